This design comes from an exercise in tuning for small area on the open sky130 flow, not from production work.
Where RTL was checked, it was by simulation tests only, not by an equivalence proof against the original.
Order is by start time. A run may have started before the one above it ended, and the first run may already hold edits.
Not every run is shown, and edits may drop behaviour that the tests do not exercise.
Function not checked in run 4: the RTL went through the layout flow alone.
No driver is modelled on the clock port, so clocking that relies on it looks cheaper here than on a real chip.
Power and IR drop assume default switching activity.

<file path="flow/run.sh">
#!/bin/bash
# synth_recipe.tcl (not shown) runs the flow's synth.tcl, then flattens the netlist and writes it again
# the make line also repeats each setting of config.mk as NAME=value (left out here)
make -C /OpenROAD-flow-scripts/flow DESIGN_CONFIG=/design/flow/config.mk WORK_HOME=/design/flow/orfs CLKGATE_MAP_FILE= SYNTH_SCRIPT=/design/flow/synth_recipe.tcl finish
</file>
<file path="flow/config.mk">
export PLATFORM = sky130hd
export DESIGN_NAME = switches_top
export DESIGN_NICKNAME = switches_top
export VERILOG_FILES = /design/flow/design.v
export SDC_FILE = /design/flow/constraint.sdc
export NUM_CORES = 4
export LEC_CHECK = 0
export CAP_MARGIN = 20
export CORE_MARGIN = 2
export CORE_UTILIZATION = 40
export PLACE_DENSITY = 0.6
export SLEW_MARGIN = 20
</file>
<file path="flow/constraint.sdc">
create_clock -name core_clock -period 8.0 [get_ports {clk}]
set_input_delay 1.6000 -clock core_clock [delete_from_list [all_inputs] [get_ports {clk}]]
set_output_delay 1.6000 -clock core_clock [all_outputs]
set_load 0.01 [all_outputs]
</file>
<file path="flow/design.v">
`timescale 1ns / 1ps
`timescale 1ns / 1ps
`timescale 1ns / 1ps
`timescale 1ns / 1ps
module switches_top(clk, reset, hsync, vsync, switches_p1, switches_p2, rgb);
	input	[7:0]	switches_p1;
	input	[7:0]	switches_p2;
	input			clk;
	input			reset;
	output	reg		hsync;
	output	reg		vsync;
	output	[2:0]	rgb;
	reg		[4:0]	hc;
	reg		[3:0]	ho;
	reg		[4:0]	vc;
	reg		[3:0]	vo;
	wire			hend	= (hc == 5'd20) && (ho == 4'd9);	 
	wire			vend	= (vc == 5'd17) && (vo == 4'd6);	 
	always @(posedge clk) begin
		if (reset || hend) begin
			hc <= 5'd0;
			ho <= 4'd1;
		end
		else if (ho == 4'd14) begin
			hc <= hc + 5'd1;
			ho <= 4'd0;
		end
		else
			ho <= ho + 4'd1;
	end
	always @(posedge clk) begin
		if (reset || (hend && vend)) begin
			vc <= 5'd0;
			vo <= 4'd0;
		end
		else if (hend) begin
			if (vo == 4'd14) begin
				vc <= vc + 5'd1;
				vo <= 4'd0;
			end
			else
				vo <= vo + 4'd1;
		end
	end
	always @(posedge clk) begin
		hsync <= (hc == 5'd17 && ho >= 4'd9) || hc == 5'd18 || (hc == 5'd19 && ho <= 4'd1);
		vsync <= (vc == 5'd16 && vo == 4'd14) || (vc == 5'd17 && vo <= 4'd1);
	end
	wire			h_on	= hc < 5'd17 || (hc == 5'd17 && ho <= 4'd1);	 
	wire			v_on	= vc < 5'd16;									 
	wire			display_on = h_on && v_on;
	wire			borders	= display_on && ((hc == 5'd0 && ho <= 4'd2) || (hc == 5'd17 && ho == 4'd1)
								|| (vc == 5'd0 && vo <= 4'd1) || (vc == 5'd15 && vo == 4'd14));
	reg				ev_q;
	reg				tick;
	reg		[5:0]	fcnt;	 
	always @(posedge clk) begin
		ev_q <= (vc == 5'd16) && (vo == 4'd14) && (hc == 5'd0) && (ho == 4'd1);
		tick <= ev_q && !reset && (fcnt[1:0] == 2'b11);
		if (reset)
			fcnt <= 6'b111100;
		else if (ev_q)
			fcnt <= fcnt + 6'd1;
	end
	reg		[7:0]	dir_sw_q;
	wire	[7:0]	dir_sw	= {switches_p2[3:0], switches_p1[3:0]};
	wire			dir_edge = |(dir_sw & ~dir_sw_q);
	reg		[1:0]	dir1;
	reg		[1:0]	dir2;
	always @(posedge clk) begin
		dir_sw_q <= dir_sw;
		if (reset || dir_edge) begin
			if (reset || (switches_p1[1] && dir1 != 2'b01))
				dir1 <= 2'b00;
			else if (switches_p1[0] && dir1 != 2'b00)
				dir1 <= 2'b01;
			else if (switches_p1[2] && dir1 != 2'b10)
				dir1 <= 2'b11;
			else if (switches_p1[3] && dir1 != 2'b11)
				dir1 <= 2'b10;
			if (!reset && switches_p2[1] && dir2 != 2'b01)
				dir2 <= 2'b00;
			else if (reset || (switches_p2[0] && dir2 != 2'b00))
				dir2 <= 2'b01;
			else if (switches_p2[2] && dir2 != 2'b10)
				dir2 <= 2'b11;
			else if (switches_p2[3] && dir2 != 2'b11)
				dir2 <= 2'b10;
		end
	end
	reg				game_over;
	wire			step	= tick && !game_over;
	wire	[4:0]	head_h1, head_v1, head_h2, head_v2;
	wire	[4:0]	nh1, nv1, nh2, nv2;
	wire	[4:0]	dh1, dv1, dh2, dv2;
	wire			hit1_0, hit1_1, hit1_2, hit1_3, hit1_4;
	wire			hit2_0, hit2_1, hit2_2, hit2_3, hit2_4;
	wire			head_hit1, head_hit2;
	wire			self1, self2;
	assign dh1 = hc - head_h1;
	assign dv1 = vc - head_v1;
	assign dh2 = hc - head_h2;
	assign dv2 = vc - head_v2;
	snake #(.H0(5'd1), .V0(5'd1), .D0(2'b00)) snake1 (
		.clk(clk), .reset(reset), .step(step), .dir(dir1),
		.dh(dh1), .dv(dv1),
		.head_h(head_h1), .head_v(head_v1), .next_h(nh1), .next_v(nv1),
		.head_hit(head_hit1), .hit0(hit1_0), .hit1(hit1_1), .hit2(hit1_2), .hit3(hit1_3), .hit4(hit1_4),
		.self_hit(self1)
	);
	snake #(.H0(5'd15), .V0(5'd14), .D0(2'b01)) snake2 (
		.clk(clk), .reset(reset), .step(step), .dir(dir2),
		.dh(dh2), .dv(dv2),
		.head_h(head_h2), .head_v(head_v2), .next_h(nh2), .next_v(nv2),
		.head_hit(head_hit2), .hit0(hit2_0), .hit1(hit2_1), .hit2(hit2_2), .hit3(hit2_3), .hit4(hit2_4),
		.self_hit(self2)
	);
	wire			out1	= nh1 == 5'd18 || nh1 == 5'd31 || nv1 == 5'd17 || nv1 == 5'd31;
	wire			out2	= nh2 == 5'd18 || nh2 == 5'd31 || nv2 == 5'd17 || nv2 == 5'd31;
	always @(posedge clk) begin
		if (reset)
			game_over <= 1'b0;
		else if (step)
			game_over <= out1 || out2 || self1 || self2;
	end
	reg		[3:0]	apple_a;	 
	reg				apple_rst;	 
	reg		[1:0]	grow1;
	reg		[1:0]	grow2;
	wire	[3:0]	apple_h	= apple_a;
	wire	[3:0]	apple_v	= {apple_a[2] | apple_rst, apple_a[1:0], 1'b0};
	wire			eat1	= nh1 == {1'b0, apple_h} && nv1 == {1'b0, apple_v};
	wire			eat2	= nh2 == {1'b0, apple_h} && nv2 == {1'b0, apple_v};
	always @(posedge clk) begin
		if (reset) begin
			apple_a <= 4'd8;
			apple_rst <= 1'b1;
			grow1 <= 2'd0;
			grow2 <= 2'd0;
		end
		else if (tick) begin
			if (eat1 || eat2) begin
				apple_a <= fcnt[5:2];
				apple_rst <= 1'b0;
			end
			if (eat1 && grow1 != 2'd3)
				grow1 <= grow1 + 2'd1;
			if (eat2 && grow2 != 2'd3)
				grow2 <= grow2 + 2'd1;
		end
	end
	wire			win_tail	= ho >= 4'd1 && ho <= 4'd11 && vo >= 4'd3 && vo <= 4'd13;
	wire			win_head	= ho <= 4'd13 && vo >= 4'd1 && vo <= 4'd14;
	wire			win_apple	= ho >= 4'd1 && ho <= 4'd14 && vo >= 4'd1 && vo <= 4'd14;
	wire			grid		= ho == 4'd1 && vo == 4'd0;
	wire			t01_1	= win_tail && (hit1_0 || hit1_1);
	wire			t01_2	= win_tail && (hit2_0 || hit2_1);
	wire			t24_1	= win_tail && ((hit1_2 && grow1 != 2'd0) || (hit1_3 && grow1[1]) || (hit1_4 && grow1 == 2'd3));
	wire			t24_2	= win_tail && ((hit2_2 && grow2 != 2'd0) || (hit2_3 && grow2[1]) || (hit2_4 && grow2 == 2'd3));
	wire			h1		= win_head && head_hit1;
	wire			h2		= win_head && head_hit2;
	wire			apple	= win_apple && hc == {1'b0, apple_h} && vc == {1'b0, apple_v};
	reg				s1_r, s1_g, s1_b, s1_k1, s1_k2;
	reg				s2_r, s2_g, s2_b, s2_k1, s2_k2;
	reg				s3_r, s3_g, s3_b, s3_k1, s3_k2;
	reg				q_r, q_g, q_b;
	always @(posedge clk) begin
		s1_r <= t01_1 || t01_2;
		s1_g <= t01_1 || h1 || h2;
		s1_b <= t01_2 || h2;
		s1_k1 <= !reset && t24_1;
		s1_k2 <= !reset && t24_2;
		s2_r <= s1_r || apple;
		s2_g <= s1_g;
		s2_b <= s1_b;
		s2_k1 <= !reset && s1_k1;
		s2_k2 <= !reset && s1_k2;
		s3_r <= s2_r;
		s3_g <= s2_g || grid;
		s3_b <= s2_b || grid;
		s3_k1 <= !reset && s2_k1;
		s3_k2 <= !reset && s2_k2;
		q_r <= display_on && (s3_r || s3_k1 || s3_k2);
		q_g <= display_on && (s3_g || s3_k1);
		q_b <= display_on && (s3_b || s3_k2);
	end
	assign rgb = {game_over || q_b || borders, q_g, q_r};
endmodule
module snake(clk, reset, step, dir, dh, dv, head_h, head_v, next_h, next_v,
		head_hit, hit0, hit1, hit2, hit3, hit4, self_hit);
	input			clk;
	input			reset;
	input			step;
	input	[1:0]	dir;
	input	[4:0]	dh;		 
	input	[4:0]	dv;		 
	output	reg [4:0]	head_h;
	output	reg [4:0]	head_v;
	output	[4:0]	next_h;
	output	[4:0]	next_v;
	output			head_hit;
	output			hit0, hit1, hit2, hit3, hit4;
	output			self_hit;
	parameter	H0 = 5'd1;
	parameter	V0 = 5'd1;
	parameter	D0 = 2'b00;
	reg		[1:0]	d0, d1, d2, d3, d4;
	reg				v1, v2, v3, v4;
	function [4:0] sx;	 
		input [1:0] c;
		sx = c[1] ? 5'd0 : (c[0] ? 5'h1f : 5'd1);
	endfunction
	function [4:0] sy;	 
		input [1:0] c;
		sy = c[1] ? (c[0] ? 5'h1f : 5'd1) : 5'd0;
	endfunction
	assign next_h = head_h + sx(dir);
	assign next_v = head_v + sy(dir);
	always @(posedge clk) begin
		if (reset) begin
			head_h <= H0;
			head_v <= V0;
			d0 <= D0;
			v1 <= 1'b0;
			v2 <= 1'b0;
			v3 <= 1'b0;
			v4 <= 1'b0;
		end
		else if (step) begin
			head_h <= next_h;
			head_v <= next_v;
			d0 <= dir;
			v1 <= 1'b1;
			v2 <= v1;
			v3 <= v2;
			v4 <= v3;
		end
		if (!reset && step) begin
			d1 <= d0;
			d2 <= d1;
			d3 <= d2;
			d4 <= d3;
		end
	end
	wire	[4:0]	th0 = 5'd0 - sx(d0);
	wire	[4:0]	tv0 = 5'd0 - sy(d0);
	wire	[4:0]	th1 = v1 ? th0 - sx(d1) : th0;
	wire	[4:0]	tv1 = v1 ? tv0 - sy(d1) : tv0;
	wire	[4:0]	th2 = v2 ? th1 - sx(d2) : th1;
	wire	[4:0]	tv2 = v2 ? tv1 - sy(d2) : tv1;
	wire	[4:0]	th3 = v3 ? th2 - sx(d3) : th2;
	wire	[4:0]	tv3 = v3 ? tv2 - sy(d3) : tv2;
	wire	[4:0]	th4 = v4 ? th3 - sx(d4) : th3;
	wire	[4:0]	tv4 = v4 ? tv3 - sy(d4) : tv3;
	assign head_hit = dh == 5'd0 && dv == 5'd0;
	assign hit0 = dh == th0 && dv == tv0;
	assign hit1 = dh == th1 && dv == tv1;
	assign hit2 = dh == th2 && dv == tv2;
	assign hit3 = dh == th3 && dv == tv3;
	assign hit4 = dh == th4 && dv == tv4;
	wire	[4:0]	mh = sx(dir);
	wire	[4:0]	mv = sy(dir);
	assign self_hit = (mh == th0 && mv == tv0) || (mh == th1 && mv == tv1)
		|| (mh == th2 && mv == tv2) || (mh == th3 && mv == tv3);
endmodule
</file>
==> summary.txt, run 1 <==
Worst hold path
The worst hold path passes through 0 cells. The startpoint of the lowest-slack hold path is s2_r. The min-delay analysis places its worst path in the category reg2reg.

Setup path
The largest individual stage delay along the critical path comes from the cell sky130_fd_sc_hd__a21boi_0. For the worst flop-to-flop path, the logic depth is 23. Broken down by cell family, the worst path's largest delay share belongs to compound AO/OA/AOI/OAI gates. The critical path starts at snake1.d0[1].

The critical path's most frequent cell is sky130_fd_sc_hd__inv_1. The signal arrival time at the worst endpoint is about 6.5 ns. The largest single stage delay on the critical path is 0.63 ns.

The critical path contains buffers and inverters numbering 4 combined. Traced cell by cell, the critical path runs through inv_1 > nor2_1 > inv_1 > fa_1 > a21boi_0 > inv_1 > ha_1 > nor2b_1 > o21a_1 > or3_1 > a31oi_1 > inv_1 > ha_1 > xor2_1 > nand2_1 > o21ai_0 > ha_1 > xor2_1 > nand2_1 > o221ai_1 > xnor2_1 > nand4_1 > o21ai_0. In this run the worst path has a maximum fanout of 12. The start-to-end type of the worst setup path is reg2reg. Setup slack on the worst reg-to-reg path comes out at 1.82 ns. The worst flop-to-flop path startpoint is snake1.d0[1]. The startpoint class of the critical path is a register. The worst setup path is captured at a register. STA puts the critical path data required time at about 8.3 ns. In this run the number of cells on the critical path is 23.

Logic synthesis
The summed instance area of the synthesized netlist is 0.0104 sq mm. The synthesized area per cell is 8.25 sq um. For this run, the register share of the synthesized area comes to 0.234. The count of yosys warnings during synthesis is 3. The dominant synthesized flop cell is sky130_fd_sc_hd__dfxtp_1. The cell count after synthesis came out at 1263.

The total nets after synthesis is 1406. The post-synthesis sequential element count is 112. The count of distinct cell types in the synthesized netlist is 77. The number of enable flip-flop cells after synthesis is 20.

The share of flip-flops with an asynchronous set or reset is 0.

Finish
Leaving out fill and tap cells, the most frequent cell in the layout is sky130_fd_sc_hd__nand2_1. For this run, the post-layout net count is 1387. After filler insertion, the fill cell instance count of the layout stands at 2626. The number of diodes added for antenna fixing is 0.

Once layout is done, the placed cells without fillers occupy roughly 0.011 sq mm. The library cells used most frequently in the layout, excluding fill and tap cells, are sky130_fd_sc_hd__nand2_1, sky130_fd_sc_hd__inv_1, sky130_fd_sc_hd__ha_1. The relative area change from synthesis to final layout is 6.95%.

In the final layout, the share of cells above drive strength 1 is 0.0424.

Clock network
At the later pin of the worst-skew pair, clock insertion delay measures between 0.3 and 0.4 ns. CTS saw 112 sinks. The clock slew seen by the registers of the worst setup and hold paths is around 0.090 ns. The H-tree was split into 3 levels. CTS placed an instance of sky130_fd_sc_hd__clkbuf_16 at the clock tree root. The number of gates resized after CTS was 0. The number of hold buffers added after CTS was 0.

The number of buffers created by CTS is 9. The buffer depth of the longest clock path is 2. The CTS tree is done.

The number of setup buffers added after CTS is 0.

Timing
The final critical-path required period is slightly above 6 ns. Setup violations remaining at the end of the flow were counted as 0. The fmax is 162 MHz.

Setup repair after global routing left no endpoint under its margin. The final clock period utilization by the worst path is 0.772. Headroom to the max-slew limit came out at 0.243. The final hold violation count was 0. On the final layout, the worst clock skew is 0.0135 ns. The number of pins with negative max-slew slack in the final report came to 0. The final sum of negative setup slack is 0 ns.

The actual slew at the worst max-slew pin is about 1.1 ns.

Drt
For this run, the detailed router's first-pass iteration total came to 5. The number of DRC violations after detailed routing is 0. The number of design-rule violations left by the first detailed-router iteration is 666. Dividing the detail-routed via count by the number of cells gives 5.49. The final route contains 8702 vias.

The final antenna-violating net count is 0. The final layout contains routed wiring with a total length of 26800 um. In the final routed layout, each cell accounts on average for 16.9 um.

Floorplan
The floorplan step set the die height to 165 um. The die covers approximately 0.027 sq mm. The floorplan step defined a core boundary enclosing between 0.02 and 0.03 sq mm. The initial utilization of the core area, before any placement, comes to 0.403. The number of I/O pins is 23. The cell row count is 59. The width of the chip is 165 um.

Placed design
The final weighted congestion in routability-driven placement is 0.873. In this run the cell area measured after placement is 0.0108 sq mm. The count of port buffers added during placement is 14. The wire-length estimate of the detail-placed layout is 20700 um.

Power
The areal power density over the cells is 115 mW/mm^2. IR analysis of the VDD net gives a maximum drop of 0.132 mV. The static leakage is 4.72 nW.

Global routing
The initial antenna violation count is 0. The residual overflow from global routing is 0. The overall fraction of global-route tracks in use is 0.200. The via count of the first global-routing pass is between 7000 and 8000. The first global-routing pass estimated roughly 43000 um of wire.

The maximum number of pins on one net before global-route repair is 50.

Flow run
The number of max-cap violations is 0.

Run status
The run finished with no timing, DRC or antenna violations.
==> metrics by stage <==
stage / power (mW) / utilization / setup WS (ns) / instances / hold WS [ns]
5_1_grt: 1.33 / 0.431 / 1.35 / 1584 / 0.351
2_1_floorplan: 0.746 / - / 2.76 / 1263 / 0.310
3_5_place_dp: 0.797 / 0.419 / 1.90 / 1568 / 0.313
3_3_place_gp: 0.794 / 0.419 / 1.90 / 1568 / 0.314
4_1_cts: 1.29 / 0.431 / 1.82 / 1584 / 0.341
6_report: 1.28 / 0.431 / 1.82 / 1584 / 0.337
==> final cells by class <==
type                            instances  area (sq um)  share of cell area
Timing Repair Buffer                   23           203              0.0182
Tap cell                              335           419              0.0376
Inverter                              105           394              0.0354
Clock buffer                            9           225              0.0202
Clock inverter                          7          98.8             0.00887
Sequential cell                       112          2440               0.219
Multi-Input combinational cell        993          7360               0.661
==> state kept, by name, summed over array words and instances, names as in the netlist, 4 cells and up <==
signal	flops
ho	4
fcnt	6
snake1.head_v	5
hc	5
vo	4
snake2.head_h	5
apple_a	4
snake2.head_v	5
snake1.head_h	5
dir_sw_q	8
vc	5
==> cell usage after synthesis, drive strengths merged, types with 12 or more instances <==
master / number / area share
o21ai: 36 / 0.018
a211oi: 19 / 0.014
nor2: 99 / 0.036
dfxtp: 92 / 0.18
nand2: 114 / 0.041
inv: 104 / 0.037
xnor2: 85 / 0.072
buf: 14 / 0.0079
nand3: 40 / 0.019
nor2b: 23 / 0.014
fa: 24 / 0.046
a21oi: 76 / 0.037
a21o: 23 / 0.017
clkbuf: 39 / 0.014
mux2i: 32 / 0.033
nand4: 21 / 0.013
o21a: 12 / 0.0086
xor2: 58 / 0.049
nor3: 24 / 0.012
or3: 21 / 0.013
edfxtp: 20 / 0.058
ha: 101 / 0.12
nand2b: 33 / 0.020
==> report_power, final <==
group          total [mW]  switching (mW)  internal, mW
Combinational       0.182           0.106        0.0769
Clock               0.493           0.262         0.231
Sequential          0.603          0.0195         0.583
Total                1.28           0.387         0.891
==> cell families (layout without fill, tap and decap cells) <==
family / Yosys count / in the layout / synth area share
muxes: 36 / 36 / 0.0375
AOI/OAI and AO/OA: 241 / 241 / 0.155
xor gates and xnor gates: 148 / 148 / 0.132
buffers and inverters: 158 / 144 / 0.0598
DFF: 112 / 112 / 0.234
and+or+nand+nor: 443 / 443 / 0.214
adders and majority gates: 125 / 125 / 0.167
==> per-layer routing <==
| metal | wire, um | vias up | share of wire | track usage |
|---|---|---|---|---|
| li1 | - | 4369 | - | - |
| met1 | 13100 | 4145 | 0.49 | 0.280 |
| met2 | 12400 | 157 | 0.46 | 0.329 |
| met3 | 887 | 31 | 0.033 | 0.0237 |
| met4 | 472 | 0 | 0.018 | 0.0505 |
| met5 | 0 | - | 0 | 0 |
==> worst paths after layout <==
check	end
max	s1_k1
max reg2reg	s1_k1
min	s3_r
min reg2reg	s3_r
==> run 2: changes to the inputs <==
==> flow/design.v (replaced) <==
`timescale 1ns / 1ps
`timescale 1ns / 1ps
`timescale 1ns / 1ps
`timescale 1ns / 1ps
module switches_top(clk, reset, hsync, vsync, switches_p1, switches_p2, rgb);
	input	[7:0]	switches_p1;
	input	[7:0]	switches_p2;
	input			clk;
	input			reset;
	output	reg		hsync;
	output	reg		vsync;
	output	[2:0]	rgb;
	reg		[4:0]	hc;
	reg		[3:0]	ho;
	reg		[4:0]	vc;
	reg		[3:0]	vo;
	function [5:0] incdec;
		input [5:0] x;
		input en;
		input dec;
		integer i;
		reg t;
		begin
			t = en;
			for (i = 0; i < 6; i = i + 1) begin
				incdec[i] = x[i] ^ t;
				t = t & (x[i] ^ dec);
			end
		end
	endfunction
	wire			hend	= (hc == 5'd20) && (ho == 4'd9);	 
	wire			vend	= (vc == 5'd17) && (vo == 4'd6);	 
	wire	[5:0]	hc_inc6	= incdec({1'b0, hc}, 1'b1, 1'b0);
	wire	[5:0]	vc_inc6	= incdec({1'b0, vc}, 1'b1, 1'b0);
	wire	[5:0]	ho_inc6	= incdec({2'b0, ho}, 1'b1, 1'b0);
	wire	[5:0]	vo_inc6	= incdec({2'b0, vo}, 1'b1, 1'b0);
	wire	[4:0]	hc_inc	= hc_inc6[4:0];
	wire	[4:0]	vc_inc	= vc_inc6[4:0];
	wire	[3:0]	ho_inc	= ho_inc6[3:0];
	wire	[3:0]	vo_inc	= vo_inc6[3:0];
	always @(posedge clk) begin
		if (reset || hend) begin
			hc <= 5'd0;
			ho <= 4'd1;
		end
		else if (ho == 4'd14) begin
			hc <= hc_inc;
			ho <= 4'd0;
		end
		else
			ho <= ho_inc;
	end
	always @(posedge clk) begin
		if (reset || (hend && vend)) begin
			vc <= 5'd0;
			vo <= 4'd0;
		end
		else if (hend) begin
			if (vo == 4'd14) begin
				vc <= vc_inc;
				vo <= 4'd0;
			end
			else
				vo <= vo_inc;
		end
	end
	always @(posedge clk) begin
		hsync <= (hc == 5'd17 && ho >= 4'd9) || hc == 5'd18 || (hc == 5'd19 && ho <= 4'd1);
		vsync <= (vc == 5'd16 && vo == 4'd14) || (vc == 5'd17 && vo <= 4'd1);
	end
	wire			h_on	= hc < 5'd17 || (hc == 5'd17 && ho <= 4'd1);	 
	wire			v_on	= vc < 5'd16;									 
	wire			display_on = h_on && v_on;
	wire			borders	= display_on && ((hc == 5'd0 && ho <= 4'd2) || (hc == 5'd17 && ho == 4'd1)
								|| (vc == 5'd0 && vo <= 4'd1) || (vc == 5'd15 && vo == 4'd14));
	reg				ev_q;
	reg				tick;
	reg		[5:0]	fcnt;	 
	always @(posedge clk) begin
		ev_q <= (vc == 5'd16) && (vo == 4'd14) && (hc == 5'd0) && (ho == 4'd1);
		tick <= ev_q && !reset && (fcnt[1:0] == 2'b11);
		if (reset)
			fcnt <= 6'b111100;
		else if (ev_q)
			fcnt <= incdec(fcnt, 1'b1, 1'b0);
	end
	reg		[7:0]	dir_sw_q;
	wire	[7:0]	dir_sw	= {switches_p2[3:0], switches_p1[3:0]};
	wire			dir_edge = |(dir_sw & ~dir_sw_q);
	reg		[1:0]	dir1;
	reg		[1:0]	dir2;
	always @(posedge clk) begin
		dir_sw_q <= dir_sw;
		if (reset || dir_edge) begin
			if (reset || (switches_p1[1] && dir1 != 2'b01))
				dir1 <= 2'b00;
			else if (switches_p1[0] && dir1 != 2'b00)
				dir1 <= 2'b01;
			else if (switches_p1[2] && dir1 != 2'b10)
				dir1 <= 2'b11;
			else if (switches_p1[3] && dir1 != 2'b11)
				dir1 <= 2'b10;
			if (!reset && switches_p2[1] && dir2 != 2'b01)
				dir2 <= 2'b00;
			else if (reset || (switches_p2[0] && dir2 != 2'b00))
				dir2 <= 2'b01;
			else if (switches_p2[2] && dir2 != 2'b10)
				dir2 <= 2'b11;
			else if (switches_p2[3] && dir2 != 2'b11)
				dir2 <= 2'b10;
		end
	end
	wire	[4:0]	vnext	= (vo == 4'd14) ? vc_inc : (vend ? 5'd0 : vc);
	wire	[4:0]	nxt_h	= (hc == 5'd20) ? 5'd0 : hc_inc;
	wire	[4:0]	nxt_v	= (hc == 5'd20) ? vnext : vc;
	wire			cell_end = ho == 4'd14 || hend;
	reg				game_over;
	wire			step	= tick && !game_over;
	wire	[4:0]	head_h1, head_v1, head_h2, head_v2;
	wire	[4:0]	nh1, nv1, nh2, nv2;
	wire			t01_c1, t24_c1, t01_c2, t24_c2;
	wire			col1, col2;
	reg		[1:0]	grow1;
	reg		[1:0]	grow2;
	snake #(.H0(5'd1), .V0(5'd1), .D0(2'b00)) snake1 (
		.clk(clk), .reset(reset), .tick(tick), .step(step), .dir(dir1), .grow(grow1),
		.ho(ho), .cell_end(cell_end), .nxt_h(nxt_h), .nxt_v(nxt_v),
		.head_h(head_h1), .head_v(head_v1), .next_h(nh1), .next_v(nv1),
		.t01(t01_c1), .t24(t24_c1), .collide(col1)
	);
	snake #(.H0(5'd15), .V0(5'd14), .D0(2'b01)) snake2 (
		.clk(clk), .reset(reset), .tick(tick), .step(step), .dir(dir2), .grow(grow2),
		.ho(ho), .cell_end(cell_end), .nxt_h(nxt_h), .nxt_v(nxt_v),
		.head_h(head_h2), .head_v(head_v2), .next_h(nh2), .next_v(nv2),
		.t01(t01_c2), .t24(t24_c2), .collide(col2)
	);
	wire			out1	= nh1 == 5'd18 || nh1 == 5'd31 || nv1 == 5'd17 || nv1 == 5'd31;
	wire			out2	= nh2 == 5'd18 || nh2 == 5'd31 || nv2 == 5'd17 || nv2 == 5'd31;
	always @(posedge clk) begin
		if (reset)
			game_over <= 1'b0;
		else if (step)
			game_over <= out1 || out2 || col1 || col2;
	end
	reg		[3:0]	apple_a;	 
	reg				apple_rst;	 
	wire	[3:0]	apple_h	= apple_a;
	wire	[3:0]	apple_v	= {apple_a[2] | apple_rst, apple_a[1:0], 1'b0};
	wire			eat1	= nh1 == {1'b0, apple_h} && nv1 == {1'b0, apple_v};
	wire			eat2	= nh2 == {1'b0, apple_h} && nv2 == {1'b0, apple_v};
	always @(posedge clk) begin
		if (reset) begin
			apple_a <= 4'd8;
			apple_rst <= 1'b1;
			grow1 <= 2'd0;
			grow2 <= 2'd0;
		end
		else if (tick) begin
			if (eat1 || eat2) begin
				apple_a <= fcnt[5:2];
				apple_rst <= 1'b0;
			end
			if (eat1 && grow1 != 2'd3)
				grow1 <= grow1 + 2'd1;
			if (eat2 && grow2 != 2'd3)
				grow2 <= grow2 + 2'd1;
		end
	end
	wire			win_tail	= ho >= 4'd1 && ho <= 4'd11 && vo >= 4'd3 && vo <= 4'd13;
	wire			win_head	= ho <= 4'd13 && vo >= 4'd1 && vo <= 4'd14;
	wire			win_apple	= ho >= 4'd1 && ho <= 4'd14 && vo >= 4'd1 && vo <= 4'd14;
	wire			grid		= ho == 4'd1 && vo == 4'd0;
	wire			t01_1	= win_tail && t01_c1;
	wire			t01_2	= win_tail && t01_c2;
	wire			t24_1	= win_tail && t24_c1;
	wire			t24_2	= win_tail && t24_c2;
	wire			h1		= win_head && hc == head_h1 && vc == head_v1;
	wire			h2		= win_head && hc == head_h2 && vc == head_v2;
	wire			apple	= win_apple && hc == {1'b0, apple_h} && vc == {1'b0, apple_v};
	reg				s1_r, s1_g, s1_b, s1_k1, s1_k2;
	reg				s2_r, s2_g, s2_b, s2_k1, s2_k2;
	reg				s3_r, s3_g, s3_b, s3_k1, s3_k2;
	reg				q_r, q_g, q_b;
	always @(posedge clk) begin
		s1_r <= t01_1 || t01_2;
		s1_g <= t01_1 || h1 || h2;
		s1_b <= t01_2 || h2;
		s1_k1 <= !reset && t24_1;
		s1_k2 <= !reset && t24_2;
		s2_r <= s1_r || apple;
		s2_g <= s1_g;
		s2_b <= s1_b;
		s2_k1 <= !reset && s1_k1;
		s2_k2 <= !reset && s1_k2;
		s3_r <= s2_r;
		s3_g <= s2_g || grid;
		s3_b <= s2_b || grid;
		s3_k1 <= !reset && s2_k1;
		s3_k2 <= !reset && s2_k2;
		q_r <= display_on && (s3_r || s3_k1 || s3_k2);
		q_g <= display_on && (s3_g || s3_k1);
		q_b <= display_on && (s3_b || s3_k2);
	end
	assign rgb = {game_over || q_b || borders, q_g, q_r};
endmodule
module snake(clk, reset, tick, step, dir, grow, ho, cell_end, nxt_h, nxt_v,
		head_h, head_v, next_h, next_v, t01, t24, collide);
	input			clk;
	input			reset;
	input			tick;		 
	input			step;		 
	input	[1:0]	dir;
	input	[1:0]	grow;		 
	input	[3:0]	ho;
	input			cell_end;
	input	[4:0]	nxt_h;
	input	[4:0]	nxt_v;
	output	reg [4:0]	head_h;
	output	reg [4:0]	head_v;
	output	[4:0]	next_h;		 
	output	[4:0]	next_v;
	output	reg		t01;		 
	output	reg		t24;		 
	output			collide;	 
	parameter	H0 = 5'd1;
	parameter	V0 = 5'd1;
	parameter	D0 = 2'b00;
	reg		[1:0]	d0, d1, d2, d3, d4;
	reg				v1, v2, v3, v4;
	reg		[4:0]	wh, wv;
	reg				a01, a24;
	wire			from_head = tick || ho == 4'd1;
	reg		[1:0]	c;
	reg				z;
	always @* begin
		c = 2'b00;
		z = 1'b1;
		if (tick) begin
			c = dir; z = 1'b0;
		end
		else case (ho)
			4'd1: begin c = d0 ^ 2'b01; z = 1'b0; end
			4'd2: begin c = d1 ^ 2'b01; z = !v1; end
			4'd3: begin c = d2 ^ 2'b01; z = !v2; end
			4'd4: begin c = d3 ^ 2'b01; z = !v3; end
			4'd5: begin c = d4 ^ 2'b01; z = !v4; end
			default: begin c = 2'b00; z = 1'b1; end
		endcase
	end
	wire	[4:0]	xh = from_head ? head_h : wh;
	wire	[4:0]	xv = from_head ? head_v : wv;
	function [4:0] incdec;
		input [4:0] x;
		input en;
		input dec;
		integer i;
		reg t;
		begin
			t = en;
			for (i = 0; i < 5; i = i + 1) begin
				incdec[i] = x[i] ^ t;
				t = t & (x[i] ^ dec);
			end
		end
	endfunction
	assign next_h = incdec(xh, !z && !c[1], c[0]);
	assign next_v = incdec(xv, !z && c[1], c[0]);
	wire			hit = wh == nxt_h && wv == nxt_v;
	always @(posedge clk) begin
		wh <= next_h;
		wv <= next_v;
		case (ho)
			4'd2: a01 <= hit;
			4'd3: a01 <= a01 || hit;
			4'd4: a24 <= hit && grow != 2'd0;
			4'd5: a24 <= a24 || (hit && grow[1]);
			4'd6: a24 <= a24 || (hit && grow == 2'd3);
			default: ;
		endcase
		if (reset) begin
			t01 <= 1'b0;
			t24 <= 1'b0;
		end
		else if (cell_end) begin
			t01 <= a01;
			t24 <= a24;
		end
	end
	always @(posedge clk) begin
		if (reset) begin
			head_h <= H0;
			head_v <= V0;
			d0 <= D0;
			v1 <= 1'b0;
			v2 <= 1'b0;
			v3 <= 1'b0;
			v4 <= 1'b0;
		end
		else if (step) begin
			head_h <= next_h;
			head_v <= next_v;
			d0 <= dir;
			v1 <= 1'b1;
			v2 <= v1;
			v3 <= v2;
			v4 <= v3;
		end
		if (!reset && step) begin
			d1 <= d0;
			d2 <= d1;
			d3 <= d2;
			d4 <= d3;
		end
	end
	assign collide = (dir == (d0 ^ 2'b01))
		|| (v2 && dir[1] != d0[1] && d1 == (dir ^ 2'b01) && d2 == (d0 ^ 2'b01));
endmodule
==> summary.txt, run 2 <==
Run status
The flow ran to the end and the layout has no timing, DRC or antenna violations.

Power
The areal power density over the cells is 237 mW/mm^2 (+110%). The maximum resistive drop on vdd is 0.146 mV (+11%). The internal power contribution was 1.48 mW (+66%). The net switching power is 0.688 mW (+78%). The static leakage is 3.42 nW (-28%). The clock share of power is 0.384 (-0.002).

The logic gate share of total power is 0.233 (+0.090). The register share of total power is 0.383 (-0.089). The switching share of total power came to 0.318 (+0.0155).

Setup path
The data required time at the worst endpoint came to 8.36 ns (+0.09 ns). The capturing element type of the critical path is a register. The worst setup path is launched from a register. The signal arrival time at the worst endpoint is 5.15 ns (-1.30 ns).

The top fanout value on the critical path came to 17 (+5). The cell with the largest stage delay on the worst path is sky130_fd_sc_hd__nor2_4. The critical path's largest stage delay is 0.56 ns (-0.07 ns).

The critical path is of the reg2reg type. The signal on the critical path passes through inv_1 > ha_1 > nor3b_4 > buf_4 > nor2_4 > mux2i_1 > nor4bb_1 > o211ai_1 > xor2_1 > nor4_1 > nand4_1 > or3_1 > a21oi_1.

Global routing
The wire length of the first global-routing pass is 36000 um (-16%). The overall fraction of global-route tracks in use is 0.213 (+0.0122). The initial antenna violation count is 0 (unchanged). The maximum number of pins on one net before global-route repair is 45 (-10%). The residual overflow from global routing came to 0 (unchanged). The via count of the first global-routing pass was 6483 (-19%).

Floorplan
The height of the chip is 147 um (-11%). The width of the chip is 147 um (-11%). The initial cell density of the core is 0.407 (+0.00372). The cell row count is 52 (-12%). The number of I/O pins was 23 (unchanged).

The core box area came to 0.0202 sq mm (-22%). The full die area was 0.0217 sq mm (-21%).

Logic synthesis
The fraction of synthesized area in multiplexers was 0.0521 (+0.0147). The number of enable flip-flop cells after synthesis is 24 (+20%). The cell with the most instances after synthesis is sky130_fd_sc_hd__dfxtp_1. By count the netlist is led by sky130_fd_sc_hd__dfxtp_1, sky130_fd_sc_hd__nand2_1, sky130_fd_sc_hd__nor2_1, sky130_fd_sc_hd__a21oi_1, sky130_fd_sc_hd__xnor2_1.

The adder-cell share of the synthesized area came to 0.0457 (-0.122). The share of flip-flops with an asynchronous set or reset was 0 (unchanged). The dominant combinational cell family by area after synthesis is simple AND/OR/NAND/NOR gates. The summed instance area of the synthesized netlist came to 0.00821 sq mm (-21%). The xor-xnor portion of the synthesized cell area is 0.106 (-0.0262). The count of yosys warnings during synthesis is 3 (unchanged). By area the synthesized netlist is led by sky130_fd_sc_hd__dfxtp_1, sky130_fd_sc_hd__edfxtp_1, sky130_fd_sc_hd__xnor2_1. The post-synthesis sequential element count is 140 (+25%). The count of distinct cell types in the synthesized netlist was 82 (+6.5%). The fraction of post-synthesis cell area in the top cell type by area came to 0.283 (+0.106). The synthesized area per cell is 8.74 sq um (+6.0%). The proportion of synthesized chip area in sequential cells is 0.371 (+0.136). The biggest area consumer among synthesized cells is sky130_fd_sc_hd__dfxtp_1.

The total nets after synthesis was 987 (-30%). The dominant synthesized flop cell is sky130_fd_sc_hd__dfxtp_1. The compound-cell area share of the yosys netlist is 0.153 (-0.00223). The post-synthesis simple-gate area fraction is 0.229 (+0.0152). The synthesized instance count is 939 (-26%).

Drt
The average routed wire per standard cell is 18.5 um (+9.3%). The number of DRC violations after detailed routing is 0 (unchanged). The number of vias after detailed routing is 6888 (-21%).

The sum of routed wire length over all layers was 22400 um (-17%). The number of design-rule violations left by the first detailed-router iteration is 597 (-10%). The first-pass detailed-route iteration total is 7 (+2). The final antenna-violating net count is 0 (unchanged). The via density per instance was 5.70 (+3.7%).

Finish
Leaving out fill and tap cells, the most frequent cell in the layout is sky130_fd_sc_hd__dfxtp_1. The final design utilization is 0.453 (+0.0217). The share of final-layout standard cells stronger than drive strength 1 is 0.0745 (+0.0321). The number of fill cells was 1987 (-24%).

In the layout the commonest cells are sky130_fd_sc_hd__dfxtp_1, sky130_fd_sc_hd__nand2_1, sky130_fd_sc_hd__nor2_1. The relative area change from synthesis to final layout is 11.3%. The area of all sequential standard cells came to 0.00304 sq mm (+25%). The flip-flop count of the largest register, all copies and words added is 8 (unchanged). In the final layout, the registers with the most flip-flops are dir_sw_q x8, fcnt x6.

The number of diodes added for antenna fixing came to 0 (unchanged). The final net count was 975 (-30%). The area of combinational cells with multiple inputs is 0.00481 sq mm (-35%).

Ranked by flip-flop count, first place goes to dir_sw_q.

Placed design
The worst slack after detailed placement was 3.33 ns (+1.42 ns). The count of port buffers added during placement is 14 (unchanged). The HPWL reported at the end of detailed placement came to 16000 um (-23%). The final weighted congestion in routability-driven placement is 0.936 (+7.2%).

Worst hold path
The kind of path behind the tightest hold check is reg2reg.

Timing
The final setup skew is 0.0118 ns (-0.00168 ns). The final critical-path required period is 4.80 ns (-1.38 ns). The worst slew margin relative to its limit came to 0.326 (+0.0829).

The actual slew at the worst max-slew pin is 1.01 ns (-0.110 ns). The minimum hold slack is 0.327 ns (-0.00999 ns). The number of pins with negative max-slew slack in the final report is 0 (unchanged). The final clock period utilization by the worst path is 0.599 (-0.173). The final sum of negative setup slack is 0 ns (unchanged). The fmax came to 209 MHz (+29%). The final hold violation count is 0 (unchanged).

The worst setup margin is 3.20 ns (+1.38 ns). Setup repair after global routing left no endpoint under its margin. The final count of negative-setup-slack endpoints is 0 (unchanged).

Clock network
The cell at the root of the clock tree is sky130_fd_sc_hd__clkbuf_16. The number of buffers created by CTS is 17 (+8). The buffer depth of the longest clock path was 2 (unchanged).

The level count of the clock H-tree is 4 (+1). The number of setup buffers added after CTS was 0 (unchanged). The quantity of gates resized following cts is 0 (unchanged). The clock slew seen by the registers of the worst setup and hold paths is 0.06 ns (-0.03 ns). The number of buffers inserted by hold repair at cts is 0 (unchanged). The clock network latency to the later pin of the worst-skew pair was 0.43 ns (+0.06 ns). TritonCTS built the clock tree.

The number of sinks driven by the clock tree is 140 (+25%).

Flow run
The number of max-cap violations is 0 (unchanged).
## run 2: kinds of logic after synthesis
logic type	Yosys count
AO/OA/AOI/OAI	185
adder cells (fa/ha/maj)	30
XOR/XNOR	88
flip-flops	140
multiplexers	42
buffers and inverters	88
AND/OR/NAND/NOR	366
## run 2: power by group through the flow
stage,logic [mW],clock network (mW),registers [mW]
6_report,0.504,0.831,0.829
5_1_grt,0.544,0.875,0.835
4_1_cts,0.496,0.841,0.826
3_5_place_dp,0.493,0,0.842
3_3_place_gp,0.488,0,0.841
2_1_floorplan,0.392,0,0.815
## run 2: worst paths after layout
check / depth (start not counted) / slack [ns] / to / start
max: 13 / 3.20 / grow1[0] / ho[1]
min: 0 / 0.33 / s2_g / s1_g
max reg2reg: 13 / 3.20 / grow1[0] / ho[1]
min reg2reg: 0 / 0.33 / s2_g / s1_g
## run 2: final cells by class
type	instances	share of cell area
inverters	33	0.0136
repair buffers	24	0.0230
multi-input cells	711	0.526
well taps	270	0.0370
clock inverters	12	0.0174
flip-flops and latches	140	0.333
clock buffers	19	0.0497
## run 2: per-layer routing
metal | wire length [um] | track usage | up-vias
li1 | - | - | 3339
met1 | 10300 | 0.297 | 3279
met2 | 10100 | 0.332 | 242
met3 | 1480 | 0.0422 | 28
met4 | 445 | 0.0663 | 0
met5 | 0 | 0 | -
## run 2: critical path, delay by kind of cell (launching register included)
kind / cells / cell delay, ns
AO/OA/AOI/OAI: 2 / 0.29
multiplexers: 1 / 0.52
AND/OR/NAND/NOR: 6 / 2.39
adder cells (fa/ha/maj): 1 / 0.41
XOR/XNOR: 1 / 0.23
flip-flops: 1 / 0.50
buffers and inverters: 2 / 0.37
## run 2: stage by stage
step                instance area (sq um)  power [mW]  cells
floorplan                            8210        1.21    939
global placement                     8520        1.33   1178
detailed placement                   8520        1.33   1178
CTS                                  9140        2.16   1209
global route                         9140        2.25   1209
finish                               9140        2.16   1209
==> run 3: changes to the inputs <==
==> flow/flow/run.sh (new file) <==
#!/bin/bash
# Own flow: the standard layout (standard.sh), with synthesis run by
# my_synth.tcl (the standard flow's synthesis with an area-oriented ABC script).
set -euo pipefail
W=$(pwd)
export OWN_ABC_SCRIPT="$W/flow/area.abc"
bash "$W/standard.sh" SYNTH_SCRIPT="$W/flow/my_synth.tcl" finish > "$W/flow_make.log" 2>&1
==> flow/flow/area.abc (new file) <==
strash
&get -n
&fraig -x
&put
scorr
dc2
strash
&get -n
&deepsyn -T 30
&put
strash
&get -n
&dch -f
&nf -R 1000 -a
&put
==> flow/flow/my_synth.tcl (new file) <==
# The standard flow's synthesis script (synth_recipe.tcl), with one change: Yosys's abc
# call uses the area-oriented ABC script next to this file instead of ORFS's
# speed script. Everything before abc, and so every register, is unchanged.
proc synth {args} { yosys synth -nofsm -noshare {*}$args }
proc abc {args} {
  set i [lsearch -exact $args -script]
  if {$i >= 0} { lset args [expr {$i + 1}] $::env(OWN_ABC_SCRIPT) }
  yosys abc {*}$args
}
source $::env(SCRIPTS_DIR)/synth.tcl
# left out here: clear keep_hierarchy, flatten, clean up, hide names made inside functions, write 1_2_yosys.v
==> flow/standard.sh (new file) <==
#!/bin/bash
# synth_recipe.tcl (not shown) runs the flow's synth.tcl, then flattens the netlist and writes it again
# the make line also repeats each setting of config.mk as NAME=value (left out here)
make -C /OpenROAD-flow-scripts/flow DESIGN_CONFIG=/design/flow/config.mk WORK_HOME=/design/flow/orfs CLKGATE_MAP_FILE= SYNTH_SCRIPT=/design/flow/synth_recipe.tcl "${@:-finish}"
removed: flow/run.sh
==> summary.txt, run 3 <==
Drt
The number of vias after detailed routing is 5430 (-21%). The number of DRC violations after detailed routing is 0 (unchanged). The number of design-rule violations left by the first detailed-router iteration is 433 (-27%). The final antenna-violating net count is 0 (unchanged).

The sum of routed wire length over all layers came to 17300 um (-23%). The via density per instance was 5.62 (-1.3%). The first-pass detailed-route iteration total is 5 (-2).

The average routed wire per standard cell was 17.9 um (-3.1%).

Power
The static leakage is 2.96 nW (-13%). The areal power density over the cells came to 247 mW/mm^2 (+4.3%). The overall power consumption was 1.91 mW (-12%). The maximum resistive drop on vdd came to 0.139 mV (-5.2%).

Logic synthesis
Counting instances in the post-synthesis netlist gives the leading cell types as sky130_fd_sc_hd__dfxtp_1, sky130_fd_sc_hd__nand2_1, sky130_fd_sc_hd__clkinv_1, sky130_fd_sc_hd__nor2_1. The cell with the most instances after synthesis is sky130_fd_sc_hd__dfxtp_1. The proportion of synthesized chip area in sequential cells is 0.454 (+0.0835). The total nets after synthesis is 746 (-24%). The dominant synthesized flop cell is sky130_fd_sc_hd__dfxtp_1. The synthesized instance count is 698 (-26%). The share of flip-flops with an asynchronous set or reset is 0 (unchanged). The count of yosys warnings during synthesis is 3 (unchanged). The post-synthesis sequential element count came to 140 (unchanged). The count of distinct cell types in the synthesized netlist was 60 (-27%). The biggest area consumer among synthesized cells is sky130_fd_sc_hd__dfxtp_1.

The fraction of post-synthesis cell area in the top cell type by area is 0.347 (+0.0637). Yosys attributes the largest share of cell area to sky130_fd_sc_hd__dfxtp_1, sky130_fd_sc_hd__edfxtp_1, sky130_fd_sc_hd__ha_1. The synthesized area per cell was 9.60 sq um (+9.8%). The number of enable flip-flop cells after synthesis is 24 (unchanged). The summed instance area of the synthesized netlist is 0.00670 sq mm (-18%).

Setup path
The worst-case reg-to-reg path depth was 22 (+9). STA classifies the critical path endpoint as a register. The worst reg-to-reg setup slack is 2.25 ns (-0.96 ns). The worst register-to-register path ends at grow2[1].

The top fanout value on the critical path is 10 (-7). The signal arrival time at the worst endpoint is 6.10 ns (+0.95 ns). Following the worst setup path forward leads to its endpoint at grow2[1]. The worst setup path is of the reg2reg kind. The most critical setup path has its startpoint at ho[1]. In this run the critical register-to-register path is launched from ho[1]. The data required time at the worst endpoint is 8.35 ns (about the same). The worst setup path is launched from a register.

Timing
The final count of negative-setup-slack endpoints was 0 (unchanged). The minimum hold slack is 0.325 ns (-0.00134 ns). The final hold violation count is 0 (unchanged). The final clock period utilization by the worst path is 0.719 (+0.120). The actual slew at the worst max-slew pin is 0.844 ns (-0.167 ns).

The worst slew margin relative to its limit came to 0.437 (+0.111). The final sum of negative setup slack is 0 ns (unchanged). The number of pins with negative max-slew slack in the final report is 0 (unchanged). Setup repair after global routing left no endpoint under its margin. The fmax was 174 MHz (-17%). The final setup skew was 0.00685 ns (-0.00496 ns). The final critical-path required period is 5.75 ns (+0.959 ns).

Global routing
The via count of the first global-routing pass came to 5249 (-19%). The wire length of the first global-routing pass came to 28100 um (-22%). The overall fraction of global-route tracks in use is 0.205 (-0.00770). The initial antenna violation count came to 0 (unchanged). The residual overflow from global routing is 0 (unchanged). The maximum number of pins on one net before global-route repair is 33 (-27%).

Flow run
The number of max-cap violations came to 0 (unchanged).

Clock network
The number of setup buffers added after CTS is 0 (unchanged). The clock network latency to the later pin of the worst-skew pair came to 0.42 ns (about the same). The number of buffers created by CTS is 17 (unchanged). The level count of the clock H-tree came to 4 (unchanged). The buffer depth of the longest clock path is 2 (unchanged).

The number of buffers inserted by hold repair at cts is 0 (unchanged). The quantity of gates resized following cts is 0 (unchanged). The cell at the root of the clock tree is sky130_fd_sc_hd__clkbuf_16. The clock slew seen by the registers of the worst setup and hold paths came to 0.06 ns (about the same). TritonCTS built the clock tree. The number of sinks driven by the clock tree is 140 (unchanged).

Finish
In the final layout, the registers with the most flip-flops are dir_sw_q x8, fcnt x6. The flip-flop count of the largest register, all copies and words added is 8 (unchanged). The count of placed standard cells in the final layout, fillers left out is 966 (-20%).

The area of combinational cells with multiple inputs was 0.00345 sq mm (-28%). In the layout the commonest cells are sky130_fd_sc_hd__dfxtp_1, sky130_fd_sc_hd__nand2_1, sky130_fd_sc_hd__clkinv_1. The area of all sequential standard cells is 0.00304 sq mm (unchanged). The top register by number of flip-flops is dir_sw_q. The library cell used most frequently in the layout, excluding fill and tap cells, is sky130_fd_sc_hd__dfxtp_1.

From synthesis to final layout, the design area changed by 15.5%. The final net count is 781 (-20%). The share of final-layout standard cells stronger than drive strength 1 is 0.0442 (-0.0303). The number of fill cells is 1579 (-21%). The final design instance area without fill was 0.00774 sq mm (-15%). The number of diodes added for antenna fixing is 0 (unchanged).

Floorplan
The cell row count is 47 (-9.6%). The initial cell density of the core is 0.407 (about the same). The number of I/O pins came to 23 (unchanged). The core box area is 0.0165 sq mm (-18%). The width of the chip is 133 um (-9.4%). The height of the chip is 133 um (-9.4%). The full die area came to 0.0178 sq mm (-18%).

Placed design
The total instance count after detailed placement is 934 (-21%). The placed instance area is 0.00715 sq mm (-16%). The count of port buffers added during placement is 14 (unchanged).

The final weighted congestion in routability-driven placement is 0.907 (-3.2%). The HPWL reported at the end of detailed placement is 13000 um (-19%).

Worst hold path
The path class of the tightest hold or removal check is reg2reg.

Run status
The flow ran to the end and the layout has no timing, DRC or antenna violations.
-- run 3: cell count changes in the layout (fill, tap and decap cells not counted), sizes merged, moves of 24 or more --
cell / before / now
clkinv: 4 / 55
nand2: 101 / 53
inv: 37 / 2
xnor2: 57 / 28
a21oi: 62 / 36
nor3: 43 / 18
nand3: 39 / 15
-- run 3: final cells by class --
cell class / count / share of cell area
Clock buffer: 24 / 0.0652
Sequential cell: 140 / 0.393
Clock inverter: 8 / 0.0105
Tap cell: 220 / 0.0356
Timing Repair Buffer: 18 / 0.0246
Inverter: 52 / 0.0252
Multi-Input combinational cell: 504 / 0.446
-- run 3: worst max-delay path, cell delays in order (launching register included) --
cell and delay (ns):
sky130_fd_sc_hd__dfxtp_1 0.44, sky130_fd_sc_hd__clkinv_1 0.19, sky130_fd_sc_hd__ha_1 0.37, sky130_fd_sc_hd__nor2b_1 0.26, sky130_fd_sc_hd__nand2_1 0.15, sky130_fd_sc_hd__o22ai_1 0.09, sky130_fd_sc_hd__nor3_1 0.18, sky130_fd_sc_hd__nor2_1 0.06
sky130_fd_sc_hd__a21oi_1 0.56, sky130_fd_sc_hd__a21oi_1 0.16, sky130_fd_sc_hd__nor2b_1 0.20, sky130_fd_sc_hd__xnor2_1 0.48, sky130_fd_sc_hd__nand2_1 0.11, sky130_fd_sc_hd__a21bo_1 0.19, sky130_fd_sc_hd__xnor2_1 0.49, sky130_fd_sc_hd__a21oi_1 0.09
sky130_fd_sc_hd__a21oi_1 0.23, sky130_fd_sc_hd__nand2_1 0.10, sky130_fd_sc_hd__xor2_1 0.23, sky130_fd_sc_hd__or4_1 0.65, sky130_fd_sc_hd__nor2_1 0.22, sky130_fd_sc_hd__nor2_1 0.07, sky130_fd_sc_hd__nor3_1 0.16
-- run 3: per-stage QoR --
step           setup WS (ns)  utilization
2_1_floorplan           2.64            -
3_3_place_gp            2.51        0.433
3_5_place_dp            2.33        0.434
4_1_cts                 2.28        0.470
5_1_grt                 1.81        0.470
6_report                2.25        0.470
-- run 3: logic make-up after synthesis --
kind of cell | Yosys count | share of synthesized area
AOI/OAI and AO/OA | 172 | 0.175
xor gates and xnor gates | 64 | 0.0837
adders and majority gates | 30 | 0.0560
buffers and inverters | 54 | 0.0314
DFF | 140 | 0.454
muxes | 31 | 0.0469
and+or+nand+nor | 207 | 0.153
-- run 3: worst min-delay path by stage --
stage                     startpoint   end  slack (ns)  cells past startpoint
after floorplan                 s1_b  s2_b        0.31                      0
after global placement          s1_b  s2_b        0.31                      0
after detailed placement        s1_g  s2_g        0.31                      0
after CTS                       s1_g  s2_g        0.33                      0
after global routing            s1_b  s2_b        0.33                      0
final                           s1_b  s2_b        0.33                      0
-- run 3: metal layers --
metal,vias to the layer above,track usage,share of wire
li1,2618,-,-
met1,2589,0.266,0.44
met2,190,0.325,0.46
met3,33,0.0586,0.068
met4,0,0.0774,0.027
met5,-,0,0
-- run 3: power by group --
| group | internal (mW) | switching [mW] |
|---|---|---|
| combinational | 0.128 | 0.206 |
| clock | 0.474 | 0.297 |
| sequential | 0.764 | 0.0425 |
==> run 4: changes to the inputs <==
==> flow/design.v (replaced) <==
`timescale 1ns / 1ps
`timescale 1ns / 1ps
`timescale 1ns / 1ps
`timescale 1ns / 1ps
module switches_top(clk, reset, hsync, vsync, switches_p1, switches_p2, rgb);
	input	[7:0]	switches_p1;
	input	[7:0]	switches_p2;
	input			clk;
	input			reset;
	output	reg		hsync;
	output	reg		vsync;
	output	[2:0]	rgb;
	function [5:0] incdec;
		input [5:0] x;
		input en;
		input dec;
		integer i;
		reg t;
		begin
			t = en;
			for (i = 0; i < 6; i = i + 1) begin
				incdec[i] = x[i] ^ t;
				t = t & (x[i] ^ dec);
			end
		end
	endfunction
	function [4:0] move_h;
		input [4:0] x;
		input [1:0] c;
		input z;
		reg [5:0] r;
		begin
			r = incdec({1'b0, x}, !z && !c[1], c[0]);
			move_h = r[4:0];
		end
	endfunction
	function [4:0] move_v;
		input [4:0] x;
		input [1:0] c;
		input z;
		reg [5:0] r;
		begin
			r = incdec({1'b0, x}, !z && c[1], c[0]);
			move_v = r[4:0];
		end
	endfunction
	reg		[4:0]	hc;
	reg		[3:0]	ho;
	reg		[4:0]	vc;
	reg		[3:0]	vo;
	wire			hend	= (hc == 5'd20) && (ho == 4'd9);	 
	wire			vend	= (vc == 5'd17) && (vo == 4'd6);	 
	wire	[5:0]	hc_inc6	= incdec({1'b0, hc}, 1'b1, 1'b0);
	wire	[5:0]	vc_inc6	= incdec({1'b0, vc}, 1'b1, 1'b0);
	wire	[5:0]	ho_inc6	= incdec({2'b0, ho}, 1'b1, 1'b0);
	wire	[5:0]	vo_inc6	= incdec({2'b0, vo}, 1'b1, 1'b0);
	always @(posedge clk) begin
		if (reset || hend) begin
			hc <= 5'd0;
			ho <= 4'd1;
		end
		else if (ho == 4'd14) begin
			hc <= hc_inc6[4:0];
			ho <= 4'd0;
		end
		else
			ho <= ho_inc6[3:0];
	end
	always @(posedge clk) begin
		if (reset || (hend && vend)) begin
			vc <= 5'd0;
			vo <= 4'd0;
		end
		else if (hend) begin
			if (vo == 4'd14) begin
				vc <= vc_inc6[4:0];
				vo <= 4'd0;
			end
			else
				vo <= vo_inc6[3:0];
		end
	end
	always @(posedge clk) begin
		hsync <= (hc == 5'd17 && ho >= 4'd9) || hc == 5'd18 || (hc == 5'd19 && ho <= 4'd1);
		vsync <= (vc == 5'd16 && vo == 4'd14) || (vc == 5'd17 && vo <= 4'd1);
	end
	wire			h_on	= hc < 5'd17 || (hc == 5'd17 && ho <= 4'd1);	 
	wire			v_on	= vc < 5'd16;									 
	wire			display_on = h_on && v_on;
	wire			borders	= display_on && ((hc == 5'd0 && ho <= 4'd2) || (hc == 5'd17 && ho == 4'd1)
								|| (vc == 5'd0 && vo <= 4'd1) || (vc == 5'd15 && vo == 4'd14));
	wire			line254	= vc == 5'd16 && vo == 4'd14 && hc == 5'd0;
	reg		[5:0]	fcnt;	 
	wire			tick	= line254 && ho == 4'd3 && fcnt[1:0] == 2'b00;
	always @(posedge clk) begin
		if (reset)
			fcnt <= {5'b11110, line254 && ho == 4'd1};
		else if (line254 && ho == 4'd2)
			fcnt <= incdec(fcnt, 1'b1, 1'b0);
	end
	reg		[7:0]	dir_sw_q;
	wire	[7:0]	dir_sw	= {switches_p2[3:0], switches_p1[3:0]};
	wire			dir_edge = |(dir_sw & ~dir_sw_q);
	reg		[1:0]	dir1;
	reg		[1:0]	dir2;
	always @(posedge clk) begin
		dir_sw_q <= dir_sw;
		if (reset || dir_edge) begin
			if (reset || (switches_p1[1] && dir1 != 2'b01))
				dir1 <= 2'b00;
			else if (switches_p1[0] && dir1 != 2'b00)
				dir1 <= 2'b01;
			else if (switches_p1[2] && dir1 != 2'b10)
				dir1 <= 2'b11;
			else if (switches_p1[3] && dir1 != 2'b11)
				dir1 <= 2'b10;
			if (!reset && switches_p2[1] && dir2 != 2'b01)
				dir2 <= 2'b00;
			else if (reset || (switches_p2[0] && dir2 != 2'b00))
				dir2 <= 2'b01;
			else if (switches_p2[2] && dir2 != 2'b10)
				dir2 <= 2'b11;
			else if (switches_p2[3] && dir2 != 2'b11)
				dir2 <= 2'b10;
		end
	end
	reg				game_over;
	wire			step	= tick && !game_over;
	reg		[4:0]	hh1, hv1, hh2, hv2;
	reg		[1:0]	a0, a1, a2, a3, a4;
	reg				av1, av2, av3, av4;
	reg		[1:0]	b0, b1, b2, b3, b4;
	reg				bv1, bv2, bv3, bv4;
	reg		[1:0]	grow1, grow2;	 
	wire	[4:0]	nxt_h	= (hc == 5'd19) ? 5'd0 : hc_inc6[4:0];
	wire	[4:0]	vnext	= (vo == 4'd14) ? vc_inc6[4:0] : (vend ? 5'd0 : vc);
	wire	[4:0]	nxt_v	= (hc == 5'd19) ? vnext : vc;
	reg		[4:0]	wh, wv;
	reg				acc01_1, acc24_1, acc01_2, acc24_2;
	reg				t01_1c, t24_1c, t01_2c, t24_2c;
	reg		[1:0]	wc;
	reg				wz;
	reg		[1:0]	wsrc;	 
	always @* begin
		wc = 2'b00;
		wz = 1'b1;
		wsrc = 2'd0;
		if (tick) begin
			wc = dir1; wz = 1'b0; wsrc = 2'd1;
		end
		else case (ho)
			4'd1:  begin wc = a0 ^ 2'b01; wz = 1'b0; wsrc = 2'd1; end
			4'd2:  begin wc = a1 ^ 2'b01; wz = !av1; end
			4'd3:  begin wc = a2 ^ 2'b01; wz = !av2; end
			4'd4:  begin wc = a3 ^ 2'b01; wz = !av3; end
			4'd5:  begin wc = a4 ^ 2'b01; wz = !av4; end
			4'd6:  begin wc = b0 ^ 2'b01; wz = 1'b0; wsrc = 2'd2; end
			4'd7:  begin wc = b1 ^ 2'b01; wz = !bv1; end
			4'd8:  begin wc = b2 ^ 2'b01; wz = !bv2; end
			4'd9:  begin wc = b3 ^ 2'b01; wz = !bv3; end
			4'd10: begin wc = b4 ^ 2'b01; wz = !bv4; end
			default: ;
		endcase
	end
	wire	[4:0]	xh	= (wsrc == 2'd1) ? hh1 : (wsrc == 2'd2) ? hh2 : wh;
	wire	[4:0]	xv	= (wsrc == 2'd1) ? hv1 : (wsrc == 2'd2) ? hv2 : wv;
	wire	[4:0]	sum_h	= move_h(xh, wc, wz);
	wire	[4:0]	sum_v	= move_v(xv, wc, wz);
	wire			hit	= wh == nxt_h && wv == nxt_v;
	wire			walk	= hc != 5'd20;
	always @(posedge clk) begin
		wh <= sum_h;
		wv <= sum_v;
		if (walk) case (ho)
			4'd2:  acc01_1 <= hit;
			4'd3:  acc01_1 <= acc01_1 || hit;
			4'd4:  acc24_1 <= hit && grow1 != 2'd0;
			4'd5:  acc24_1 <= acc24_1 || (hit && grow1[1]);
			4'd6:  acc24_1 <= acc24_1 || (hit && grow1 == 2'd3);
			4'd7:  acc01_2 <= hit;
			4'd8:  acc01_2 <= acc01_2 || hit;
			4'd9:  acc24_2 <= hit && grow2 != 2'd0;
			4'd10: acc24_2 <= acc24_2 || (hit && grow2[1]);
			4'd11: acc24_2 <= acc24_2 || (hit && grow2 == 2'd3);
			default: ;
		endcase
		if (reset || (ho == 4'd14 && hc == 5'd19)) begin
			t01_1c <= 1'b0;
			t24_1c <= 1'b0;
			t01_2c <= 1'b0;
			t24_2c <= 1'b0;
		end
		else if (ho == 4'd14 || hend) begin
			t01_1c <= acc01_1;
			t24_1c <= acc24_1;
			t01_2c <= acc01_2;
			t24_2c <= acc24_2;
		end
	end
	wire	[4:0]	nh1	= sum_h;
	wire	[4:0]	nv1	= sum_v;
	wire	[4:0]	nh2	= move_h(hh2, dir2, 1'b0);
	wire	[4:0]	nv2	= move_v(hv2, dir2, 1'b0);
	always @(posedge clk) begin
		if (reset) begin
			hh1 <= 5'd1;
			hv1 <= 5'd1;
			a0 <= 2'b00;
			av1 <= 1'b0;
			av2 <= 1'b0;
			av3 <= 1'b0;
			av4 <= 1'b0;
			hh2 <= 5'd15;
			hv2 <= 5'd14;
			b0 <= 2'b01;
			bv1 <= 1'b0;
			bv2 <= 1'b0;
			bv3 <= 1'b0;
			bv4 <= 1'b0;
		end
		else if (step) begin
			hh1 <= nh1;
			hv1 <= nv1;
			a0 <= dir1;
			av1 <= 1'b1;
			av2 <= av1;
			av3 <= av2;
			av4 <= av3;
			hh2 <= nh2;
			hv2 <= nv2;
			b0 <= dir2;
			bv1 <= 1'b1;
			bv2 <= bv1;
			bv3 <= bv2;
			bv4 <= bv3;
		end
		if (!reset && step) begin
			a1 <= a0;
			a2 <= a1;
			a3 <= a2;
			a4 <= a3;
			b1 <= b0;
			b2 <= b1;
			b3 <= b2;
			b4 <= b3;
		end
	end
	wire			col1	= (dir1 == (a0 ^ 2'b01))
		|| (av2 && dir1[1] != a0[1] && a1 == (dir1 ^ 2'b01) && a2 == (a0 ^ 2'b01));
	wire			col2	= (dir2 == (b0 ^ 2'b01))
		|| (bv2 && dir2[1] != b0[1] && b1 == (dir2 ^ 2'b01) && b2 == (b0 ^ 2'b01));
	wire			out1	= nh1 == 5'd18 || nh1 == 5'd31 || nv1 == 5'd17 || nv1 == 5'd31;
	wire			out2	= nh2 == 5'd18 || nh2 == 5'd31 || nv2 == 5'd17 || nv2 == 5'd31;
	always @(posedge clk) begin
		if (reset)
			game_over <= 1'b0;
		else if (step)
			game_over <= out1 || out2 || col1 || col2;
	end
	reg		[3:0]	apple_a;	 
	reg				apple_rst;	 
	wire	[3:0]	apple_h	= apple_a;
	wire	[3:0]	apple_v	= {apple_a[2] | apple_rst, apple_a[1:0], 1'b0};
	wire			eat1	= nh1 == {1'b0, apple_h} && nv1 == {1'b0, apple_v};
	wire			eat2	= nh2 == {1'b0, apple_h} && nv2 == {1'b0, apple_v};
	always @(posedge clk) begin
		if (reset) begin
			apple_a <= 4'd8;
			apple_rst <= 1'b1;
			grow1 <= 2'd0;
			grow2 <= 2'd0;
		end
		else if (tick) begin
			if (eat1 || eat2) begin
				apple_a <= fcnt[5:2];
				apple_rst <= 1'b0;
			end
			if (eat1 && grow1 != 2'd3)
				grow1 <= grow1 + 2'd1;
			if (eat2 && grow2 != 2'd3)
				grow2 <= grow2 + 2'd1;
		end
	end
	wire			win_tail	= ho >= 4'd1 && ho <= 4'd11 && vo >= 4'd3 && vo <= 4'd13;
	wire			win_head	= ho <= 4'd13 && vo >= 4'd1 && vo <= 4'd14;
	wire			win_apple	= ho >= 4'd1 && ho <= 4'd14 && vo >= 4'd1 && vo <= 4'd14;
	wire			grid		= ho == 4'd1 && vo == 4'd0;
	wire			t01_1	= win_tail && t01_1c;
	wire			t01_2	= win_tail && t01_2c;
	wire			t24_1	= win_tail && t24_1c;
	wire			t24_2	= win_tail && t24_2c;
	wire			h1		= win_head && hc == hh1 && vc == hv1;
	wire			h2		= win_head && hc == hh2 && vc == hv2;
	wire			apple	= win_apple && hc == {1'b0, apple_h} && vc == {1'b0, apple_v};
	reg				s1_r, s1_g, s1_b, s1_k1, s1_k2;
	reg				s2_r, s2_g, s2_b, s2_k1, s2_k2;
	reg				s3_r, s3_g, s3_b, s3_k1, s3_k2;
	reg				q_r, q_g, q_b;
	always @(posedge clk) begin
		s1_r <= t01_1 || t01_2;
		s1_g <= t01_1 || h1 || h2;
		s1_b <= t01_2 || h2;
		s1_k1 <= !reset && t24_1;
		s1_k2 <= !reset && t24_2;
		s2_r <= s1_r || apple;
		s2_g <= s1_g;
		s2_b <= s1_b;
		s2_k1 <= !reset && s1_k1;
		s2_k2 <= !reset && s1_k2;
		s3_r <= s2_r;
		s3_g <= s2_g || grid;
		s3_b <= s2_b || grid;
		s3_k1 <= !reset && s2_k1;
		s3_k2 <= !reset && s2_k2;
		q_r <= display_on && (s3_r || s3_k1 || s3_k2);
		q_g <= display_on && (s3_g || s3_k1);
		q_b <= display_on && (s3_b || s3_k2);
	end
	assign rgb = {game_over || q_b || borders, q_g, q_r};
endmodule
--- a/flow/config.mk
+++ b/flow/config.mk
@@ -8,5 +8,6 @@
 export CAP_MARGIN = 20
 export CORE_MARGIN = 2
 export CORE_UTILIZATION = 40
+export CTS_BUF_LIST = sky130_fd_sc_hd__clkbuf_8
 export PLACE_DENSITY = 0.6
 export SLEW_MARGIN = 20
==> summary.txt, run 4 <==
Clock network
The number of setup buffers added after CTS is 0 (unchanged). The quantity of gates resized following cts is 0 (unchanged). TritonCTS built the clock tree. The clock network latency to the later pin of the worst-skew pair is 0.46 ns (+0.04 ns). The number of buffers inserted by hold repair at cts is 0 (unchanged). The clock slew seen by the registers of the worst setup and hold paths is 0.07 ns (about the same). The number of sinks driven by the clock tree is 128 (-8.6%). The cell at the root of the clock tree is sky130_fd_sc_hd__clkbuf_8.

The buffer depth of the longest clock path came to 2 (unchanged). The level count of the clock H-tree came to 4 (unchanged). The number of buffers created by CTS is 17 (unchanged).

Finish
The final design utilization is 0.457 (-0.0131). The share of final-layout standard cells stronger than drive strength 1 is 0.0457 (+0.00146). Leaving out fill and tap cells, the most frequent cell in the layout is sky130_fd_sc_hd__dfxtp_1. The number of diodes added for antenna fixing is 0 (unchanged). In the layout the commonest cells are sky130_fd_sc_hd__dfxtp_1, sky130_fd_sc_hd__nor2_1, sky130_fd_sc_hd__nand2_1. More flip-flops sit in one register than any other, and that register is dir_sw_q. The relative area change from synthesis to final layout is 12.5%. The final net count is 780 (-0.13%). The flip-flop count of the largest register, all copies and words added is 8 (unchanged). In the final layout, the registers with the most flip-flops are dir_sw_q x8, fcnt x6.

Placed design
The final weighted congestion in routability-driven placement is 1.02 (+13%). The worst slack after detailed placement is 1.83 ns (-0.501 ns). The count of port buffers added during placement is 14 (unchanged). The HPWL reported at the end of detailed placement was 12800 um (-1.5%).

Drt
The number of design-rule violations left by the first detailed-router iteration is 510 (+18%). The first-pass detailed-route iteration total is 5 (unchanged). The number of vias after detailed routing came to 5521 (+1.7%). The via density per instance is 5.75 (+2.3%). The final antenna-violating net count came to 0 (unchanged). The number of DRC violations after detailed routing is 0 (unchanged). The average routed wire per standard cell is 18.1 um (+1.1%). The sum of routed wire length over all layers was 17400 um (+0.51%).

Timing
The worst slew margin relative to its limit is 0.484 (+0.0462). The minimum hold slack was 0.334 ns (+0.00814 ns). The final setup skew was 0.0137 ns (+0.00681 ns).

The final count of negative-setup-slack endpoints is 0 (unchanged). The final critical-path required period is 6.40 ns (+0.649 ns). The number of pins with negative max-slew slack in the final report is 0 (unchanged).

The final sum of negative setup slack was 0 ns (unchanged). The actual slew at the worst max-slew pin is 0.775 ns (-0.0692 ns). The final clock period utilization by the worst path is 0.800 (+0.0812).

The fmax was 156 MHz (-10%). The worst setup margin was 1.60 ns (-0.649 ns). Setup repair after global routing left no endpoint under its margin. The final hold violation count is 0 (unchanged).

Setup path
In this run the critical register-to-register path is launched from vo[2]. The signal arrival time at the worst endpoint is 6.73 ns (+0.63 ns). The data required time at the worst endpoint is 8.33 ns (-0.02 ns). The end of the worst register-to-register path is apple_a[3]. The start-to-end type of the worst setup path is reg2reg. The startpoint class of the critical path is a register.

The worst-case reg-to-reg path depth is 20 (-9.1%). The worst reg-to-reg setup slack is 1.60 ns (-0.65 ns). The top fanout value on the critical path is 9 (-1). STA classifies the critical path endpoint as a register.

Logic synthesis
The synthesized area per cell is 9.20 sq um (-4.2%). The adder-cell share of the synthesized area is 0.0606 (+0.00456). The compound-cell area share of the yosys netlist was 0.207 (+0.0314). The xor-xnor portion of the synthesized cell area is 0.0684 (-0.0153). The total nets after synthesis is 745 (-0.13%). The dominant synthesized flop cell is sky130_fd_sc_hd__dfxtp_1. The post-synthesis simple-gate area fraction was 0.177 (+0.0241). The fraction of synthesized area in multiplexers is 0.0178 (-0.0291).

The synthesized instance count is 696 (-0.29%). The summed instance area of the synthesized netlist came to 0.00640 sq mm (-4.4%). The cell with the most instances after synthesis is sky130_fd_sc_hd__dfxtp_1. The count of distinct cell types in the synthesized netlist is 56 (-6.7%). By area the synthesized netlist is led by sky130_fd_sc_hd__dfxtp_1, sky130_fd_sc_hd__edfxtp_1, sky130_fd_sc_hd__ha_1. The count of yosys warnings during synthesis was 1 (-2). The number of enable flip-flop cells after synthesis is 25 (+4.2%). The biggest area consumer among synthesized cells is sky130_fd_sc_hd__dfxtp_1. The share of flip-flops with an asynchronous set or reset is 0 (unchanged). The dominant combinational cell family by area after synthesis is compound AO/OA/AOI/OAI gates. The fraction of post-synthesis cell area in the top cell type by area was 0.322 (-0.0245). The proportion of synthesized chip area in sequential cells is 0.439 (-0.0148). The post-synthesis sequential element count came to 128 (-8.6%). Counting instances in the post-synthesis netlist gives the leading cell types as sky130_fd_sc_hd__dfxtp_1, sky130_fd_sc_hd__nor2_1, sky130_fd_sc_hd__nand2_1, sky130_fd_sc_hd__clkinv_1, sky130_fd_sc_hd__a21oi_1.

Run status
The flow ran to the end and the layout has no timing, DRC or antenna violations.

Floorplan
The number of I/O pins came to 23 (unchanged). The height of the chip is 131 um (-2.2%). The width of the chip is 131 um (-2.2%).

The full die area was 0.0170 sq mm (-4.3%). The core box area is 0.0158 sq mm (-4.2%). The initial cell density of the core is 0.406 (-0.000933). The cell row count is 46 (-2.1%).

Global routing
The wire length of the first global-routing pass was 28100 um (about the same). The maximum number of pins on one net before global-route repair is 32 (-3.0%). The via count of the first global-routing pass came to 5362 (+2.2%). The initial antenna violation count is 0 (unchanged).

The overall fraction of global-route tracks in use is 0.216 (+0.0115). The residual overflow from global routing is 0 (unchanged).

Flow run
The number of max-cap violations is 0 (unchanged).

Power
The static leakage came to 2.74 nW (-7.6%). The maximum resistive drop on vdd is 0.139 mV (+0.37%). The areal power density over the cells was 217 mW/mm^2 (-12%).

Worst hold path
The worst hold path begins at s1_g. For hold timing, the worst endpoint is s2_g. The hold-critical path depth is 0 (unchanged). The tightest min-delay check is of the reg2reg type.
[run 4: changes by cell type after synthesis, sizes merged, moves of 9 or more]
cell | before | now
a22o | 23 | 32
dfxtp | 116 | 103
mux2i | 28 | 8
nor2 | 52 | 67
o22ai | 15 | 24
xor2 | 36 | 24
[run 4: cell type report]
| cell class | count | area (sq um) |
|---|---|---|
| repair buffers | 18 | 170 |
| multi-input cells | 518 | 3390 |
| clock inverters | 15 | 144 |
| inverters | 48 | 180 |
| clock buffers | 17 | 234 |
| flip-flops and latches | 128 | 2810 |
| well taps | 216 | 270 |
| fillers | 1538 | 8560 |
[run 4: worst max-delay path by stage]
stage | from | end | slack [ns] | cells past startpoint
detailed placement | vo[2] | apple_a[3] | 1.83 | 20
finish | vo[2] | apple_a[3] | 1.60 | 20
global placement | vo[2] | apple_a[3] | 1.95 | 20
global route | vo[2] | apple_a[3] | 1.15 | 20
CTS | vo[2] | apple_a[3] | 1.73 | 20
floorplan | hc[0] | apple_a[0] | 2.72 | 21
[run 4: critical path, cell delays in order (launching register included)]
cell and delay (ns):
sky130_fd_sc_hd__dfxtp_1 0.47, sky130_fd_sc_hd__nand3_1 0.17, sky130_fd_sc_hd__nor2_1 0.32, sky130_fd_sc_hd__nand4_1 0.24
sky130_fd_sc_hd__nor2b_1 0.39, sky130_fd_sc_hd__nand3_1 0.43, sky130_fd_sc_hd__mux2i_1 0.64, sky130_fd_sc_hd__and2_0 0.25
sky130_fd_sc_hd__mux2i_1 0.10, sky130_fd_sc_hd__nor2_1 0.16, sky130_fd_sc_hd__xor2_1 0.43, sky130_fd_sc_hd__nand2b_1 0.16
sky130_fd_sc_hd__a211o_1 0.34, sky130_fd_sc_hd__xnor2_1 0.37, sky130_fd_sc_hd__mux2i_1 0.29, sky130_fd_sc_hd__nand2_1 0.09
sky130_fd_sc_hd__xnor2_1 0.27, sky130_fd_sc_hd__or3_1 0.26, sky130_fd_sc_hd__a21boi_0 0.41, sky130_fd_sc_hd__nor2b_1 0.34
sky130_fd_sc_hd__a22oi_1 0.13
[run 4: stage by stage]
step	instance area, sq um	instances	power [mW]
2_1_floorplan	6400	696	0.938
3_3_place_gp	6830	928	1.02
3_5_place_dp	6830	928	1.02
4_1_cts	7210	960	1.57
5_1_grt	7210	960	1.63
6_report	7210	960	1.56
[run 4: cells by family (layout without fill, tap and decap cells)]
family / count (synthesis) / after routing
AO/OA/AOI/OAI: 192 / 192
XOR/XNOR: 50 / 50
adder cells (fa/ha/maj): 31 / 31
buffers and inverters: 50 / 98
flip-flops: 128 / 128
multiplexers: 11 / 11
AND/OR/NAND/NOR: 234 / 234
[run 4: routing by layer]
layer / share of wire / track usage
met1: 0.44 / 0.280
met2: 0.46 / 0.349
met3: 0.063 / 0.0436
met4: 0.031 / 0.100
met5: 0 / 0
[run 4: report_power, final]
group | switching, mW | total (mW) | internal [mW] | leakage [nW]
clock | 0.272 | 0.546 | 0.274 | 0.193
sequential | 0.0401 | 0.736 | 0.696 | 1.07
combinational | 0.175 | 0.282 | 0.106 | 1.47
==> run 5: changes to the inputs <==
--- a/flow/design.v
+++ b/flow/design.v
@@ -128,9 +128,8 @@
 	wire			step	= tick && !game_over;
 	reg		[4:0]	hh1, hv1, hh2, hv2;
 	reg		[1:0]	a0, a1, a2, a3, a4;
-	reg				av1, av2, av3, av4;
 	reg		[1:0]	b0, b1, b2, b3, b4;
-	reg				bv1, bv2, bv3, bv4;
+	reg				v1, v2, v3, v4;	 
 	reg		[1:0]	grow1, grow2;	 
 	wire	[4:0]	nxt_h	= (hc == 5'd19) ? 5'd0 : hc_inc6[4:0];
 	wire	[4:0]	vnext	= (vo == 4'd14) ? vc_inc6[4:0] : (vend ? 5'd0 : vc);
@@ -150,15 +149,15 @@
 		end
 		else case (ho)
 			4'd1:  begin wc = a0 ^ 2'b01; wz = 1'b0; wsrc = 2'd1; end
-			4'd2:  begin wc = a1 ^ 2'b01; wz = !av1; end
-			4'd3:  begin wc = a2 ^ 2'b01; wz = !av2; end
-			4'd4:  begin wc = a3 ^ 2'b01; wz = !av3; end
-			4'd5:  begin wc = a4 ^ 2'b01; wz = !av4; end
+			4'd2:  begin wc = a1 ^ 2'b01; wz = !v1; end
+			4'd3:  begin wc = a2 ^ 2'b01; wz = !v2; end
+			4'd4:  begin wc = a3 ^ 2'b01; wz = !v3; end
+			4'd5:  begin wc = a4 ^ 2'b01; wz = !v4; end
 			4'd6:  begin wc = b0 ^ 2'b01; wz = 1'b0; wsrc = 2'd2; end
-			4'd7:  begin wc = b1 ^ 2'b01; wz = !bv1; end
-			4'd8:  begin wc = b2 ^ 2'b01; wz = !bv2; end
-			4'd9:  begin wc = b3 ^ 2'b01; wz = !bv3; end
-			4'd10: begin wc = b4 ^ 2'b01; wz = !bv4; end
+			4'd7:  begin wc = b1 ^ 2'b01; wz = !v1; end
+			4'd8:  begin wc = b2 ^ 2'b01; wz = !v2; end
+			4'd9:  begin wc = b3 ^ 2'b01; wz = !v3; end
+			4'd10: begin wc = b4 ^ 2'b01; wz = !v4; end
 			default: ;
 		endcase
 	end
@@ -206,33 +205,25 @@
 			hh1 <= 5'd1;
 			hv1 <= 5'd1;
 			a0 <= 2'b00;
-			av1 <= 1'b0;
-			av2 <= 1'b0;
-			av3 <= 1'b0;
-			av4 <= 1'b0;
 			hh2 <= 5'd15;
 			hv2 <= 5'd14;
 			b0 <= 2'b01;
-			bv1 <= 1'b0;
-			bv2 <= 1'b0;
-			bv3 <= 1'b0;
-			bv4 <= 1'b0;
+			v1 <= 1'b0;
+			v2 <= 1'b0;
+			v3 <= 1'b0;
+			v4 <= 1'b0;
 		end
 		else if (step) begin
 			hh1 <= nh1;
 			hv1 <= nv1;
 			a0 <= dir1;
-			av1 <= 1'b1;
-			av2 <= av1;
-			av3 <= av2;
-			av4 <= av3;
 			hh2 <= nh2;
 			hv2 <= nv2;
 			b0 <= dir2;
-			bv1 <= 1'b1;
-			bv2 <= bv1;
-			bv3 <= bv2;
-			bv4 <= bv3;
+			v1 <= 1'b1;
+			v2 <= v1;
+			v3 <= v2;
+			v4 <= v3;
 		end
 		if (!reset && step) begin
 			a1 <= a0;
@@ -246,9 +237,9 @@
 		end
 	end
 	wire			col1	= (dir1 == (a0 ^ 2'b01))
-		|| (av2 && dir1[1] != a0[1] && a1 == (dir1 ^ 2'b01) && a2 == (a0 ^ 2'b01));
+		|| (v2 && dir1[1] != a0[1] && a1 == (dir1 ^ 2'b01) && a2 == (a0 ^ 2'b01));
 	wire			col2	= (dir2 == (b0 ^ 2'b01))
-		|| (bv2 && dir2[1] != b0[1] && b1 == (dir2 ^ 2'b01) && b2 == (b0 ^ 2'b01));
+		|| (v2 && dir2[1] != b0[1] && b1 == (dir2 ^ 2'b01) && b2 == (b0 ^ 2'b01));
 	wire			out1	= nh1 == 5'd18 || nh1 == 5'd31 || nv1 == 5'd17 || nv1 == 5'd31;
 	wire			out2	= nh2 == 5'd18 || nh2 == 5'd31 || nv2 == 5'd17 || nv2 == 5'd31;
 	always @(posedge clk) begin
@@ -287,34 +278,29 @@
 	wire			grid		= ho == 4'd1 && vo == 4'd0;
 	wire			t01_1	= win_tail && t01_1c;
 	wire			t01_2	= win_tail && t01_2c;
-	wire			t24_1	= win_tail && t24_1c;
-	wire			t24_2	= win_tail && t24_2c;
 	wire			h1		= win_head && hc == hh1 && vc == hv1;
 	wire			h2		= win_head && hc == hh2 && vc == hv2;
 	wire			apple	= win_apple && hc == {1'b0, apple_h} && vc == {1'b0, apple_v};
-	reg				s1_r, s1_g, s1_b, s1_k1, s1_k2;
-	reg				s2_r, s2_g, s2_b, s2_k1, s2_k2;
-	reg				s3_r, s3_g, s3_b, s3_k1, s3_k2;
+	wire			win_tail3	= ho >= 4'd4 && vo >= 4'd3 && vo <= 4'd13;
+	wire			k1		= win_tail3 && t24_1c;
+	wire			k2		= win_tail3 && t24_2c;
+	reg				s1_r, s1_g, s1_b;
+	reg				s2_r, s2_g, s2_b;
+	reg				s3_r, s3_g, s3_b;
 	reg				q_r, q_g, q_b;
 	always @(posedge clk) begin
 		s1_r <= t01_1 || t01_2;
 		s1_g <= t01_1 || h1 || h2;
 		s1_b <= t01_2 || h2;
-		s1_k1 <= !reset && t24_1;
-		s1_k2 <= !reset && t24_2;
 		s2_r <= s1_r || apple;
 		s2_g <= s1_g;
 		s2_b <= s1_b;
-		s2_k1 <= !reset && s1_k1;
-		s2_k2 <= !reset && s1_k2;
 		s3_r <= s2_r;
 		s3_g <= s2_g || grid;
 		s3_b <= s2_b || grid;
-		s3_k1 <= !reset && s2_k1;
-		s3_k2 <= !reset && s2_k2;
-		q_r <= display_on && (s3_r || s3_k1 || s3_k2);
-		q_g <= display_on && (s3_g || s3_k1);
-		q_b <= display_on && (s3_b || s3_k2);
+		q_r <= display_on && (s3_r || k1 || k2);
+		q_g <= display_on && (s3_g || k1);
+		q_b <= display_on && (s3_b || k2);
 	end
 	assign rgb = {game_over || q_b || borders, q_g, q_r};
 endmodule
==> summary.txt, run 5 <==
Timing
The final clock period utilization by the worst path came to 0.816 (+0.0156). The final count of negative-setup-slack endpoints is 0 (unchanged). The minimum hold slack was 0.334 ns (+0.000531 ns). The number of pins with negative max-slew slack in the final report is 0 (unchanged). The actual slew at the worst max-slew pin is 1.02 ns (+0.249 ns). The final critical-path required period is 6.53 ns (+0.125 ns). The final sum of negative setup slack is 0 ns (unchanged). The worst slew margin relative to its limit was 0.313 (-0.171). The fmax was 153 MHz (-1.9%).

Setup repair after global routing left no endpoint under its margin. The final hold violation count came to 0 (unchanged). The final setup skew was 0.0103 ns (-0.00334 ns).

Placed design
The HPWL reported at the end of detailed placement is 12600 um (-1.1%). The count of port buffers added during placement is 14 (unchanged). The final weighted congestion in routability-driven placement is 0.943 (-7.8%).

Logic synthesis
In the synthesized netlist, the cells that appear most often are sky130_fd_sc_hd__dfxtp_1, sky130_fd_sc_hd__nor2_1, sky130_fd_sc_hd__nand2_1, sky130_fd_sc_hd__clkinv_1, sky130_fd_sc_hd__a21oi_1. In the synthesized netlist the dominant register cell turns out to be sky130_fd_sc_hd__dfxtp_1. The summed instance area of the synthesized netlist is 0.00624 sq mm (-2.5%). The synthesized instance count came to 686 (-1.4%). The number of enable flip-flop cells after synthesis was 25 (unchanged). The synthesized area per cell was 9.10 sq um (-1.1%). The share of flip-flops with an asynchronous set or reset is 0 (unchanged). The total nets after synthesis was 735 (-1.3%). Yosys attributes the largest share of cell area to sky130_fd_sc_hd__dfxtp_1, sky130_fd_sc_hd__edfxtp_1, sky130_fd_sc_hd__ha_1.

The proportion of synthesized chip area in sequential cells is 0.431 (-0.00806). The post-synthesis sequential element count is 122 (-4.7%). The cell with the most instances after synthesis is sky130_fd_sc_hd__dfxtp_1. The fraction of post-synthesis cell area in the top cell type by area is 0.311 (-0.0110).

The count of yosys warnings during synthesis is 1 (unchanged). The biggest area consumer among synthesized cells is sky130_fd_sc_hd__dfxtp_1. The count of distinct cell types in the synthesized netlist came to 56 (unchanged).

Clock network
The number of setup buffers added after CTS was 0 (unchanged). The level count of the clock H-tree came to 4 (unchanged). The number of buffers inserted by hold repair at cts came to 0 (unchanged).

The clock slew seen by the registers of the worst setup and hold paths is 0.08 ns (about the same). The number of sinks driven by the clock tree is 122 (-4.7%). The root buffer cell chosen for the clock tree is sky130_fd_sc_hd__clkbuf_8.

The number of buffers created by CTS came to 17 (unchanged). The buffer depth of the longest clock path is 2 (unchanged). The quantity of gates resized following cts was 0 (unchanged).

The CTS tree is done. The clock network latency to the later pin of the worst-skew pair came to 0.45 ns (about the same).

Setup path
The data required time at the worst endpoint was 8.34 ns (about the same). The worst reg-to-reg setup slack came to 1.47 ns (-0.13 ns). The critical path is of the reg2reg type. The critical path's largest stage delay is 0.69 ns (+0.05 ns). The worst flop-to-flop path startpoint is hc[0]. The end of the worst register-to-register path is apple_a[2]. The signal arrival time at the worst endpoint is 6.87 ns (+0.14 ns).

Among all stages on the critical path, the largest delay is contributed by sky130_fd_sc_hd__nor2_1. The capturing element type of the critical path is a register. The startpoint class of the critical path is a register. The top fanout value on the critical path came to 14 (+5). The worst-case reg-to-reg path depth is 22 (+10%). The signal on the critical path passes through clkinv_1 > ha_1 > nand2b_1 > nor3_1 > nor2b_1 > nand3_1 > buf_4 > nand2_1 > nor2_1 > a21oi_1 > o21ai_0 > a211o_1 > xor2_1 > or2_0 > a21oi_1 > xnor2_1 > mux2_1 > nor2_1 > xnor2_1 > or3b_1 > and3_1 > a22o_1.

Finish
Relative to the synthesized area, the layout overhead comes to 13.0%. In the final layout, the registers with the most flip-flops are dir_sw_q x8, fcnt x6. The commonest non-fill, non-tap cell in the layout is sky130_fd_sc_hd__dfxtp_1. In the layout the commonest cells are sky130_fd_sc_hd__dfxtp_1, sky130_fd_sc_hd__nor2_1, sky130_fd_sc_hd__nand2_1. The number of diodes added for antenna fixing is 0 (unchanged).

The share of final-layout standard cells stronger than drive strength 1 is 0.0490 (+0.00335). The top register by number of flip-flops is dir_sw_q. The final net count is 770 (-1.3%). The number of fill cells is 1468 (-4.6%). The flip-flop count of the largest register, all copies and words added was 8 (unchanged). The final design utilization is 0.464 (+0.00728).

Power
The maximum resistive drop on vdd was 0.184 mV (+32%). The areal power density over the cells is 217 mW/mm^2 (-0.13%). The static leakage was 2.69 nW (-1.6%).

Worst hold path
The worst hold path begins at s2_r. The endpoint of the worst hold-timing path is s3_r. The kind of path behind the tightest hold check is reg2reg.

The hold-critical path depth is 0 (unchanged).

Global routing
The via count of the first global-routing pass is 5167 (-3.6%). The initial antenna violation count was 0 (unchanged). The wire length of the first global-routing pass is 27300 um (-2.8%). The overall fraction of global-route tracks in use was 0.216 (-0.000729). The maximum number of pins on one net before global-route repair is 22 (-31%).

The residual overflow from global routing is 0 (unchanged).

Flow run
The number of max-cap violations is 0 (unchanged).

Floorplan
The height of the chip is 129 um (-1.2%). The initial cell density of the core is 0.411 (+0.00472). The core box area came to 0.0152 sq mm (-3.6%).

The full die area was 0.0166 sq mm (-2.4%). The width of the chip is 129 um (-1.2%). The number of I/O pins was 23 (unchanged). The cell row count is 45 (-2.2%).

Run status
The flow ran to the end and the layout has no timing, DRC or antenna violations.

Drt
The number of design-rule violations left by the first detailed-router iteration is 542 (+6.3%). The sum of routed wire length over all layers is 16900 um (-3.0%). The number of DRC violations after detailed routing is 0 (unchanged).

The number of vias after detailed routing came to 5353 (-3.0%). The via density per instance is 5.81 (+0.95%). The final antenna-violating net count was 0 (unchanged). The first-pass detailed-route iteration total came to 5 (unchanged).

The average routed wire per standard cell is 18.3 um (+1.0%).
==> run 5: worst max path at each step <==
stage                     slack, ns  depth (start not counted)         end   from
final                          1.47                         22  apple_a[2]  hc[0]
after global placement         1.88                         22  apple_a[2]  hc[0]
after detailed placement       1.73                         22  apple_a[2]  hc[0]
after CTS                      1.69                         22  apple_a[2]  hc[0]
after global routing           1.23                         22  apple_a[3]  hc[0]
after floorplan                2.98                         21  apple_a[0]  hc[0]
==> run 5: layout make-up <==
cell class	instances	area (sq um)	area share
Multi-Input combinational cell	514	3360	0.476
Inverter	48	180	0.0255
Timing Repair Buffer	18	170	0.0241
Tap cell	188	235	0.0333
Sequential cell	122	2690	0.382
Clock inverter	15	189	0.0268
Clock buffer	17	234	0.0332
==> run 5: layer usage <==
layer	wire length [um]	global-route usage
met5	0	0
met1	7430	0.282
met2	7870	0.339
met3	1110	0.0582
met4	498	0.0882
==> run 5: logic make-up after synthesis <==
| group | count (synthesis) | share of synthesized area |
|---|---|---|
| muxes | 9 | 0.0154 |
| buffers and inverters | 50 | 0.0313 |
| and+or+nand+nor | 234 | 0.178 |
| DFF | 122 | 0.431 |
| AOI/OAI and AO/OA | 181 | 0.199 |
| adders and majority gates | 31 | 0.0621 |
| xor gates and xnor gates | 59 | 0.0828 |
==> run 5: worst max-delay path: cells and delay by family, from the launching register on <==
family          cells  cell delay [ns]
simple gates       10             2.52
compound gates      5             1.12
xor+xnor            3             1.09
buf+inv             2             0.51
flops               1             0.50
mux                 1             0.39
fa+ha+maj           1             0.28
==> run 5: power by group <==
group | internal, mW | leakage [nW] | switching [mW]
logic | 0.0979 | 1.45 | 0.154
clock network | 0.313 | 0.202 | 0.272
registers | 0.659 | 1.04 | 0.0329
total | 1.07 | 2.69 | 0.459
==> run 5: metrics by stage <==
step           power [mW]  instance area (sq um)  setup WS, ns  instances
2_1_floorplan       0.875                   6240          2.98        686
3_3_place_gp        0.945                   6630          1.88        890
3_5_place_dp        0.951                   6630          1.73        890
4_1_cts              1.54                   7060          1.69        922
5_1_grt              1.60                   7060          1.23        922
6_report             1.53                   7060          1.47        922
==> run 6: changes to the inputs <==
==> flow/flow/run.sh (replaced) <==
#!/bin/bash
# Own flow: the standard layout (standard.sh), with synthesis run by
# my_synth.tcl (the standard flow's synthesis, area-oriented for the combinational
# logic), the smallest buffer on the ports, and a clock tree of few large
# buffers without dummy loads.
set -euo pipefail
W=$(pwd)
export OWN_ABC_SCRIPT="$W/flow/area.abc"
bash "$W/standard.sh" SYNTH_SCRIPT="$W/flow/my_synth.tcl" \
  BUFFER_PORTS_ARGS="-buffer_cell sky130_fd_sc_hd__buf_1" \
  CTS_ARGS="-sink_clustering_enable -repair_clock_nets -buf_list sky130_fd_sc_hd__clkbuf_16 -sink_clustering_size 40 -sink_clustering_max_diameter 200 -dont_use_dummy_load" \
  finish > "$W/flow_make.log" 2>&1
==> flow/flow/my_synth.tcl (replaced) <==
# The standard flow's synthesis script (synth_recipe.tcl), with two changes that touch
# only combinational logic: no full/half-adder extraction (the adders stay
# plain gates for ABC), and Yosys's abc call uses the area-oriented ABC
# script next to this file instead of ORFS's speed script.  Everything that
# makes the registers is unchanged.
proc synth {args} { yosys synth -nofsm -noshare {*}$args }
proc extract_fa {args} {}
proc abc {args} {
  set i [lsearch -exact $args -script]
  if {$i >= 0} { lset args [expr {$i + 1}] $::env(OWN_ABC_SCRIPT) }
  yosys abc {*}$args
}
source $::env(SCRIPTS_DIR)/synth.tcl
# left out here: clear keep_hierarchy, flatten, clean up, hide names made inside functions, write 1_2_yosys.v
--- a/flow/config.mk
+++ b/flow/config.mk
@@ -8,6 +8,5 @@
 export CAP_MARGIN = 20
 export CORE_MARGIN = 2
 export CORE_UTILIZATION = 40
-export CTS_BUF_LIST = sky130_fd_sc_hd__clkbuf_8
 export PLACE_DENSITY = 0.6
 export SLEW_MARGIN = 20
==> summary.txt, run 6 <==
Logic synthesis
The synthesized instance count came to 675 (-1.6%). The summed instance area of the synthesized netlist was 0.00595 sq mm (-4.7%). The post-synthesis sequential element count is 122 (unchanged). The most common cell in the synthesized netlist is sky130_fd_sc_hd__dfxtp_1.

The biggest area consumer among synthesized cells is sky130_fd_sc_hd__dfxtp_1. The share of flip-flops with an asynchronous set or reset is 0 (unchanged). The count of distinct cell types in the synthesized netlist was 53 (-5.4%). After synthesis, the cell types taking the most area are sky130_fd_sc_hd__dfxtp_1, sky130_fd_sc_hd__edfxtp_1, sky130_fd_sc_hd__xnor2_1.

The proportion of synthesized chip area in sequential cells was 0.453 (+0.0213). The count of yosys warnings during synthesis is 1 (unchanged). The number of enable flip-flop cells after synthesis is 25 (unchanged).

The synthesized area per cell was 8.81 sq um (-3.2%). The total nets after synthesis is 693 (-5.7%). In the synthesized netlist, the cells that appear most often are sky130_fd_sc_hd__dfxtp_1, sky130_fd_sc_hd__nor2_1, sky130_fd_sc_hd__nand2_1, sky130_fd_sc_hd__clkinv_1, sky130_fd_sc_hd__a21oi_1. The fraction of post-synthesis cell area in the top cell type by area was 0.326 (+0.0154). The dominant synthesized flop cell is sky130_fd_sc_hd__dfxtp_1.

Timing
The final count of negative-setup-slack endpoints is 0 (unchanged). Setup repair after global routing left no endpoint under its margin. The worst setup margin is 1.29 ns (-0.181 ns). The final critical-path required period is 6.71 ns (+0.181 ns). The final clock period utilization by the worst path is 0.839 (+0.0227). The final hold violation count is 0 (unchanged). The worst slew margin relative to its limit is 0.303 (-0.0101).

The final setup skew is 0.0207 ns (+0.0104 ns). The actual slew at the worst max-slew pin was 1.04 ns (+0.0156 ns). The minimum hold slack is 0.325 ns (-0.00930 ns).

The final sum of negative setup slack is 0 ns (unchanged). The number of pins with negative max-slew slack in the final report is 0 (unchanged). The fmax is 149 MHz (-2.7%).

Placed design
The count of port buffers added during placement is 14 (unchanged). The HPWL reported at the end of detailed placement is 12400 um (-2.1%). The final weighted congestion in routability-driven placement came to 0.885 (-6.2%).

The worst slack after detailed placement was 1.41 ns (-0.319 ns).

Drt
The final antenna-violating net count is 0 (unchanged). The number of vias after detailed routing is 5293 (-1.1%). The number of design-rule violations left by the first detailed-router iteration came to 447 (-18%). The via density per instance is 5.95 (+2.5%). The first-pass detailed-route iteration total was 5 (unchanged). The sum of routed wire length over all layers was 16800 um (-0.53%). The average routed wire per standard cell was 18.9 um (+3.2%). The number of DRC violations after detailed routing was 0 (unchanged).

Worst hold path
The tightest min-delay check is of the reg2reg type. The path with the worst hold slack has its endpoint at s3_r. The hold-critical path depth is 0 (unchanged).

The worst hold path begins at s2_r.

Clock network
The number of buffers created by CTS is 17 (unchanged). The number of setup buffers added after CTS was 0 (unchanged). The clock slew seen by the registers of the worst setup and hold paths was 0.05 ns (-0.03 ns).

The number of buffers inserted by hold repair at cts came to 0 (unchanged). The level count of the clock H-tree is 4 (unchanged). The buffer depth of the longest clock path is 2 (unchanged). The CTS tree is done. The quantity of gates resized following cts is 0 (unchanged).

The clock network latency to the later pin of the worst-skew pair is 0.42 ns (-0.03 ns). The cell at the root of the clock tree is sky130_fd_sc_hd__clkbuf_16. The number of sinks driven by the clock tree came to 122 (unchanged).

Setup path
STA classifies the critical path endpoint as a register. The end of the worst register-to-register path is apple_a[1]. Traced cell by cell, the critical path runs through or2_0 > or4_1 > or2_0 > nand2_1 > nor2_1 > a22oi_1 > o21ai_0 > xor2_1 > nand3_1 > xnor2_1 > clkinv_1 > nand2_1 > a21oi_1 > xnor2_1 > mux2i_1 > nor2b_1 > xnor2_1 > or4_1 > clkinv_1 > a31oi_1 > nor2b_1 > a22o_1. In this run the critical register-to-register path is launched from ho[2].

The worst reg-to-reg setup slack came to 1.29 ns (-0.18 ns). The start-to-end type of the worst setup path is reg2reg. Among all stages on the critical path, the largest delay is contributed by sky130_fd_sc_hd__nor2_1. The startpoint class of the critical path is a register. The data required time at the worst endpoint is 8.30 ns (-0.04 ns). The worst-case reg-to-reg path depth is 22 (unchanged). The signal arrival time at the worst endpoint came to 7.01 ns (+0.14 ns).

The cell that appears most often on the critical path is sky130_fd_sc_hd__xnor2_1. The critical path's largest stage delay was 0.66 ns (-0.03 ns). The top fanout value on the critical path is 18 (+4).

Floorplan
The height of the chip is 126 um (-2.3%). The core box area is 0.0145 sq mm (-4.4%). The full die area was 0.0159 sq mm (-4.6%). The initial cell density of the core came to 0.409 (-0.00135). The cell row count came to 44 (-2.2%). The number of I/O pins is 23 (unchanged). The width of the chip is 126 um (-2.3%).

Power
The static leakage is 2.38 nW (-12%). The maximum resistive drop on vdd is 0.173 mV (-5.9%). The areal power density over the cells is 232 mW/mm^2 (+7.0%).

Finish
The number of diodes added for antenna fixing was 0 (unchanged). The relative area change from synthesis to final layout is 11.8%. The final net count is 725 (-5.8%).

The share of final-layout standard cells stronger than drive strength 1 is 0.0270 (-0.0221). The final design utilization is 0.458 (-0.00647). The register with the most flip-flops in the final layout is dir_sw_q. The top cell types in the final layout, fill and taps aside, are sky130_fd_sc_hd__dfxtp_1, sky130_fd_sc_hd__nor2_1, sky130_fd_sc_hd__nand2_1. The flip-flop count of the largest register, all copies and words added came to 8 (unchanged). The commonest non-fill, non-tap cell in the layout is sky130_fd_sc_hd__dfxtp_1.

The largest registers in the layout are dir_sw_q x8, fcnt x6.

Global routing
The initial antenna violation count is 0 (unchanged). The via count of the first global-routing pass came to 5277 (+2.1%). The residual overflow from global routing is 0 (unchanged). The overall fraction of global-route tracks in use came to 0.219 (+0.00350).

The wire length of the first global-routing pass is 27600 um (+0.98%). The maximum number of pins on one net before global-route repair is 31 (+41%).

Run status
The flow ran to the end and the layout has no timing, DRC or antenna violations.

Flow run
The number of max-cap violations is 0 (unchanged).
## run 6: cell count changes after synthesis, sizes merged, moves of 4 or more
cell	before	now
a22o	28	18
nor2	64	72
xor2	33	25
mux2	5	0
a21o	1	6
ha	31	0
xnor2	26	40
o31ai	4	0
and2	9	4
clkinv	48	42
nor2b	5	12
a22oi	7	13
nor3	22	28
## run 6: layer usage
layer | global-route usage | wire length [um] | vias up
li1 | - | - | 2519
met1 | 0.291 | 7570 | 2573
met2 | 0.351 | 7960 | 174
met3 | 0.0569 | 969 | 27
met4 | 0.0679 | 313 | 0
met5 | 0 | 0 | -
## run 6: layout make-up
type	instances	area, sq um
clock buffers	17	425
fillers	1442	7880
inverters	42	158
multi-input cells	509	3090
flip-flops and latches	122	2690
well taps	184	230
repair buffers	15	60.1
## run 6: where the power goes
group	switching [mW]	internal, mW	leakage (nW)
Combinational	0.147	0.0938	1.14
Sequential	0.0427	0.663	1.02
Clock	0.232	0.365	0.209
Total	0.422	1.12	2.38
## run 6: through the flow
| stage | instances | total power [mW] | instance area [sq um] |
|---|---|---|---|
| 6_report | 889 | 1.54 | 6650 |
| 5_1_grt | 889 | 1.61 | 6650 |
| 4_1_cts | 889 | 1.55 | 6650 |
| 3_5_place_dp | 872 | 0.952 | 6220 |
| 3_3_place_gp | 872 | 0.943 | 6220 |
| 2_1_floorplan | 675 | 0.883 | 5950 |
## run 6: kinds of logic after synthesis
group / after synthesis / synth area share
xor gates and xnor gates: 65 / 0.0957
muxes: 6 / 0.0101
buffers and inverters: 44 / 0.0290
DFF: 122 / 0.453
and+or+nand+nor: 258 / 0.208
AOI/OAI and AO/OA: 180 / 0.204
## run 6: how the worst max path moves through the flow
stage / startpoint / endpoint / slack, ns / cells past startpoint
2_1_floorplan: ho[1] / apple_a[1] / 2.82 / 22
3_3_place_gp: ho[2] / apple_a[0] / 1.49 / 22
3_5_place_dp: ho[2] / apple_a[1] / 1.41 / 22
4_1_cts: ho[2] / apple_a[1] / 1.38 / 22
5_1_grt: ho[2] / apple_a[3] / 0.62 / 22
6_report: ho[2] / apple_a[1] / 1.29 / 22
## run 6: critical path, delay by kind of cell (launching register included)
kind | cells | cell delay [ns]
AO/OA/AOI/OAI | 5 | 0.77
XOR/XNOR | 4 | 1.02
buffers and inverters | 2 | 0.32
flip-flops | 1 | 0.65
multiplexers | 1 | 0.29
AND/OR/NAND/NOR | 10 | 3.54
==> run 7: changes to the inputs <==
==> flow/flow/run.sh (replaced) <==
#!/bin/bash
# Own flow: the standard layout (standard.sh) with
# - synthesis by my_synth.tcl: the standard flow's synthesis, area-oriented for the
#   combinational logic (registers unchanged),
# - the smallest buffer on the ports,
# - a clock tree of small buffers without dummy loads, where post_cts.tcl
#   upsizes the buffers whose flip-flop clock pins see too much slew.
set -euo pipefail
W=$(pwd)
export OWN_ABC_SCRIPT="$W/flow/area.abc"
bash "$W/standard.sh" SYNTH_SCRIPT="$W/flow/my_synth.tcl" \
  BUFFER_PORTS_ARGS="-buffer_cell sky130_fd_sc_hd__buf_1" \
  CTS_ARGS="-sink_clustering_enable -repair_clock_nets -buf_list sky130_fd_sc_hd__clkbuf_4 -dont_use_dummy_load" \
  POST_CTS_TCL="$W/flow/post_cts.tcl" \
  finish > "$W/flow_make.log" 2>&1
==> flow/flow/post_cts.tcl (new file) <==
# After clock tree synthesis: upsize every clock buffer whose flip-flop clock
# pins see a slew above the target, until none does.
set_propagated_clock [all_clocks]
set target 0.085
set sizes {sky130_fd_sc_hd__clkbuf_4 sky130_fd_sc_hd__clkbuf_8 sky130_fd_sc_hd__clkbuf_16}
for {set round 0} {$round < 6} {incr round} {
  estimate_parasitics -placement
  set bump {}
  foreach pin [get_pins -hierarchical */CLK] {
    set s 0
    foreach p {slew_max_rise slew_max_fall} { set v [get_property $pin $p]; if {$v > $s} {set s $v} }
    if {$s > $target} {
      set net [get_nets -of_objects $pin]
      foreach drv [get_pins -of_objects $net -filter "direction==output"] {
        lappend bump [get_full_name [get_cells -of_objects $drv]]
      }
    }
  }
  set bump [lsort -unique $bump]
  if {[llength $bump] == 0} { break }
  set changed 0
  foreach c $bump {
    set m [get_property [get_cells $c] ref_name]
    set i [lsearch $sizes $m]
    if {$i >= 0 && $i < [llength $sizes] - 1} {
      replace_cell [get_cells $c] [lindex $sizes [expr {$i + 1}]]
      incr changed
    }
  }
  puts "post_cts round $round: upsized $changed clock buffers"
  if {$changed == 0} { break }
}
detailed_placement
estimate_parasitics -placement
==> summary.txt, run 7 <==
Run status
The flow ran to the end and the layout has no timing, DRC or antenna violations.

Logic synthesis
The fraction of post-synthesis cell area in the top cell type by area is 0.326 (unchanged). The count of yosys warnings during synthesis is 1 (unchanged). After synthesis, the cell types taking the most area are sky130_fd_sc_hd__dfxtp_1, sky130_fd_sc_hd__edfxtp_1, sky130_fd_sc_hd__xnor2_1. In the synthesized netlist, the cells that appear most often are sky130_fd_sc_hd__dfxtp_1, sky130_fd_sc_hd__nor2_1, sky130_fd_sc_hd__nand2_1, sky130_fd_sc_hd__clkinv_1, sky130_fd_sc_hd__a21oi_1.

The count of distinct cell types in the synthesized netlist came to 53 (unchanged). The synthesized instance count came to 675 (unchanged). sky130_fd_sc_hd__dfxtp_1 is the most common cell in the netlist.

The synthesized area per cell is 8.81 sq um (unchanged). The post-synthesis sequential element count was 122 (unchanged). The largest total area in the synthesized netlist belongs to sky130_fd_sc_hd__dfxtp_1.

The dominant synthesized flop cell is sky130_fd_sc_hd__dfxtp_1. The number of enable flip-flop cells after synthesis is 25 (unchanged). The summed instance area of the synthesized netlist was 0.00595 sq mm (unchanged). The proportion of synthesized chip area in sequential cells is 0.453 (unchanged). The share of flip-flops with an asynchronous set or reset was 0 (unchanged). The total nets after synthesis came to 693 (unchanged).

Global routing
The overall fraction of global-route tracks in use is 0.218 (-0.000719). The wire length of the first global-routing pass was 27500 um (-0.20%). The initial antenna violation count is 0 (unchanged). The via count of the first global-routing pass is 5312 (+0.66%). The residual overflow from global routing is 0 (unchanged). The maximum number of pins on one net before global-route repair came to 31 (unchanged).

Worst hold path
The startpoint of the lowest-slack hold path is s2_r. The hold-critical path depth is 0 (unchanged). The kind of path behind the tightest hold check is reg2reg. For hold timing, the worst endpoint is s3_r.

Timing
The final critical-path required period is 6.66 ns (-0.0460 ns). The worst slew margin relative to its limit is 0.300 (-0.00333). The number of pins with negative max-slew slack in the final report is 0 (unchanged). The final sum of negative setup slack was 0 ns (unchanged). The final hold violation count is 0 (unchanged). The actual slew at the worst max-slew pin is 1.04 ns (+0.00497 ns). The final count of negative-setup-slack endpoints is 0 (unchanged). The final clock period utilization by the worst path is 0.833 (-0.00575). The final setup skew is 0.0312 ns (+0.0104 ns).

Setup repair after global routing left no endpoint under its margin. The fmax is 150 MHz (+0.69%).

Setup path
The critical path's largest stage delay is 0.66 ns (about the same). The number of buffer and inverter stages on the critical path is 2 (unchanged). The worst-case reg-to-reg path depth was 22 (unchanged).

The data required time at the worst endpoint is 8.47 ns (+0.17 ns). The startpoint class of the critical path is a register. The critical path's most frequent cell is sky130_fd_sc_hd__xnor2_1. The largest delay contributor family on the critical path is simple AND/OR/NAND/NOR gates. The signal arrival time at the worst endpoint was 7.14 ns (+0.13 ns).

Traced cell by cell, the critical path runs through or2_0 > or4_1 > or2_0 > nand2_1 > nor2_1 > a22oi_1 > o21ai_0 > xor2_1 > nand3_1 > xnor2_1 > clkinv_1 > nand2_1 > a21oi_1 > xnor2_1 > mux2i_1 > nor2b_1 > xnor2_1 > or4_1 > clkinv_1 > a31oi_1 > nor2b_1 > a22o_1. The worst reg-to-reg setup slack is 1.34 ns (+0.05 ns). The worst register-to-register path ends at apple_a[1]. STA classifies the critical path endpoint as a register. The cell with the largest stage delay on the worst path is sky130_fd_sc_hd__nor2_1. The start-to-end type of the worst setup path is reg2reg. The startpoint identified for the worst register-to-register timing path is ho[2].

The top fanout value on the critical path is 18 (unchanged).

Power
The register share of total power is 0.547 (+0.090). The internal power contribution came to 0.898 mW (-20%). The switching share of total power was 0.302 (+0.0288). The logic gate share of total power is 0.186 (+0.030). The static leakage is 2.27 nW (-4.5%). The net switching power came to 0.389 mW (-7.8%). The areal power density over the cells came to 201 mW/mm^2 (-13%). The maximum resistive drop on vdd is 0.130 mV (-25%).

The clock share of power was 0.267 (-0.120).

Finish
The final net count is 725 (unchanged). Leaving out fill and tap cells, the most frequent cells in the layout are sky130_fd_sc_hd__dfxtp_1, sky130_fd_sc_hd__nor2_1, sky130_fd_sc_hd__nand2_1. The largest registers in the layout are dir_sw_q x8, fcnt x6. The library cell used most frequently in the layout, excluding fill and tap cells, is sky130_fd_sc_hd__dfxtp_1.

Relative to the synthesized area, the layout overhead comes to 7.76%. The flip-flop count of the largest register, all copies and words added is 8 (unchanged). The final design instance area without fill is 0.00641 sq mm (-3.6%). The share of final-layout standard cells stronger than drive strength 1 was 0.0270 (unchanged). Counting flops per register, the top entry is dir_sw_q. The number of diodes added for antenna fixing is 0 (unchanged).

Drt
The number of design-rule violations left by the first detailed-router iteration is 383 (-14%). The number of DRC violations after detailed routing is 0 (unchanged). The first-pass detailed-route iteration total was 6 (+1). The average routed wire per standard cell is 18.7 um (-0.87%).

The final antenna-violating net count was 0 (unchanged). The via density per instance is 5.96 (+0.17%). The sum of routed wire length over all layers is 16700 um (-0.87%). The number of vias after detailed routing is 5302 (+0.17%).

Floorplan
The full die area came to 0.0159 sq mm (unchanged). The initial cell density of the core is 0.409 (unchanged). The core box area is 0.0145 sq mm (unchanged). The cell row count is 44 (unchanged).

The height of the chip is 126 um (unchanged). The number of I/O pins is 23 (unchanged). The width of the chip is 126 um (unchanged).

Clock network
The CTS tree is done. The number of sinks driven by the clock tree was 122 (unchanged). The clock slew seen by the registers of the worst setup and hold paths was 0.08 ns (+0.03 ns). The clock network latency to the later pin of the worst-skew pair is 0.58 ns (+0.16 ns).

Placed design
The final weighted congestion in routability-driven placement was 0.885 (unchanged). The count of port buffers added during placement is 14 (unchanged). The HPWL reported at the end of detailed placement is 12400 um (unchanged). The placed instance area is 0.00622 sq mm (unchanged).

Flow run
The number of max-cap violations is 0 (unchanged).
-- run 7: changes by cell type in the layout (fill, tap and decap cells not counted) --
| cell | previous run | this run |
|---|---|---|
| sky130_fd_sc_hd__clkbuf_16 | 17 | 0 |
| sky130_fd_sc_hd__clkbuf_8 | 0 | 9 |
| sky130_fd_sc_hd__clkbuf_4 | 0 | 8 |
-- run 7: logic make-up after synthesis --
logic type             after synthesis  share of synthesized area
AND/OR/NAND/NOR                    258                      0.208
AO/OA/AOI/OAI                      180                      0.204
multiplexers                         6                     0.0101
buffers and inverters               44                     0.0290
flip-flops                         122                      0.453
XOR/XNOR                            65                     0.0957
-- run 7: final cells by class --
class                      instances  area, sq um
fill                            1477         8120
timing repair buffer              15         60.1
multi-input combinational        509         3090
tap                              184          230
inverter                          42          158
sequential                       122         2690
clock buffer                      17          184
-- run 7: power by group through the flow --
stage | combinational [mW] | sequential (mW) | clock (mW)
6_report | 0.240 | 0.703 | 0.343
3_3_place_gp | 0.228 | 0.715 | 0
2_1_floorplan | 0.184 | 0.699 | 0
3_5_place_dp | 0.236 | 0.716 | 0
5_1_grt | 0.268 | 0.707 | 0.379
-- run 7: worst max path at each step --
stage,startpoint,endpoint,slack (ns),depth (start not counted)
final,ho[2],apple_a[1],1.34,22
after floorplan,ho[1],apple_a[1],2.82,22
after global routing,ho[2],apple_a[3],0.60,22
after global placement,ho[2],apple_a[0],1.49,22
after detailed placement,ho[2],apple_a[1],1.41,22
-- run 7: layer usage --
| metal | global-route usage | wire (um) |
|---|---|---|
| met1 | 0.288 | 7410 |
| met2 | 0.351 | 7830 |
| met3 | 0.0527 | 1070 |
| met5 | 0 | 0 |
| met4 | 0.0776 | 361 |
-- run 7: metrics by stage --
step            util  hold slack (ns)  setup WS, ns  total power [mW]  cells
2_1_floorplan      -            0.310          2.82             0.883    675
3_3_place_gp   0.428            0.313          1.49             0.943    872
3_5_place_dp   0.428            0.312          1.41             0.952    872
5_1_grt        0.441            0.333         0.596              1.35    889
6_report       0.441            0.329          1.34              1.29    889
==> run 8: changes to the inputs <==
==> flow/flow/area.abc (replaced) <==
strash
&get -n
&fraig -x
&put
scorr
dc2
strash
&get -n
&deepsyn -T 30
&put
strash
dch -f
amap -m
==> summary.txt, run 8 <==
Floorplan
The core box area is 0.0144 sq mm (-1.1%). The initial cell density of the core came to 0.404 (-0.00487). The width of the chip is 125 um (-1.1%). The height of the chip came to 125 um (-1.1%). The number of I/O pins is 23 (unchanged). The full die area was 0.0155 sq mm (-2.2%).

The cell row count came to 44 (unchanged).

Setup path
In this design, the critical path's most frequently occurring cell is sky130_fd_sc_hd__clkinv_1. The worst-case reg-to-reg path depth was 26 (+18%). STA classifies the critical path startpoint as a register. The kind of cell with the highest combined delay along the critical path is simple AND/OR/NAND/NOR gates. The signal arrival time at the worst endpoint came to 7.41 ns (+0.27 ns). The top fanout value on the critical path is 11 (-7). The data required time at the worst endpoint came to 8.46 ns (about the same). The setup path with the least slack is of type reg2reg. The worst setup path is captured at a register. The critical path's largest stage delay is 0.63 ns (-0.03 ns). For this design, the slowest cell found on the critical path is sky130_fd_sc_hd__nor4_1. The logic depth of the worst path, buffers included came to 26 (+18%). The number of buffer and inverter stages on the critical path is 8 (+6).

Timing
The actual slew at the worst max-slew pin is 0.993 ns (-0.0512 ns). The worst slew margin relative to its limit is 0.336 (+0.0368). The final critical-path required period came to 6.95 ns (+0.286 ns).

The number of pins with negative max-slew slack in the final report came to 0 (unchanged). The final hold violation count was 0 (unchanged). The final sum of negative setup slack is 0 ns (unchanged). The final setup skew came to 0.0303 ns (-0.000870 ns).

Setup repair after global routing left no endpoint under its margin. The final clock period utilization by the worst path came to 0.869 (+0.0357). The final count of negative-setup-slack endpoints is 0 (unchanged). The worst setup margin is 1.05 ns (-0.286 ns). The fmax is 144 MHz (-4.1%).

Power
The internal power contribution was 0.914 mW (+1.7%). The register share of total power is 0.526 (-0.021). The areal power density over the cells is 207 mW/mm^2 (+3.1%). The switching share of total power is 0.304 (+0.00166). The maximum resistive drop on vdd is 0.134 mV (+2.8%). The static leakage was 2.10 nW (-7.4%).

The logic gate share of total power is 0.193 (+0.007). The overall power consumption came to 1.31 mW (+2.0%). The clock share of power is 0.281 (+0.014). The net switching power is 0.399 mW (+2.5%).

Finish
The final net count is 789 (+8.8%). The final design instance area without fill is 0.00634 sq mm (-1.1%). The top register by number of flip-flops is dir_sw_q. The area of combinational cells with multiple inputs is 0.00265 sq mm (-14%).

The area of all sequential standard cells is 0.00269 sq mm (unchanged). The share of final-layout standard cells stronger than drive strength 1 is 0.0312 (+0.00426). The flip-flop count of the largest register, all copies and words added is 8 (unchanged). The number of fill cells is 1416 (-4.1%). The largest registers in the layout are dir_sw_q x8, fcnt x6. The commonest non-fill, non-tap cell in the layout is sky130_fd_sc_hd__nor2_1. The library cells used most frequently in the layout, excluding fill and tap cells, are sky130_fd_sc_hd__nor2_1, sky130_fd_sc_hd__clkinv_1, sky130_fd_sc_hd__dfxtp_1. The relative area change from synthesis to final layout is 9.09%.

Drt
The number of DRC violations after detailed routing was 0 (unchanged). The final antenna-violating net count is 0 (unchanged). The number of vias after detailed routing is 5709 (+7.7%).

The via density per instance is 5.98 (+0.23%). The average routed wire per standard cell came to 18.1 um (-3.4%). The first-pass detailed-route iteration total was 7 (+1). The number of design-rule violations left by the first detailed-router iteration was 564 (+47%).

The sum of routed wire length over all layers is 17300 um (+3.8%).

Logic synthesis
The proportion of synthesized chip area in sequential cells came to 0.463 (+0.0107). The number of enable flip-flop cells after synthesis is 25 (unchanged). The count of distinct cell types in the synthesized netlist is 46 (-13%). By area the synthesized netlist is led by sky130_fd_sc_hd__dfxtp_1, sky130_fd_sc_hd__edfxtp_1, sky130_fd_sc_hd__nor2_1. The synthesized area per cell is 7.92 sq um (-10%).

Sorting the synthesized cells by how often they occur yields sky130_fd_sc_hd__nor2_1, sky130_fd_sc_hd__clkinv_1, sky130_fd_sc_hd__dfxtp_1, sky130_fd_sc_hd__a21oi_1, sky130_fd_sc_hd__o22ai_1. The fraction of post-synthesis cell area in the top cell type by area was 0.334 (+0.00773). The summed instance area of the synthesized netlist came to 0.00581 sq mm (-2.3%). The post-synthesis simple-gate area fraction is 0.179 (-0.0291). The post-synthesis sequential element count came to 122 (unchanged). The compound-cell area share of the yosys netlist is 0.274 (+0.0703). The synthesized instance count is 734 (+8.7%). The adder-cell share of the synthesized area is 0 (unchanged). The dominant synthesized flop cell is sky130_fd_sc_hd__dfxtp_1. The biggest area consumer among synthesized cells is sky130_fd_sc_hd__dfxtp_1. The xor-xnor portion of the synthesized cell area came to 0.00151 (-0.0942). The count of yosys warnings during synthesis is 1 (unchanged). The dominant combinational cell family by area after synthesis is compound AO/OA/AOI/OAI gates. The fraction of synthesized area in multiplexers is 0 (-0.0101).

By instance count, the leading cell after synthesis is sky130_fd_sc_hd__nor2_1. The total nets after synthesis is 752 (+8.5%). The share of flip-flops with an asynchronous set or reset is 0 (unchanged).

Worst hold path
The kind of path behind the tightest hold check is reg2reg. The hold-critical path depth is 0 (unchanged).

Global routing
The residual overflow from global routing was 0 (unchanged). The overall fraction of global-route tracks in use came to 0.227 (+0.00837). The initial antenna violation count is 1 (+1). The via count of the first global-routing pass was 5428 (+2.2%).

The maximum number of pins on one net before global-route repair was 29 (-6.5%). The wire length of the first global-routing pass is 27800 um (+1.0%).

Placed design
The HPWL reported at the end of detailed placement is 13300 um (+7.3%). The final weighted congestion in routability-driven placement is 0.952 (+7.6%). The worst slack after detailed placement is 1.19 ns (-0.225 ns). The placed instance area is 0.00613 sq mm (-1.6%). The count of port buffers added during placement is 14 (unchanged).

Run status
The run finished with no timing, DRC or antenna violations.

Flow run
The number of max-cap violations is 0 (unchanged).

Clock network
The clock slew seen by the registers of the worst setup and hold paths is 0.07 ns (about the same). The number of sinks driven by the clock tree is 122 (unchanged). The clock network latency to the later pin of the worst-skew pair is 0.59 ns (about the same).

TritonCTS built the clock tree.
-- run 8: stage by stage --
stage	instances	hold WS, ns	utilization
after global routing	955	0.329	0.441
final	955	0.328	0.441
after global placement	936	0.311	0.426
after detailed placement	936	0.319	0.426
after floorplan	734	0.310	-
-- run 8: worst paths after layout --
check	endpoint	startpoint	slack, ns
setup / recovery	apple_a[3]	ho[0]	1.05
hold / removal	s2_b	s1_b	0.33
setup reg to reg	apple_a[3]	ho[0]	1.05
hold reg to reg	s2_b	s1_b	0.33
-- run 8: cell families after synthesis --
group	Yosys count
AOI/OAI and AO/OA	245
xor gates and xnor gates	1
buffers and inverters	124
DFF	122
and+or+nand+nor	242
-- run 8: area by class of cell --
cell class,count,area share
diodes,2,0.000789
multi-input cells,488,0.418
well taps,184,0.0363
inverters,122,0.0722
repair buffers,20,0.0154
flip-flops and latches,122,0.425
clock buffers,17,0.0328
-- run 8: metal layers --
metal  global-route usage  up-vias  share of wire
li1                     -     2750              -
met1                0.301     2639           0.44
met2                0.349      278           0.45
met3               0.0580       42          0.083
met4                0.102        0          0.031
met5                    0        -              0
-- run 8: power groups by stage --
stage | clock (mW) | sequential (mW) | combinational, mW
final | 0.369 | 0.690 | 0.253
after global placement | 0 | 0.702 | 0.243
after global routing | 0.403 | 0.694 | 0.281
after detailed placement | 0 | 0.702 | 0.247
after floorplan | 0 | 0.690 | 0.185
==> run 9: changes to the inputs <==
--- a/flow/config.mk
+++ b/flow/config.mk
@@ -8,5 +8,6 @@
 export CAP_MARGIN = 20
 export CORE_MARGIN = 2
 export CORE_UTILIZATION = 40
+export GPL_TIMING_DRIVEN = 0
 export PLACE_DENSITY = 0.6
 export SLEW_MARGIN = 20
==> summary.txt, run 9 <==
Timing
The minimum hold slack is 0.339 ns (+0.0110 ns). The final setup skew is 0.0265 ns (-0.00374 ns). The fmax is 136 MHz (-5.8%).

The final critical-path required period is 7.38 ns (+0.427 ns). The final sum of negative setup slack came to 0 ns (unchanged). The final count of negative-setup-slack endpoints is 0 (unchanged). The final hold violation count is 0 (unchanged).

Setup repair after global routing left no endpoint under its margin. The number of pins with negative max-slew slack in the final report is 0 (unchanged). The final clock period utilization by the worst path is 0.922 (+0.0534).

The actual slew at the worst max-slew pin is 0.997 ns (+0.00399 ns). The worst slew margin relative to its limit was 0.333 (-0.00351).

Run status
The flow ran to the end and the layout has no timing, DRC or antenna violations.

Drt
The via density per instance came to 5.96 (-0.32%). The average routed wire per standard cell came to 18.6 um (+2.9%). The sum of routed wire length over all layers is 17700 um (+2.4%). The number of vias after detailed routing is 5667 (-0.74%). The number of DRC violations after detailed routing is 0 (unchanged). The first-pass detailed-route iteration total came to 5 (-2). The number of design-rule violations left by the first detailed-router iteration came to 598 (+6.0%). The final antenna-violating net count is 0 (unchanged).

Finish
The library cells used most frequently in the layout, excluding fill and tap cells, are sky130_fd_sc_hd__nor2_1, sky130_fd_sc_hd__clkinv_1, sky130_fd_sc_hd__dfxtp_1. The final net count came to 787 (-0.25%). The flip-flop count of the largest register, all copies and words added is 8 (unchanged). The largest registers in the layout are dir_sw_q x8, fcnt x6. From synthesis to final layout, the design area changed by 9.24%. The library cell used most frequently in the layout, excluding fill and tap cells, is sky130_fd_sc_hd__nor2_1.

The share of final-layout standard cells stronger than drive strength 1 came to 0.0326 (+0.00139). The number of diodes added for antenna fixing came to 0 (-2). dir_sw_q holds more flip-flops than any other register.

Logic synthesis
Yosys attributes the largest share of cell area to sky130_fd_sc_hd__dfxtp_1, sky130_fd_sc_hd__edfxtp_1, sky130_fd_sc_hd__nor2_1. The adder-cell share of the synthesized area is 0 (unchanged). The commonest cells after synthesis are sky130_fd_sc_hd__nor2_1, sky130_fd_sc_hd__clkinv_1, sky130_fd_sc_hd__dfxtp_1, sky130_fd_sc_hd__a21oi_1, sky130_fd_sc_hd__o22ai_1. The number of enable flip-flop cells after synthesis is 25 (unchanged). The fraction of post-synthesis cell area in the top cell type by area was 0.334 (unchanged). The xor-xnor portion of the synthesized cell area was 0.00151 (unchanged).

The post-synthesis sequential element count is 122 (unchanged). The share of flip-flops with an asynchronous set or reset is 0 (unchanged). The total nets after synthesis is 752 (unchanged). The synthesized area per cell was 7.92 sq um (unchanged). The synthesized instance count was 734 (unchanged). The dominant combinational cell family by area after synthesis is compound AO/OA/AOI/OAI gates. The compound-cell area share of the yosys netlist is 0.274 (unchanged).

The post-synthesis simple-gate area fraction is 0.179 (unchanged). The fraction of synthesized area in multiplexers is 0 (unchanged). The summed instance area of the synthesized netlist is 0.00581 sq mm (unchanged). The biggest area consumer among synthesized cells is sky130_fd_sc_hd__dfxtp_1. The cell with the most instances after synthesis is sky130_fd_sc_hd__nor2_1. The count of distinct cell types in the synthesized netlist is 46 (unchanged).

The dominant synthesized flop cell is sky130_fd_sc_hd__dfxtp_1. The count of yosys warnings during synthesis is 1 (unchanged). The proportion of synthesized chip area in sequential cells is 0.463 (unchanged).

Global routing
The maximum number of pins on one net before global-route repair is 26 (-10%). The wire length of the first global-routing pass is 28600 um (+2.8%). The residual overflow from global routing is 0 (unchanged).

The overall fraction of global-route tracks in use is 0.232 (+0.00513). The via count of the first global-routing pass is 5389 (-0.72%). The initial antenna violation count is 0 (-1).

Setup path
The top fanout value on the critical path is 11 (unchanged). The signal arrival time at the worst endpoint was 7.84 ns (+0.43 ns). The data required time at the worst endpoint is 8.46 ns (about the same). In this run the critical register-to-register path is launched from ho[0].

The most critical setup path has its startpoint at ho[0]. The capturing element type of the critical path is a register. The critical path is of the reg2reg type.

The startpoint class of the critical path is a register.

Worst hold path
The path class of the tightest hold or removal check is reg2reg. The startpoint of the lowest-slack hold path is s1_g.

Floorplan
The cell row count is 44 (unchanged). The number of I/O pins is 23 (unchanged). The height of the chip is 125 um (unchanged). The initial cell density of the core was 0.404 (unchanged). The width of the chip is 125 um (unchanged). The core box area is 0.0144 sq mm (unchanged). The full die area is 0.0155 sq mm (unchanged).

Clock network
The number of sinks driven by the clock tree is 122 (unchanged). The clock slew seen by the registers of the worst setup and hold paths is 0.08 ns (about the same). TritonCTS built the clock tree. The clock network latency to the later pin of the worst-skew pair is 0.57 ns (-0.02 ns).

Flow run
The number of max-cap violations is 0 (unchanged).

Power
The maximum resistive drop on vdd came to 0.126 mV (-5.6%). The static leakage came to 2.10 nW (about the same). The areal power density over the cells is 207 mW/mm^2 (about the same).

Placed design
The count of port buffers added during placement is 14 (unchanged). The HPWL reported at the end of detailed placement is 13400 um (+0.59%). The final weighted congestion in routability-driven placement was 0.945 (-0.73%).
[run 9: kinds of logic (layout without fill, tap and decap cells)]
| logic type | Yosys count | in the layout |
|---|---|---|
| buffers and inverters | 124 | 157 |
| XOR/XNOR | 1 | 1 |
| flip-flops | 122 | 122 |
| AND/OR/NAND/NOR | 242 | 242 |
| AO/OA/AOI/OAI | 245 | 245 |
[run 9: through the flow]
stage | setup WS (ns) | utilization | area, sq um | instances | total power [mW]
floorplan | 2.42 | - | 5810 | 734 | 0.876
global placement | 0.538 | 0.424 | 6090 | 932 | 0.939
detailed placement | 0.447 | 0.427 | 6130 | 933 | 0.947
global route | 0.0301 | 0.442 | 6350 | 951 | 1.38
finish | 0.623 | 0.442 | 6350 | 951 | 1.31
[run 9: cell type report]
cell class / count / area, sq um
buffer: 2 / 15.0
sequential: 122 / 2690
clock buffer: 17 / 201
fill: 1449 / 8020
inverter: 122 / 458
multi-input combinational: 488 / 2660
timing repair buffer: 16 / 88.8
tap: 184 / 230
[run 9: worst max-delay path, stage by stage, from the launching register on]
cell	delay, ns
sky130_fd_sc_hd__dfxtp_1	0.47
sky130_fd_sc_hd__clkinv_1	0.28
sky130_fd_sc_hd__nor2_1	0.31
sky130_fd_sc_hd__clkinv_1	0.31
sky130_fd_sc_hd__or4_1	0.58
sky130_fd_sc_hd__nor2_1	0.25
sky130_fd_sc_hd__clkinv_1	0.33
sky130_fd_sc_hd__nand2_2	0.32
sky130_fd_sc_hd__nor2_1	0.23
sky130_fd_sc_hd__a222oi_1	0.43
sky130_fd_sc_hd__buf_4	0.19
sky130_fd_sc_hd__clkinv_1	0.08
sky130_fd_sc_hd__o221ai_1	0.20
sky130_fd_sc_hd__clkinv_1	0.12
sky130_fd_sc_hd__o221ai_1	0.15
sky130_fd_sc_hd__nor2_1	0.09
sky130_fd_sc_hd__a21oi_1	0.39
sky130_fd_sc_hd__clkinv_1	0.20
sky130_fd_sc_hd__o22ai_1	0.32
sky130_fd_sc_hd__nor3_1	0.12
sky130_fd_sc_hd__nand2_1	0.07
sky130_fd_sc_hd__o21ai_0	0.23
sky130_fd_sc_hd__or4_1	0.50
sky130_fd_sc_hd__nor4_2	0.54
sky130_fd_sc_hd__o21ai_0	0.31
sky130_fd_sc_hd__o22a_1	0.22
[run 9: path summary, 6_finish.rpt]
path | to | slack (ns) | cells past startpoint
max | apple_a[3] | 0.62 | 25
min | s2_g | 0.34 | 0
max reg2reg | apple_a[3] | 0.62 | 25
min reg2reg | s2_g | 0.34 | 0
[run 9: power breakdown]
part	switching, mW	internal, mW
Combinational	0.168	0.0890
Clock	0.209	0.159
Sequential	0.0293	0.659
Total	0.406	0.907
[run 9: routing by layer]
metal  part of all wire  global-route usage
met5                  0                   0
met4              0.016              0.0687
met3              0.072              0.0601
met2               0.46               0.372
met1               0.45               0.309
==> run 10: changes to the inputs <==
--- a/flow/config.mk
+++ b/flow/config.mk
@@ -7,7 +7,7 @@
 export LEC_CHECK = 0
 export CAP_MARGIN = 20
 export CORE_MARGIN = 2
-export CORE_UTILIZATION = 40
+export CORE_UTILIZATION = 60
 export GPL_TIMING_DRIVEN = 0
-export PLACE_DENSITY = 0.6
+export PLACE_DENSITY = 0.75
 export SLEW_MARGIN = 20
==> summary.txt, run 10 <==
Run status
The flow ran to the end and the layout has no timing, DRC or antenna violations.

Worst hold path
The tightest min-delay check is of the reg2reg type. For hold timing, the worst endpoint is s3_r. The startpoint of the lowest-slack hold path is s2_r.

The hold-critical path depth came to 0 (unchanged).

Finish
The largest registers in the layout are dir_sw_q x8, fcnt x6. The commonest non-fill, non-tap cell in the layout is sky130_fd_sc_hd__nor2_1. The final design utilization is 0.670 (+0.228). The relative area change from synthesis to final layout is 7.53%. In the layout the commonest cells are sky130_fd_sc_hd__nor2_1, sky130_fd_sc_hd__clkinv_1, sky130_fd_sc_hd__dfxtp_1. The flip-flop count of the largest register, all copies and words added is 8 (unchanged). The share of final-layout standard cells stronger than drive strength 1 is 0.0313 (-0.00134). The number of diodes added for antenna fixing was 0 (unchanged). dir_sw_q holds more flip-flops than any other register.

The final net count is 788 (+0.13%).

Drt
The number of design-rule violations left by the first detailed-router iteration is 649 (+8.5%). The number of DRC violations after detailed routing is 0 (unchanged). The via density per instance is 6.44 (+8.1%). The sum of routed wire length over all layers is 16800 um (-5.3%).

The final antenna-violating net count is 0 (unchanged). The number of vias after detailed routing is 5776 (+1.9%). The first-pass detailed-route iteration total is 8 (+3). The average routed wire per standard cell was 18.7 um (+0.41%).

Global routing
The overall fraction of global-route tracks in use is 0.341 (+0.109). The maximum number of pins on one net before global-route repair was 30 (+15%). The initial antenna violation count is 0 (unchanged). The residual overflow from global routing is 0 (unchanged).

The wire length of the first global-routing pass is 27000 um (-5.6%). The via count of the first global-routing pass came to 5185 (-3.8%).

Setup path
The startpoint class of the critical path is a register. The startpoint identified for the worst register-to-register timing path is ho[0]. The data required time at the worst endpoint is 8.43 ns (-0.03 ns). The top fanout value on the critical path was 11 (unchanged).

The signal arrival time at the worst endpoint is 8.02 ns (+0.18 ns). The worst reg-to-reg setup slack is 0.41 ns (-0.21 ns). The worst-case reg-to-reg path depth is 24 (-4.0%). The end of the worst register-to-register path is apple_a[3].

The capturing element type of the critical path is a register. By startpoint and endpoint, the worst setup path is classified as reg2reg.

Logic synthesis
The proportion of synthesized chip area in sequential cells is 0.463 (unchanged). Of all cell types, the one taking the most synthesized area is sky130_fd_sc_hd__dfxtp_1. The synthesized area per cell is 7.92 sq um (unchanged).

The post-synthesis sequential element count was 122 (unchanged). The count of distinct cell types in the synthesized netlist was 46 (unchanged). The total nets after synthesis is 752 (unchanged). The count of yosys warnings during synthesis is 1 (unchanged). The fraction of post-synthesis cell area in the top cell type by area is 0.334 (unchanged). The summed instance area of the synthesized netlist is 0.00581 sq mm (unchanged). Ranked by total cell area, the synthesized netlist is headed by sky130_fd_sc_hd__dfxtp_1, sky130_fd_sc_hd__edfxtp_1, sky130_fd_sc_hd__nor2_1. The synthesized instance count is 734 (unchanged). In the synthesized netlist, the cells that appear most often are sky130_fd_sc_hd__nor2_1, sky130_fd_sc_hd__clkinv_1, sky130_fd_sc_hd__dfxtp_1, sky130_fd_sc_hd__a21oi_1, sky130_fd_sc_hd__o22ai_1. The share of flip-flops with an asynchronous set or reset was 0 (unchanged). The number of enable flip-flop cells after synthesis is 25 (unchanged). The cell with the most instances after synthesis is sky130_fd_sc_hd__nor2_1. For this run, the leading register cell type out of synthesis is sky130_fd_sc_hd__dfxtp_1.

Clock network
The number of sinks driven by the clock tree was 122 (unchanged). The clock network latency to the later pin of the worst-skew pair came to 0.55 ns (-0.02 ns). The clock slew seen by the registers of the worst setup and hold paths is 0.07 ns (about the same). The CTS tree is done.

Placed design
The count of port buffers added during placement is 14 (unchanged). The final weighted congestion in routability-driven placement is 1.02 (+7.6%). The worst slack after detailed placement is 0.431 ns (-0.0155 ns). The HPWL reported at the end of detailed placement was 12500 um (-6.3%).

Power
The static leakage is 2.09 nW (-0.56%). The maximum resistive drop on vdd came to 0.141 mV (+12%). The areal power density over the cells is 206 mW/mm^2 (-0.50%).

Timing
The final setup skew is 0.0324 ns (+0.00581 ns). The worst setup margin is 0.410 ns (-0.212 ns). The final clock period utilization by the worst path was 0.949 (+0.0265).

The actual slew at the worst max-slew pin is 1.11 ns (+0.110 ns). The number of pins with negative max-slew slack in the final report is 0 (unchanged). The final critical-path required period is 7.59 ns (+0.212 ns). The final hold violation count is 0 (unchanged). The fmax is 132 MHz (-2.8%). The worst slew margin relative to its limit is 0.259 (-0.0735). The final count of negative-setup-slack endpoints is 0 (unchanged).

Floorplan
The number of I/O pins is 23 (unchanged). The core box area is 0.00933 sq mm (-35%). The initial cell density of the core is 0.623 (+0.219). The width of the chip is 102 um (-18%).

The cell row count is 35 (-20%). The full die area was 0.0105 sq mm (-32%). The height of the chip came to 102 um (-18%).

Flow run
The number of max-cap violations is 0 (unchanged).
-- run 10: cell counts after synthesis --
No cell type changed its count.
-- run 10: worst max-delay path by stage --
stage	from	end	slack [ns]	cells past startpoint
6_report	ho[0]	apple_a[3]	0.41	24
5_1_grt	ho[0]	grow1[0]	-0.03	24
3_3_place_gp	ho[0]	apple_a[3]	0.41	24
2_1_floorplan	ho[0]	apple_a[3]	2.42	24
3_5_place_dp	ho[0]	apple_a[3]	0.43	24
-- run 10: area by class of cell --
type / instances / area [sq um]
buffer: 2 / 15.0
clock buffer: 17 / 184
fill: 824 / 3080
inverter: 122 / 458
multi-input combinational: 488 / 2660
sequential: 122 / 2690
tap: 129 / 161
timing repair buffer: 17 / 78.8
-- run 10: routing by layer --
layer,vias up,part of all wire,GRT usage
li1,2733,-,-
met1,2657,0.43,0.478
met2,339,0.44,0.515
met3,47,0.10,0.0752
met4,0,0.031,0.129
met5,-,0,0
-- run 10: stage by stage --
stage | setup TNS, ns | cell area, sq um | hold WS (ns) | instances | total power [mW]
global placement | 0 | 6030 | 0.311 | 877 | 0.938
global route | -0.0414 | 6250 | 0.348 | 897 | 1.34
finish | 0 | 6250 | 0.328 | 897 | 1.29
detailed placement | 0 | 6030 | 0.313 | 877 | 0.945
floorplan | 0 | 5810 | 0.310 | 734 | 0.876
-- run 10: power by group --
part	total [mW]	internal, mW	switching, mW	leakage, nW
Combinational	0.255	0.0902	0.164	0.960
Sequential	0.692	0.659	0.0336	1.03
Clock	0.339	0.143	0.196	0.102
Total	1.29	0.892	0.394	2.09
-- run 10: worst max-delay path: stages, from the launching register on --
cell                       delay (ns)
sky130_fd_sc_hd__dfxtp_1         0.48
sky130_fd_sc_hd__clkinv_1        0.31
sky130_fd_sc_hd__nor2_1          0.30
sky130_fd_sc_hd__clkinv_1        0.28
sky130_fd_sc_hd__or4_1           0.58
sky130_fd_sc_hd__nor2_1          0.29
sky130_fd_sc_hd__clkinv_1        0.35
sky130_fd_sc_hd__nand2_1         0.48
sky130_fd_sc_hd__nor2_1          0.30
sky130_fd_sc_hd__a222oi_1        0.51
sky130_fd_sc_hd__o21ai_0         0.16
sky130_fd_sc_hd__a21oi_1         0.22
sky130_fd_sc_hd__o221ai_1        0.25
sky130_fd_sc_hd__a21oi_1         0.38
sky130_fd_sc_hd__nand2_1         0.13
sky130_fd_sc_hd__a21oi_1         0.20
sky130_fd_sc_hd__nor2_1          0.07
sky130_fd_sc_hd__a21oi_1         0.33
sky130_fd_sc_hd__clkinv_1        0.24
sky130_fd_sc_hd__o22ai_1         0.23
sky130_fd_sc_hd__nor2b_1         0.20
sky130_fd_sc_hd__o21ai_0         0.23
sky130_fd_sc_hd__nor4_2          0.46
sky130_fd_sc_hd__o21ai_0         0.31
sky130_fd_sc_hd__o22a_1          0.22
-- run 10: logic make-up (layout without fill, tap and decap cells) --
| logic type | Yosys count | count (layout) | synth area share |
|---|---|---|---|
| flip-flops | 122 | 122 | 0.463 |
| AND/OR/NAND/NOR | 242 | 242 | 0.179 |
| XOR/XNOR | 1 | 1 | 0.00151 |
| buffers and inverters | 124 | 158 | 0.0814 |
| AO/OA/AOI/OAI | 245 | 245 | 0.274 |
==> run 11: changes to the inputs <==
--- a/flow/design.v
+++ b/flow/design.v
@@ -48,8 +48,23 @@
 	reg		[3:0]	ho;
 	reg		[4:0]	vc;
 	reg		[3:0]	vo;
-	wire			hend	= (hc == 5'd20) && (ho == 4'd9);	 
-	wire			vend	= (vc == 5'd17) && (vo == 4'd6);	 
+	wire			hc0		= hc == 5'd0;
+	wire			hc15	= hc == 5'd15;
+	wire			hc17	= hc[4] && !hc[1] && hc[0];
+	wire			hc18	= hc[4] && hc[1] && !hc[0];
+	wire			hc19	= hc[4] && hc[1] && hc[0];
+	wire			hc20	= hc[4] && hc[2];
+	wire			vc0		= vc == 5'd0;
+	wire			vc15	= !vc[4] && vc[3:0] == 4'd15;
+	wire			vc16	= vc[4] && !vc[0];
+	wire			vc17	= vc[4] && vc[0];
+	wire			ho0		= ho == 4'd0;
+	wire			ho1		= ho == 4'd1;
+	wire			ho14	= ho[3] && ho[2] && ho[1];
+	wire			vo0		= vo == 4'd0;
+	wire			vo14	= vo[3] && vo[2] && vo[1];
+	wire			hend	= hc20 && ho[3] && ho[0];			 
+	wire			vend	= vc17 && vo[2] && vo[1];			 
 	wire	[5:0]	hc_inc6	= incdec({1'b0, hc}, 1'b1, 1'b0);
 	wire	[5:0]	vc_inc6	= incdec({1'b0, vc}, 1'b1, 1'b0);
 	wire	[5:0]	ho_inc6	= incdec({2'b0, ho}, 1'b1, 1'b0);
@@ -59,7 +74,7 @@
 			hc <= 5'd0;
 			ho <= 4'd1;
 		end
-		else if (ho == 4'd14) begin
+		else if (ho14) begin
 			hc <= hc_inc6[4:0];
 			ho <= 4'd0;
 		end
@@ -72,7 +87,7 @@
 			vo <= 4'd0;
 		end
 		else if (hend) begin
-			if (vo == 4'd14) begin
+			if (vo14) begin
 				vc <= vc_inc6[4:0];
 				vo <= 4'd0;
 			end
@@ -81,20 +96,20 @@
 		end
 	end
 	always @(posedge clk) begin
-		hsync <= (hc == 5'd17 && ho >= 4'd9) || hc == 5'd18 || (hc == 5'd19 && ho <= 4'd1);
-		vsync <= (vc == 5'd16 && vo == 4'd14) || (vc == 5'd17 && vo <= 4'd1);
+		hsync <= (hc17 && ho >= 4'd9) || hc18 || (hc19 && ho <= 4'd1);
+		vsync <= (vc16 && vo14) || (vc17 && vo <= 4'd1);
 	end
-	wire			h_on	= hc < 5'd17 || (hc == 5'd17 && ho <= 4'd1);	 
-	wire			v_on	= vc < 5'd16;									 
+	wire			h_on	= !hc[4] || (hc == 5'd16) || (hc17 && ho <= 4'd1);	 
+	wire			v_on	= !vc[4];											 
 	wire			display_on = h_on && v_on;
-	wire			borders	= display_on && ((hc == 5'd0 && ho <= 4'd2) || (hc == 5'd17 && ho == 4'd1)
-								|| (vc == 5'd0 && vo <= 4'd1) || (vc == 5'd15 && vo == 4'd14));
-	wire			line254	= vc == 5'd16 && vo == 4'd14 && hc == 5'd0;
+	wire			borders	= display_on && ((hc0 && ho <= 4'd2) || (hc17 && ho1)
+								|| (vc0 && vo <= 4'd1) || (vc15 && vo14));
+	wire			line254	= vc16 && vo14 && hc0;
 	reg		[5:0]	fcnt;	 
 	wire			tick	= line254 && ho == 4'd3 && fcnt[1:0] == 2'b00;
 	always @(posedge clk) begin
 		if (reset)
-			fcnt <= {5'b11110, line254 && ho == 4'd1};
+			fcnt <= {5'b11110, line254 && ho1};
 		else if (line254 && ho == 4'd2)
 			fcnt <= incdec(fcnt, 1'b1, 1'b0);
 	end
@@ -131,9 +146,9 @@
 	reg		[1:0]	b0, b1, b2, b3, b4;
 	reg				v1, v2, v3, v4;	 
 	reg		[1:0]	grow1, grow2;	 
-	wire	[4:0]	nxt_h	= (hc == 5'd19) ? 5'd0 : hc_inc6[4:0];
-	wire	[4:0]	vnext	= (vo == 4'd14) ? vc_inc6[4:0] : (vend ? 5'd0 : vc);
-	wire	[4:0]	nxt_v	= (hc == 5'd19) ? vnext : vc;
+	wire	[4:0]	nxt_h	= hc19 ? 5'd0 : hc_inc6[4:0];
+	wire	[4:0]	vnext	= vo14 ? vc_inc6[4:0] : (vend ? 5'd0 : vc);
+	wire	[4:0]	nxt_v	= hc19 ? vnext : vc;
 	reg		[4:0]	wh, wv;
 	reg				acc01_1, acc24_1, acc01_2, acc24_2;
 	reg				t01_1c, t24_1c, t01_2c, t24_2c;
@@ -166,7 +181,7 @@
 	wire	[4:0]	sum_h	= move_h(xh, wc, wz);
 	wire	[4:0]	sum_v	= move_v(xv, wc, wz);
 	wire			hit	= wh == nxt_h && wv == nxt_v;
-	wire			walk	= hc != 5'd20;
+	wire			walk	= !hc20;
 	always @(posedge clk) begin
 		wh <= sum_h;
 		wv <= sum_v;
@@ -183,13 +198,13 @@
 			4'd11: acc24_2 <= acc24_2 || (hit && grow2 == 2'd3);
 			default: ;
 		endcase
-		if (reset || (ho == 4'd14 && hc == 5'd19)) begin
+		if (ho14 && hc19) begin
 			t01_1c <= 1'b0;
 			t24_1c <= 1'b0;
 			t01_2c <= 1'b0;
 			t24_2c <= 1'b0;
 		end
-		else if (ho == 4'd14 || hend) begin
+		else if (ho14 || hend) begin
 			t01_1c <= acc01_1;
 			t24_1c <= acc24_1;
 			t01_2c <= acc01_2;
@@ -240,8 +255,8 @@
 		|| (v2 && dir1[1] != a0[1] && a1 == (dir1 ^ 2'b01) && a2 == (a0 ^ 2'b01));
 	wire			col2	= (dir2 == (b0 ^ 2'b01))
 		|| (v2 && dir2[1] != b0[1] && b1 == (dir2 ^ 2'b01) && b2 == (b0 ^ 2'b01));
-	wire			out1	= nh1 == 5'd18 || nh1 == 5'd31 || nv1 == 5'd17 || nv1 == 5'd31;
-	wire			out2	= nh2 == 5'd18 || nh2 == 5'd31 || nv2 == 5'd17 || nv2 == 5'd31;
+	wire			out1	= (nh1[4] && nh1[1]) || (nv1[4] && nv1[0]);
+	wire			out2	= (nh2[4] && nh2[1]) || (nv2[4] && nv2[0]);
 	always @(posedge clk) begin
 		if (reset)
 			game_over <= 1'b0;
@@ -272,10 +287,10 @@
 				grow2 <= grow2 + 2'd1;
 		end
 	end
-	wire			win_tail	= ho >= 4'd1 && ho <= 4'd11 && vo >= 4'd3 && vo <= 4'd13;
-	wire			win_head	= ho <= 4'd13 && vo >= 4'd1 && vo <= 4'd14;
-	wire			win_apple	= ho >= 4'd1 && ho <= 4'd14 && vo >= 4'd1 && vo <= 4'd14;
-	wire			grid		= ho == 4'd1 && vo == 4'd0;
+	wire			win_tail	= !ho0 && ho <= 4'd11 && vo >= 4'd3 && vo <= 4'd13;
+	wire			win_head	= !ho14 && !vo0;
+	wire			win_apple	= !ho0 && !vo0;
+	wire			grid		= ho1 && vo0;
 	wire			t01_1	= win_tail && t01_1c;
 	wire			t01_2	= win_tail && t01_2c;
 	wire			h1		= win_head && hc == hh1 && vc == hv1;
--- a/flow/flow/post_cts.tcl
+++ b/flow/flow/post_cts.tcl
@@ -1,7 +1,7 @@
 # After clock tree synthesis: upsize every clock buffer whose flip-flop clock
 # pins see a slew above the target, until none does.
 set_propagated_clock [all_clocks]
-set target 0.085
+set target 0.1
 set sizes {sky130_fd_sc_hd__clkbuf_4 sky130_fd_sc_hd__clkbuf_8 sky130_fd_sc_hd__clkbuf_16}
 for {set round 0} {$round < 6} {incr round} {
   estimate_parasitics -placement
--- a/flow/config.mk
+++ b/flow/config.mk
@@ -7,7 +7,6 @@
 export LEC_CHECK = 0
 export CAP_MARGIN = 20
 export CORE_MARGIN = 2
-export CORE_UTILIZATION = 60
-export GPL_TIMING_DRIVEN = 0
-export PLACE_DENSITY = 0.75
+export CORE_UTILIZATION = 40
+export PLACE_DENSITY = 0.6
 export SLEW_MARGIN = 20
==> summary.txt, run 11 <==
Global routing
The wire length of the first global-routing pass was 27600 um (+2.4%). The initial antenna violation count is 0 (unchanged). The overall fraction of global-route tracks in use is 0.224 (-0.116).

The met2 usage in global routing is 0.342 (-0.174). The met1 track demand over resource is 0.302 (-0.176). The via count of the first global-routing pass is 5373 (+3.6%). The maximum number of pins on one net before global-route repair is 23 (-23%). The met3 layer usage reported by global route was 0.0571 (-0.0181). In this run the most used layer during global routing was met2. The residual overflow from global routing is 0 (unchanged).

Logic synthesis
The share of flip-flops with an asynchronous set or reset is 0 (unchanged). The dominant synthesized flop cell is sky130_fd_sc_hd__dfxtp_1. The fraction of post-synthesis cell area in the top cell type by area is 0.335 (+0.00115). The summed instance area of the synthesized netlist came to 0.00579 sq mm (-0.34%). The cell with the most instances after synthesis is sky130_fd_sc_hd__clkinv_1. The post-synthesis sequential element count is 122 (unchanged). The count of yosys warnings during synthesis is 1 (unchanged). The commonest cells after synthesis are sky130_fd_sc_hd__clkinv_1, sky130_fd_sc_hd__nor2_1, sky130_fd_sc_hd__dfxtp_1, sky130_fd_sc_hd__o22ai_1, sky130_fd_sc_hd__o21ai_0. The number of enable flip-flop cells after synthesis is 25 (unchanged). The count of distinct cell types in the synthesized netlist is 44 (-4.3%).

The synthesized area per cell is 8.03 sq um (+1.5%). By area the synthesized netlist is led by sky130_fd_sc_hd__dfxtp_1, sky130_fd_sc_hd__edfxtp_1, sky130_fd_sc_hd__clkinv_1. The synthesized design spends more area on one cell type than any other, namely sky130_fd_sc_hd__dfxtp_1.

The synthesized instance count was 721 (-1.8%). The total nets after synthesis is 739 (-1.7%). The proportion of synthesized chip area in sequential cells is 0.465 (+0.00160).

Worst hold path
The startpoint of the lowest-slack hold path is s2_r. The kind of path behind the tightest hold check is reg2reg.

Finish
The final design instance area without fill is 0.00626 sq mm (+0.18%). The number of fill cells is 1422 (+73%). The number of diodes added for antenna fixing came to 0 (unchanged).

Leaving out fill and tap cells, the most frequent cell in the layout is sky130_fd_sc_hd__clkinv_1. The share of final-layout standard cells stronger than drive strength 1 is 0.0317 (+0.000496). The final design utilization is 0.448 (-0.222). The area of combinational cells with multiple inputs was 0.00258 sq mm (-3.0%). The final net count is 776 (-1.5%). The largest registers in the layout are dir_sw_q x8, fcnt x6. The area of all sequential standard cells is 0.00269 sq mm (unchanged). Ranked by flip-flop count, first place goes to dir_sw_q. Leaving out fill and tap cells, the most frequent cells in the layout are sky130_fd_sc_hd__clkinv_1, sky130_fd_sc_hd__nor2_1, sky130_fd_sc_hd__dfxtp_1. The flip-flop count of the largest register, all copies and words added is 8 (unchanged). The relative area change from synthesis to final layout is 8.10%.

Timing
The number of pins with negative max-slew slack in the final report is 0 (unchanged). The final clock period utilization by the worst path is 0.755 (-0.193). The actual slew at the worst max-slew pin was 1.10 ns (-0.00219 ns). The fmax is 165 MHz (+26%). The final setup skew is 0.0321 ns (-0.000298 ns). The final sum of negative setup slack is 0 ns (unchanged).

The final hold violation count came to 0 (unchanged). The final critical-path required period was 6.04 ns (-1.55 ns). The worst slew margin relative to its limit came to 0.257 (-0.00260). The final count of negative-setup-slack endpoints is 0 (unchanged). Setup repair after global routing left no endpoint under its margin.

Drt
The first-pass detailed-route iteration total is 5 (-3). The number of vias after detailed routing is 5602 (-3.0%). The number of DRC violations after detailed routing is 0 (unchanged). The average routed wire per standard cell is 18.4 um (-1.8%).

The sum of routed wire length over all layers is 17200 um (+2.5%). The final antenna-violating net count is 0 (unchanged). The via density per instance was 5.99 (-7.1%). The number of design-rule violations left by the first detailed-router iteration came to 529 (-18%).

Placed design
The final weighted congestion in routability-driven placement is 0.958 (-5.8%). The placed instance area is 0.00610 sq mm (+1.1%). The HPWL reported at the end of detailed placement came to 12900 um (+2.8%).

The count of port buffers added during placement came to 14 (unchanged).

Setup path
The signal arrival time at the worst endpoint is 6.49 ns (-1.53 ns). Tracing the worst setup path back leads to its startpoint at ho[1]. The start-to-end type of the worst setup path is reg2reg. The worst reg-to-reg setup slack is 1.96 ns (+1.55 ns). The top fanout value on the critical path is 11 (unchanged). The data required time at the worst endpoint is 8.45 ns (+0.02 ns). STA classifies the critical path endpoint as a register. The startpoint class of the critical path is a register. The worst flop-to-flop path startpoint is ho[1].

Floorplan
The number of I/O pins is 23 (unchanged). The width of the chip was 124 um (+21%). The height of the chip is 124 um (+21%). The core box area came to 0.0140 sq mm (+50%). The initial cell density of the core is 0.414 (-0.209). The full die area is 0.0155 sq mm (+47%).

The cell row count came to 43 (+23%).

Clock network
The clock slew seen by the registers of the worst setup and hold paths was 0.09 ns (+0.02 ns). The CTS tree is done. The number of sinks driven by the clock tree came to 122 (unchanged). The clock network latency to the later pin of the worst-skew pair is 0.56 ns (about the same).

Power
The maximum resistive drop on vdd is 0.106 mV (-25%). The areal power density over the cells is 195 mW/mm^2 (-5.5%). The static leakage is 2.06 nW (-1.4%).

Flow run
The number of max-cap violations is 0 (unchanged).

Run status
The run finished with no timing, DRC or antenna violations.
## run 11: cell count changes in the layout (fill, tap and decap cells not counted), sizes merged, moves of 4 or more
| cell | previous run | this run |
|---|---|---|
| o22ai | 56 | 51 |
| a211oi | 8 | 13 |
| nand2 | 45 | 41 |
| nand3 | 15 | 5 |
| o221ai | 8 | 19 |
| a221oi | 9 | 4 |
| a21oi | 57 | 36 |
| clkinv | 122 | 135 |
## run 11: routing by layer
metal  share of wire  vias to the layer above
met5               0                        -
met4           0.025                        0
met3           0.078                       32
met2            0.45                      230
met1            0.45                     2631
li1                -                     2709
## run 11: critical path: stages (launching register included)
cell	delay, ns
sky130_fd_sc_hd__dfxtp_1	0.48
sky130_fd_sc_hd__clkinv_1	0.29
sky130_fd_sc_hd__nor2_1	0.28
sky130_fd_sc_hd__clkinv_1	0.36
sky130_fd_sc_hd__nor4_1	0.33
sky130_fd_sc_hd__buf_4	0.21
sky130_fd_sc_hd__clkinv_1	0.14
sky130_fd_sc_hd__o21ai_0	0.11
sky130_fd_sc_hd__buf_4	0.21
sky130_fd_sc_hd__nor2_1	0.19
sky130_fd_sc_hd__a222oi_1	0.39
sky130_fd_sc_hd__clkinv_1	0.19
sky130_fd_sc_hd__a221oi_1	0.48
sky130_fd_sc_hd__o21ai_0	0.20
sky130_fd_sc_hd__o21ai_0	0.40
sky130_fd_sc_hd__clkinv_1	0.16
sky130_fd_sc_hd__a222oi_1	0.27
sky130_fd_sc_hd__o221ai_1	0.16
sky130_fd_sc_hd__or4_1	0.53
sky130_fd_sc_hd__o41ai_1	0.14
sky130_fd_sc_hd__nand2_1	0.20
sky130_fd_sc_hd__o22a_1	0.21
## run 11: worst paths after layout
check / to / cells after the start
worst max-delay path: apple_a[3] / 21
worst min-delay path: s3_r / 0
worst max register to register: apple_a[3] / 21
worst min register to register: s3_r / 0
## run 11: cell type report
| type | count | share of cell area |
|---|---|---|
| timing repair buffer | 20 | 0.0156 |
| sequential | 122 | 0.430 |
| inverter | 135 | 0.0809 |
| clock buffer | 17 | 0.0254 |
| tap | 180 | 0.0360 |
| multi-input combinational | 462 | 0.412 |
## run 11: metrics by stage
step,cells,hold slack (ns),setup WS [ns],power (mW)
final,936,0.308,1.96,1.22
after global routing,936,0.319,1.24,1.28
after detailed placement,919,0.320,2.07,0.904
after global placement,919,0.311,2.12,0.899
after floorplan,721,0.310,2.45,0.842
## run 11: kinds of logic (layout without fill, tap and decap cells)
logic type / after synthesis / count (layout) / synth area share
simple gates: 227 / 227 / 0.167
buf+inv: 137 / 172 / 0.0901
flops: 122 / 122 / 0.465
compound gates: 235 / 235 / 0.278
## run 11: power breakdown
group	leakage (nW)	internal, mW	total [mW]	switching [mW]
clock network	0.0912	0.123	0.323	0.200
registers	1.02	0.657	0.685	0.0279
logic	0.941	0.0702	0.211	0.141
==> run 12: changes to the inputs <==
--- a/flow/design.v
+++ b/flow/design.v
@@ -118,6 +118,20 @@
 	wire			dir_edge = |(dir_sw & ~dir_sw_q);
 	reg		[1:0]	dir1;
 	reg		[1:0]	dir2;
+	reg		[1:0]	dir2_next;
+	always @* begin
+		dir2_next = dir2;
+		if (dir_edge) begin
+			if (switches_p2[1] && dir2 != 2'b01)
+				dir2_next = 2'b00;
+			else if (switches_p2[0] && dir2 != 2'b00)
+				dir2_next = 2'b01;
+			else if (switches_p2[2] && dir2 != 2'b10)
+				dir2_next = 2'b11;
+			else if (switches_p2[3] && dir2 != 2'b11)
+				dir2_next = 2'b10;
+		end
+	end
 	always @(posedge clk) begin
 		dir_sw_q <= dir_sw;
 		if (reset || dir_edge) begin
@@ -129,15 +143,8 @@
 				dir1 <= 2'b11;
 			else if (switches_p1[3] && dir1 != 2'b11)
 				dir1 <= 2'b10;
-			if (!reset && switches_p2[1] && dir2 != 2'b01)
-				dir2 <= 2'b00;
-			else if (reset || (switches_p2[0] && dir2 != 2'b00))
-				dir2 <= 2'b01;
-			else if (switches_p2[2] && dir2 != 2'b10)
-				dir2 <= 2'b11;
-			else if (switches_p2[3] && dir2 != 2'b11)
-				dir2 <= 2'b10;
 		end
+		dir2 <= reset ? 2'b01 : dir2_next;
 	end
 	reg				game_over;
 	wire			step	= tick && !game_over;
@@ -162,6 +169,9 @@
 		if (tick) begin
 			wc = dir1; wz = 1'b0; wsrc = 2'd1;
 		end
+		else if (line254 && ho == 4'd2) begin
+			wc = dir2_next; wz = 1'b0; wsrc = 2'd2;
+		end
 		else case (ho)
 			4'd1:  begin wc = a0 ^ 2'b01; wz = 1'b0; wsrc = 2'd1; end
 			4'd2:  begin wc = a1 ^ 2'b01; wz = !v1; end
@@ -213,8 +223,8 @@
 	end
 	wire	[4:0]	nh1	= sum_h;
 	wire	[4:0]	nv1	= sum_v;
-	wire	[4:0]	nh2	= move_h(hh2, dir2, 1'b0);
-	wire	[4:0]	nv2	= move_v(hv2, dir2, 1'b0);
+	wire	[4:0]	nh2	= wh;
+	wire	[4:0]	nv2	= wv;
 	always @(posedge clk) begin
 		if (reset) begin
 			hh1 <= 5'd1;
==> summary.txt, run 12 <==
Floorplan
The full die area is 0.0150 sq mm (-2.7%). The width of the chip is 123 um (-1.4%). The core box area is 0.0138 sq mm (-1.2%). The height of the chip is 123 um (-1.4%). The cell row count was 43 (unchanged). The initial cell density of the core was 0.407 (-0.00684). The number of I/O pins is 23 (unchanged).

Timing
The final setup skew is 0.0356 ns (+0.00357 ns). The final critical-path required period is 6.23 ns (+0.189 ns). The final count of negative-setup-slack endpoints is 0 (unchanged). Setup repair after global routing left no endpoint under its margin.

The worst slew margin relative to its limit is 0.310 (+0.0528). The actual slew at the worst max-slew pin is 1.03 ns (-0.0716 ns). The final hold violation count is 0 (unchanged).

The final clock period utilization by the worst path is 0.779 (+0.0236). The fmax is 160 MHz (-3.0%). The final sum of negative setup slack was 0 ns (unchanged). The number of pins with negative max-slew slack in the final report is 0 (unchanged).

Finish
The top register by number of flip-flops is dir_sw_q. In the final layout, the registers with the most flip-flops are dir_sw_q x8, fcnt x6. The number of fill cells is 1417 (-0.35%). The final net count was 755 (-2.7%).

The number of diodes added for antenna fixing is 0 (unchanged). The flip-flop count of the largest register, all copies and words added is 8 (unchanged). The area of combinational cells with multiple inputs is 0.00250 sq mm (-3.1%).

The area of all sequential standard cells came to 0.00267 sq mm (-0.74%). The share of final-layout standard cells stronger than drive strength 1 is 0.0272 (-0.00454). The library cell used most frequently in the layout, excluding fill and tap cells, is sky130_fd_sc_hd__nor2_1.

The final design instance area without fill was 0.00606 sq mm (-3.2%). The top cell types in the final layout, fill and taps aside, are sky130_fd_sc_hd__nor2_1, sky130_fd_sc_hd__clkinv_1, sky130_fd_sc_hd__dfxtp_1. From synthesis to final layout, the design area changed by 7.62%.

Logic synthesis
The largest total area in the synthesized netlist belongs to sky130_fd_sc_hd__dfxtp_1. The count of yosys warnings during synthesis was 1 (unchanged). The synthesized instance count came to 704 (-2.4%). The commonest cells after synthesis are sky130_fd_sc_hd__nor2_1, sky130_fd_sc_hd__clkinv_1, sky130_fd_sc_hd__dfxtp_1, sky130_fd_sc_hd__o21ai_0, sky130_fd_sc_hd__nand2_1.

The fraction of post-synthesis cell area in the top cell type by area is 0.352 (+0.0167). The post-synthesis sequential element count came to 122 (unchanged). The share of flip-flops with an asynchronous set or reset was 0 (unchanged). The total nets after synthesis came to 722 (-2.3%).

The count of distinct cell types in the synthesized netlist was 38 (-14%). By area the synthesized netlist is led by sky130_fd_sc_hd__dfxtp_1, sky130_fd_sc_hd__edfxtp_1, sky130_fd_sc_hd__nor2_1. The proportion of synthesized chip area in sequential cells is 0.475 (+0.00977). The dominant synthesized flop cell is sky130_fd_sc_hd__dfxtp_1.

Yosys instantiated no cell more often than sky130_fd_sc_hd__nor2_1. The summed instance area of the synthesized netlist is 0.00563 sq mm (-2.8%). The synthesized area per cell is 8.00 sq um (-0.44%). The number of enable flip-flop cells after synthesis came to 23 (-8.0%).

Setup path
The data required time at the worst endpoint came to 8.46 ns (about the same). The worst flop-to-flop path startpoint is vo[3]. The signal arrival time at the worst endpoint is 6.69 ns (+0.20 ns). The worst setup path is launched from a register.

The capturing element type of the critical path is a register. The critical path is of the reg2reg type. In this run the worst setup path begins at vo[3]. The top fanout value on the critical path is 9 (-2).

Clock network
The clock network latency to the later pin of the worst-skew pair is 0.55 ns (about the same). The clock slew seen by the registers of the worst setup and hold paths came to 0.10 ns (about the same). TritonCTS built the clock tree. The number of sinks driven by the clock tree was 122 (unchanged).

Placed design
The final weighted congestion in routability-driven placement came to 0.904 (-5.6%). The HPWL reported at the end of detailed placement came to 12000 um (-6.5%). The count of port buffers added during placement is 14 (unchanged). The placed instance area is 0.00591 sq mm (-3.1%).

Drt
The via density per instance came to 5.75 (-3.9%). The number of design-rule violations left by the first detailed-router iteration is 501 (-5.3%). The final antenna-violating net count is 0 (unchanged).

The number of DRC violations after detailed routing is 0 (unchanged). The first-pass detailed-route iteration total was 8 (+3). The sum of routed wire length over all layers is 15900 um (-7.7%). The average routed wire per standard cell is 17.3 um (-5.6%). The number of vias after detailed routing came to 5262 (-6.1%).

Global routing
The overall fraction of global-route tracks in use is 0.225 (+0.000821). The via count of the first global-routing pass came to 5033 (-6.3%). The residual overflow from global routing was 0 (unchanged). The maximum number of pins on one net before global-route repair is 27 (+17%).

The wire length of the first global-routing pass is 25800 um (-6.5%). The initial antenna violation count is 0 (unchanged).

Worst hold path
The worst hold path begins at s1_b. The worst hold path belongs to the class reg2reg.

Power
The maximum resistive drop on vdd is 0.103 mV (-2.5%). The areal power density over the cells was 204 mW/mm^2 (+4.6%). The static leakage is 1.97 nW (-4.2%).

Run status
The flow ran to the end and the layout has no timing, DRC or antenna violations.

Flow run
The number of max-cap violations came to 0 (unchanged).
==> run 12: per-layer routing <==
metal / vias to the layer above / track usage / wire length [um]
li1: 2593 / - / -
met3: 35 / 0.0530 / 904
met1: 2452 / 0.305 / 7550
met4: 0 / 0.0697 / 276
met2: 182 / 0.357 / 7140
met5: - / 0 / 0
==> run 12: cell families (layout without fill, tap and decap cells) <==
logic type             after synthesis  after routing  share of synthesized area
buffers and inverters              121            152                     0.0820
AND/OR/NAND/NOR                    245            245                      0.188
AO/OA/AOI/OAI                      216            216                      0.256
flip-flops                         122            122                      0.475
==> run 12: per-stage QoR <==
| stage | setup WS [ns] | instances | power (mW) | util | hold slack (ns) |
|---|---|---|---|---|---|
| 2_1_floorplan | 2.95 | 704 | 0.855 | - | 0.310 |
| 3_3_place_gp | 1.81 | 898 | 0.922 | 0.428 | 0.311 |
| 3_5_place_dp | 1.67 | 898 | 0.927 | 0.428 | 0.312 |
| 5_1_grt | 1.09 | 915 | 1.29 | 0.438 | 0.337 |
| 6_report | 1.77 | 915 | 1.23 | 0.438 | 0.332 |
==> run 12: final timing paths <==
kind           endpoint  slack [ns]  cells after the start
min                s2_b        0.33                      0
max reg2reg  apple_a[3]        1.77                     18
max          apple_a[3]        1.77                     18
min reg2reg        s2_b        0.33                      0
==> run 12: report_power, final <==
part / switching (mW) / leakage [nW] / internal [mW] / total [mW]
logic: 0.152 / 0.862 / 0.0748 / 0.227
clock network: 0.204 / 0.0860 / 0.112 / 0.317
registers: 0.0342 / 1.02 / 0.656 / 0.690
total: 0.391 / 1.97 / 0.843 / 1.23
==> run 12: final cells by class <==
class,count,area share
inverter,119,0.0737
tap,180,0.0372
timing repair buffer,16,0.0112
clock buffer,17,0.0242
multi-input combinational,461,0.413
sequential,122,0.441
==> run 12: worst max-delay path: stages, from the launching register on <==
cell                       delay (ns)
sky130_fd_sc_hd__dfxtp_1         0.40
sky130_fd_sc_hd__clkinv_1        0.15
sky130_fd_sc_hd__nor2_1          0.28
sky130_fd_sc_hd__clkinv_1        0.26
sky130_fd_sc_hd__nor3_1          0.28
sky130_fd_sc_hd__clkinv_1        0.15
sky130_fd_sc_hd__nor3_1          0.56
sky130_fd_sc_hd__clkinv_1        0.40
sky130_fd_sc_hd__o221ai_1        0.74
sky130_fd_sc_hd__clkinv_1        0.38
sky130_fd_sc_hd__a22oi_1         0.24
sky130_fd_sc_hd__nor2_1          0.09
sky130_fd_sc_hd__o22ai_1         0.29
sky130_fd_sc_hd__clkinv_1        0.14
sky130_fd_sc_hd__a221oi_1        0.32
sky130_fd_sc_hd__o221ai_1        0.20
sky130_fd_sc_hd__nor4_1          0.68
sky130_fd_sc_hd__o21ai_0         0.34
sky130_fd_sc_hd__o22a_1          0.23
==> run 13: changes to the inputs <==
--- a/flow/flow/post_cts.tcl
+++ b/flow/flow/post_cts.tcl
@@ -1,7 +1,7 @@
 # After clock tree synthesis: upsize every clock buffer whose flip-flop clock
 # pins see a slew above the target, until none does.
 set_propagated_clock [all_clocks]
-set target 0.1
+set target 0.11
 set sizes {sky130_fd_sc_hd__clkbuf_4 sky130_fd_sc_hd__clkbuf_8 sky130_fd_sc_hd__clkbuf_16}
 for {set round 0} {$round < 6} {incr round} {
   estimate_parasitics -placement
==> summary.txt, run 13 <==
Power
The switching share of total power is 0.322 (+0.00558). The clock share of power is 0.246 (-0.011). The static leakage is 2.01 nW (+1.9%). The areal power density over the cells is 205 mW/mm^2 (+0.78%). The maximum resistive drop on vdd is 0.0986 mV (-4.4%). The logic gate share of total power was 0.198 (+0.014).

The register share of total power is 0.555 (-0.004). The internal power contribution is 0.841 mW (-0.23%). The overall power consumption is 1.24 mW (+0.59%).

The net switching power was 0.400 mW (+2.4%).

Clock network
TritonCTS built the clock tree. The clock slew seen by the registers of the worst setup and hold paths is 0.09 ns (about the same). The number of sinks driven by the clock tree came to 122 (unchanged). The clock network latency to the later pin of the worst-skew pair was 0.55 ns (about the same).

Timing
The final setup skew is 0.0316 ns (-0.00403 ns). The minimum hold slack is 0.333 ns (+0.000897 ns). The final clock period utilization by the worst path is 0.822 (+0.0430).

The worst slew margin relative to its limit was 0.483 (+0.173). The final sum of negative setup slack is 0 ns (unchanged). The actual slew at the worst max-slew pin was 0.770 ns (-0.263 ns).

The worst setup margin is 1.42 ns (-0.344 ns). The final hold violation count is 0 (unchanged). The final count of negative-setup-slack endpoints is 0 (unchanged). The fmax is 152 MHz (-5.2%). The number of pins with negative max-slew slack in the final report is 0 (unchanged). The final critical-path required period came to 6.58 ns (+0.344 ns). Setup repair after global routing left no endpoint under its margin.

Global routing
The overall fraction of global-route tracks in use is 0.244 (+0.0188). The via count of the first global-routing pass is 5125 (+1.8%). The initial antenna violation count is 1 (+1). The residual overflow from global routing came to 0 (unchanged). The maximum number of pins on one net before global-route repair is 27 (unchanged). The wire length of the first global-routing pass is 27300 um (+5.9%).

Finish
The count of placed standard cells in the final layout, fillers left out came to 902 (-1.4%). The share of final-layout standard cells stronger than drive strength 1 came to 0.0376 (+0.0103). The final design utilization is 0.441 (+0.00262). In the final layout, the registers with the most flip-flops are dir_sw_q x8, fcnt x6. The final design instance area without fill is 0.00605 sq mm (-0.19%). The commonest non-fill, non-tap cell in the layout is sky130_fd_sc_hd__clkinv_1. The final net count was 739 (-2.1%). The top register by number of flip-flops is dir_sw_q. The relative area change from synthesis to final layout is 8.58%. In the layout the commonest cells are sky130_fd_sc_hd__clkinv_1, sky130_fd_sc_hd__nor2_1, sky130_fd_sc_hd__dfxtp_1.

The flip-flop count of the largest register, all copies and words added is 8 (unchanged).

Drt
The number of design-rule violations left by the first detailed-router iteration came to 541 (+8.0%). The via density per instance came to 5.97 (+3.8%). The first-pass detailed-route iteration total was 5 (-3). The average routed wire per standard cell is 18.8 um (+8.6%). The number of vias after detailed routing is 5386 (+2.4%).

The sum of routed wire length over all layers is 17000 um (+7.1%). The number of DRC violations after detailed routing is 0 (unchanged). The final antenna-violating net count is 0 (unchanged).

Placed design
The total instance count after detailed placement is 882 (-1.8%). The HPWL reported at the end of detailed placement is 12700 um (+5.2%). The count of port buffers added during placement is 14 (unchanged). The placed instance area is 0.00590 sq mm (-0.21%). The worst slack after detailed placement was 1.54 ns (-0.130 ns). The final weighted congestion in routability-driven placement was 0.949 (+5.0%).

Logic synthesis
The fraction of post-synthesis cell area in the top cell type by area was 0.356 (+0.00380). After synthesis, the most frequently instantiated cells are sky130_fd_sc_hd__clkinv_1, sky130_fd_sc_hd__nor2_1, sky130_fd_sc_hd__dfxtp_1, sky130_fd_sc_hd__o22ai_1, sky130_fd_sc_hd__nand2_1. The share of flip-flops with an asynchronous set or reset is 0 (unchanged). The count of yosys warnings during synthesis is 1 (unchanged). The total nets after synthesis is 701 (-2.9%). The synthesized area per cell is 8.16 sq um (+2.0%). The post-synthesis sequential element count came to 122 (unchanged). The biggest area consumer among synthesized cells is sky130_fd_sc_hd__dfxtp_1. By area the synthesized netlist is led by sky130_fd_sc_hd__dfxtp_1, sky130_fd_sc_hd__edfxtp_1, sky130_fd_sc_hd__clkinv_1. The summed instance area of the synthesized netlist came to 0.00557 sq mm (-1.1%). For this run, the leading register cell type out of synthesis is sky130_fd_sc_hd__dfxtp_1. The number of enable flip-flop cells after synthesis is 23 (unchanged). The cell with the most instances after synthesis is sky130_fd_sc_hd__clkinv_1. The proportion of synthesized chip area in sequential cells was 0.480 (+0.00512). The synthesized instance count came to 683 (-3.0%).

The count of distinct cell types in the synthesized netlist is 45 (+18%).

Setup path
The start-to-end type of the worst setup path is reg2reg. The data required time at the worst endpoint came to 8.42 ns (-0.04 ns). The top fanout value on the critical path came to 12 (+3). The slowest stage of the critical path belongs to the cell sky130_fd_sc_hd__nor2_1. The critical path's largest stage delay is 0.62 ns (-0.12 ns).

The number of buffer and inverter stages on the critical path is 8 (+2). Grouping stages by cell kind, the critical path spends the most delay in compound AO/OA/AOI/OAI gates. The signal arrival time at the worst endpoint is 7.00 ns (+0.31 ns).

Counting stages on the worst path, the most repeated cell is sky130_fd_sc_hd__clkinv_1. The signal on the critical path passes through clkinv_1 > nor2_1 > clkinv_1 > nor4_1 > clkinv_1 > o21ai_0 > buf_4 > nor2_1 > buf_4 > a222oi_1 > clkinv_1 > o221ai_1 > clkinv_1 > o22ai_1 > clkinv_1 > a222oi_1 > o221ai_1 > nor3_1 > o21ai_0 > o22a_1. The startpoint class of the critical path is a register. The capturing element type of the critical path is a register.

Floorplan
The initial cell density of the core is 0.406 (-0.00118). The width of the chip is 122 um (-0.52%). The height of the chip is 122 um (-0.52%).

The core box area is 0.0137 sq mm (-0.78%). The full die area is 0.0149 sq mm (-1.0%). The cell row count is 43 (unchanged). The number of I/O pins is 23 (unchanged).

Worst hold path
The kind of path behind the tightest hold check is reg2reg.

Flow run
The number of max-cap violations is 0 (unchanged).

Run status
The run finished with no timing, DRC or antenna violations.
-- run 13: cell count changes after synthesis, moves of 5 or more --
cell                       change
sky130_fd_sc_hd__o21a_1        +5
sky130_fd_sc_hd__nor3_1       -14
sky130_fd_sc_hd__a222oi_1     +10
sky130_fd_sc_hd__clkinv_1     +14
sky130_fd_sc_hd__o22ai_1      +17
sky130_fd_sc_hd__nand2_1       -8
sky130_fd_sc_hd__o22a_1       -11
sky130_fd_sc_hd__o221ai_1      -5
sky130_fd_sc_hd__o21ai_0      -14
sky130_fd_sc_hd__nor2_1       -17
-- run 13: final cells by class --
type / count / area (sq um)
diodes: 3 / 7.51
clock buffers: 17 / 140
fillers: 1402 / 7670
inverters: 133 / 499
multi-input cells: 426 / 2400
flip-flops and latches: 122 / 2670
well taps: 180 / 225
repair buffers: 21 / 105
-- run 13: path summary, 6_finish.rpt --
kind,depth (start not counted),slack [ns],end,start
max reg2reg,20,1.42,apple_a[3],ho[0]
min reg2reg,0,0.33,s2_g,s1_g
max,20,1.42,apple_a[3],ho[0]
min,0,0.33,s2_g,s1_g
-- run 13: power groups by stage --
| stage | Sequential (mW) | Clock [mW] | Combinational (mW) |
|---|---|---|---|
| 3_3_place_gp | 0.702 | 0 | 0.235 |
| 2_1_floorplan | 0.688 | 0 | 0.169 |
| 5_1_grt | 0.693 | 0.339 | 0.273 |
| 6_report | 0.689 | 0.306 | 0.246 |
| 3_5_place_dp | 0.702 | 0 | 0.240 |
-- run 13: kinds of logic after synthesis --
kind of cell	after synthesis	synth area share
flops	122	0.480
compound gates	222	0.269
simple gates	204	0.159
buf+inv	135	0.0923
-- run 13: per-layer routing --
layer  global-route usage  vias to the layer above  share of wire
met2                0.375                      242           0.44
li1                     -                     2575              -
met4                0.106                        0          0.031
met5                    0                        -              0
met3               0.0440                       38          0.069
met1                0.337                     2531           0.46
==> run 14: changes to the inputs <==
--- a/flow/flow/post_cts.tcl
+++ b/flow/flow/post_cts.tcl
@@ -1,7 +1,7 @@
 # After clock tree synthesis: upsize every clock buffer whose flip-flop clock
 # pins see a slew above the target, until none does.
 set_propagated_clock [all_clocks]
-set target 0.11
+set target 0.1
 set sizes {sky130_fd_sc_hd__clkbuf_4 sky130_fd_sc_hd__clkbuf_8 sky130_fd_sc_hd__clkbuf_16}
 for {set round 0} {$round < 6} {incr round} {
   estimate_parasitics -placement
--- a/flow/config.mk
+++ b/flow/config.mk
@@ -7,6 +7,6 @@
 export LEC_CHECK = 0
 export CAP_MARGIN = 20
 export CORE_MARGIN = 2
-export CORE_UTILIZATION = 40
-export PLACE_DENSITY = 0.6
+export CORE_UTILIZATION = 55
+export PLACE_DENSITY = 0.7
 export SLEW_MARGIN = 20
==> summary.txt, run 14 <==
Setup path
Tracing the worst setup path back leads to its startpoint at ho[0]. The start-to-end type of the worst setup path is reg2reg. The worst register-to-register path begins at ho[0]. The top fanout value on the critical path is 12 (unchanged). The worst-case reg-to-reg path depth is 21 (+5.0%). The signal arrival time at the worst endpoint came to 7.20 ns (+0.20 ns). The worst reg-to-reg setup slack is 1.22 ns (-0.20 ns). The data required time at the worst endpoint came to 8.42 ns (about the same). The end of the worst register-to-register path is apple_a[3]. The startpoint class of the critical path is a register.

STA classifies the critical path endpoint as a register.

Logic synthesis
The dominant synthesized flop cell is sky130_fd_sc_hd__dfxtp_1. The adder-cell share of the synthesized area is 0 (unchanged). The fraction of synthesized area in multiplexers was 0 (unchanged). The count of distinct cell types in the synthesized netlist was 45 (unchanged).

The commonest cells after synthesis are sky130_fd_sc_hd__clkinv_1, sky130_fd_sc_hd__nor2_1, sky130_fd_sc_hd__dfxtp_1, sky130_fd_sc_hd__o22ai_1, sky130_fd_sc_hd__nand2_1. Yosys attributes the largest share of cell area to sky130_fd_sc_hd__dfxtp_1, sky130_fd_sc_hd__edfxtp_1, sky130_fd_sc_hd__clkinv_1. The count of yosys warnings during synthesis is 1 (unchanged). The biggest area consumer among synthesized cells is sky130_fd_sc_hd__dfxtp_1.

The summed instance area of the synthesized netlist is 0.00557 sq mm (unchanged). The post-synthesis simple-gate area fraction is 0.159 (unchanged). The total nets after synthesis is 701 (unchanged).

sky130_fd_sc_hd__clkinv_1 is the most common cell in the netlist. The number of enable flip-flop cells after synthesis came to 23 (unchanged). The compound-cell area share of the yosys netlist was 0.269 (unchanged). The synthesized area per cell was 8.16 sq um (unchanged). The dominant combinational cell family by area after synthesis is compound AO/OA/AOI/OAI gates. The share of flip-flops with an asynchronous set or reset is 0 (unchanged). The post-synthesis sequential element count is 122 (unchanged). The synthesized instance count is 683 (unchanged). The proportion of synthesized chip area in sequential cells is 0.480 (unchanged). The fraction of post-synthesis cell area in the top cell type by area is 0.356 (unchanged). The xor-xnor portion of the synthesized cell area was 0 (unchanged).

Worst hold path
The hold-critical path depth came to 0 (unchanged). The worst hold path begins at s1_g. The endpoint of the worst hold-timing path is s2_g. In this run the worst hold path is classified as reg2reg.

Placed design
The final weighted congestion in routability-driven placement is 0.961 (+1.3%). The HPWL reported at the end of detailed placement is 12500 um (-1.1%). The placed instance area was 0.00584 sq mm (-1.1%). The worst slack after detailed placement came to 1.46 ns (-0.0853 ns). The count of port buffers added during placement was 14 (unchanged).

Finish
The final net count is 739 (unchanged). The share of final-layout standard cells stronger than drive strength 1 was 0.0362 (-0.00139). dir_sw_q holds more flip-flops than any other register. The final design utilization is 0.609 (+0.168).

The flip-flop count of the largest register, all copies and words added is 8 (unchanged). The number of fill cells is 949 (-32%). The library cell used most frequently in the layout, excluding fill and tap cells, is sky130_fd_sc_hd__clkinv_1. The number of diodes added for antenna fixing is 0 (-3). The final design instance area without fill came to 0.00598 sq mm (-1.2%).

The relative area change from synthesis to final layout is 7.28%. In the final layout, the registers with the most flip-flops are dir_sw_q x8, fcnt x6. In the layout the commonest cells are sky130_fd_sc_hd__clkinv_1, sky130_fd_sc_hd__nor2_1, sky130_fd_sc_hd__dfxtp_1.

Global routing
met2 is the most crowded layer. The initial antenna violation count is 0 (-1). The met2 usage in global routing is 0.473 (+0.0979).

The met1 track demand over resource is 0.418 (+0.0818). The maximum number of pins on one net before global-route repair is 27 (unchanged). The wire length of the first global-routing pass was 26300 um (-4.0%). The met3 layer usage reported by global route was 0.0979 (+0.0539).

The via count of the first global-routing pass is 4971 (-3.0%). The residual overflow from global routing was 0 (unchanged). The overall fraction of global-route tracks in use was 0.312 (+0.0681).

Timing
The final setup skew is 0.0274 ns (-0.00423 ns). The final count of negative-setup-slack endpoints came to 0 (unchanged). The fmax is 148 MHz (-2.9%). The final sum of negative setup slack is 0 ns (unchanged).

The final hold violation count is 0 (unchanged). The final clock period utilization by the worst path is 0.847 (+0.0249). The worst setup margin was 1.22 ns (-0.200 ns). The actual slew at the worst max-slew pin is 0.834 ns (+0.0641 ns). The worst slew margin relative to its limit was 0.440 (-0.0427).

The final critical-path required period came to 6.78 ns (+0.200 ns). The number of pins with negative max-slew slack in the final report is 0 (unchanged). Setup repair after global routing left no endpoint under its margin.

Floorplan
The number of I/O pins came to 23 (unchanged). The width of the chip is 105 um (-14%). The height of the chip is 105 um (-14%).

The cell row count is 36 (-16%). The full die area is 0.0109 sq mm (-26%). The initial cell density of the core is 0.567 (+0.161). The core box area is 0.00982 sq mm (-28%).

Power
The areal power density over the cells is 206 mW/mm^2 (+0.15%). The overall power consumption is 1.23 mW (-1.1%). The static leakage was 2.01 nW (about the same). The maximum resistive drop on vdd is 0.143 mV (+45%).

Drt
The number of vias after detailed routing is 5404 (+0.33%). The final antenna-violating net count is 0 (unchanged). The first-pass detailed-route iteration total was 8 (+3). The sum of routed wire length over all layers is 16700 um (-1.6%). The number of DRC violations after detailed routing is 0 (unchanged). The average routed wire per standard cell is 19.6 um (+4.1%). The number of design-rule violations left by the first detailed-router iteration is 606 (+12%). The via density per instance is 6.34 (+6.2%).

Clock network
The clock slew seen by the registers of the worst setup and hold paths is 0.08 ns (about the same). The clock network latency to the later pin of the worst-skew pair is 0.53 ns (-0.02 ns). The number of sinks driven by the clock tree is 122 (unchanged). TritonCTS built the clock tree.

Run status
The run finished with no timing, DRC or antenna violations.

Flow run
The number of max-cap violations is 0 (unchanged).
run 14: cell count changes in the layout (fill, tap and decap cells not counted), sizes merged:
cell   previous run  this run
diode             3         0
run 14: logic make-up after synthesis:
kind of cell	count (synthesis)
compound gates	222
flops	122
simple gates	204
buf+inv	135
run 14: per-stage QoR:
step / std cells / hold slack (ns)
floorplan: 683 / 0.310
global placement: 835 / 0.310
detailed placement: 835 / 0.312
global route: 852 / 0.340
finish: 852 / 0.329
run 14: worst max-delay path, cell delays in order (launching register included):
cell	delay, ns
sky130_fd_sc_hd__dfxtp_1	0.53
sky130_fd_sc_hd__clkinv_1	0.31
sky130_fd_sc_hd__nor2_1	0.55
sky130_fd_sc_hd__clkinv_1	0.44
sky130_fd_sc_hd__nor4_1	0.44
sky130_fd_sc_hd__clkinv_1	0.33
sky130_fd_sc_hd__o21ai_0	0.16
sky130_fd_sc_hd__buf_4	0.22
sky130_fd_sc_hd__nor2_1	0.19
sky130_fd_sc_hd__a222oi_1	0.74
sky130_fd_sc_hd__clkinv_1	0.20
sky130_fd_sc_hd__o221ai_1	0.28
sky130_fd_sc_hd__clkinv_1	0.12
sky130_fd_sc_hd__o221ai_1	0.11
sky130_fd_sc_hd__clkinv_1	0.14
sky130_fd_sc_hd__o221ai_1	0.11
sky130_fd_sc_hd__nor2_1	0.07
sky130_fd_sc_hd__a21oi_1	0.28
sky130_fd_sc_hd__o2111ai_1	0.16
sky130_fd_sc_hd__nor3_1	0.70
sky130_fd_sc_hd__o21ai_0	0.33
sky130_fd_sc_hd__o22a_1	0.24
run 14: how the worst max path moves through the flow:
stage	end	slack, ns
3_3_place_gp	apple_a[3]	1.62
6_report	apple_a[3]	1.22
2_1_floorplan	apple_a[3]	2.60
3_5_place_dp	apple_a[3]	1.46
5_1_grt	apple_a[3]	0.67
run 14: per-layer routing:
metal | share of wire | vias to the layer above
met2 | 0.44 | 253
met1 | 0.44 | 2540
met4 | 0.028 | 0
met5 | 0 | -
li1 | - | 2576
met3 | 0.096 | 35
run 14: power by group:
| group | switching (mW) | internal (mW) | total, mW | leakage (nW) |
|---|---|---|---|---|
| clock network | 0.189 | 0.107 | 0.296 | 0.0834 |
| logic | 0.164 | 0.0777 | 0.242 | 0.903 |
| registers | 0.0351 | 0.655 | 0.690 | 1.02 |
| total | 0.388 | 0.840 | 1.23 | 2.01 |
run 14: layout make-up:
cell class | instances | area, sq um | area share
Multi-Input combinational cell | 426 | 2390 | 0.400
Tap cell | 133 | 166 | 0.0278
Sequential cell | 122 | 2670 | 0.447
Timing Repair Buffer | 21 | 105 | 0.0176
Inverter | 133 | 499 | 0.0835
Clock buffer | 17 | 140 | 0.0235
==> run 15: changes to the inputs <==
--- a/flow/flow/post_cts.tcl
+++ b/flow/flow/post_cts.tcl
@@ -1,7 +1,7 @@
 # After clock tree synthesis: upsize every clock buffer whose flip-flop clock
 # pins see a slew above the target, until none does.
 set_propagated_clock [all_clocks]
-set target 0.1
+set target 0.11
 set sizes {sky130_fd_sc_hd__clkbuf_4 sky130_fd_sc_hd__clkbuf_8 sky130_fd_sc_hd__clkbuf_16}
 for {set round 0} {$round < 6} {incr round} {
   estimate_parasitics -placement
==> summary.txt, run 15 <==
Setup path
Walking the worst path, the cells encountered are clkinv_1 > nor2_1 > clkinv_1 > nor4_1 > clkinv_1 > o21ai_0 > buf_4 > nor2_1 > a222oi_1 > clkinv_1 > o221ai_1 > clkinv_1 > o221ai_1 > clkinv_1 > o221ai_1 > nor2_1 > a21oi_1 > o2111ai_1 > nor3_1 > o21ai_0 > o22a_1. The number of buffer and inverter stages on the critical path was 7 (unchanged). The worst reg-to-reg setup slack is 1.25 ns (+0.02 ns). The signal arrival time at the worst endpoint is 7.16 ns (-0.04 ns). The data required time at the worst endpoint is 8.41 ns (about the same). The start-to-end type of the worst setup path is reg2reg. The cell with the largest stage delay on the worst path is sky130_fd_sc_hd__a222oi_1. The critical path's most frequent cell is sky130_fd_sc_hd__clkinv_1. The worst setup path is launched from a register. The capturing element type of the critical path is a register. The top fanout value on the critical path is 12 (unchanged). The cell family contributing the most delay on the critical path is compound AO/OA/AOI/OAI gates.

The critical path's largest stage delay is 0.74 ns (about the same).

Power
The areal power density over the cells is 204 mW/mm^2 (-0.76%). The maximum resistive drop on vdd is 0.143 mV (-0.44%). The static leakage is 2.00 nW (-0.26%). The overall power consumption is 1.22 mW (-0.96%).

Clock network
The clock network latency to the later pin of the worst-skew pair is 0.53 ns (about the same). The number of sinks driven by the clock tree was 122 (unchanged). The clock slew seen by the registers of the worst setup and hold paths is 0.10 ns (+0.02 ns). TritonCTS built the clock tree.

Placed design
The HPWL reported at the end of detailed placement is 12500 um (unchanged). The final weighted congestion in routability-driven placement was 0.961 (unchanged). The count of port buffers added during placement is 14 (unchanged). The placed instance area came to 0.00584 sq mm (unchanged). The total instance count after detailed placement was 835 (unchanged).

Run status
The flow ran to the end and the layout has no timing, DRC or antenna violations.

Finish
The flip-flop count of the largest register, all copies and words added is 8 (unchanged). The largest registers in the layout are dir_sw_q x8, fcnt x6. The count of placed standard cells in the final layout, fillers left out came to 852 (unchanged).

The final design utilization was 0.607 (-0.00127). The number of fill cells came to 950 (+0.11%). The area of combinational cells with multiple inputs is 0.00239 sq mm (unchanged). The library cell used most frequently in the layout, excluding fill and tap cells, is sky130_fd_sc_hd__clkinv_1. The area of all sequential standard cells came to 0.00267 sq mm (unchanged). The share of final-layout standard cells stronger than drive strength 1 is 0.0362 (unchanged).

The relative area change from synthesis to final layout is 7.05%. The number of diodes added for antenna fixing came to 0 (unchanged). The library cells used most frequently in the layout, excluding fill and tap cells, are sky130_fd_sc_hd__clkinv_1, sky130_fd_sc_hd__nor2_1, sky130_fd_sc_hd__dfxtp_1. The final design instance area without fill was 0.00596 sq mm (-0.21%). The top register by number of flip-flops is dir_sw_q. The final net count is 739 (unchanged).

Logic synthesis
The fraction of post-synthesis cell area in the top cell type by area is 0.356 (unchanged). The count of yosys warnings during synthesis is 1 (unchanged). The summed instance area of the synthesized netlist is 0.00557 sq mm (unchanged). The synthesized area per cell is 8.16 sq um (unchanged). sky130_fd_sc_hd__clkinv_1 is the most common cell in the netlist. The synthesized design spends more area on one cell type than any other, namely sky130_fd_sc_hd__dfxtp_1.

The count of distinct cell types in the synthesized netlist came to 45 (unchanged). The commonest cells after synthesis are sky130_fd_sc_hd__clkinv_1, sky130_fd_sc_hd__nor2_1, sky130_fd_sc_hd__dfxtp_1, sky130_fd_sc_hd__o22ai_1, sky130_fd_sc_hd__nand2_1. The share of flip-flops with an asynchronous set or reset is 0 (unchanged). For this run, the leading register cell type out of synthesis is sky130_fd_sc_hd__dfxtp_1. The total nets after synthesis is 701 (unchanged). By area the synthesized netlist is led by sky130_fd_sc_hd__dfxtp_1, sky130_fd_sc_hd__edfxtp_1, sky130_fd_sc_hd__clkinv_1.

The synthesized instance count is 683 (unchanged). The number of enable flip-flop cells after synthesis came to 23 (unchanged). The post-synthesis sequential element count is 122 (unchanged). The proportion of synthesized chip area in sequential cells is 0.480 (unchanged).

Floorplan
The initial cell density of the core came to 0.567 (unchanged). The cell row count was 36 (unchanged). The core box area was 0.00982 sq mm (unchanged).

The width of the chip is 105 um (unchanged). The height of the chip is 105 um (unchanged). The number of I/O pins came to 23 (unchanged). The full die area is 0.0109 sq mm (unchanged).

Timing
The number of pins with negative max-slew slack in the final report is 0 (unchanged). The final count of negative-setup-slack endpoints is 0 (unchanged). The final clock period utilization by the worst path came to 0.844 (-0.00292). The final hold violation count is 0 (unchanged).

The final sum of negative setup slack is 0 ns (unchanged). The final critical-path required period is 6.75 ns (-0.0233 ns). The worst slew margin relative to its limit is 0.439 (-0.000976). The final setup skew is 0.0297 ns (+0.00230 ns). The fmax is 148 MHz (+0.35%).

The actual slew at the worst max-slew pin came to 0.835 ns (+0.00145 ns). Setup repair after global routing left no endpoint under its margin.

Flow run
The number of max-cap violations is 0 (unchanged).

Drt
The first-pass detailed-route iteration total is 9 (+1). The number of DRC violations after detailed routing came to 0 (unchanged). The final antenna-violating net count is 0 (unchanged). The average routed wire per standard cell came to 19.6 um (+0.14%).

The sum of routed wire length over all layers was 16700 um (+0.14%). The via density per instance is 6.37 (+0.43%). The number of vias after detailed routing is 5427 (+0.43%). The number of design-rule violations left by the first detailed-router iteration is 600 (-0.99%).

Global routing
The overall fraction of global-route tracks in use is 0.312 (unchanged). The via count of the first global-routing pass is 4971 (unchanged). The initial antenna violation count is 0 (unchanged). The wire length of the first global-routing pass is 26300 um (unchanged). The residual overflow from global routing is 0 (unchanged). The maximum number of pins on one net before global-route repair is 27 (unchanged).

Worst hold path
The kind of path behind the tightest hold check is reg2reg.
run 15: kinds of logic after synthesis:
logic type / after synthesis / share of synthesized area
AO/OA/AOI/OAI: 222 / 0.269
buffers and inverters: 135 / 0.0923
flip-flops: 122 / 0.480
AND/OR/NAND/NOR: 204 / 0.159
run 15: area by class of cell:
type	count	area share
well taps	133	0.0279
inverters	133	0.0837
multi-input cells	426	0.401
flip-flops and latches	122	0.448
clock buffers	17	0.0214
repair buffers	21	0.0176
run 15: path summary, 6_finish.rpt:
path / from / endpoint / cells after the start
min: s2_r / s3_r / 0
max: ho[0] / apple_a[3] / 21
min reg2reg: s2_r / s3_r / 0
max reg2reg: ho[0] / apple_a[3] / 21
run 15: through the flow:
step / setup WS, ns / hold slack (ns)
2_1_floorplan: 2.60 / 0.310
6_report: 1.25 / 0.317
5_1_grt: 0.668 / 0.320
3_5_place_dp: 1.46 / 0.312
3_3_place_gp: 1.62 / 0.310
run 15: power breakdown:
part,switching [mW],internal (mW)
sequential,0.0351,0.655
combinational,0.164,0.0777
clock,0.187,0.0967
total,0.387,0.830
run 15: layer usage:
metal,share of wire,wire length (um),GRT usage,up-vias
li1,-,-,-,2579
met1,0.43,7220,0.418,2568
met2,0.45,7460,0.473,244
met3,0.097,1620,0.0979,36
met4,0.027,444,0.119,0
met5,0,0,0,-
==> run 16: changes to the inputs <==
--- a/flow/config.mk
+++ b/flow/config.mk
@@ -7,6 +7,6 @@
 export LEC_CHECK = 0
 export CAP_MARGIN = 20
 export CORE_MARGIN = 2
-export CORE_UTILIZATION = 55
-export PLACE_DENSITY = 0.7
+export CORE_UTILIZATION = 65
+export PLACE_DENSITY = 0.8
 export SLEW_MARGIN = 20
==> summary.txt, run 16 <==
Worst hold path
The startpoint of the lowest-slack hold path is s1_b. The worst hold path belongs to the class reg2reg. For hold timing, the worst endpoint is s2_b.

The hold-critical path depth is 0 (unchanged).

Logic synthesis
The synthesized instance count is 683 (unchanged). The cell with the most instances after synthesis is sky130_fd_sc_hd__clkinv_1. The synthesized area per cell is 8.16 sq um (unchanged). The share of flip-flops with an asynchronous set or reset came to 0 (unchanged). Among all flip-flop cells after synthesis, the most frequent one is sky130_fd_sc_hd__dfxtp_1. The proportion of synthesized chip area in sequential cells is 0.480 (unchanged). The post-synthesis sequential element count is 122 (unchanged). Of all cell types, the one taking the most synthesized area is sky130_fd_sc_hd__dfxtp_1. Counting instances in the post-synthesis netlist gives the leading cell types as sky130_fd_sc_hd__clkinv_1, sky130_fd_sc_hd__nor2_1, sky130_fd_sc_hd__dfxtp_1, sky130_fd_sc_hd__o22ai_1, sky130_fd_sc_hd__nand2_1.

The summed instance area of the synthesized netlist is 0.00557 sq mm (unchanged). The fraction of post-synthesis cell area in the top cell type by area came to 0.356 (unchanged). The number of enable flip-flop cells after synthesis is 23 (unchanged). The count of yosys warnings during synthesis is 1 (unchanged). By area the synthesized netlist is led by sky130_fd_sc_hd__dfxtp_1, sky130_fd_sc_hd__edfxtp_1, sky130_fd_sc_hd__clkinv_1.

The total nets after synthesis is 701 (unchanged). The count of distinct cell types in the synthesized netlist came to 45 (unchanged).

Setup path
The worst reg-to-reg setup slack came to 1.44 ns (+0.20 ns). The largest delay contributor family on the critical path is compound AO/OA/AOI/OAI gates. The top fanout value on the critical path is 12 (unchanged). The end of the worst register-to-register path is apple_a[3]. The worst setup path is launched from a register. The data required time at the worst endpoint is 8.43 ns (+0.02 ns). The signal on the critical path passes through clkinv_1 > nor2_1 > clkinv_1 > nor4_1 > clkinv_1 > o21ai_0 > buf_4 > nor2_1 > a222oi_1 > clkinv_1 > o221ai_1 > clkinv_1 > o22ai_1 > clkinv_1 > a222oi_1 > o221ai_1 > nor3_1 > o21ai_0 > o22a_1. The cell with the largest stage delay on the worst path is sky130_fd_sc_hd__a222oi_1. The signal arrival time at the worst endpoint was 6.98 ns (-0.18 ns). The number of buffer and inverter stages on the critical path is 7 (unchanged). The worst register-to-register path begins at ho[0]. The worst-case reg-to-reg path depth was 19 (-9.5%). The capturing element type of the critical path is a register. Among the stages of the critical path, the cell type that occurs most often is sky130_fd_sc_hd__clkinv_1. The critical path's largest stage delay came to 0.63 ns (-0.11 ns). The start-to-end type of the worst setup path is reg2reg.

Timing
The final count of negative-setup-slack endpoints is 0 (unchanged). The final sum of negative setup slack is 0 ns (unchanged). The fmax is 153 MHz (+3.0%). Setup repair after global routing left no endpoint under its margin.

The final critical-path required period is 6.56 ns (-0.196 ns). The actual slew at the worst max-slew pin is 0.828 ns (-0.00718 ns). The number of pins with negative max-slew slack in the final report was 0 (unchanged). The minimum hold slack is 0.329 ns (+0.0120 ns). The final hold violation count is 0 (unchanged).

The worst slew margin relative to its limit came to 0.446 (+0.00698). The final clock period utilization by the worst path is 0.820 (-0.0245). The final setup skew came to 0.0357 ns (+0.00598 ns).

Power
The maximum resistive drop on vdd is 0.137 mV (-3.9%). The areal power density over the cells is 208 mW/mm^2 (+1.9%). The static leakage is 2.01 nW (+0.29%).

Floorplan
The initial cell density of the core is 0.675 (+0.107). The width of the chip was 96.6 um (-7.7%). The cell row count is 33 (-8.3%). The height of the chip was 96.6 um (-7.7%). The full die area is 0.00933 sq mm (-15%). The number of I/O pins came to 23 (unchanged). The core box area is 0.00826 sq mm (-16%).

Global routing
The wire length of the first global-routing pass came to 26700 um (+1.8%). The residual overflow from global routing is 0 (unchanged). The maximum number of pins on one net before global-route repair is 28 (+3.7%). The initial antenna violation count is 0 (unchanged). The overall fraction of global-route tracks in use is 0.388 (+0.0762). The via count of the first global-routing pass is 5217 (+4.9%).

Clock network
The number of sinks driven by the clock tree is 122 (unchanged). The CTS tree is done. The clock network latency to the later pin of the worst-skew pair is 0.54 ns (about the same). The clock slew seen by the registers of the worst setup and hold paths is 0.11 ns (about the same).

Finish
The area of all sequential standard cells is 0.00267 sq mm (unchanged). Compared with the post-synthesis result, the final layout area differs by 6.78%. The flip-flop count of the largest register, all copies and words added is 8 (unchanged). The count of placed standard cells in the final layout, fillers left out is 824 (-3.3%). The commonest non-fill, non-tap cell in the layout is sky130_fd_sc_hd__clkinv_1. The top cell types in the final layout, fill and taps aside, are sky130_fd_sc_hd__clkinv_1, sky130_fd_sc_hd__nor2_1, sky130_fd_sc_hd__dfxtp_1. The final design utilization is 0.720 (+0.113). Ranked by flip-flop count, first place goes to dir_sw_q. The number of fill cells came to 657 (-31%). The final net count came to 739 (unchanged).

The number of diodes added for antenna fixing was 0 (unchanged). In the final layout, the registers with the most flip-flops are dir_sw_q x8, fcnt x6. The area of combinational cells with multiple inputs came to 0.00240 sq mm (+0.31%). The share of final-layout standard cells stronger than drive strength 1 was 0.0362 (unchanged).

Drt
The first-pass detailed-route iteration total is 8 (-1). The via density per instance came to 6.78 (+6.4%). The number of DRC violations after detailed routing is 0 (unchanged). The average routed wire per standard cell is 20.4 um (+3.9%). The final antenna-violating net count is 0 (unchanged). The number of design-rule violations left by the first detailed-router iteration is 613 (+2.2%).

The sum of routed wire length over all layers is 16800 um (+0.53%). The number of vias after detailed routing is 5585 (+2.9%).

Placed design
The count of port buffers added during placement is 14 (unchanged). The total instance count after detailed placement was 807 (-3.4%). The HPWL reported at the end of detailed placement is 12600 um (+0.31%).

The final weighted congestion in routability-driven placement came to 1.04 (+7.9%).

Flow run
The number of max-cap violations came to 0 (unchanged).

Run status
The run finished with no timing, DRC or antenna violations.
[run 16: area by class of cell]
class | count | area share
inverter | 133 | 0.0839
multi-input combinational | 426 | 0.403
clock buffer | 17 | 0.0236
timing repair buffer | 21 | 0.0177
sequential | 122 | 0.449
tap | 105 | 0.0221
[run 16: power by group]
group	internal, mW	total (mW)	switching (mW)	leakage [nW]
clock network	0.107	0.299	0.192	0.0834
logic	0.0790	0.247	0.168	0.903
registers	0.655	0.690	0.0343	1.02
total	0.841	1.24	0.394	2.01
[run 16: worst max-delay path by stage]
stage / slack, ns / depth (start not counted) / to / startpoint
floorplan: 2.60 / 21 / apple_a[3] / ho[2]
finish: 1.44 / 19 / apple_a[3] / ho[0]
global route: 0.92 / 19 / apple_a[3] / ho[0]
global placement: 1.84 / 21 / apple_a[3] / switches_p2[1]
detailed placement: 1.60 / 21 / apple_a[3] / switches_p2[1]
[run 16: through the flow]
step / setup slack [ns] / cell area, sq um / power (mW)
2_1_floorplan: 2.60 / 5570 / 0.857
3_3_place_gp: 1.84 / 5800 / 0.929
3_5_place_dp: 1.60 / 5810 / 0.938
5_1_grt: 0.925 / 5950 / 1.28
6_report: 1.44 / 5950 / 1.24
[run 16: cells by family (layout without fill, tap and decap cells)]
| kind of cell | Yosys count | in the layout | share of synthesized area |
|---|---|---|---|
| flops | 122 | 122 | 0.480 |
| buf+inv | 135 | 171 | 0.0923 |
| simple gates | 204 | 204 | 0.159 |
| compound gates | 222 | 222 | 0.269 |
[run 16: per-layer routing]
metal | routed length, um | global-route usage | vias up
met5 | 0 | 0 | -
li1 | - | - | 2556
met2 | 7770 | 0.612 | 350
met1 | 6870 | 0.519 | 2644
met4 | 332 | 0.106 | 0
met3 | 1860 | 0.123 | 35
==> run 17: changes to the inputs <==
--- a/flow/config.mk
+++ b/flow/config.mk
@@ -7,6 +7,7 @@
 export LEC_CHECK = 0
 export CAP_MARGIN = 20
 export CORE_MARGIN = 2
-export CORE_UTILIZATION = 65
-export PLACE_DENSITY = 0.8
+export CORE_UTILIZATION = 55
+export GPL_TIMING_DRIVEN = 0
+export PLACE_DENSITY = 0.7
 export SLEW_MARGIN = 20
==> summary.txt, run 17 <==
Drt
The number of vias after detailed routing is 5385 (-3.6%). The number of design-rule violations left by the first detailed-router iteration is 469 (-23%). The via density per instance is 6.34 (-6.5%).

The final antenna-violating net count is 0 (unchanged). The number of DRC violations after detailed routing is 0 (unchanged). The first-pass detailed-route iteration total came to 8 (unchanged). The average routed wire per standard cell is 19.6 um (-4.2%).

The sum of routed wire length over all layers is 16600 um (-1.1%).

Logic synthesis
The summed instance area of the synthesized netlist is 0.00557 sq mm (unchanged). The total nets after synthesis came to 701 (unchanged). The dominant combinational cell family by area after synthesis is compound AO/OA/AOI/OAI gates. The xor-xnor portion of the synthesized cell area is 0 (unchanged). Ranked by total cell area, the synthesized netlist is headed by sky130_fd_sc_hd__dfxtp_1, sky130_fd_sc_hd__edfxtp_1, sky130_fd_sc_hd__clkinv_1.

The proportion of synthesized chip area in sequential cells came to 0.480 (unchanged). The compound-cell area share of the yosys netlist came to 0.269 (unchanged). The fraction of post-synthesis cell area in the top cell type by area is 0.356 (unchanged). The commonest cells after synthesis are sky130_fd_sc_hd__clkinv_1, sky130_fd_sc_hd__nor2_1, sky130_fd_sc_hd__dfxtp_1, sky130_fd_sc_hd__o22ai_1, sky130_fd_sc_hd__nand2_1.

The post-synthesis sequential element count was 122 (unchanged). The count of yosys warnings during synthesis is 1 (unchanged). The adder-cell share of the synthesized area is 0 (unchanged).

The share of flip-flops with an asynchronous set or reset is 0 (unchanged). The post-synthesis simple-gate area fraction is 0.159 (unchanged). By instance count, the leading cell after synthesis is sky130_fd_sc_hd__clkinv_1. The number of enable flip-flop cells after synthesis is 23 (unchanged). The dominant synthesized flop cell is sky130_fd_sc_hd__dfxtp_1.

The synthesized design spends more area on one cell type than any other, namely sky130_fd_sc_hd__dfxtp_1. The count of distinct cell types in the synthesized netlist came to 45 (unchanged). The fraction of synthesized area in multiplexers was 0 (unchanged).

The synthesized instance count is 683 (unchanged). The synthesized area per cell is 8.16 sq um (unchanged).

Setup path
Traced cell by cell, the critical path runs through clkinv_1 > nor2_1 > clkinv_1 > nor4_1 > buf_2 > clkinv_1 > o21ai_1 > nor2_1 > a222oi_1 > clkinv_1 > o221ai_1 > clkinv_1 > o221ai_1 > clkinv_1 > o221ai_1 > nor2_1 > a21oi_1 > o2111ai_1 > nor3_1 > o21ai_0 > o22a_1. The origin of the worst setup path is ho[0]. On the critical path the largest part of the delay comes from compound AO/OA/AOI/OAI gates. The logic depth of the worst path, buffers included is 21 (+2). The largest individual stage delay along the critical path comes from the cell sky130_fd_sc_hd__a222oi_1. The endpoint identified for the worst register-to-register timing path is apple_a[3]. The capturing element type of the critical path is a register. The startpoint class of the critical path is a register. The worst reg-to-reg setup slack is 0.71 ns (-0.74 ns). The worst setup path is of the reg2reg kind. The critical path's largest stage delay is 0.80 ns (+0.17 ns). The worst register-to-register path begins at ho[0].

The data required time at the worst endpoint is 8.42 ns (about the same). The worst-case reg-to-reg path depth is 21 (+2). The signal arrival time at the worst endpoint came to 7.72 ns (+0.74 ns). The number of buffer and inverter stages on the critical path was 7 (unchanged). The cell that appears most often on the critical path is sky130_fd_sc_hd__clkinv_1. The top fanout value on the critical path is 12 (unchanged).

Timing
The final hold violation count is 0 (unchanged). The worst setup margin was 0.708 ns (-0.735 ns). The final count of negative-setup-slack endpoints was 0 (unchanged). The actual slew at the worst max-slew pin is 1.17 ns (+0.345 ns). The minimum hold slack is 0.320 ns (-0.00910 ns). Setup repair after global routing left no endpoint under its margin. The fmax came to 137 MHz (-10%). The final setup skew is 0.0276 ns (-0.00810 ns). The worst slew margin relative to its limit is 0.218 (-0.228). The final clock period utilization by the worst path is 0.912 (+0.0919). The number of pins with negative max-slew slack in the final report was 0 (unchanged). The final critical-path required period came to 7.29 ns (+0.735 ns).

Finish
Counting flops per register, the top entry is dir_sw_q. The share of final-layout standard cells stronger than drive strength 1 is 0.0349 (-0.00129). The largest registers in the layout are dir_sw_q x8, fcnt x6. Compared with the post-synthesis result, the final layout area differs by 7.12%. The flip-flop count of the largest register, all copies and words added is 8 (unchanged).

The library cells used most frequently in the layout, excluding fill and tap cells, are sky130_fd_sc_hd__clkinv_1, sky130_fd_sc_hd__nor2_1, sky130_fd_sc_hd__dfxtp_1. The number of diodes added for antenna fixing is 0 (unchanged). The count of placed standard cells in the final layout, fillers left out was 850 (+3.2%). The final design instance area without fill is 0.00597 sq mm (+0.32%). The commonest non-fill, non-tap cell in the layout is sky130_fd_sc_hd__clkinv_1. The final net count was 737 (-0.27%).

Floorplan
The number of I/O pins is 23 (unchanged). The core box area is 0.00982 sq mm (+19%). The initial cell density of the core came to 0.567 (-0.107). The full die area is 0.0109 sq mm (+17%). The height of the chip is 105 um (+8.4%). The cell row count is 36 (+9.1%). The width of the chip came to 105 um (+8.4%).

Clock network
The number of sinks driven by the clock tree was 122 (unchanged). The clock slew seen by the registers of the worst setup and hold paths is 0.10 ns (about the same). The CTS tree is done. The clock network latency to the later pin of the worst-skew pair is 0.54 ns (about the same).

Power
The maximum resistive drop on vdd is 0.165 mV (+20%). The static leakage is 2.00 nW (-0.61%). The areal power density over the cells is 206 mW/mm^2 (-1.0%).

Global routing
The maximum number of pins on one net before global-route repair came to 28 (unchanged). The overall fraction of global-route tracks in use is 0.316 (-0.0721). The initial antenna violation count was 0 (unchanged). The wire length of the first global-routing pass is 26700 um (-0.26%). The via count of the first global-routing pass was 5066 (-2.9%). The residual overflow from global routing was 0 (unchanged).

Worst hold path
The tightest min-delay check is of the reg2reg type. The hold-critical path depth was 0 (unchanged). The worst hold path begins at s1_g. The worst hold path terminates at s2_g.

Placed design
The final weighted congestion in routability-driven placement is 1.02 (-1.2%). The HPWL reported at the end of detailed placement is 12500 um (-0.21%). The placed instance area was 0.00584 sq mm (+0.54%). The worst slack after detailed placement was 0.780 ns (-0.822 ns). The count of port buffers added during placement came to 14 (unchanged).

The total instance count after detailed placement is 833 (+3.2%).

Run status
The flow ran to the end and the layout has no timing, DRC or antenna violations.

Flow run
The number of max-cap violations is 0 (unchanged).
## run 17: per-layer routing
| layer | wire length, um | up-vias | GRT usage |
|---|---|---|---|
| met1 | 7200 | 2516 | 0.425 |
| met4 | 531 | 0 | 0.142 |
| met3 | 1740 | 44 | 0.105 |
| met5 | 0 | - | 0 |
| li1 | - | 2555 | - |
| met2 | 7170 | 270 | 0.463 |
## run 17: where the power goes
group / switching (mW) / internal (mW)
Combinational: 0.165 / 0.0761
Clock: 0.196 / 0.0968
Sequential: 0.0381 / 0.655
## run 17: layout make-up
cell class,count,area [sq um]
Clock buffer,17,128
Inverter,133,499
Multi-Input combinational cell,426,2410
Timing Repair Buffer,17,80.1
Sequential cell,122,2670
Tap cell,133,166
Fill cell,949,3850
Buffer,2,15.0
## run 17: stage by stage
step	power [mW]	util	TNS (ns)
floorplan	0.857	-	0
global placement	0.932	0.590	-1.61
detailed placement	0.937	0.595	0
global route	1.28	0.608	0
finish	1.23	0.608	0
## run 17: how the worst max path moves through the flow
| stage | endpoint | slack (ns) |
|---|---|---|
| floorplan | apple_a[3] | 2.60 |
| global placement | hh1[0] | -0.19 |
| detailed placement | apple_a[3] | 0.78 |
| global route | apple_a[3] | 0.14 |
| finish | apple_a[3] | 0.71 |
## run 17: kinds of logic after synthesis
kind of cell    Yosys count
compound gates          222
simple gates            204
flops                   122
buf+inv                 135
==> run 18: changes to the inputs <==
==> flow/flow/area.abc (replaced) <==
strash
&get -n
&fraig -x
&put
scorr
dc2
strash
&get -n
&deepsyn -J 200
&put
strash
dch -f
amap -m
--- a/flow/config.mk
+++ b/flow/config.mk
@@ -8,6 +8,5 @@
 export CAP_MARGIN = 20
 export CORE_MARGIN = 2
 export CORE_UTILIZATION = 55
-export GPL_TIMING_DRIVEN = 0
 export PLACE_DENSITY = 0.7
 export SLEW_MARGIN = 20
==> summary.txt, run 18 <==
Run status
The run finished with no timing, DRC or antenna violations.

Setup path
The worst setup path is launched from a register. The largest delay contributor family on the critical path is compound AO/OA/AOI/OAI gates. The setup path with the least slack is of type reg2reg. The capturing element type of the critical path is a register.

The critical path's most frequent cell is sky130_fd_sc_hd__clkinv_1. The number of buffer and inverter stages on the critical path is 7 (unchanged). The top fanout value on the critical path is 12 (unchanged). Among all stages on the critical path, the largest delay is contributed by sky130_fd_sc_hd__a222oi_1.

The critical path goes through clkinv_1 > nor2_1 > clkinv_1 > nor4_1 > clkinv_1 > o21ai_0 > buf_4 > nor2_1 > a222oi_1 > clkinv_1 > o221ai_1 > clkinv_1 > o221ai_1 > clkinv_1 > o221ai_1 > nor2_1 > a21oi_1 > o2111ai_1 > nor3_1 > o21ai_0 > o22a_1. The data required time at the worst endpoint is 8.41 ns (about the same). The critical path's largest stage delay is 0.74 ns (-0.06 ns). The signal arrival time at the worst endpoint is 7.16 ns (-0.56 ns).

Global routing
The layer flagged by global routing as most heavily used is met2. The met1 track demand over resource is 0.418 (-0.00679). The residual overflow from global routing is 0 (unchanged).

The met2 usage in global routing is 0.473 (+0.00980). The via count of the first global-routing pass is 4971 (-1.9%). The overall fraction of global-route tracks in use was 0.312 (-0.00406). The initial antenna violation count is 0 (unchanged).

The wire length of the first global-routing pass is 26300 um (-1.6%). The maximum number of pins on one net before global-route repair is 27 (-3.6%). The met3 layer usage reported by global route is 0.0979 (-0.00686).

Timing
The actual slew at the worst max-slew pin was 0.835 ns (-0.338 ns). The worst slew margin relative to its limit came to 0.439 (+0.221). Setup repair after global routing left no endpoint under its margin. The final sum of negative setup slack is 0 ns (unchanged).

The final clock period utilization by the worst path is 0.844 (-0.0675). The final count of negative-setup-slack endpoints was 0 (unchanged). The final setup skew was 0.0297 ns (+0.00212 ns). The number of pins with negative max-slew slack in the final report came to 0 (unchanged). The fmax came to 148 MHz (+8.0%). The worst setup margin was 1.25 ns (+0.540 ns). The final critical-path required period is 6.75 ns (-0.540 ns). The final hold violation count is 0 (unchanged).

Logic synthesis
The total nets after synthesis is 701 (unchanged). The count of yosys warnings during synthesis was 1 (unchanged). The summed instance area of the synthesized netlist is 0.00557 sq mm (unchanged). The cell with the most instances after synthesis is sky130_fd_sc_hd__clkinv_1. The count of distinct cell types in the synthesized netlist was 45 (unchanged). The number of enable flip-flop cells after synthesis is 23 (unchanged).

The synthesized instance count was 683 (unchanged). The post-synthesis sequential element count was 122 (unchanged). For this run, the leading register cell type out of synthesis is sky130_fd_sc_hd__dfxtp_1.

The fraction of post-synthesis cell area in the top cell type by area was 0.356 (unchanged). The synthesized area per cell is 8.16 sq um (unchanged). The proportion of synthesized chip area in sequential cells was 0.480 (unchanged). The share of flip-flops with an asynchronous set or reset was 0 (unchanged). After synthesis, the cell types taking the most area are sky130_fd_sc_hd__dfxtp_1, sky130_fd_sc_hd__edfxtp_1, sky130_fd_sc_hd__clkinv_1. The biggest area consumer among synthesized cells is sky130_fd_sc_hd__dfxtp_1. Sorting the synthesized cells by how often they occur yields sky130_fd_sc_hd__clkinv_1, sky130_fd_sc_hd__nor2_1, sky130_fd_sc_hd__dfxtp_1, sky130_fd_sc_hd__o22ai_1, sky130_fd_sc_hd__nand2_1.

Drt
The number of design-rule violations left by the first detailed-router iteration was 600 (+28%). The number of vias after detailed routing was 5427 (+0.78%). The average routed wire per standard cell was 19.6 um (+0.37%). The via density per instance came to 6.37 (+0.54%). The sum of routed wire length over all layers was 16700 um (+0.61%). The number of DRC violations after detailed routing is 0 (unchanged).

The final antenna-violating net count is 0 (unchanged). The first-pass detailed-route iteration total is 9 (+1).

Power
The static leakage is 2.00 nW (+0.32%). The maximum resistive drop on vdd is 0.143 mV (-14%). The areal power density over the cells is 204 mW/mm^2 (-0.79%). The overall power consumption is 1.22 mW (-0.85%).

Finish
The share of final-layout standard cells stronger than drive strength 1 is 0.0362 (+0.00129). The commonest non-fill, non-tap cell in the layout is sky130_fd_sc_hd__clkinv_1. The flip-flop count of the largest register, all copies and words added was 8 (unchanged). The top register by number of flip-flops is dir_sw_q. The top cell types in the final layout, fill and taps aside, are sky130_fd_sc_hd__clkinv_1, sky130_fd_sc_hd__nor2_1, sky130_fd_sc_hd__dfxtp_1.

The relative area change from synthesis to final layout is 7.05% (about the same). In the final layout, the registers with the most flip-flops are dir_sw_q x8, fcnt x6. The final net count is 739 (+0.27%). The final design utilization came to 0.607 (about the same). The count of placed standard cells in the final layout, fillers left out is 852 (+0.24%). The number of diodes added for antenna fixing came to 0 (unchanged).

Floorplan
The cell row count is 36 (unchanged). The core box area was 0.00982 sq mm (unchanged). The height of the chip is 105 um (unchanged). The number of I/O pins is 23 (unchanged). The full die area was 0.0109 sq mm (unchanged). The initial cell density of the core is 0.567 (unchanged).

The width of the chip is 105 um (unchanged).

Clock network
TritonCTS built the clock tree. The clock slew seen by the registers of the worst setup and hold paths is 0.10 ns (about the same). The clock network latency to the later pin of the worst-skew pair is 0.53 ns (about the same).

The number of sinks driven by the clock tree is 122 (unchanged).

Placed design
The total instance count after detailed placement is 835 (+0.24%). The final weighted congestion in routability-driven placement is 0.961 (-6.1%). The HPWL reported at the end of detailed placement is 12500 um (-0.10%). The count of port buffers added during placement is 14 (unchanged).

The worst slack after detailed placement is 1.46 ns (+0.676 ns).

Worst hold path
The kind of path behind the tightest hold check is reg2reg.

Flow run
The number of max-cap violations is 0 (unchanged).
==> run 18: kinds of logic (layout without fill, tap and decap cells) <==
logic type	count (synthesis)	in the layout	share of synthesized area
buffers and inverters	135	171	0.0923
AND/OR/NAND/NOR	204	204	0.159
AO/OA/AOI/OAI	222	222	0.269
flip-flops	122	122	0.480
==> run 18: power by group <==
group,internal (mW),switching [mW]
clock network,0.0967,0.187
logic,0.0777,0.164
registers,0.655,0.0351
total,0.830,0.387
==> run 18: final timing paths <==
| kind | start | end | slack, ns | cells past startpoint |
|---|---|---|---|---|
| min reg2reg | s2_r | s3_r | 0.32 | 0 |
| max reg2reg | ho[0] | apple_a[3] | 1.25 | 21 |
| min | s2_r | s3_r | 0.32 | 0 |
| max | ho[0] | apple_a[3] | 1.25 | 21 |
==> run 18: cell type report <==
class	instances	area, sq um
tap	133	166
clock buffer	17	128
multi-input combinational	426	2390
fill	950	3860
inverter	133	499
timing repair buffer	21	105
sequential	122	2670
==> run 18: per-stage QoR <==
step	hold slack (ns)	cell area, sq um
3_3_place_gp	0.310	5840
2_1_floorplan	0.310	5570
6_report	0.317	5960
3_5_place_dp	0.312	5840
5_1_grt	0.320	5960
==> run 18: metal layers <==
layer / share of wire / vias up
met2: 0.45 / 244
met3: 0.097 / 36
met5: 0 / -
met1: 0.43 / 2568
li1: - / 2579
met4: 0.027 / 0

[afterwards: timing with drivers on the ports]
In the flow no input, the clock included, has a driving cell. The finished layouts below were timed again as built, in two steps. Step 1 (the two cells are an assumption about what drives the block):
set clk [get_ports {clk}]
set_driving_cell -lib_cell sky130_fd_sc_hd__clkbuf_16 $clk
set_driving_cell -lib_cell sky130_fd_sc_hd__buf_2 [delete_from_list [all_inputs] $clk]
Step 2 adds t to the input delays and takes it off the output delays; t is the mean of the earliest and latest rising clock arrival at the registers after step 1. Input paths then give back, and output paths get back, about the clock's delay inside the block. a / b / c = no drivers / after step 1 / after step 2; a / b = the first two.
run | shift t [ns] | setup slack, ns | latest minus earliest clock arrival (ns)
run 1 | 0.412 | 1.824 / 1.824 / 1.824 | 0.014 / 0.014
run 2 | 0.465 | 3.205 / 3.205 / 3.205 | 0.012 / 0.012
run 3 | 0.461 | 2.245 / 2.245 / 2.245 | 0.007 / 0.007
run 4 | 0.491 | 1.596 / 1.596 / 1.596 | 0.013 / 0.014
run 5 | 0.482 | 1.471 / 1.471 / 1.471 | 0.010 / 0.011
run 6 | 0.453 | 1.290 / 1.290 / 1.290 | 0.021 / 0.021
run 7 | 0.597 | 1.336 / 1.336 / 1.336 | 0.031 / 0.031
run 8 | 0.621 | 1.050 / 1.050 / 1.050 | 0.030 / 0.030
run 9 | 0.595 | 0.623 / 0.623 / 0.623 | 0.027 / 0.026
run 10 | 0.569 | 0.410 / 0.410 / 0.410 | 0.033 / 0.033
run 11 | 0.580 | 1.956 / 1.956 / 1.956 | 0.032 / 0.032
run 12 | 0.571 | 1.768 / 1.768 / 1.739 | 0.036 / 0.036
run 13 | 0.573 | 1.424 / 1.424 / 1.424 | 0.032 / 0.032
run 14 | 0.554 | 1.224 / 1.224 / 1.224 | 0.029 / 0.029
run 15 | 0.554 | 1.248 / 1.248 / 1.248 | 0.030 / 0.030
run 16 | 0.553 | 1.443 / 1.443 / 1.443 | 0.036 / 0.036
run 17 | 0.561 | 0.708 / 0.708 / 0.708 | 0.028 / 0.028
run 18 | 0.554 | 1.248 / 1.248 / 1.248 | 0.030 / 0.030
After both steps setup and hold are still met in every run listed. For run 12, which loses most, drivers alone change the setup slack by 0.000 ns; drivers and shift together by -0.029 ns.
